From an optimization exercise on the open Yosys and OpenROAD flow, aimed at small area; shortcuts taken in it are not production practice.
At most, simulation tests tie the RTL to the original design; equivalence was not proved.
Order is by start time. A run may have started before the one above it ended, and the first run may already hold edits.
The series may have gaps, and a smaller design here may also do less where the tests do not look.
No functional check of the RTL was part of run 9.

--- design/flow/design.v ---
module lcd_ctrl(clk, reset, datain, cmd, cmd_valid, dataout, output_valid, busy);
input           clk;
input           reset;
input   [7:0]   datain;
input   [2:0]   cmd;
input           cmd_valid;
output  reg     [7:0]dataout;
output  reg     output_valid;
output  reg     busy;
reg   [7:0]buffer[107:0]; 
reg   [6:0]count;
reg   [3:0]out_count;
reg   [6:0]origin;
reg   [1:0]state;
reg   valid, sign;
parameter load = 3'd0,
          in = 3'd1,
          fit = 3'd2,
          right = 3'd3,
          left = 3'd4,
          up = 3'd5,
          down = 3'd6;  
integer i;         
always@(posedge clk)
begin
  if(reset)
    begin
      output_valid <= 1'b0;
      busy <= 1'b0;
      count <= 7'd0;
      out_count <= 4'd0;
      origin <= 7'd0;
      state <= 2'd0;
      valid <= 1'b0;
      sign <= 1'b0;
      for(i = 0; i < 108; i = i + 1)
        buffer[i] <= 0;
    end
  else
    begin
      if(cmd_valid)
        begin
          if(!busy)
            begin
              busy <= 1'b1;
              case(state)
                2'd0:begin
                  if(cmd == load)
                    begin
                      state <= 2'd1;
                      origin <= 7'd13;
                      valid <= 1'b1;
                      output_valid <= 1'b0;
                      sign <= 1'b1;
                    end
                  else
                    begin
                      state <= 2'd0;
                      origin <= 7'd0;
                      valid <= 1'b0;
                      output_valid <= 1'b1;
                      sign <= 1'b0;
                    end
                end
                2'd1:begin
                  case(cmd)
                    load:begin
                      state <= 2'd1;
                      origin <= 7'd13;
                      valid <= 1'b1;
                      output_valid <= 1'b0;
                      sign <= 1'b1;
                    end
                    in:begin
                      state <= 2'd2;
                      origin <= 7'd40;
                      output_valid <= 1'b1;
                      sign <= 1'b0;
                    end
                    fit:begin
                      state <= 2'd1;
                      origin <= 7'd13;
                      output_valid <= 1'b1;
                      sign <= 1'b1;
                    end
                    right:begin
                      state <= 2'd1;
                      origin <= 7'd13;
                      output_valid <= 1'b1;
                      sign <= 1'b1;
                    end
                    left:begin
                      state <= 2'd1;
                      origin <= 7'd13;
                      output_valid <= 1'b1;
                      sign <= 1'b1;
                    end
                    up:begin
                      state <= 2'd1;
                      origin <= 7'd13;
                      output_valid <= 1'b1;
                      sign <= 1'b1;
                    end
                    down:begin
                      state <= 2'd1;
                      origin <= 7'd13;
                      output_valid <= 1'b1;
                      sign <= 1'b1;
                    end
                    default:begin
                      state <= 2'd0;
                      origin <= origin;
                      output_valid <= 1'b0;
                      sign <= 1'b0;
                    end
                  endcase
                end
                2'd2:begin
                  case(cmd)
                    load:begin
                      state <= 2'd1;
                      origin <= 7'd13;
                      valid <= 1'b1;
                      output_valid <= 1'b0;
                      sign <= 1'b1;
                    end
                    in:begin
                      state <= 2'd2;
                      origin <= origin;
                      output_valid <= 1'b1;
                      sign <= 1'b0;
                    end
                    fit:begin
                      state <= 2'd1;
                      origin <= 7'd13;
                      output_valid <= 1'b1;
                      sign <= 1'b1;
                    end
                    right:begin
                      state <= 2'd2;
                      output_valid <= 1'b1;
                      sign <= 1'b0;
                      if(origin == 7'd8 || origin == 7'd20 || origin == 7'd32 || origin == 7'd44 || origin == 7'd56 || origin == 7'd68)
                        origin <= origin;
                      else
                        origin <= origin + 1;
                    end
                    left:begin
                      state <= 2'd2;
                      output_valid <= 1'b1;
                      sign <= 1'b0;
                      if(origin == 7'd0 || origin == 7'd12 || origin == 7'd24 || origin == 7'd36 || origin == 7'd48 || origin == 7'd60)
                        origin <= origin;
                      else
                        origin <= origin - 1;
                    end
                    up:begin
                      state <= 2'd2;
                      output_valid <= 1'b1;
                      sign <= 1'b0;
                      if(origin == 0 || origin == 1 || origin == 2 || origin == 3 || origin == 4 || origin == 5 || origin == 6 || origin == 7 || origin == 8)
                        origin <= origin;
                      else
                        origin <= origin - 12;
                    end
                    down:begin
                      state <= 2'd2;
                      output_valid <= 1'b1;
                      sign <= 1'b0;
                      if(origin == 60 || origin == 61 || origin == 62 || origin == 63 || origin == 64 || origin == 65 || origin == 66 || origin == 67 || origin == 68)
                        origin <= origin;
                      else
                        origin <= origin + 12;
                    end
                    default:begin
                      state <= 2'd0;
                      sign <= 1'b0;
                      origin <= origin;
                      output_valid <= 1'b0;
                    end
                  endcase
                end
                default:begin
                  state <= 2'd0;
                  origin <= origin;
                  output_valid <= 1'b0;
                  sign <= 1'b0;
                end
              endcase
            end
          else
            begin
              origin <= origin;
              valid <= valid;
              output_valid <= output_valid;
              sign <= sign;
            end
        end
      else
        begin
          if(valid)
            begin
              if(count == 7'd108)
                begin
                  count <= 7'd0;
                  output_valid <= 1;
                  valid <= 0;
                end
              else
                begin
                  buffer[count] <= datain;
                  count <= count + 1;
                end
            end
          else
            begin
              if(output_valid)
                begin
                  if(out_count == 4'd15)
                    begin
                      out_count <= 4'd0;
                      output_valid <= 0;
                      busy <= 0;
                      if(sign)
                        origin <= origin - 81;
                      else
                        origin <= origin - 39;
                    end
                  else
                    begin
                      out_count <= out_count + 1;
                      if(sign)
                        begin
                          if(out_count == 4'd3 || out_count == 4'd7 || out_count == 4'd11)
                            begin
                              origin <= origin + 15;
                            end
                          else
                            begin
                              origin <= origin + 3;
                            end
                        end
                      else
                        begin
                          if(out_count == 4'd3 || out_count == 4'd7 || out_count == 4'd11)
                            begin
                              origin <= origin + 9;
                            end
                          else
                            begin
                              origin <= origin + 1;
                            end
                        end                     
                    end
                end
              else
                begin
                  origin <= origin;
                  valid <= valid;
                 	output_valid <= output_valid;
                end
            end
        end   
    end       
end        
always@(negedge clk)
begin
  if(reset)
      dataout <= 8'd0;     
  else
    begin
    if(valid)
        dataout <= 8'd0;
    else
        dataout <= buffer[origin];
  end 
end                                                             
endmodule
--- design/flow/run.sh ---
#!/bin/bash
# synth_recipe.tcl (not shown) runs the flow's synth.tcl, then flattens the netlist and writes it again
# the make line also repeats each setting of config.mk as NAME=value (left out here)
make -C /OpenROAD-flow-scripts/flow DESIGN_CONFIG=/design/flow/config.mk WORK_HOME=/design/flow/orfs CLKGATE_MAP_FILE= SYNTH_SCRIPT=/design/flow/synth_recipe.tcl finish
--- design/flow/config.mk ---
export PLATFORM = sky130hd
export DESIGN_NAME = lcd_ctrl
export DESIGN_NICKNAME = lcd_ctrl
export VERILOG_FILES = /design/flow/design.v
export SDC_FILE = /design/flow/constraint.sdc
export NUM_CORES = 4
export LEC_CHECK = 0
export CAP_MARGIN = 20
export CORE_MARGIN = 2
export CORE_UTILIZATION = 40
export SLEW_MARGIN = 20
--- design/flow/constraint.sdc ---
create_clock -name core_clock -period 8.0 [get_ports {clk}]
set_input_delay 1.6000 -clock core_clock [delete_from_list [all_inputs] [get_ports {clk}]]
set_output_delay 1.6000 -clock core_clock [all_outputs]
set_load 0.01 [all_outputs]
==> results.txt, run 1 <==
worst-path cell chain clkdlybuf4s50_1; slowest cell delay on critical path 0.62 ns; Slew @ Worst Pin between 1 and 1.5 ns; Fillers 10.6k; via count 27.8k; synth warn 1; hold_ws 0.500 ns; total grt overflow 0; Main synth FF type edfxtp_1; syn_area_per_cell 14.9 µm²; largest area contributor in the netlist edfxtp_1; post-synthesis instance total roughly 3.3k; total of max-cap violations 0; Max stage delay cell, worst path clkdlybuf4s50_1; post-synthesis sequential area ratio 63.9%; Mapped Area 49100 µm²; Core Region 122000 µm²; clock buffer depth 3; clk slew on worst S/H paths approximately 0.060 ns; dpl hpwl 81.3 mm; CTS root buffer clkbuf_16; Final Wtd Congestion 0.836; remaining routing DRC violations 0; Post-CTS Hold Buffers 0; top cells by count, synth edfxtp_1, and2_1, mux4_2; element type at the critical path end output port; skew final between 0.02 and 0.03 ns; CTS tree built; Synth Area in Compound Gates 3.87%; first-pass GRT wire length between 150 and 200 mm; n_diodes 0; wire per inst approximately 26 µm; Final ANT Viol Nets 0; Max H-tree Level 3; library cells used by synthesis 73; outcome timing/DRC/antenna clean; FP Rows 128; Hold WC Path Type flip-flop to flip-flop; first-pass iteration count of the detailed router 5; Synthesized Nets 3339; largest family of logic cells by synthesized area simple AND/OR/NAND/NOR gates; Tot GR Track Use 20.6%; headroom to the max-slew limit 19.8%; top-count cell post-synth edfxtp_1; DRT Wirelength 129 mm; I/O pin count 24; CTS resizes 0; Final Hold Fails 0; # setup viols final 0; CP arrival 5.81 ns; max-slew violations 0; Post-Synth Simple-Gate Area 16.0%; Nets around 3.3k; mux contribution to synthesized area between 10% and 20%; die area 126000 µm²; pin count of the biggest net entering global routing 90; #FFs+latches synth about 1.1k; CP bufs+invs 1; Async S/R FF share, synth 0%; initial antenna violation count 3; initial drt markers roughly 2.8k; Adder-Cell Fraction of Synth Area less than 1%; worst path required time 6.40 ns; die width 354 µm; Area contributors post-synth edfxtp_1, mux4_2, and2_1; startpoint types flip-flop; clk latency of the worst-skew pair 0.70 ns; EDFF count, synth 1024; CP delay by family, top buffers and inverters; Post CTS Setup Buffer Count 0; via count of the first global-routing pass roughly 28k; Initial Utilization 40.3%; vias per std cell 5.57; TritonCTS buffer count 109; clk sink count 1056; RSZ-0062 raised after global routing false; post-synth top area share 62.6%; die height 354 µm; Area Growth Syn to Fin 11.1%; setup_tns 0 ns; XOR/XNOR Fraction of Synth Area 0.303%; fraction of layout cells with a size suffix above 1 18.7%; buffers added on ports 23; Crit Path Class flip-flop to output port; crit path max fanout 1
-- worst reg2reg max path, cell delays in order (launching register included) --
cell,delay (ns)
dfxtp_4,0.88
buf_4,0.51
mux4_2,0.60
a22oi_1,0.34
o22ai_1,0.23
o21ai_0,0.44
o32ai_1,0.14
-- path summary, 6_finish.rpt --
kind | from | endpoint | slack, ns | depth (start not counted)
hold reg to reg | out_count[1] | out_count[1] | 0.50 | 2
setup / recovery | dataout[6] | dataout[6] | 0.59 | 1
hold / removal | out_count[1] | out_count[1] | 0.50 | 2
setup reg to reg | origin[0] | dataout[4] | 0.71 | 6
-- flip-flops by register name, indices dropped and copies added, names as in the netlist --
signal / count
buffer: 1024
sign: 1
origin: 7
state: 2
busy: 1
dataout: 8
count: 7
out_count: 4
valid: 1
output_valid: 1
-- cell type report --
cell class / instances / area (µm²) / share of cell area (%)
clock buffers: 144 / 2940 / 5.40
clock inverters: 64 / 507 / 0.929
inverters: 17 / 66.3 / 0.122
multi-input cells: 1981 / 16500 / 30.3
flip-flops and latches: 1056 / 31400 / 57.6
well taps: 1625 / 2030 / 3.73
repair buffers: 104 / 1040 / 1.91
-- cell usage in the layout (no fill, tap or decap), types with 19 or more instances in the layout --
cell and n:
nand2_1 90, nor2_1 175, mux4_2 256, edfxtp_1 1024, dfxtp_1 28, clkbuf_16 112
a22oi_1 22, buf_4 72, a221oi_1 41, mux2i_1 50, ha_1 25, a21oi_1 58
inv_1 25, o21ai_0 42, clkinv_1 19, and2_1 870, clkbuf_1 30, or2_2 109
-- cell families after synthesis --
kind of cell,Yosys count
multiplexers,308
adder cells (fa/ha/maj),27
AO/OA/AOI/OAI,272
flip-flops,1056
XOR/XNOR,17
AND/OR/NAND/NOR,1357
buffers and inverters,262
-- metrics by stage --
| step | instances | setup slack [ns] | util (%) | area, µm² |
|---|---|---|---|---|
| 6_report | 4991 | 0.591 | 44.8 | 54500 |
| 5_1_grt | 4991 | 0.530 | 44.8 | 54500 |
| 4_1_cts | 4991 | 0.548 | 44.8 | 54500 |
| 3_5_place_dp | 4784 | 0.677 | 42.0 | 51100 |
| 3_3_place_gp | 4783 | 0.0991 | 42.0 | 51100 |
| 2_1_floorplan | 3299 | 1.39 | - | 49100 |
-- metal layers --
layer / GRT usage, % / vias to the layer above / part of all wire (%)
met2: 33.2 / 991 / 48
met5: 0 / - / 0
met4: 5.44 / 0 / 2.4
li1: - / 12269 / -
met1: 29.2 / 14370 / 43
met3: 3.13 / 192 / 7.0
Power of run 1 is not shown: the default activity estimate is doubtful for this run.
==> run 2: changes to the inputs <==
==> design/flow/design.v (replaced) <==
module lcd_ctrl(clk, reset, datain, cmd, cmd_valid, dataout, output_valid, busy);
input           clk;
input           reset;
input   [7:0]   datain;
input   [2:0]   cmd;
input           cmd_valid;
output  [7:0]   dataout;
output  reg     output_valid;
output  reg     busy;
reg   [7:0] ring [0:107];
reg         loading;       
reg         img;           
reg         zoom;          
reg   [3:0] fr, fc;        
reg   [3:0] pr, pc;        
reg   [3:0] out_count;
wire accept = cmd_valid & ~busy;
wire [1:0] j = out_count[1:0];
integer i;
always @(posedge clk) begin
  ring[0] <= loading ? datain : ring[107];
  for (i = 1; i < 108; i = i + 1)
    ring[i] <= ring[i-1];
end
always @(posedge clk) begin
  if (accept && cmd == 3'd0) begin
    fr <= 4'd0;
    fc <= 4'd0;
  end else if (fc == 4'd11) begin
    fc <= 4'd0;
    fr <= (fr == 4'd8) ? 4'd0 : fr + 4'd1;
  end else
    fc <= fc + 4'd1;
end
always @(posedge clk) begin
  if (reset) begin
    busy <= 1'b0;
    output_valid <= 1'b0;
    loading <= 1'b0;
    img <= 1'b0;
  end else if (accept) begin
    busy <= 1'b1;
    out_count <= 4'd0;
    if (cmd == 3'd0) begin
      loading <= 1'b1;
      img <= 1'b1;
      zoom <= 1'b0;
      pr <= 4'd1;
      pc <= 4'd1;
    end else begin
      output_valid <= 1'b1;
      if (img) begin
        case (cmd)
          3'd1: if (!zoom) begin
                  zoom <= 1'b1;
                  pr <= 4'd3;
                  pc <= 4'd4;
                end
          3'd2: begin
                  zoom <= 1'b0;
                  pr <= 4'd1;
                  pc <= 4'd1;
                end
          3'd3: if (zoom && pc != 4'd8) pc <= pc + 4'd1;
          3'd4: if (zoom && pc != 4'd0) pc <= pc - 4'd1;
          3'd5: if (zoom && pr != 4'd0) pr <= pr - 4'd1;
          3'd6: if (zoom && pr != 4'd5) pr <= pr + 4'd1;
          default: ;
        endcase
      end
    end
  end else if (loading) begin
    if (fr == 4'd8 && fc == 4'd11)
      loading <= 1'b0;
  end else if (output_valid) begin
    out_count <= out_count + 4'd1;
    if (out_count == 4'd15) begin
      output_valid <= 1'b0;
      busy <= 1'b0;
    end
    if (j != 2'd3)
      pc <= pc + (zoom ? 4'd1 : 4'd3);
    else begin
      pc <= pc - (zoom ? 4'd3 : 4'd9);
      if (out_count[3:2] == 2'd3)
        pr <= pr - (zoom ? 4'd3 : 4'd6);
      else
        pr <= pr + (zoom ? 4'd1 : 4'd2);
    end
  end else if (busy)
    output_valid <= 1'b1;
end
wire [4:0] dc = {1'b0, pc} - {1'b0, fc};
wire       bw = dc[4];
wire [3:0] mc = bw ? dc[3:0] + 4'd12 : dc[3:0];
wire [4:0] dr = {1'b0, pr} - {1'b0, fr} - {4'd0, bw};
wire [3:0] mr = dr[4] ? dr[3:0] + 4'd9 : dr[3:0];
reg [7:0] rowval [0:8];
reg [7:0] dout;
integer r, c;
always @(*) begin
  for (r = 0; r < 9; r = r + 1) begin
    rowval[r] = 8'd0;
    for (c = 0; c < 12; c = c + 1)
      rowval[r] = rowval[r] | ({8{mc == c}} & ring[107 - (12*r + c)]);
  end
  dout = 8'd0;
  for (r = 0; r < 9; r = r + 1)
    dout = dout | ({8{img && mr == r}} & rowval[r]);
end
assign dataout = dout;
endmodule
--- a/design/flow/config.mk
+++ b/design/flow/config.mk
@@ -5,6 +5,7 @@
 export SDC_FILE = /design/flow/constraint.sdc
 export NUM_CORES = 4
 export LEC_CHECK = 0
+export ABC_AREA = 1
 export CAP_MARGIN = 20
 export CORE_MARGIN = 2
 export CORE_UTILIZATION = 40
==> results.txt, run 2 <==
clock buffer depth 3 (unchanged); post-synthesis sequential area ratio 64.3% (was 63.9%); pin count of the biggest net entering global routing 163 (was 90); max-slew violations 0 (unchanged); buffers added on ports 23 (unchanged); # setup viols final 0 (unchanged); first-pass GRT wire length 107 mm (was 192 mm); Post CTS Setup Buffer Count 0 (unchanged); Final Wtd Congestion 0.834 (was 0.836); die area 71800 µm² (was 126000 µm²); Area Growth Syn to Fin 15.4% (was 11.1%); crit path max fanout 8 (was 1); wire per inst 16.6 µm (was 25.8 µm); syn_area_per_cell 9.16 µm² (was 14.9 µm²); top-count cell post-synth dfxtp_1 (was edfxtp_1); RSZ-0062 raised after global routing false (unchanged); total of max-cap violations 0 (unchanged); Async S/R FF share, synth 0% (unchanged); Final ANT Viol Nets 0 (unchanged); initial antenna violation count 0 (was 3); clk latency of the worst-skew pair 0.63 ns (was 0.70 ns); EDFF count, synth 13 (was 1024); clk sink count 889 (was 1056); first-pass iteration count of the detailed router 5 (unchanged); CTS root buffer clkbuf_16 (unchanged); outcome timing/DRC/antenna clean (unchanged); largest area contributor in the netlist dfxtp_1 (was edfxtp_1); most frequent cells in the layout dfxtp_1, nand3_1, nand2_1, nor2_1, clkbuf_16 (was edfxtp_1, and2_1, mux4_2, nor2_1, clkbuf_16); Core Region 68800 µm² (was 122000 µm²); TritonCTS buffer count 88 (was 109); Slew @ Worst Pin 1.11 ns (was 1.20 ns); Area contributors post-synth dfxtp_1, nand3_1, nand2_1 (was edfxtp_1, mux4_2, and2_1); Mapped Area 27900 µm² (was 49100 µm²); die height 268 µm (was 354 µm); Nets 3052 (was 3317); FP Rows 96 (was 128); initial drt markers 1330 (was 2795); remaining routing DRC violations 0 (unchanged); DP Worst Slack 1.14 ns (was 0.677 ns); Main synth FF type dfxtp_1 (was edfxtp_1); die width 268 µm (was 354 µm); Initial Utilization 40.5% (was 40.3%); CP delay by family, top adder cells (was buffers and inverters); Synthesized Nets 3088 (was 3339); library cells used by synthesis 40 (was 73); CTS tree built (unchanged); Tot GR Track Use 18.6% (was 20.6%); vias per std cell 5.08 (was 5.57); Max stage delay cell, worst path clkdlybuf4s50_1 (unchanged); top cells by count, synth dfxtp_1, nand3_1, nand2_1 (was edfxtp_1, and2_1, mux4_2); Final Hold Fails 0 (unchanged); Max H-tree Level 3 (unchanged); element type at the critical path end output port (unchanged); Hold WC Path Type flip-flop to flip-flop (unchanged); Biggest register ring (was buffer); CP bufs+invs 5 (was 1); worst path required time 6.40 ns (about the same); post-synthesis instance total 3044 (was 3299); via count of the first global-routing pass 20.2k (was 28.3k); most common cell after layout, fill and taps aside dfxtp_1 (was edfxtp_1); CP arrival 5.96 ns (was 5.81 ns); slowest cell delay on critical path 0.59 ns (was 0.62 ns); headroom to the max-slew limit 25.4% (was 19.8%); via count 20.4k (was 27.8k); total grt overflow 0 (unchanged); hold_ws 0.337 ns (was 0.500 ns); Crit Path Class flip-flop to output port (unchanged); startpoint types flip-flop (unchanged); #FFs+latches synth 889 (was 1056); n_diodes 0 (unchanged); DRT Wirelength 66.7 mm (was 129 mm); synth warn 3 (was 1); skew final 0.0166 ns (was 0.0270 ns); Peak Freq roughly 130 MHz; final setup margin 0.444 ns (was 0.591 ns); max reg flops 864 (was 1024); period utilization a little over nine tenths; dpl hpwl 39.3 mm (was 81.3 mm); fraction of layout cells with a size suffix above 1 6.42% (was 18.7%); clk slew on worst S/H paths 0.06 ns (about the same); worst-path cell chain inv_1 -> ha_1 -> inv_1 -> fa_1 -> inv_1 -> nor2_1 -> nor2_2 -> fa_1 -> inv_1 -> ha_1 -> nor2_1 -> fa_1 -> nand2_1 -> a21oi_4 -> xor2_4 -> o21ai_0 -> nand3_1 -> nor2_1 -> nand2_1 -> nand2_1 -> nor2_1 -> nand2_1 -> clkdlybuf4s50_1 (was clkdlybuf4s50_1); post-synth top area share 62.9% (was 62.6%); setup_tns 0 ns (unchanged); I/O pin count 24 (unchanged); Final min period 7.56 ns
[run 2: logic make-up after synthesis]
| logic type | share of synthesized area (%) |
|---|---|
| and+or+nand+nor | 28.6 |
| buffers and inverters | 3.53 |
| adders and majority gates | 1.51 |
| AOI/OAI and AO/OA | 1.18 |
| xor gates and xnor gates | 0.880 |
| DFF | 64.3 |
[run 2: routing by layer]
metal | global-route usage, % | part of all wire [%] | vias to the layer above
met4 | 6.15 | 2.1 | 0
met2 | 30.3 | 45 | 459
met5 | 0 | 0 | -
met3 | 2.89 | 4.8 | 107
li1 | - | - | 9994
met1 | 25.4 | 48 | 9828
[run 2: layout make-up]
class | count | area, µm²
fillers | 6282 | 36700
flip-flops and latches | 889 | 17900
multi-input cells | 1924 | 9010
clock buffers | 127 | 2610
well taps | 931 | 1160
repair buffers | 53 | 631
clock inverters | 37 | 611
inverters | 52 | 198
[run 2: stage by stage]
step / std cells / util (%) / area (µm²)
after floorplan: 3044 / - / 27900
after global placement: 3848 / 42.0 / 28900
after detailed placement: 3849 / 42.0 / 28900
after CTS: 4013 / 46.7 / 32200
after global routing: 4013 / 46.7 / 32200
final: 4013 / 46.7 / 32200
[run 2: final timing paths]
path | start | to | slack [ns] | cells after the start
max | pc[0] | dataout[7] | 0.44 | 23
max reg2reg | loading | pc[3] | 5.19 | 5
min reg2reg | ring[17][0] | ring[18][0] | 0.34 | 0
min | ring[17][0] | ring[18][0] | 0.34 | 0
[run 2: what timing repair did]
action / 4_1_cts / 5_1_grt
endpoints found under the setup margin: 0 / 5
gates resized for setup: 0 / 2
hold buffers: 0 / 0
[run 2: worst reg2reg max path: stages (launching register included)]
cell and delay, ns:
dfxtp_1 0.38, inv_1 0.45, nand2_1 0.15, a21oi_1 0.46
o311ai_0 0.33, a211oi_1 0.68
Power of run 2 is not shown: the default activity estimate is doubtful for this run.
==> run 3: changes to the inputs <==
==> design/flow/flow/run.sh (new file) <==
#!/bin/bash
# Standard layout (standard.sh), with synthesis mapped by flow/synth_abc.tcl.
set -euo pipefail
work=$(pwd)
export FLOW_ABC_SCRIPT=$work/flow/area.abc
bash standard.sh SYNTH_SCRIPT=$work/flow/synth_abc.tcl finish > $work/flow_make.log 2>&1
==> design/flow/flow/area.abc (new file) <==
strash
&get -n
&st
&dch -f
&nf -R 1000
&st
&syn2
&dch -f
&nf -R 1000
&put
==> design/flow/flow/synth_abc.tcl (new file) <==
# synth_recipe.tcl (the standard synthesis), except that the final mapping to
# library cells runs flow/area.abc, an area-recovering &nf script, instead of
# ORFS's abc_area.script. Registers are mapped before ABC runs, so they are
# the standard synthesis's registers with the same names and cells.
proc synth {args} { yosys synth -nofsm -noshare {*}$args }
proc abc {args} {
  set keep {}
  set skip 0
  foreach a $args {
    if {$skip} { set skip 0; continue }
    if {$a in {-script -D}} { set skip 1; continue }
    lappend keep $a
  }
  yosys abc -script $::env(FLOW_ABC_SCRIPT) {*}$keep
}
source $::env(SCRIPTS_DIR)/synth.tcl
# left out here: clear keep_hierarchy, flatten, clean up, hide names made inside functions, write 1_2_yosys.v
==> design/flow/standard.sh (new file) <==
#!/bin/bash
# synth_recipe.tcl (not shown) runs the flow's synth.tcl, then flattens the netlist and writes it again
# the make line also repeats each setting of config.mk as NAME=value (left out here)
make -C /OpenROAD-flow-scripts/flow DESIGN_CONFIG=/design/flow/config.mk WORK_HOME=/design/flow/orfs CLKGATE_MAP_FILE= SYNTH_SCRIPT=/design/flow/synth_recipe.tcl "${@:-finish}"
removed: design/flow/run.sh
==> results.txt, run 3 <==
outcome timing/DRC/antenna clean (unchanged); Max H-tree Level 3 (unchanged); pin count of the biggest net entering global routing 68 (was 163); Nets 1860 (was 3052); r2r setup slk 5.68 ns (was 5.19 ns); Crit Path Class flip-flop to output port (unchanged); Reg area 17900 µm² (unchanged); Final Wtd Congestion 0.790 (was 0.834); Area Growth Syn to Fin 18.9% (was 15.4%); Final min period 7.64 ns (was 7.56 ns); Synth Area in Compound Gates 16.7% (was 1.18%); max-slew violations 0 (unchanged); Async S/R FF share, synth 0% (unchanged); FP Rows 89 (was 96); Final Hold Fails 0 (unchanged); Peak Freq 131 MHz (was 132 MHz); CP delay by family, top adder cells (unchanged); CP bufs+invs 5 (unchanged); Hold WC Path Type flip-flop to flip-flop (unchanged); CTS root buffer clkbuf_16 (unchanged); via count of the first global-routing pass 15.3k (was 20.2k); total of max-cap violations 0 (unchanged); library cells used by synthesis 37 (was 40); CP arrival 6.04 ns (was 5.96 ns); die area 61200 µm² (was 71800 µm²); final core utilization 47.9% (was 46.7%); XOR/XNOR Fraction of Synth Area 0.998% (was 0.880%); clock buffer depth 3 (unchanged); Multi-input gate area 5830 µm² (was 9010 µm²); n_diodes 0 (unchanged); largest family of logic cells by synthesized area compound AO/OA/AOI/OAI gates (was simple AND/OR/NAND/NOR gates); initial antenna violation count 1 (was 0); CTS tree built (unchanged); element type at the critical path end output port (unchanged); dpl hpwl 32.2 mm (was 39.3 mm); Core Region 58800 µm² (was 68800 µm²); sink of the worst hold path ring[102][0] (was ring[18][0]); Final Instance Area 28200 µm² (was 32200 µm²); first-pass GRT wire length 90.2 mm (was 107 mm); worst path required time 6.40 ns (about the same); worst-case reg-to-reg path depth 4 (was 5); period utilization 95.5% (was 94.5%); clk latency of the worst-skew pair 0.62 ns (was 0.63 ns); hold depth 0 (unchanged); total grt overflow 0 (unchanged); initial drt markers 1536 (was 1330); vias per std cell 5.61 (was 5.08); Area contributors post-synth dfxtp_1, a222oi_1, a221oi_1 (was dfxtp_1, nand3_1, nand2_1); DP Area 25300 µm² (was 28900 µm²); Post-Synth Simple-Gate Area 4.07% (was 28.6%); wire per inst 22.2 µm (was 16.6 µm); largest area contributor in the netlist dfxtp_1 (unchanged); die width 247 µm (was 268 µm); Initial Utilization 40.3% (was 40.5%); skew final 0.0136 ns (was 0.0166 ns); mux contribution to synthesized area 0.422% (was 0%); startpoint types flip-flop (unchanged); top-count cell post-synth dfxtp_1 (unchanged); most common cell after layout, fill and taps aside dfxtp_1 (unchanged); clk slew on worst S/H paths 0.06 ns (about the same); post-synth top area share 74.0% (was 62.9%); top cells by count, synth dfxtp_1, a222oi_1, a221oi_1 (was dfxtp_1, nand3_1, nand2_1); Biggest register ring (unchanged); via count 14.9k (was 20.4k); I/O pin count 24 (unchanged); Main synth FF type dfxtp_1 (unchanged); slowest cell delay on critical path 0.53 ns (was 0.59 ns); Post-CTS Hold Buffers 0 (unchanged); Final ANT Viol Nets 0 (unchanged); max reg flops 864 (unchanged); setup_tns 0 ns (unchanged); synth warn 3 (unchanged); syn_area_per_cell 14.2 µm² (was 9.16 µm²); Tot GR Track Use 19.1% (was 18.6%); Max stage delay cell, worst path clkdlybuf4s50_1 (unchanged); headroom to the max-slew limit 27.0% (was 25.4%); TritonCTS buffer count 83 (was 88); R2R Path End pr[3] (was pc[3]); buffers added on ports 23 (unchanged); post-synthesis sequential area ratio 75.6% (was 64.3%); first-pass iteration count of the detailed router 6 (was 5); EDFF count, synth 13 (unchanged); Synthesized Nets 1719 (was 3088); Adder-Cell Fraction of Synth Area 1.77% (was 1.51%); Fillers 5148 (was 6282); crit path max fanout 6 (was 8); most frequent cells in the layout dfxtp_1, a222oi_1, a221oi_1, clkbuf_16, a22o_1 (was dfxtp_1, nand3_1, nand2_1, nor2_1, clkbuf_16); DRT Wirelength 58.8 mm (was 66.7 mm); post-synthesis instance total 1675 (was 3044); Slew @ Worst Pin 1.09 ns (was 1.11 ns); #FFs+latches synth 889 (unchanged); clk sink count 889 (unchanged); # setup viols final 0 (unchanged); HP Start ring[101][0] (was ring[17][0]); R2R Path Start busy (was loading); remaining routing DRC violations 0 (unchanged); worst-path cell chain clkinv_1 -> ha_1 -> clkinv_1 -> fa_1 -> a31oi_1 -> fa_1 -> clkinv_1 -> ha_1 -> nor2_1 -> fa_1 -> nand2_1 -> a21oi_1 -> xnor2_2 -> nor2b_1 -> xnor2_2 -> nand2_1 -> or2_0 -> buf_4 -> a31oi_1 -> nor4_1 -> nand3_1 -> clkdlybuf4s50_1 (was inv_1 -> ha_1 -> inv_1 -> fa_1 -> inv_1 -> nor2_1 -> nor2_2 -> fa_1 -> inv_1 -> ha_1 -> nor2_1 -> fa_1 -> nand2_1 -> a21oi_4 -> xor2_4 -> o21ai_0 -> nand3_1 -> nor2_1 -> nand2_1 -> nand2_1 -> nor2_1 -> nand2_1 -> clkdlybuf4s50_1); die height 247 µm (was 268 µm); fraction of layout cells with a size suffix above 1 9.67% (was 6.42%); RSZ-0062 raised after global routing false (unchanged); Mapped Area 23700 µm² (was 27900 µm²)
## run 3: worst max-delay path by stage
| stage | from | end | slack [ns] | depth (start not counted) |
|---|---|---|---|---|
| global placement | pc[0] | dataout[7] | 0.90 | 22 |
| finish | pc[0] | dataout[3] | 0.36 | 22 |
| floorplan | pc[0] | dataout[4] | 1.14 | 14 |
| detailed placement | pc[0] | dataout[5] | 0.71 | 22 |
| CTS | pc[0] | dataout[7] | 0.06 | 22 |
| global route | pc[0] | dataout[3] | 0.02 | 22 |
## run 3: cells by family after synthesis
| family | after synthesis |
|---|---|
| fa+ha+maj | 30 |
| flops | 889 |
| simple gates | 208 |
| buf+inv | 24 |
| xor+xnor | 27 |
| mux | 9 |
| compound gates | 488 |
## run 3: layer usage
layer	part of all wire, %	GRT usage (%)	vias up
li1	-	-	6812
met1	46	26.2	7533
met2	45	30.3	441
met3	6.0	3.58	110
met4	2.7	6.55	0
met5	0	0	-
## run 3: area by class of cell
cell class | count | share of cell area [%]
sequential | 889 | 63.6
multi-input combinational | 762 | 20.7
clock buffer | 126 | 8.77
tap | 773 | 3.43
timing repair buffer | 56 | 2.05
clock inverter | 25 | 1.10
inverter | 24 | 0.320
## run 3: per-stage QoR
step / worst slack, ns / hold WS [ns] / instances
global placement: 0.901 / 0.329 / 2503
detailed placement: 0.708 / 0.335 / 2503
CTS: 0.0630 / 0.343 / 2654
global route: 0.0198 / 0.349 / 2655
floorplan: 1.14 / 0.326 / 1675
finish: 0.362 / 0.338 / 2655
## run 3: what timing repair did
item                       CTS  global route
setup buffers                0             1
resized for setup            1            11
setup endpoints to repair    1             8
Power of run 3 is not shown: the default activity estimate is doubtful for this run.
==> run 4: changes to the inputs <==
--- a/design/flow/config.mk
+++ b/design/flow/config.mk
@@ -8,5 +8,6 @@
 export ABC_AREA = 1
 export CAP_MARGIN = 20
 export CORE_MARGIN = 2
-export CORE_UTILIZATION = 40
+export CORE_UTILIZATION = 65
+export CTS_BUF_LIST = sky130_fd_sc_hd__clkbuf_4
 export SLEW_MARGIN = 20
==> results.txt, run 4 <==
outcome timing/DRC/antenna clean (unchanged); Final min period 7.67 ns (was 7.64 ns); CTS root buffer clkbuf_4 (was clkbuf_16); top-count cell post-synth dfxtp_1 (unchanged); CP bufs+invs 5 (unchanged); Synthesized Nets 1719 (unchanged); wire per inst 22.2 µm (about the same); Async S/R FF share, synth 0% (unchanged); pin count of the biggest net entering global routing 73 (was 68); Biggest register ring (unchanged); total grt overflow 0 (unchanged); max-slew violations 0 (unchanged); DRT Wirelength 56.7 mm (was 58.8 mm); Final Wtd Congestion 0.834 (was 0.790); first-pass iteration count of the detailed router 6 (unchanged); via count of the first global-routing pass 16.1k (was 15.3k); TritonCTS buffer count 199 (was 83); headroom to the max-slew limit 29.4% (was 27.0%); post-synthesis instance total 1675 (unchanged); startpoint types flip-flop (unchanged); syn_area_per_cell 14.2 µm² (unchanged); most common cell after layout, fill and taps aside dfxtp_1 (unchanged); #FFs+latches synth 889 (unchanged); largest area contributor in the netlist dfxtp_1 (unchanged); first-pass GRT wire length 88.3 mm (was 90.2 mm); Mapped Area 23700 µm² (unchanged); Area contributors post-synth dfxtp_1, a222oi_1, a221oi_1 (unchanged); r2r setup slk 5.63 ns (was 5.68 ns); CP arrival 6.07 ns (was 6.04 ns); Core Region 35700 µm² (was 58800 µm²); post-synthesis sequential area ratio 75.6% (unchanged); Area Growth Syn to Fin 16.8% (was 18.9%); most frequent cells in the layout dfxtp_1, clkbuf_4, a222oi_1, a221oi_1, a22o_1 (was dfxtp_1, a222oi_1, a221oi_1, clkbuf_16, a22o_1); Slew @ Worst Pin 1.06 ns (was 1.09 ns); # setup viols final 0 (unchanged); worst path required time 6.40 ns (about the same); die area 38000 µm² (was 61200 µm²); slowest cell delay on critical path 0.52 ns (was 0.53 ns); final core utilization 77.5% (was 47.9%); clk sink count 889 (unchanged); period utilization 95.9% (was 95.5%); vias per std cell 6.12 (was 5.61); Tot GR Track Use 30.0% (was 19.1%); sink of the worst hold path ring[87][7] (was ring[102][0]); dpl hpwl 32.1 mm (was 32.2 mm); Max H-tree Level 4 (was 3); I/O pin count 24 (unchanged); Max stage delay cell, worst path clkdlybuf4s50_1 (unchanged); Final ANT Viol Nets 0 (unchanged); initial drt markers 1599 (was 1536); initial antenna violation count 3 (was 1); FP Rows 69 (was 89); total of max-cap violations 0 (unchanged); via count 15.6k (was 14.9k); R2R Path Start busy (unchanged); Initial Utilization 66.3% (was 40.3%); Main synth FF type dfxtp_1 (unchanged); hold depth 0 (unchanged); buffers added on ports 23 (unchanged); post-synth top area share 74.0% (unchanged); clk slew on worst S/H paths 0.07 ns (was 0.06 ns); EDFF count, synth 13 (unchanged); Crit Path Class flip-flop to output port (unchanged); Hold WC Path Type flip-flop to flip-flop (unchanged); Final Non-Filler Cells 2555 (was 2655); synth warn 3 (unchanged); worst-path cell chain clkinv_1 -> ha_1 -> clkinv_1 -> fa_1 -> a31oi_2 -> fa_1 -> clkinv_1 -> ha_1 -> nor2_1 -> fa_1 -> nand2_1 -> a21oi_1 -> xnor2_2 -> nor2b_1 -> xnor2_2 -> nand2b_1 -> or2_4 -> buf_4 -> a31oi_1 -> nor4_1 -> nand3_1 -> clkdlybuf4s50_1 (was clkinv_1 -> ha_1 -> clkinv_1 -> fa_1 -> a31oi_1 -> fa_1 -> clkinv_1 -> ha_1 -> nor2_1 -> fa_1 -> nand2_1 -> a21oi_1 -> xnor2_2 -> nor2b_1 -> xnor2_2 -> nand2_1 -> or2_0 -> buf_4 -> a31oi_1 -> nor4_1 -> nand3_1 -> clkdlybuf4s50_1); Peak Freq 130 MHz (was 131 MHz); Final Hold Fails 0 (unchanged); max reg flops 864 (unchanged); Nets 1984 (was 1860); die height 195 µm (was 247 µm); fraction of layout cells with a size suffix above 1 18.7% (was 9.67%); top cells by count, synth dfxtp_1, a222oi_1, a221oi_1 (unchanged); DP Cell Count 2195 (was 2503); worst-case reg-to-reg path depth 4 (unchanged); crit path max fanout 5 (was 6); skew final 0.0600 ns (was 0.0136 ns); CP delay by family, top adder cells (unchanged); die width 195 µm (was 247 µm); HP Start ring[86][7] (was ring[101][0]); R2R Path End pr[1] (was pr[3]); clock buffer depth 3 (unchanged); CTS tree built (unchanged); element type at the critical path end output port (unchanged); library cells used by synthesis 37 (unchanged); remaining routing DRC violations 0 (unchanged); clk latency of the worst-skew pair 0.91 ns (was 0.62 ns)
## run 4: cell count changes in the layout (fill, tap and decap cells not counted), moves of 9 or more
| cell | previous run | this run |
|---|---|---|
| clkinv_1 | 24 | 54 |
| clkbuf_4 | 0 | 307 |
| clkbuf_1 | 23 | 0 |
| clkbuf_16 | 86 | 0 |
| clkbuf_8 | 17 | 0 |
| buf_4 | 25 | 34 |
## run 4: repair_timing
item | 4_1_cts | 5_1_grt
endpoints found under the setup margin | 8 | 8
resized for setup | 14 | 10
buffers inserted | 3 | 2
hold endpoints to repair | 0 | 0
pin swaps | 1 | 1
hold buffers | 0 | 0
## run 4: worst max-delay path by stage
stage / start / end / slack, ns / cells past startpoint
after global placement: pc[0] / dataout[6] / 0.84 / 22
final: pc[0] / dataout[3] / 0.33 / 22
after detailed placement: pc[0] / dataout[1] / 0.60 / 20
after floorplan: pc[0] / dataout[4] / 1.14 / 14
after CTS: pc[0] / dataout[1] / 0.01 / 22
after global routing: pc[0] / dataout[3] / -0.02 / 22
## run 4: cells by family after synthesis
family / synth area share [%]
buffers and inverters: 0.380
AO/OA/AOI/OAI: 16.7
flip-flops: 75.6
multiplexers: 0.422
XOR/XNOR: 0.998
AND/OR/NAND/NOR: 4.07
adder cells (fa/ha/maj): 1.77
## run 4: area by class of cell
| cell class | count | area (µm²) |
|---|---|---|
| antenna | 3 | 7.51 |
| timing repair buffer | 64 | 626 |
| multi-input combinational | 762 | 5890 |
| clock buffer | 307 | 2300 |
| inverter | 24 | 90.1 |
| fill | 2334 | 8060 |
| tap | 461 | 577 |
| clock inverter | 45 | 267 |
| sequential | 889 | 17900 |
## run 4: metal layers
metal | part of all wire (%) | global-route usage, %
met5 | 0 | 0
met4 | 2.2 | 11.6
met3 | 7.1 | 7.55
met2 | 47 | 46.9
met1 | 44 | 40.5
## run 4: worst reg2reg max path, delay by kind of cell, from the launching register on
kind	cells	cell delay (ns)
AOI/OAI and AO/OA	2	0.71
DFF	1	0.34
and+or+nand+nor	2	0.96
## run 4: metrics by stage
step	hold slack [ns]	TNS, ns	area, µm²	setup slack (ns)
2_1_floorplan	0.326	0	23700	1.14
3_3_place_gp	0.331	0	25000	0.844
3_5_place_dp	0.335	0	25000	0.596
4_1_cts	0.301	0	27600	0.00996
5_1_grt	0.305	-0.0237	27700	-0.0237
6_report	0.304	0	27700	0.330
Power of run 4 is not shown: the default activity estimate is doubtful for this run.
==> run 5: changes to the inputs <==
==> design/flow/design.v (replaced) <==
module lcd_ctrl(clk, reset, datain, cmd, cmd_valid, dataout, output_valid, busy);
input           clk;
input           reset;
input   [7:0]   datain;
input   [2:0]   cmd;
input           cmd_valid;
output  [7:0]   dataout;
output  reg     output_valid;
output  reg     busy;
reg   [7:0] ring [0:107];
reg         loading;       
reg         img;           
reg         zoom;          
reg   [3:0] fr, fc;        
reg   [2:0] orow;          
reg   [3:0] ocol;          
reg   [3:0] out_count;
wire accept = cmd_valid & ~busy;
integer i;
always @(posedge clk) begin
  ring[0] <= loading ? datain : ring[107];
  for (i = 1; i < 108; i = i + 1)
    ring[i] <= ring[i-1];
end
always @(posedge clk) begin
  if (accept && cmd == 3'd0) begin
    fr <= 4'd0;
    fc <= 4'd0;
  end else if (fc == 4'd11) begin
    fc <= 4'd0;
    fr <= (fr == 4'd8) ? 4'd0 : fr + 4'd1;
  end else
    fc <= fc + 4'd1;
end
always @(posedge clk) begin
  if (reset) begin
    busy <= 1'b0;
    output_valid <= 1'b0;
    loading <= 1'b0;
    img <= 1'b0;
  end else if (accept) begin
    busy <= 1'b1;
    out_count <= 4'd0;
    if (cmd == 3'd0) begin
      loading <= 1'b1;
      img <= 1'b1;
      zoom <= 1'b0;
    end else begin
      output_valid <= 1'b1;
      if (img) begin
        case (cmd)
          3'd1: if (!zoom) begin
                  zoom <= 1'b1;
                  orow <= 3'd3;
                  ocol <= 4'd4;
                end
          3'd2: zoom <= 1'b0;
          3'd3: if (zoom && ocol != 4'd8) ocol <= ocol + 4'd1;
          3'd4: if (zoom && ocol != 4'd0) ocol <= ocol - 4'd1;
          3'd5: if (zoom && orow != 3'd0) orow <= orow - 3'd1;
          3'd6: if (zoom && orow != 3'd5) orow <= orow + 3'd1;
          default: ;
        endcase
      end
    end
  end else if (loading) begin
    if (fr == 4'd8 && fc == 4'd11)
      loading <= 1'b0;
  end else if (output_valid) begin
    out_count <= out_count + 4'd1;
    if (out_count == 4'd15) begin
      output_valid <= 1'b0;
      busy <= 1'b0;
    end
  end else if (busy)
    output_valid <= 1'b1;
end
wire [1:0] vi = out_count[3:2];
wire [1:0] vj = out_count[1:0];
wire [3:0] pr = zoom ? {1'b0, orow} + {2'b0, vi} : {1'b0, vi, 1'b1};
wire [3:0] pc = zoom ? ocol + {2'b0, vj} : {vj, 2'b01} - {2'b0, vj};
wire [4:0] dc = {1'b0, pc} - {1'b0, fc};
wire       bw = dc[4];
wire [4:0] dr = {1'b0, pr} - {1'b0, fr} - {4'd0, bw};
wire [11:0] colsel;
wire [8:0]  rowsel;
genvar gr, gc, gb;
generate
  for (gc = 0; gc < 12; gc = gc + 1) begin : CS
    assign colsel[gc] = (dc == gc) | (dc == gc + 20);
  end
  for (gr = 0; gr < 9; gr = gr + 1) begin : RS
    assign rowsel[gr] = img & ((dr == gr) | (dr == gr + 23));
  end
endgenerate
wire [7:0] rowval [0:8];
generate
  for (gr = 0; gr < 9; gr = gr + 1) begin : RV
    for (gb = 0; gb < 8; gb = gb + 1) begin : B
      wire [3:0] part_n;
      for (gc = 0; gc < 4; gc = gc + 1) begin : P
        lcd_ctrl_sel3 u (
          .d0(ring[107 - (12*gr + 3*gc)][gb]),     .s0(colsel[3*gc]),
          .d1(ring[107 - (12*gr + 3*gc + 1)][gb]), .s1(colsel[3*gc + 1]),
          .d2(ring[107 - (12*gr + 3*gc + 2)][gb]), .s2(colsel[3*gc + 2]),
          .y_n(part_n[gc]));
      end
      assign rowval[gr][gb] = ~&part_n;
    end
  end
  for (gb = 0; gb < 8; gb = gb + 1) begin : O
    wire [2:0] part_n;
    for (gr = 0; gr < 3; gr = gr + 1) begin : P
      lcd_ctrl_sel3 u (
        .d0(rowval[3*gr][gb]),     .s0(rowsel[3*gr]),
        .d1(rowval[3*gr + 1][gb]), .s1(rowsel[3*gr + 1]),
        .d2(rowval[3*gr + 2][gb]), .s2(rowsel[3*gr + 2]),
        .y_n(part_n[gr]));
    end
    assign dataout[gb] = ~&part_n;
  end
endgenerate
endmodule
module lcd_ctrl_sel3(d0, d1, d2, s0, s1, s2, y_n);
input  d0, d1, d2, s0, s1, s2;
output y_n;
assign y_n = ~((d0 & s0) | (d1 & s1) | (d2 & s2));
endmodule
==> design/flow/flow/run.sh (replaced) <==
#!/bin/bash
# Standard layout (standard.sh), with synthesis mapped by flow/synth_abc.tcl and
# the small select module lcd_ctrl_sel3 kept as its own module during synthesis
# (the netlist is flattened before layout, as in the standard synthesis).
set -euo pipefail
work=$(pwd)
export FLOW_ABC_SCRIPT=$work/flow/area.abc
bash standard.sh SYNTH_SCRIPT=$work/flow/synth_abc.tcl SYNTH_KEEP_MODULES=lcd_ctrl_sel3 finish > $work/flow_make.log 2>&1
--- a/design/flow/config.mk
+++ b/design/flow/config.mk
@@ -9,5 +9,7 @@
 export CAP_MARGIN = 20
 export CORE_MARGIN = 2
 export CORE_UTILIZATION = 65
-export CTS_BUF_LIST = sky130_fd_sc_hd__clkbuf_4
+export CTS_BUF_LIST = sky130_fd_sc_hd__clkbuf_16
+export CTS_CLUSTER_DIAMETER = 100
+export CTS_CLUSTER_SIZE = 30
 export SLEW_MARGIN = 20
==> results.txt, run 5 <==
total of max-cap violations 0 (unchanged); post-synthesis instance total 1504 (was 1675); via count 13.7k (was 15.6k); first-pass GRT wire length 78.7 mm (was 88.3 mm); die area 36900 µm² (was 38000 µm²); Peak Freq 129 MHz (was 130 MHz); final setup margin 0.276 ns (was 0.330 ns); Area contributors post-synth dfxtp_1, a222oi_1, nand4_1 (was dfxtp_1, a222oi_1, a221oi_1); CP bufs+invs 4 (was 5); Fillers 2339 (was 2334); outcome timing/DRC/antenna clean (unchanged); DRT Wirelength 50.6 mm (was 56.7 mm); pin count of the biggest net entering global routing 64 (was 73); Critical Path Start out_count[0] (was pc[0]); DP Worst Slack 0.553 ns (was 0.596 ns); crit path max fanout 6 (was 5); max reg flops 864 (unchanged); #FFs+latches synth 888 (was 889); Worst Setup EP dataout[3] (unchanged); r2r setup slk 5.95 ns (was 5.63 ns); dpl hpwl 28.4 mm (was 32.1 mm); Hold WC Path Type flip-flop to flip-flop (unchanged); element type at the critical path end output port (unchanged); slowest cell delay on critical path 0.58 ns (was 0.52 ns); Initial Utilization 66.2% (was 66.3%); CTS tree built (unchanged); vias per std cell 6.65 (was 6.12); initial drt markers 2208 (was 1599); total grt overflow 0 (unchanged); skew final 0.0219 ns (was 0.0600 ns); Synthesized Nets 1544 (was 1719); Async S/R FF share, synth 0% (unchanged); synth warn 3 (unchanged); Main synth FF type dfxtp_1 (unchanged); top cells by count, synth dfxtp_1, a222oi_1, nand4_1 (was dfxtp_1, a222oi_1, a221oi_1); most common cell after layout, fill and taps aside dfxtp_1 (unchanged); busiest grt layer met2 (unchanged); worst path required time 6.40 ns (about the same); setup_tns 0 ns (unchanged); Slew @ Worst Pin 1.07 ns (was 1.06 ns); Nets 1637 (was 1984); GR Util met1 39.2% (was 40.5%); Area Growth Syn to Fin 9.45% (was 16.8%); headroom to the max-slew limit 28.7% (was 29.4%); R2R Path End ocol[1] (was pr[1]); Post-CTS Hold Buffers 0 (unchanged); post-synth top area share 76.3% (was 74.0%); CP delay by family, top adder cells (unchanged); FP Rows 68 (was 69); Final Wtd Congestion 0.804 (was 0.834); worst-case reg-to-reg path depth 5 (was 4); via count of the first global-routing pass 13.9k (was 16.1k); TritonCTS buffer count 35 (was 199); clk slew on worst S/H paths 0.11 ns (was 0.07 ns); period utilization 96.5% (was 95.9%); cell mode on critical path fa_1; CP arrival 6.12 ns (was 6.07 ns); Mapped Area 23000 µm² (was 23700 µm²); Core Region 34700 µm² (was 35700 µm²); Final Hold Fails 0 (unchanged); first-pass iteration count of the detailed router 13 (was 6); die height 192 µm (was 195 µm); Tot GR Track Use 27.6% (was 30.0%); Crit Path Class flip-flop to output port (unchanged); clk latency of the worst-skew pair 0.54 ns (was 0.91 ns); Biggest register ring (unchanged); syn_area_per_cell 15.3 µm² (was 14.2 µm²); worst-path cell chain ha_1 -> fa_1 -> mux2_1 -> clkinv_1 -> fa_1 -> clkinv_1 -> a21o_1 -> a21oi_2 -> fa_1 -> fa_1 -> nand2_1 -> a21oi_1 -> xor2_1 -> nor2_1 -> nand2_1 -> nor2_1 -> a31oi_1 -> nor2_1 -> buf_4 -> a222oi_1 -> nand3_1 -> clkdlybuf4s50_1 (was clkinv_1 -> ha_1 -> clkinv_1 -> fa_1 -> a31oi_2 -> fa_1 -> clkinv_1 -> ha_1 -> nor2_1 -> fa_1 -> nand2_1 -> a21oi_1 -> xnor2_2 -> nor2b_1 -> xnor2_2 -> nand2b_1 -> or2_4 -> buf_4 -> a31oi_1 -> nor4_1 -> nand3_1 -> clkdlybuf4s50_1); top-count cell post-synth dfxtp_1 (unchanged); # setup viols final 0 (unchanged); n_diodes 0 (was 3); buffers added on ports 23 (unchanged); remaining routing DRC violations 0 (unchanged); startpoint types flip-flop (unchanged); cell count along the critical path 22 (unchanged); clock buffer depth 3 (unchanged); die width 192 µm (was 195 µm); initial antenna violation count 0 (was 3); wire per inst 24.6 µm (was 22.2 µm); most frequent cells in the layout dfxtp_1, a222oi_1, nand4_1, nor2_1, clkbuf_16 (was dfxtp_1, clkbuf_4, a222oi_1, a221oi_1, a22o_1); I/O pin count 24 (unchanged); Max H-tree Level 2 (was 4); EDFF count, synth 12 (was 13); met2 usage 44.5% (was 46.9%); Final min period 7.72 ns (was 7.67 ns); fraction of layout cells with a size suffix above 1 5.44% (was 18.7%); post-synthesis sequential area ratio 77.8% (was 75.6%); met3 GRT Util 3.78% (was 7.55%); clk sink count 888 (was 889); Max stage delay cell, worst path clkdlybuf4s50_1 (unchanged); library cells used by synthesis 35 (was 37); R2R Path Start busy (unchanged); largest area contributor in the netlist dfxtp_1 (unchanged); max-slew violations 0 (unchanged); CTS root buffer clkbuf_16 (was clkbuf_4); Final ANT Viol Nets 0 (unchanged)
-- run 5: layout make-up --
class                   count  area, µm²  area share (%)
inverters                  17       63.8           0.254
clock inverters             4       32.5           0.129
repair buffers             56        578            2.30
flip-flops and latches    888      17900            71.1
clock buffers              35        876            3.48
multi-input cells         599       5150            20.5
well taps                 455        569            2.26
-- run 5: worst register-to-register path: cells and delay by family, from the launching register on --
kind | cells | cell delay, ns
flops | 1 | 0.37
simple gates | 3 | 0.79
compound gates | 2 | 0.56
-- run 5: cell families after synthesis --
group           Yosys count  share of synthesized area (%)
buf+inv                  17                          0.277
flops                   888                           77.8
simple gates            190                           4.39
mux                      10                          0.484
xor+xnor                 21                          0.800
fa+ha+maj                26                           1.64
compound gates          352                           14.6
-- run 5: metal layers --
metal / share of wire [%] / routed length [µm]
met1: 44 / 22200
met2: 46 / 23400
met3: 7.7 / 3880
met4: 2.2 / 1110
met5: 0 / 0
-- run 5: worst min-delay path by stage --
stage | from | end | slack [ns] | depth (start not counted)
final | ring[98][4] | ring[99][4] | 0.34 | 0
after detailed placement | ring[38][0] | ring[39][0] | 0.34 | 0
after global routing | ring[91][6] | ring[92][6] | 0.34 | 0
after floorplan | ring[101][0] | ring[102][0] | 0.33 | 0
after CTS | ring[91][6] | ring[92][6] | 0.34 | 0
after global placement | ring[75][7] | ring[76][7] | 0.33 | 0
-- run 5: modules after synthesis, one instance, submodules excluded --
module         cells inside  cell area, µm²
lcd_ctrl               1192           19900
lcd_ctrl_sel3             1            10.0
-- run 5: per-stage QoR --
| step | area [µm²] | cells | hold slack [ns] | utilization [%] |
|---|---|---|---|---|
| after CTS | 25200 | 2054 | 0.344 | 72.5 |
| after global routing | 25200 | 2054 | 0.337 | 72.5 |
| after floorplan | 23000 | 1504 | 0.330 | - |
| after global placement | 24200 | 2015 | 0.332 | 69.8 |
| after detailed placement | 24200 | 2015 | 0.336 | 69.8 |
| final | 25200 | 2054 | 0.340 | 72.5 |
-- run 5: what timing repair did --
| item | CTS | global route |
|---|---|---|
| endpoints found under the hold margin | 0 | 0 |
| setup endpoints to repair | 4 | 8 |
| buffers inserted | 0 | 0 |
| gates resized for setup | 3 | 3 |
Power of run 5 is not shown: the default activity estimate is doubtful for this run.
==> run 6: changes to the inputs <==
--- a/design/flow/config.mk
+++ b/design/flow/config.mk
@@ -9,7 +9,7 @@
 export CAP_MARGIN = 20
 export CORE_MARGIN = 2
 export CORE_UTILIZATION = 65
-export CTS_BUF_LIST = sky130_fd_sc_hd__clkbuf_16
-export CTS_CLUSTER_DIAMETER = 100
-export CTS_CLUSTER_SIZE = 30
+export CTS_BUF_LIST = sky130_fd_sc_hd__clkbuf_8
+export CTS_CLUSTER_DIAMETER = 60
+export CTS_CLUSTER_SIZE = 18
 export SLEW_MARGIN = 20
==> results.txt, run 6 <==
outcome timing/DRC/antenna clean (unchanged); #FFs+latches synth 888 (unchanged); synth warn 3 (unchanged); Critical Path Start out_count[0] (unchanged); pin count of the biggest net entering global routing 64 (unchanged); Area contributors post-synth dfxtp_1, a222oi_1, nand4_1 (unchanged); top cells by count, synth dfxtp_1, a222oi_1, nand4_1 (unchanged); CTS tree built (unchanged); R2R Path Start busy (unchanged); Fillers 2369 (was 2339); first-pass GRT wire length 79.1 mm (was 78.7 mm); startpoint types flip-flop (unchanged); Crit Path Class flip-flop to output port (unchanged); crit path max fanout 8 (was 6); worst path required time 6.40 ns (about the same); CTS root buffer clkbuf_8 (was clkbuf_16); Mapped Area 23000 µm² (unchanged); Tot GR Track Use 28.0% (was 27.6%); initial drt markers 1922 (was 2208); n_diodes 0 (unchanged); Initial Utilization 66.2% (unchanged); Multi-input gate area 5180 µm² (was 5150 µm²); Final Wtd Congestion 0.804 (unchanged); Post CTS Setup Buffer Count 0 (unchanged); post-synthesis instance total 1504 (unchanged); Final Hold Fails 0 (unchanged); skew final 0.0104 ns (was 0.0219 ns); I/O pin count 24 (unchanged); via count of the first global-routing pass 14.0k (was 13.9k); period utilization 96.5% (about the same); Peak Freq 129 MHz (about the same); DP Cell Count 2015 (unchanged); top-count cell post-synth dfxtp_1 (unchanged); HP Start ring[15][2] (was ring[98][4]); Max stage delay cell, worst path clkdlybuf4s50_1 (unchanged); Final min period 7.72 ns (about the same); clk sink count 888 (unchanged); Max H-tree Level 2 (unchanged); EDFF count, synth 12 (unchanged); vias per std cell 6.61 (was 6.65); element type at the critical path end output port (unchanged); max reg flops 864 (unchanged); die height 192 µm (unchanged); Reg area 17900 µm² (unchanged); Nets 1657 (was 1637); most frequent cells in the layout dfxtp_1, a222oi_1, nand4_1, clkbuf_8, nor2_1 (was dfxtp_1, a222oi_1, nand4_1, nor2_1, clkbuf_16); library cells used by synthesis 35 (unchanged); Area Growth Syn to Fin 9.22% (was 9.45%); syn_area_per_cell 15.3 µm² (unchanged); max-slew violations 0 (unchanged); DRT Wirelength 50.9 mm (was 50.6 mm); post-synthesis sequential area ratio 77.8% (unchanged); die area 36900 µm² (unchanged); buffers added on ports 23 (unchanged); CP bufs+invs 4 (unchanged); largest area contributor in the netlist dfxtp_1 (unchanged); Biggest register ring (unchanged); total grt overflow 0 (unchanged); Post-CTS Hold Buffers 0 (unchanged); FP Rows 68 (unchanged); total of max-cap violations 0 (unchanged); clock buffer depth 3 (unchanged); initial antenna violation count 0 (unchanged); Hold WC Path Type flip-flop to flip-flop (unchanged); final setup margin 0.276 ns (about the same); Final Non-Filler Cells 2076 (was 2054); via count 13.7k (about the same); dpl hpwl 28.4 mm (unchanged); remaining routing DRC violations 0 (unchanged); wire per inst 24.5 µm (was 24.6 µm); CP delay by family, top adder cells (unchanged); Synthesized Nets 1544 (unchanged); # setup viols final 0 (unchanged); post-synth top area share 76.3% (unchanged); slowest cell delay on critical path 0.53 ns (was 0.58 ns); Main synth FF type dfxtp_1 (unchanged); cell mode on critical path fa_1 (unchanged); RSZ-0062 raised after global routing true; DP Worst Slack 0.553 ns (unchanged); Final Instance Area 25100 µm² (was 25200 µm²); TritonCTS buffer count 55 (was 35); CP arrival 6.12 ns (about the same); die width 192 µm (unchanged); worst-path cell chain ha_1 -> fa_1 -> mux2_1 -> clkinv_1 -> fa_1 -> clkinv_1 -> a21o_1 -> a21oi_2 -> fa_1 -> fa_1 -> nand2_1 -> a21oi_1 -> xnor2_1 -> nor4_1 -> o21ai_0 -> nor2_1 -> buf_4 -> a222oi_1 -> nand3_1 -> clkdlybuf4s50_1 (was ha_1 -> fa_1 -> mux2_1 -> clkinv_1 -> fa_1 -> clkinv_1 -> a21o_1 -> a21oi_2 -> fa_1 -> fa_1 -> nand2_1 -> a21oi_1 -> xor2_1 -> nor2_1 -> nand2_1 -> nor2_1 -> a31oi_1 -> nor2_1 -> buf_4 -> a222oi_1 -> nand3_1 -> clkdlybuf4s50_1); DP Area 24200 µm² (unchanged); headroom to the max-slew limit 31.2% (was 28.7%); most common cell after layout, fill and taps aside dfxtp_1 (unchanged); Final ANT Viol Nets 0 (unchanged); Core Region 34700 µm² (unchanged); clk slew on worst S/H paths 0.10 ns (was 0.11 ns); first-pass iteration count of the detailed router 8 (was 13); Slew @ Worst Pin 1.03 ns (was 1.07 ns); clk latency of the worst-skew pair 0.68 ns (was 0.54 ns); fraction of layout cells with a size suffix above 1 7.09% (was 5.44%); Async S/R FF share, synth 0% (unchanged)
-- run 6: cell counts after synthesis --
No cell type changed its count.
-- run 6: final timing paths --
check / end / slack [ns] / cells past startpoint
worst max register to register: ocol[0] / 5.96 / 5
worst min register to register: ring[16][2] / 0.35 / 0
worst max-delay path: dataout[4] / 0.28 / 20
worst min-delay path: ring[16][2] / 0.35 / 0
-- run 6: Yosys stat by module, one instance, submodules excluded --
module,times used,flip-flops and latches
lcd_ctrl_sel3,312,0
lcd_ctrl,1,888
-- run 6: cells by family after synthesis --
group,synth area share (%)
xor gates and xnor gates,0.800
buffers and inverters,0.277
DFF,77.8
adders and majority gates,1.64
muxes,0.484
and+or+nand+nor,4.39
AOI/OAI and AO/OA,14.6
-- run 6: timing repair --
| item | CTS | global route |
|---|---|---|
| gates resized for setup | 4 | 10 |
| endpoints found under the setup margin | 8 | 8 |
| gates cloned | 0 | 0 |
-- run 6: per-stage QoR --
step	TNS, ns	util [%]	hold WS [ns]
global route	-0.0930	72.4	0.353
detailed placement	0	69.8	0.336
floorplan	0	-	0.330
global placement	0	69.8	0.332
CTS	0	72.3	0.341
finish	0	72.4	0.349
-- run 6: layer usage --
layer,share of wire [%],wire [µm],GRT usage [%]
met3,7.4,3750,4.20
met1,44,22300,39.5
met4,2.5,1290,9.84
met5,0,0,0
met2,46,23600,44.3
-- run 6: layout make-up --
type	count	share of cell area, %
repair buffers	56	2.30
clock buffers	56	3.07
inverters	17	0.254
multi-input cells	599	20.6
clock inverters	5	0.234
well taps	455	2.27
flip-flops and latches	888	71.3
Power of run 6 is not shown: the default activity estimate is doubtful for this run.
==> run 7: changes to the inputs <==
--- a/design/flow/config.mk
+++ b/design/flow/config.mk
@@ -6,10 +6,10 @@
 export NUM_CORES = 4
 export LEC_CHECK = 0
 export ABC_AREA = 1
-export CAP_MARGIN = 20
+export CAP_MARGIN = 0
 export CORE_MARGIN = 2
-export CORE_UTILIZATION = 65
+export CORE_UTILIZATION = 75
 export CTS_BUF_LIST = sky130_fd_sc_hd__clkbuf_8
 export CTS_CLUSTER_DIAMETER = 60
 export CTS_CLUSTER_SIZE = 18
-export SLEW_MARGIN = 20
+export SLEW_MARGIN = 0
==> results.txt, run 7 <==
Area Growth Syn to Fin 8.61% (was 9.22%); R2R Path Start busy (unchanged); Area contributors post-synth dfxtp_1, a222oi_1, nand4_1 (unchanged); Post-Synth Simple-Gate Area 4.39% (unchanged); dpl hpwl 29.2 mm (was 28.4 mm); setup_tns 0 ns (unchanged); library cells used by synthesis 35 (unchanged); Core Region 30400 µm² (was 34700 µm²); vias per std cell 6.94 (was 6.61); skew final 0.0304 ns (was 0.0104 ns); Mapped Area 23000 µm² (unchanged); total grt overflow 0 (unchanged); largest family of logic cells by synthesized area compound AO/OA/AOI/OAI gates (unchanged); Fillers 1713 (was 2369); mux contribution to synthesized area 0.484% (unchanged); Peak Freq 131 MHz (was 129 MHz); EDFF count, synth 12 (unchanged); DRT Wirelength 51.4 mm (was 50.9 mm); slowest cell delay on critical path 0.53 ns (about the same); period utilization 95.2% (was 96.5%); RSZ-0062 raised after global routing false (was true); remaining routing DRC violations 0 (unchanged); initial antenna violation count 0 (unchanged); most frequent cells in the layout dfxtp_1, a222oi_1, nand4_1, clkbuf_8, nor2_1 (unchanged); post-synthesis instance total 1504 (unchanged); outcome timing/DRC/antenna clean (unchanged); Post-CTS Hold Buffers 0 (unchanged); max-slew violations 0 (unchanged); XOR/XNOR Fraction of Synth Area 0.800% (unchanged); Main synth FF type dfxtp_1 (unchanged); post-synthesis sequential area ratio 77.8% (unchanged); cell mode on critical path fa_1 (unchanged); total of max-cap violations 0 (unchanged); # setup viols final 0 (unchanged); Tot GR Track Use 32.0% (was 28.0%); CTS root buffer clkbuf_8 (unchanged); largest area contributor in the netlist dfxtp_1 (unchanged); Final min period 7.61 ns (was 7.72 ns); clk sink count 888 (unchanged); buffers added on ports 23 (unchanged); fraction of layout cells with a size suffix above 1 6.78% (was 7.09%); die width 179 µm (was 192 µm); via count 14.0k (was 13.7k); Synthesized Nets 1544 (unchanged); Max stage delay cell, worst path clkdlybuf4s50_1 (unchanged); first-pass GRT wire length 78.7 mm (was 79.1 mm); top-count cell post-synth dfxtp_1 (unchanged); startpoint types flip-flop (unchanged); via count of the first global-routing pass 14.3k (was 14.0k); Adder-Cell Fraction of Synth Area 1.64% (unchanged); die area 32100 µm² (was 36900 µm²); Synth Area in Compound Gates 14.6% (unchanged); Max H-tree Level 2 (unchanged); most common cell after layout, fill and taps aside dfxtp_1 (unchanged); n_diodes 0 (unchanged); Worst Setup EP dataout[2] (was dataout[4]); Hold WC Path Type flip-flop to flip-flop (unchanged); r2r setup slk 5.96 ns (about the same); TritonCTS buffer count 55 (unchanged); Final Hold Fails 0 (unchanged); FP Rows 64 (was 68); max reg flops 864 (unchanged); top cells by count, synth dfxtp_1, a222oi_1, nand4_1 (unchanged); R2R Path End zoom (was ocol[0]); Biggest register ring (unchanged); pin count of the biggest net entering global routing 73 (was 64); clock buffer depth 3 (unchanged); headroom to the max-slew limit 37.8% (was 31.2%); die height 179 µm (was 192 µm); post-synth top area share 76.3% (unchanged); Nets 1659 (was 1657); #FFs+latches synth 888 (unchanged); Async S/R FF share, synth 0% (unchanged); I/O pin count 24 (unchanged); Initial Utilization 75.6% (was 66.2%); clk slew on worst S/H paths 0.11 ns (was 0.10 ns); CTS tree built (unchanged); first-pass iteration count of the detailed router 15 (was 8); Slew @ Worst Pin 0.933 ns (was 1.03 ns); syn_area_per_cell 15.3 µm² (unchanged); Critical Path Start out_count[0] (unchanged); element type at the critical path end output port (unchanged); synth warn 3 (unchanged); crit path max fanout 8 (unchanged); worst-case reg-to-reg path depth 4 (was 5); Crit Path Class flip-flop to output port (unchanged); initial drt markers 2057 (was 1922); Final Wtd Congestion 0.805 (was 0.804); worst path required time 6.40 ns (about the same); worst-path cell chain ha_1 -> fa_1 -> mux2_1 -> clkinv_1 -> fa_1 -> clkinv_1 -> a21o_1 -> a21oi_2 -> fa_1 -> fa_1 -> nand2_1 -> a21oi_1 -> xor2_1 -> nor2_1 -> nand2_1 -> nor2_1 -> a31oi_1 -> nor2_1 -> buf_4 -> a222oi_1 -> nand3_1 -> clkdlybuf4s50_1 (was ha_1 -> fa_1 -> mux2_1 -> clkinv_1 -> fa_1 -> clkinv_1 -> a21o_1 -> a21oi_2 -> fa_1 -> fa_1 -> nand2_1 -> a21oi_1 -> xnor2_1 -> nor4_1 -> o21ai_0 -> nor2_1 -> buf_4 -> a222oi_1 -> nand3_1 -> clkdlybuf4s50_1); clk latency of the worst-skew pair 0.64 ns (was 0.68 ns); Final ANT Viol Nets 0 (unchanged); CP arrival 6.01 ns (was 6.12 ns); wire per inst 25.5 µm (was 24.5 µm)
## run 7: cell counts after synthesis
Identical to the previous run, type by type.
## run 7: what timing repair did
item	in CTS	in global routing
setup endpoints to repair	0	8
buffers inserted	0	0
gates resized for setup	0	4
## run 7: worst min path at each step
stage | startpoint | to | slack (ns) | depth (start not counted)
floorplan | ring[101][0] | ring[102][0] | 0.33 | 0
global placement | ring[2][4] | ring[3][4] | 0.33 | 0
detailed placement | ring[8][5] | ring[9][5] | 0.34 | 0
CTS | ring[11][2] | ring[12][2] | 0.33 | 0
global route | ring[11][2] | ring[12][2] | 0.34 | 0
finish | ring[29][4] | ring[30][4] | 0.34 | 0
## run 7: routing by layer
layer / wire length [µm] / global-route usage (%) / vias to the layer above
met1: 21400 / 44.1 / 6987
met4: 1270 / 10.9 / 0
met2: 24200 / 51.8 / 642
met3: 4440 / 5.51 / 80
li1: - / - / 6304
met5: 0 / 0 / -
## run 7: worst max-delay path, delay by kind of cell, from the launching register on
family	cells	cell delay, ns
adder cells (fa/ha/maj)	5	2.07
AO/OA/AOI/OAI	5	0.92
buffers and inverters	4	0.90
AND/OR/NAND/NOR	6	0.63
flip-flops	1	0.51
XOR/XNOR	1	0.19
multiplexers	1	0.16
## run 7: Yosys stat by module, one instance, submodules excluded
module,flip-flops and latches,times used
lcd_ctrl,888,1
lcd_ctrl_sel3,0,312
## run 7: per-stage QoR
stage,hold slack (ns),setup WS [ns],utilization (%),std cells,area (µm²)
finish,0.338,0.386,82.1,2018,25000
global route,0.344,0.0377,82.1,2018,25000
CTS,0.333,0.187,82.1,2018,25000
detailed placement,0.335,0.901,79.4,1958,24200
global placement,0.333,0.985,79.4,1958,24200
floorplan,0.330,0.963,-,1504,23000
## run 7: cell families (layout without fill, tap and decap cells)
group | Yosys count | in the layout
xor gates and xnor gates | 21 | 21
muxes | 10 | 10
adders and majority gates | 26 | 26
DFF | 888 | 888
buffers and inverters | 17 | 135
and+or+nand+nor | 190 | 190
AOI/OAI and AO/OA | 352 | 352
## run 7: area by class of cell
class	count	area, µm²	share of cell area (%)
timing repair buffer	58	568	2.27
multi-input combinational	599	5150	20.6
clock buffer	56	771	3.09
sequential	888	17900	71.7
tap	396	495	1.98
inverter	17	63.8	0.255
clock inverter	4	35.0	0.140
Power of run 7 is not shown: the default activity estimate is doubtful for this run.
==> run 8: changes to the inputs <==
==> design/flow/flow/run.sh (replaced) <==
#!/bin/bash
# Standard layout (standard.sh), with synthesis mapped by flow/synth_abc.tcl and
# the small select module lcd_ctrl_sel3 kept as its own module during synthesis
# (the netlist is flattened before layout, as in the standard synthesis).
# Every port still gets a buffer; it is a buf_1.
set -euo pipefail
work=$(pwd)
export FLOW_ABC_SCRIPT=$work/flow/area.abc
bash standard.sh SYNTH_SCRIPT=$work/flow/synth_abc.tcl SYNTH_KEEP_MODULES=lcd_ctrl_sel3 \
  "BUFFER_PORTS_ARGS=-buffer_cell sky130_fd_sc_hd__buf_1" finish > $work/flow_make.log 2>&1
==> results.txt, run 8 <==
Tot GR Track Use 32.4% (was 32.0%); headroom to the max-slew limit 22.2% (was 37.8%); r2r setup slk 5.97 ns (was 5.96 ns); Post-CTS Hold Buffers 0 (unchanged); TritonCTS buffer count 55 (unchanged); Final min period 7.68 ns (was 7.61 ns); slowest cell delay on critical path 0.92 ns (was 0.53 ns); CTS root buffer clkbuf_8 (unchanged); #FFs+latches synth 888 (unchanged); total grt overflow 0 (unchanged); worst-path cell chain ha_1 -> fa_1 -> mux2_1 -> clkinv_1 -> fa_1 -> clkinv_1 -> a21o_1 -> a21oi_1 -> fa_1 -> fa_1 -> nand2_1 -> a21oi_1 -> xnor2_1 -> nor4_1 -> o21ai_0 -> nor2_1 -> a222oi_1 -> nand3_1 -> buf_1 (was ha_1 -> fa_1 -> mux2_1 -> clkinv_1 -> fa_1 -> clkinv_1 -> a21o_1 -> a21oi_2 -> fa_1 -> fa_1 -> nand2_1 -> a21oi_1 -> xor2_1 -> nor2_1 -> nand2_1 -> nor2_1 -> a31oi_1 -> nor2_1 -> buf_4 -> a222oi_1 -> nand3_1 -> clkdlybuf4s50_1); Synthesized Nets 1544 (unchanged); clk latency of the worst-skew pair 0.65 ns (was 0.64 ns); clk sink count 888 (unchanged); max-slew violations 0 (unchanged); vias per std cell 6.95 (was 6.94); syn_area_per_cell 15.3 µm² (unchanged); die height 179 µm (unchanged); R2R Path Start zoom (was busy); # setup viols final 0 (unchanged); library cells used by synthesis 35 (unchanged); Slew @ Worst Pin 1.16 ns (was 0.933 ns); Peak Freq 130 MHz (was 131 MHz); period utilization 96.0% (was 95.2%); largest area contributor in the netlist dfxtp_1 (unchanged); Max stage delay cell, worst path nor2_1 (was clkdlybuf4s50_1); Crit Path Class flip-flop to output port (unchanged); die width 179 µm (unchanged); Fillers 1713 (unchanged); FP Rows 64 (unchanged); post-synthesis sequential area ratio 77.8% (unchanged); n_diodes 0 (unchanged); wire per inst 25.6 µm (was 25.5 µm); DP Area 24000 µm² (was 24200 µm²); Final Wtd Congestion 0.820 (was 0.805); post-synth top area share 76.3% (unchanged); setup_tns 0 ns (unchanged); hold depth 0 (unchanged); Biggest register ring (unchanged); Area Growth Syn to Fin 8.18% (was 8.61%); crit path max fanout 8 (unchanged); skew final 0.0265 ns (was 0.0304 ns); Main synth FF type dfxtp_1 (unchanged); dpl hpwl 29.4 mm (was 29.2 mm); clock buffer depth 3 (unchanged); top cells by count, synth dfxtp_1, a222oi_1, nand4_1 (unchanged); first-pass iteration count of the detailed router 12 (was 15); first-pass GRT wire length 79.4 mm (was 78.7 mm); most common cell after layout, fill and taps aside dfxtp_1 (unchanged); CTS tree built (unchanged); Nets 1655 (was 1659); Mapped Area 23000 µm² (unchanged); via count 14.0k (about the same); top-count cell post-synth dfxtp_1 (unchanged); initial drt markers 2451 (was 2057); Initial Utilization 75.6% (unchanged); via count of the first global-routing pass 14.3k (about the same); Core Region 30400 µm² (unchanged); Multi-input gate area 5140 µm² (was 5150 µm²); total of max-cap violations 0 (unchanged); Final ANT Viol Nets 0 (unchanged); I/O pin count 24 (unchanged); synth warn 3 (unchanged); Async S/R FF share, synth 0% (unchanged); cell mode on critical path fa_1 (unchanged); outcome timing/DRC/antenna clean (unchanged); startpoint types flip-flop (unchanged); CP delay by family, top adder cells (unchanged); Final Instance Area 24900 µm² (was 25000 µm²); worst path required time 6.40 ns (about the same); worst-case reg-to-reg path depth 4 (unchanged); CP arrival 6.08 ns (was 6.01 ns); sink of the worst hold path ring[86][4] (was ring[30][4]); initial antenna violation count 0 (unchanged); Area contributors post-synth dfxtp_1, a222oi_1, nand4_1 (unchanged); RSZ-0062 raised after global routing false (unchanged); element type at the critical path end output port (unchanged); remaining routing DRC violations 0 (unchanged); max reg flops 864 (unchanged); fraction of layout cells with a size suffix above 1 6.42% (was 6.78%); Reg area 17900 µm² (unchanged); Max H-tree Level 2 (unchanged); post-synthesis instance total 1504 (unchanged); Final Hold Fails 0 (unchanged); buffers added on ports 23 (unchanged); HP Start ring[85][4] (was ring[29][4]); DRT Wirelength 51.6 mm (was 51.4 mm); R2R Path End ocol[1] (was zoom); clk slew on worst S/H paths 0.10 ns (was 0.11 ns); die area 32100 µm² (unchanged); most frequent cells in the layout dfxtp_1, a222oi_1, nand4_1, clkbuf_8, nor2_1 (unchanged); Hold WC Path Type flip-flop to flip-flop (unchanged); pin count of the biggest net entering global routing 73 (unchanged); CP bufs+invs 3 (was 4); EDFF count, synth 12 (unchanged)
-- run 8: cell counts after synthesis --
Identical to the previous run, type by type.
-- run 8: per-stage QoR --
stage          hold slack, ns  setup slack, ns  utilization (%)  std cells
4_1_cts                 0.333            0.372             81.8       2016
6_report                0.334            0.319             81.8       2016
2_1_floorplan           0.330            0.963                -       1504
3_5_place_dp            0.336             1.09             78.8       1954
3_3_place_gp            0.332             1.28             78.8       1954
5_1_grt                 0.352           0.0654             81.8       2016
-- run 8: final cells by class --
cell class              instances  area share [%]
clock inverters                 5           0.422
inverters                      17           0.257
multi-input cells             599            20.7
clock buffers                  57            3.15
repair buffers                 54            1.58
flip-flops and latches        888            71.9
well taps                     396            1.99
-- run 8: logic make-up (layout without fill, tap and decap cells) --
family          count (synthesis)  in the layout  share of synthesized area (%)
compound gates                352            352                           14.6
xor+xnor                       21             21                          0.800
fa+ha+maj                      26             26                           1.64
buf+inv                        17            133                          0.277
flops                         888            888                           77.8
mux                            10             10                          0.484
simple gates                  190            190                           4.39
-- run 8: worst max-delay path by stage --
stage | to | slack (ns) | startpoint | depth (start not counted)
global placement | dataout[7] | 1.28 | out_count[0] | 19
global route | dataout[6] | 0.07 | out_count[0] | 24
finish | dataout[2] | 0.32 | out_count[0] | 19
detailed placement | dataout[4] | 1.09 | out_count[0] | 22
floorplan | dataout[0] | 0.96 | out_count[0] | 15
CTS | dataout[2] | 0.37 | out_count[0] | 22
-- run 8: per-module statistics from Yosys, one instance, submodules excluded --
module	cell area, µm²	flops+latches	cells inside	copies in the design
lcd_ctrl	19900	888	1192	1
lcd_ctrl_sel3	10.0	0	1	312
-- run 8: timing repair --
item / CTS / global route
setup endpoints to repair: 0 / 7
setup buffers: 0 / 0
resized for setup: 0 / 2
-- run 8: metal layers --
layer	up-vias	global-route usage, %	wire [µm]
met5	-	0	0
met4	0	9.64	1060
met3	85	6.28	4570
met2	650	53.0	24700
met1	6975	44.1	21400
li1	6308	-	-
Power of run 8 is not shown: the default activity estimate is doubtful for this run.
==> run 9: changes to the inputs <==
--- a/design/flow/design.v
+++ b/design/flow/design.v
@@ -82,12 +82,12 @@
 wire [4:0] dc = {1'b0, pc} - {1'b0, fc};
 wire       bw = dc[4];
 wire [4:0] dr = {1'b0, pr} - {1'b0, fr} - {4'd0, bw};
-wire [11:0] colsel;
+wire [11:0] colsel [0:3];
 wire [8:0]  rowsel;
 genvar gr, gc, gb;
 generate
-  for (gc = 0; gc < 12; gc = gc + 1) begin : CS
-    assign colsel[gc] = (dc == gc) | (dc == gc + 20);
+  for (gb = 0; gb < 4; gb = gb + 1) begin : CS
+    lcd_ctrl_coldec u (.d(dc), .sel(colsel[gb]));
   end
   for (gr = 0; gr < 9; gr = gr + 1) begin : RS
     assign rowsel[gr] = img & ((dr == gr) | (dr == gr + 23));
@@ -100,9 +100,9 @@
       wire [3:0] part_n;
       for (gc = 0; gc < 4; gc = gc + 1) begin : P
         lcd_ctrl_sel3 u (
-          .d0(ring[107 - (12*gr + 3*gc)][gb]),     .s0(colsel[3*gc]),
-          .d1(ring[107 - (12*gr + 3*gc + 1)][gb]), .s1(colsel[3*gc + 1]),
-          .d2(ring[107 - (12*gr + 3*gc + 2)][gb]), .s2(colsel[3*gc + 2]),
+          .d0(ring[107 - (12*gr + 3*gc)][gb]),     .s0(colsel[gb/2][3*gc]),
+          .d1(ring[107 - (12*gr + 3*gc + 1)][gb]), .s1(colsel[gb/2][3*gc + 1]),
+          .d2(ring[107 - (12*gr + 3*gc + 2)][gb]), .s2(colsel[gb/2][3*gc + 2]),
           .y_n(part_n[gc]));
       end
       assign rowval[gr][gb] = ~&part_n;
@@ -126,3 +126,13 @@
 output y_n;
 assign y_n = ~((d0 & s0) | (d1 & s1) | (d2 & s2));
 endmodule
+module lcd_ctrl_coldec(d, sel);
+input  [4:0]  d;
+output [11:0] sel;
+genvar c;
+generate
+  for (c = 0; c < 12; c = c + 1) begin : S
+    assign sel[c] = (d == c) | (d == c + 20);
+  end
+endgenerate
+endmodule
==> design/flow/flow/run.sh (replaced) <==
#!/bin/bash
# Standard layout (standard.sh), with synthesis mapped by flow/synth_abc.tcl and
# the small modules lcd_ctrl_sel3 and lcd_ctrl_coldec kept as its own module during synthesis
# as their own modules during synthesis (the netlist is flattened before layout, as in the standard synthesis).
# Every port still gets a buffer; it is a buf_1.
set -euo pipefail
work=$(pwd)
export FLOW_ABC_SCRIPT=$work/flow/area.abc
bash standard.sh SYNTH_SCRIPT=$work/flow/synth_abc.tcl "SYNTH_KEEP_MODULES=lcd_ctrl_sel3 lcd_ctrl_coldec" \
  "BUFFER_PORTS_ARGS=-buffer_cell sky130_fd_sc_hd__buf_1" finish > $work/flow_make.log 2>&1
==> results.txt, run 9 <==
outcome timing/DRC/antenna clean (unchanged); total grt overflow 0 (unchanged); period utilization 95.3% (was 96.0%); most common cell after layout, fill and taps aside dfxtp_1 (unchanged); Max H-tree Level 2 (unchanged); first-pass GRT wire length 82.7 mm (was 79.4 mm); FP Rows 64 (unchanged); most frequent cells in the layout dfxtp_1, a222oi_1, nand4_1, nor2_1, clkbuf_8 (was dfxtp_1, a222oi_1, nand4_1, clkbuf_8, nor2_1); pin count of the biggest net entering global routing 25 (was 73); Post CTS Setup Buffer Count 0 (unchanged); worst-case reg-to-reg path depth 4 (unchanged); Synthesized Nets 1607 (was 1544); die area 32500 µm² (was 32100 µm²); largest area contributor in the netlist dfxtp_1 (unchanged); initial antenna violation count 1 (was 0); final core utilization 82.3% (was 81.8%); Final Non-Filler Cells 2100 (was 2016); Tot GR Track Use 32.0% (was 32.4%); headroom to the max-slew limit 30.0% (was 22.2%); fraction of layout cells with a size suffix above 1 7.34% (was 6.42%); Adder-Cell Fraction of Synth Area 1.62% (was 1.64%); Final Wtd Congestion 0.825 (was 0.820); top-count cell post-synth dfxtp_1 (unchanged); total of max-cap violations 0 (unchanged); Synth Area in Compound Gates 14.6% (about the same); setup_tns 0 ns (unchanged); vias per std cell 6.94 (was 6.95); Final Hold Fails 0 (unchanged); R2R Path Start zoom (unchanged); HP Start ring[90][0] (was ring[85][4]); remaining routing DRC violations 0 (unchanged); slowest cell delay on critical path 0.78 ns (was 0.92 ns); I/O pin count 24 (unchanged); worst-path cell chain ha_1 -> fa_1 -> mux2_1 -> fa_1 -> a21o_1 -> a21oi_1 -> buf_4 -> fa_1 -> clkinv_1 -> ha_1 -> clkinv_1 -> o21ai_0 -> xnor2_1 -> nor2_1 -> nand2_1 -> nand2_1 -> o21ai_0 -> nor2_1 -> a222oi_1 -> nand3_1 -> buf_1 (was ha_1 -> fa_1 -> mux2_1 -> clkinv_1 -> fa_1 -> clkinv_1 -> a21o_1 -> a21oi_1 -> fa_1 -> fa_1 -> nand2_1 -> a21oi_1 -> xnor2_1 -> nor4_1 -> o21ai_0 -> nor2_1 -> a222oi_1 -> nand3_1 -> buf_1); Critical Path Start out_count[0] (unchanged); Final ANT Viol Nets 0 (unchanged); cell mode on critical path fa_1 (unchanged); Fillers 1683 (was 1713); Biggest register ring (unchanged); CP arrival 6.03 ns (was 6.08 ns); startpoint types flip-flop (unchanged); sink of the worst hold path ring[91][0] (was ring[86][4]); TritonCTS buffer count 55 (unchanged); mux contribution to synthesized area 0.478% (was 0.484%); Hold WC Path Type flip-flop to flip-flop (unchanged); syn_area_per_cell 14.9 µm² (was 15.3 µm²); EDFF count, synth 12 (unchanged); n_diodes 0 (unchanged); die height 180 µm (was 179 µm); Area contributors post-synth dfxtp_1, a222oi_1, nand4_1 (unchanged); dpl hpwl 31.9 mm (was 29.4 mm); Area Growth Syn to Fin 8.05% (was 8.18%); Peak Freq 131 MHz (was 130 MHz); Initial Utilization 76.2% (was 75.6%); via count 14.6k (was 14.0k); clk latency of the worst-skew pair 0.63 ns (was 0.65 ns); Core Region 30600 µm² (was 30400 µm²); CP bufs+invs 4 (was 3); first-pass iteration count of the detailed router 14 (was 12); Post-CTS Hold Buffers 0 (unchanged); initial drt markers 2306 (was 2451); DRT Wirelength 52.4 mm (was 51.6 mm); Mapped Area 23300 µm² (was 23000 µm²); synth warn 3 (unchanged); cell count along the critical path 21 (was 19); Slew @ Worst Pin 1.05 ns (was 1.16 ns); Main synth FF type dfxtp_1 (unchanged); Async S/R FF share, synth 0% (unchanged); buffers added on ports 23 (unchanged); CP delay by family, top adder cells (unchanged); DP Cell Count 2037 (was 1954); die width 180 µm (was 179 µm); skew final 0.0161 ns (was 0.0265 ns); post-synthesis instance total 1567 (was 1504); max reg flops 864 (unchanged); via count of the first global-routing pass 15.1k (was 14.3k); post-synth top area share 75.3% (was 76.3%); r2r setup slk 6.07 ns (was 5.97 ns); Nets 1738 (was 1655); worst path required time 6.40 ns (about the same); CTS resizes 0 (unchanged); clk slew on worst S/H paths 0.11 ns (was 0.10 ns); post-synthesis sequential area ratio 76.8% (was 77.8%); Multi-input gate area 5430 µm² (was 5140 µm²); crit path max fanout 9 (was 8); Final min period 7.63 ns (was 7.68 ns); max-slew violations 0 (unchanged); XOR/XNOR Fraction of Synth Area 0.714% (was 0.800%); Reg area 17900 µm² (unchanged); # setup viols final 0 (unchanged); R2R Path End ocol[1] (unchanged); clock buffer depth 3 (unchanged); CTS tree built (unchanged); hold depth 0 (unchanged); clk sink count 888 (unchanged); largest family of logic cells by synthesized area compound AO/OA/AOI/OAI gates (unchanged); library cells used by synthesis 34 (was 35); CTS root buffer clkbuf_8 (unchanged); RSZ-0062 raised after global routing false (unchanged); top cells by count, synth dfxtp_1, a222oi_1, nand4_1 (unchanged); Post-Synth Simple-Gate Area 5.51% (was 4.39%); element type at the critical path end output port (unchanged); wire per inst 25.0 µm (was 25.6 µm); #FFs+latches synth 888 (unchanged); Max stage delay cell, worst path nor2_1 (unchanged); Crit Path Class flip-flop to output port (unchanged)
## run 9: cell types whose count changed after synthesis, sizes merged, moves of 3 or more
cell / previous run / this run
nor3: 9 / 19
nand2b: 11 / 17
nand2: 17 / 27
nor2: 47 / 69
a21oi: 18 / 21
nor2b: 6 / 13
o21ai: 9 / 13
## run 9: modules after synthesis (local to each module, per instance)
module           cells  cell area [µm²]  flops+latches
lcd_ctrl_sel3        1             10.0              0
lcd_ctrl          1167            19800            888
lcd_ctrl_coldec     22              100              0
## run 9: worst max path at each step
stage / to / slack (ns)
global placement: dataout[1] / 1.41
global route: dataout[5] / 0.003
floorplan: dataout[0] / 1.86
detailed placement: dataout[2] / 1.21
finish: dataout[6] / 0.37
CTS: dataout[2] / 0.47
## run 9: kinds of logic after synthesis
logic type                 Yosys count
AOI/OAI and AO/OA                  360
buffers and inverters               16
adders and majority gates           26
DFF                                888
xor gates and xnor gates            19
muxes                               10
and+or+nand+nor                    248
## run 9: layer usage
| metal | track usage, % | vias up | routed length (µm) |
|---|---|---|---|
| met5 | 0 | - | 11 |
| met4 | 12.4 | 2 | 1530 |
| met3 | 5.60 | 121 | 4920 |
| met2 | 52.1 | 755 | 24700 |
| met1 | 43.4 | 7133 | 21300 |
| li1 | - | 6555 | - |
## run 9: area by class of cell
cell class / count / share of cell area [%]
Clock buffer: 56 / 3.06
Clock inverter: 7 / 0.174
Sequential cell: 888 / 71.1
Multi-Input combinational cell: 663 / 21.6
Timing Repair Buffer: 74 / 1.86
Inverter: 16 / 0.239
Tap cell: 396 / 1.97
## run 9: through the flow
| stage | hold slack, ns | cell area [µm²] | setup slack [ns] |
|---|---|---|---|
| 2_1_floorplan | 0.330 | 23300 | 1.86 |
| 3_3_place_gp | 0.333 | 24400 | 1.41 |
| 6_report | 0.341 | 25200 | 0.374 |
| 3_5_place_dp | 0.336 | 24400 | 1.21 |
| 4_1_cts | 0.344 | 25200 | 0.469 |
| 5_1_grt | 0.354 | 25200 | 0.00255 |
## run 9: worst reg2reg max path: stages (launching register included)
cell and delay, ns:
edfxtp_1 0.63, nor3b_1 0.24, nor3_1 0.21, o221ai_1 0.16
a21oi_1 0.36
Power of run 9 is not shown: the default activity estimate is doubtful for this run.
==> run 10: changes to the inputs <==
--- a/design/flow/design.v
+++ b/design/flow/design.v
@@ -82,12 +82,12 @@
 wire [4:0] dc = {1'b0, pc} - {1'b0, fc};
 wire       bw = dc[4];
 wire [4:0] dr = {1'b0, pr} - {1'b0, fr} - {4'd0, bw};
-wire [11:0] colsel [0:3];
+wire [11:0] colsel;
 wire [8:0]  rowsel;
 genvar gr, gc, gb;
 generate
-  for (gb = 0; gb < 4; gb = gb + 1) begin : CS
-    lcd_ctrl_coldec u (.d(dc), .sel(colsel[gb]));
+  for (gc = 0; gc < 12; gc = gc + 1) begin : CS
+    assign colsel[gc] = (dc == gc) | (dc == gc + 20);
   end
   for (gr = 0; gr < 9; gr = gr + 1) begin : RS
     assign rowsel[gr] = img & ((dr == gr) | (dr == gr + 23));
@@ -100,9 +100,9 @@
       wire [3:0] part_n;
       for (gc = 0; gc < 4; gc = gc + 1) begin : P
         lcd_ctrl_sel3 u (
-          .d0(ring[107 - (12*gr + 3*gc)][gb]),     .s0(colsel[gb/2][3*gc]),
-          .d1(ring[107 - (12*gr + 3*gc + 1)][gb]), .s1(colsel[gb/2][3*gc + 1]),
-          .d2(ring[107 - (12*gr + 3*gc + 2)][gb]), .s2(colsel[gb/2][3*gc + 2]),
+          .d0(ring[107 - (12*gr + 3*gc)][gb]),     .s0(colsel[3*gc]),
+          .d1(ring[107 - (12*gr + 3*gc + 1)][gb]), .s1(colsel[3*gc + 1]),
+          .d2(ring[107 - (12*gr + 3*gc + 2)][gb]), .s2(colsel[3*gc + 2]),
           .y_n(part_n[gc]));
       end
       assign rowval[gr][gb] = ~&part_n;
@@ -126,13 +126,3 @@
 output y_n;
 assign y_n = ~((d0 & s0) | (d1 & s1) | (d2 & s2));
 endmodule
-module lcd_ctrl_coldec(d, sel);
-input  [4:0]  d;
-output [11:0] sel;
-genvar c;
-generate
-  for (c = 0; c < 12; c = c + 1) begin : S
-    assign sel[c] = (d == c) | (d == c + 20);
-  end
-endgenerate
-endmodule
==> design/flow/flow/run.sh (replaced) <==
#!/bin/bash
# Standard layout (standard.sh), with synthesis mapped by flow/synth_abc.tcl and
# the small select module lcd_ctrl_sel3 kept as its own module during synthesis
# (the netlist is flattened before layout, as in the standard synthesis).
# Every port still gets a buffer; it is a buf_1.
set -euo pipefail
work=$(pwd)
export FLOW_ABC_SCRIPT=$work/flow/area.abc
bash standard.sh SYNTH_SCRIPT=$work/flow/synth_abc.tcl SYNTH_KEEP_MODULES=lcd_ctrl_sel3 \
  "BUFFER_PORTS_ARGS=-buffer_cell sky130_fd_sc_hd__buf_1" finish > $work/flow_make.log 2>&1
--- a/design/flow/config.mk
+++ b/design/flow/config.mk
@@ -6,10 +6,10 @@
 export NUM_CORES = 4
 export LEC_CHECK = 0
 export ABC_AREA = 1
-export CAP_MARGIN = 0
+export CAP_MARGIN = 20
 export CORE_MARGIN = 2
-export CORE_UTILIZATION = 75
+export CORE_UTILIZATION = 65
 export CTS_BUF_LIST = sky130_fd_sc_hd__clkbuf_8
 export CTS_CLUSTER_DIAMETER = 60
 export CTS_CLUSTER_SIZE = 18
-export SLEW_MARGIN = 0
+export SLEW_MARGIN = 20
==> results.txt, run 10 <==
outcome timing/DRC/antenna clean (unchanged); busiest grt layer met2 (unchanged); # setup viols final 0 (unchanged); Area Growth Syn to Fin 8.24% (was 8.05%); DRT Wirelength 51.1 mm (was 52.4 mm); Max H-tree Level 2 (unchanged); total of max-cap violations 0 (unchanged); #FFs+latches synth 888 (unchanged); wire per inst 24.6 µm (was 25.0 µm); dpl hpwl 28.4 mm (was 31.9 mm); Nets 1652 (was 1738); Fillers 2376 (was 1683); TritonCTS buffer count 56 (was 55); Final min period 7.74 ns (was 7.63 ns); total grt overflow 0 (unchanged); skew final 0.0254 ns (was 0.0161 ns); Core Region 34700 µm² (was 30600 µm²); GR Util met1 39.5% (was 43.4%); max-slew violations 0 (unchanged); RSZ-0062 raised after global routing false (unchanged); post-synthesis sequential area ratio 77.8% (was 76.8%); r2r setup slk 5.92 ns (was 6.07 ns); CTS tree built (unchanged); Final Wtd Congestion 0.776 (was 0.825); fraction of layout cells with a size suffix above 1 6.25% (was 7.34%); via count 13.8k (was 14.6k); max reg flops 864 (unchanged); Hold WC Path Type flip-flop to flip-flop (unchanged); remaining routing DRC violations 0 (unchanged); first-pass iteration count of the detailed router 8 (was 14); startpoint types flip-flop (unchanged); Slew @ Worst Pin 1.16 ns (was 1.05 ns); CTS root buffer clkbuf_8 (unchanged); vias per std cell 6.67 (was 6.94); period utilization 96.7% (was 95.3%); Final ANT Viol Nets 0 (unchanged); setup_tns 0 ns (unchanged); worst path required time 6.40 ns (about the same); clk latency of the worst-skew pair 0.69 ns (was 0.63 ns); clk sink count 888 (unchanged); Final Non-Filler Cells 2072 (was 2100); most common cell after layout, fill and taps aside dfxtp_1 (unchanged); buffers added on ports 23 (unchanged); element type at the critical path end output port (unchanged); pin count of the biggest net entering global routing 65 (was 25); Post-CTS Hold Buffers 0 (unchanged); syn_area_per_cell 15.3 µm² (was 14.9 µm²); post-synth top area share 76.3% (was 75.3%); clk slew on worst S/H paths 0.11 ns (about the same); Post CTS Setup Buffer Count 0 (unchanged); crit path max fanout 8 (was 9); most frequent cells in the layout dfxtp_1, a222oi_1, nand4_1, clkbuf_8, nor2_1 (was dfxtp_1, a222oi_1, nand4_1, nor2_1, clkbuf_8); initial drt markers 1831 (was 2306); Main synth FF type dfxtp_1 (unchanged); final setup margin 0.263 ns (was 0.374 ns); I/O pin count 24 (unchanged); die area 36900 µm² (was 32500 µm²); DP Cell Count 2009 (was 2037); Final Hold Fails 0 (unchanged); Peak Freq 129 MHz (was 131 MHz); Initial Utilization 66.2% (was 76.2%); CP arrival 6.14 ns (was 6.03 ns); FP Rows 68 (was 64); Mapped Area 23000 µm² (was 23300 µm²); die width 192 µm (was 180 µm); Tot GR Track Use 28.0% (was 32.0%); Crit Path Class flip-flop to output port (unchanged); DP Worst Slack 0.974 ns (was 1.21 ns); first-pass GRT wire length 79.6 mm (was 82.7 mm); top cells by count, synth dfxtp_1, a222oi_1, nand4_1 (unchanged); met2 usage 45.6% (was 52.1%); synth warn 3 (unchanged); Async S/R FF share, synth 0% (unchanged); EDFF count, synth 12 (unchanged); met3 GRT Util 3.65% (was 5.60%); die height 192 µm (was 180 µm); n_diodes 0 (unchanged); CTS resizes 0 (unchanged); Biggest register ring (unchanged); largest area contributor in the netlist dfxtp_1 (unchanged); Synthesized Nets 1544 (was 1607); top-count cell post-synth dfxtp_1 (unchanged); library cells used by synthesis 35 (was 34); initial antenna violation count 0 (was 1); headroom to the max-slew limit 22.2% (was 30.0%); Area contributors post-synth dfxtp_1, a222oi_1, nand4_1 (unchanged); via count of the first global-routing pass 14.1k (was 15.1k); post-synthesis instance total 1504 (was 1567); clock buffer depth 3 (unchanged)
## run 10: changes by cell type after synthesis, moves of 3 or more
cell      before  now
nor3_1        19    9
nor2b_1       13    6
nand2_1       27   17
nand2b_1      17   11
o21ai_0       13    9
nor2_1        69   47
a21oi_1       21   18
## run 10: cell type report
type	instances	area, µm²	share of cell area (%)
sequential	888	17900	71.9
inverter	17	63.8	0.256
clock inverter	6	51.3	0.206
clock buffer	57	785	3.15
timing repair buffer	50	389	1.56
multi-input combinational	599	5140	20.6
tap	455	569	2.29
## run 10: cell families (layout without fill, tap and decap cells)
logic type | after synthesis | in the layout | share of synthesized area (%)
simple gates | 190 | 190 | 4.39
compound gates | 352 | 352 | 14.6
buf+inv | 17 | 130 | 0.277
fa+ha+maj | 26 | 26 | 1.64
mux | 10 | 10 | 0.484
xor+xnor | 21 | 21 | 0.800
flops | 888 | 888 | 77.8
## run 10: path summary, 6_finish.rpt
path / depth (start not counted) / to / startpoint
max: 19 / dataout[3] / out_count[0]
min: 0 / ring[57][1] / ring[56][1]
max reg2reg: 4 / zoom / busy
min reg2reg: 0 / ring[57][1] / ring[56][1]
## run 10: Yosys stat by module (local to each module, per instance)
module         flip-flops and latches  cell area [µm²]  cells
lcd_ctrl                          888            19900   1192
lcd_ctrl_sel3                       0             10.0      1
## run 10: per-layer routing
metal,share of wire (%),up-vias,routed length (µm)
li1,-,6299,-
met4,2.1,0,1100
met5,0,-,0
met1,44,6931,22600
met2,47,513,23800
met3,7.0,87,3600
## run 10: metrics by stage
step                instance area [µm²]  hold slack [ns]  util [%]
floorplan                         23000            0.330         -
global placement                  24100            0.332      69.3
CTS                               24900            0.342      71.7
global route                      24900            0.344      71.7
detailed placement                24100            0.335      69.3
finish                            24900            0.336      71.7
## run 10: worst max-delay path, cell delays in order, from the launching register on
cell      delay (ns)
edfxtp_1        0.49
ha_1            0.25
fa_1            0.48
mux2_1          0.16
clkinv_1        0.09
fa_1            0.43
clkinv_1        0.06
a21o_1          0.11
a21oi_1         0.11
fa_1            0.46
fa_1            0.45
nand2_1         0.10
a21oi_1         0.11
xnor2_1         0.17
nor4_1          0.23
o21ai_0         0.14
nor2_1          0.92
a222oi_1        0.27
nand3_1         0.25
buf_1           0.19
Power of run 10 is not shown: the default activity estimate is doubtful for this run.
==> run 11: changes to the inputs <==
--- a/design/flow/design.v
+++ b/design/flow/design.v
@@ -26,11 +26,11 @@
   if (accept && cmd == 3'd0) begin
     fr <= 4'd0;
     fc <= 4'd0;
-  end else if (fc == 4'd11) begin
-    fc <= 4'd0;
-    fr <= (fr == 4'd8) ? 4'd0 : fr + 4'd1;
+  end else if (fc == 4'd0) begin
+    fc <= 4'd11;
+    fr <= (fr == 4'd0) ? 4'd8 : fr - 4'd1;
   end else
-    fc <= fc + 4'd1;
+    fc <= fc - 4'd1;
 end
 always @(posedge clk) begin
   if (reset) begin
@@ -40,7 +40,6 @@
     img <= 1'b0;
   end else if (accept) begin
     busy <= 1'b1;
-    out_count <= 4'd0;
     if (cmd == 3'd0) begin
       loading <= 1'b1;
       img <= 1'b1;
@@ -64,10 +63,9 @@
       end
     end
   end else if (loading) begin
-    if (fr == 4'd8 && fc == 4'd11)
+    if (fr == 4'd0 && fc == 4'd1)
       loading <= 1'b0;
   end else if (output_valid) begin
-    out_count <= out_count + 4'd1;
     if (out_count == 4'd15) begin
       output_valid <= 1'b0;
       busy <= 1'b0;
@@ -75,22 +73,24 @@
   end else if (busy)
     output_valid <= 1'b1;
 end
+always @(posedge clk)
+  out_count <= output_valid ? out_count + 4'd1 : 4'd0;
 wire [1:0] vi = out_count[3:2];
 wire [1:0] vj = out_count[1:0];
 wire [3:0] pr = zoom ? {1'b0, orow} + {2'b0, vi} : {1'b0, vi, 1'b1};
 wire [3:0] pc = zoom ? ocol + {2'b0, vj} : {vj, 2'b01} - {2'b0, vj};
-wire [4:0] dc = {1'b0, pc} - {1'b0, fc};
-wire       bw = dc[4];
-wire [4:0] dr = {1'b0, pr} - {1'b0, fr} - {4'd0, bw};
+wire [4:0] dc = {1'b0, pc} + {1'b0, fc};
+wire       cy = dc > 5'd11;
+wire [4:0] dr = {1'b0, pr} + {1'b0, fr} + {4'd0, cy};
 wire [11:0] colsel;
 wire [8:0]  rowsel;
 genvar gr, gc, gb;
 generate
   for (gc = 0; gc < 12; gc = gc + 1) begin : CS
-    assign colsel[gc] = (dc == gc) | (dc == gc + 20);
+    assign colsel[gc] = (dc == gc) | (dc == gc + 12);
   end
   for (gr = 0; gr < 9; gr = gr + 1) begin : RS
-    assign rowsel[gr] = img & ((dr == gr) | (dr == gr + 23));
+    assign rowsel[gr] = img & ((dr == gr) | (dr == gr + 9));
   end
 endgenerate
 wire [7:0] rowval [0:8];
==> results.txt, run 11 <==
max-slew violations 0 (unchanged); n_diodes 0 (unchanged); top cells by count, synth dfxtp_1, a222oi_1, nand4_1 (unchanged); first-pass iteration count of the detailed router 11 (was 8); max reg flops 864 (unchanged); most frequent cells in the layout dfxtp_1, a222oi_1, nand4_1, clkbuf_8, buf_4 (was dfxtp_1, a222oi_1, nand4_1, clkbuf_8, nor2_1); total grt overflow 0 (unchanged); top-count cell post-synth dfxtp_1 (unchanged); setup_tns 0 ns (unchanged); clk sink count 888 (unchanged); vias per std cell 6.68 (was 6.67); worst path required time 6.40 ns (about the same); TritonCTS buffer count 55 (was 56); fraction of layout cells with a size suffix above 1 7.90% (was 6.25%); most common cell after layout, fill and taps aside dfxtp_1 (unchanged); via count 13.9k (was 13.8k); DRT Wirelength 52.3 mm (was 51.1 mm); Crit Path Class flip-flop to output port (unchanged); buffers added on ports 23 (unchanged); initial drt markers 2031 (was 1831); Final Wtd Congestion 0.787 (was 0.776); RSZ-0062 raised after global routing false (unchanged); dpl hpwl 30.4 mm (was 28.4 mm); Max stage delay cell, worst path edfxtp_1 (was nor2_1); library cells used by synthesis 33 (was 35); total of max-cap violations 0 (unchanged); syn_area_per_cell 15.3 µm² (about the same); I/O pin count 24 (unchanged); #FFs+latches synth 888 (unchanged); initial antenna violation count 0 (unchanged); Fillers 2394 (was 2376); crit path max fanout 8 (unchanged); Area Growth Syn to Fin 8.91% (was 8.24%); synth warn 3 (unchanged); outcome timing/DRC/antenna clean (unchanged); die area 36700 µm² (was 36900 µm²); Max H-tree Level 2 (unchanged); first-pass GRT wire length 80.5 mm (was 79.6 mm); CTS root buffer clkbuf_8 (unchanged); CP delay by family, top compound AO/OA/AOI/OAI gates (was adder cells); worst-path cell chain ha_1 -> fa_1 -> mux2_1 -> ha_1 -> a21o_1 -> a21oi_1 -> xor2_2 -> clkinv_1 -> a21oi_1 -> fa_1 -> clkinv_1 -> a21o_1 -> a21oi_1 -> xor2_2 -> xor2_2 -> nand2b_1 -> nor2_4 -> a222oi_1 -> nand3_1 -> buf_1 (was ha_1 -> fa_1 -> mux2_1 -> clkinv_1 -> fa_1 -> clkinv_1 -> a21o_1 -> a21oi_1 -> fa_1 -> fa_1 -> nand2_1 -> a21oi_1 -> xnor2_1 -> nor4_1 -> o21ai_0 -> nor2_1 -> a222oi_1 -> nand3_1 -> buf_1); Core Region 34600 µm² (was 34700 µm²); headroom to the max-slew limit 31.8% (was 22.2%); post-synthesis sequential area ratio 78.0% (was 77.8%); Area contributors post-synth dfxtp_1, a222oi_1, nand4_1 (unchanged); Hold WC Path Type flip-flop to flip-flop (unchanged); period utilization 94.5% (was 96.7%); hold_ws 0.342 ns (was 0.336 ns); EDFF count, synth 8 (was 12); slowest cell delay on critical path 0.46 ns (was 0.92 ns); post-synthesis instance total 1496 (was 1504); clk latency of the worst-skew pair 0.69 ns (about the same); Async S/R FF share, synth 0% (unchanged); Nets 1657 (was 1652); Main synth FF type dfxtp_1 (unchanged); Final min period 7.56 ns (was 7.74 ns); remaining routing DRC violations 0 (unchanged); via count of the first global-routing pass 13.9k (was 14.1k); CP arrival 5.96 ns (was 6.14 ns); CTS tree built (unchanged); Initial Utilization 66.1% (was 66.2%); Post-CTS Hold Buffers 0 (unchanged); Tot GR Track Use 28.7% (was 28.0%); Peak Freq 132 MHz (was 129 MHz); element type at the critical path end output port (unchanged); Synthesized Nets 1534 (was 1544); Biggest register ring (unchanged); largest area contributor in the netlist dfxtp_1 (unchanged); post-synth top area share 76.9% (was 76.3%); skew final 0.0203 ns (was 0.0254 ns); Final ANT Viol Nets 0 (unchanged); final core utilization 72.0% (was 71.7%); die width 192 µm (about the same); startpoint types flip-flop (unchanged); clk slew on worst S/H paths 0.11 ns (about the same); pin count of the biggest net entering global routing 64 (was 65); die height 192 µm (about the same); wire per inst 25.2 µm (was 24.6 µm); FP Rows 68 (unchanged); Mapped Area 22900 µm² (was 23000 µm²); r2r setup slk 5.95 ns (was 5.92 ns); Final Hold Fails 0 (unchanged); # setup viols final 0 (unchanged); CP bufs+invs 3 (unchanged); clock buffer depth 3 (unchanged); Slew @ Worst Pin 1.02 ns (was 1.16 ns)
## run 11: kinds of logic (layout without fill, tap and decap cells)
logic type                 Yosys count  in the layout  share of synthesized area, %
AOI/OAI and AO/OA                  355            355                          14.7
xor gates and xnor gates            17             17                         0.650
DFF                                888            888                          78.0
and+or+nand+nor                    190            190                          4.40
buffers and inverters               12            136                         0.197
muxes                               10             10                         0.492
adders and majority gates           24             24                          1.54
## run 11: worst paths after layout
check,endpoint,cells after the start,start
min reg2reg,ring[60][5],0,ring[59][5]
max,dataout[7],20,ocol[0]
min,ring[60][5],0,ring[59][5]
max reg2reg,ocol[2],3,zoom
## run 11: area by class of cell
class	count	area, µm²	share of cell area (%)
Sequential cell	888	17900	71.6
Multi-Input combinational cell	596	5200	20.9
Clock buffer	56	771	3.09
Tap cell	455	569	2.28
Timing Repair Buffer	66	472	1.89
Inverter	12	45.0	0.181
Clock inverter	2	18.8	0.0753
## run 11: per-layer routing
metal	track usage, %	wire (µm)
met4	8.67	1160
met2	45.2	23600
met1	40.8	23500
met5	0	0
met3	4.84	4030
## run 11: stage by stage
step	cell area [µm²]	std cells	worst slack [ns]
after floorplan	22900	1496	0.906
after global placement	24000	2014	0.758
after detailed placement	24000	2014	0.642
after CTS	24800	2072	0.0422
after global routing	24900	2075	0.0788
final	24900	2075	0.439
## run 11: repair_timing
item | 4_1_cts | 5_1_grt
pin swaps | 0 | 2
endpoints found under the setup margin | 8 | 8
gates cloned | 0 | 0
endpoints found under the hold margin | 0 | 0
setup buffers | 0 | 3
resized for setup | 5 | 12
## run 11: Yosys stat by module, one instance, submodules excluded
module | copies in the design | flip-flops and latches
lcd_ctrl | 1 | 888
lcd_ctrl_sel3 | 312 | 0
Power of run 11 is not shown: the default activity estimate is doubtful for this run.
==> run 12: changes to the inputs <==
--- a/design/flow/config.mk
+++ b/design/flow/config.mk
@@ -8,7 +8,7 @@
 export ABC_AREA = 1
 export CAP_MARGIN = 20
 export CORE_MARGIN = 2
-export CORE_UTILIZATION = 65
+export CORE_UTILIZATION = 85
 export CTS_BUF_LIST = sky130_fd_sc_hd__clkbuf_8
 export CTS_CLUSTER_DIAMETER = 60
 export CTS_CLUSTER_SIZE = 18
==> results.txt, run 12 <==
Tot GR Track Use 43.4% (was 28.7%); EDFF count, synth 8 (unchanged); die width 168 µm (was 192 µm); Mapped Area 22900 µm² (unchanged); FP Rows 60 (was 68); #FFs+latches synth 888 (unchanged); Fillers 875 (was 2394); pin count of the biggest net entering global routing 73 (was 64); CTS tree built (unchanged); # setup viols final 0 (unchanged); library cells used by synthesis 33 (unchanged); dpl hpwl 32.3 mm (was 30.4 mm); most frequent cells in the layout dfxtp_1, a222oi_1, nand4_1, clkbuf_8, nor2_1 (was dfxtp_1, a222oi_1, nand4_1, clkbuf_8, buf_4); DP Area 23700 µm² (was 24000 µm²); largest area contributor in the netlist dfxtp_1 (unchanged); syn_area_per_cell 15.3 µm² (unchanged); DP Cell Count 1885 (was 2014); Multi-input gate area 5170 µm² (was 5200 µm²); total grt overflow 0 (unchanged); die area 28300 µm² (was 36700 µm²); vias per std cell 7.81 (was 6.68); Final ANT Viol Nets 0 (unchanged); max-slew violations 0 (unchanged); Post-CTS Hold Buffers 0 (unchanged); CTS root buffer clkbuf_8 (unchanged); wire per inst 32.1 µm (was 25.2 µm); Slew @ Worst Pin 1.12 ns (was 1.02 ns); initial drt markers 3428 (was 2031); first-pass GRT wire length 93.7 mm (was 80.5 mm); Final Wtd Congestion 0.797 (was 0.787); Area contributors post-synth dfxtp_1, a222oi_1, nand4_1 (unchanged); Biggest register ring (unchanged); total of max-cap violations 0 (unchanged); most common cell after layout, fill and taps aside dfxtp_1 (unchanged); Crit Path Class flip-flop to output port (unchanged); remaining routing DRC violations 0 (unchanged); hold depth 0 (unchanged); element type at the critical path end output port (unchanged); worst path required time 6.40 ns (about the same); n_diodes 0 (unchanged); Final min period 7.82 ns (was 7.56 ns); Initial Utilization 85.7% (was 66.1%); Hold WC Path Type flip-flop to flip-flop (unchanged); period utilization 97.8% (was 94.5%); I/O pin count 24 (unchanged); Area Growth Syn to Fin 7.70% (was 8.91%); Main synth FF type dfxtp_1 (unchanged); clk slew on worst S/H paths 0.12 ns (was 0.11 ns); post-synth top area share 76.9% (unchanged); Reg area 17900 µm² (unchanged); Nets 1641 (was 1657); worst-case reg-to-reg path depth 3 (unchanged); Max H-tree Level 2 (unchanged); outcome timing/DRC/antenna clean (unchanged); Final Hold Fails 0 (unchanged); post-synthesis sequential area ratio 78.0% (unchanged); fraction of layout cells with a size suffix above 1 6.85% (was 7.90%); Final Non-Filler Cells 1947 (was 2075); top cells by count, synth dfxtp_1, a222oi_1, nand4_1 (unchanged); clk latency of the worst-skew pair 0.63 ns (was 0.69 ns); die height 168 µm (was 192 µm); Synthesized Nets 1534 (unchanged); skew final 0.0234 ns (was 0.0203 ns); via count 15.2k (was 13.9k); buffers added on ports 23 (unchanged); post-synthesis instance total 1496 (unchanged); Core Region 26700 µm² (was 34600 µm²); Peak Freq 128 MHz (was 132 MHz); crit path max fanout 8 (unchanged); initial antenna violation count 0 (unchanged); headroom to the max-slew limit 25.4% (was 31.8%); top-count cell post-synth dfxtp_1 (unchanged); TritonCTS buffer count 55 (unchanged); Async S/R FF share, synth 0% (unchanged); via count of the first global-routing pass 16.1k (was 13.9k); startpoint types flip-flop (unchanged); clk sink count 888 (unchanged); first-pass iteration count of the detailed router 14 (was 11); CP arrival 6.22 ns (was 5.96 ns); max reg flops 864 (unchanged); clock buffer depth 3 (unchanged); DRT Wirelength 62.5 mm (was 52.3 mm); Final Instance Area 24700 µm² (was 24900 µm²); synth warn 3 (unchanged)
==> run 12: cell counts after synthesis <==
No cell type changed its count.
==> run 12: per-module statistics from Yosys (local to each module, per instance) <==
module	cell area, µm²	cells inside	times used	flip-flops and latches
lcd_ctrl	19800	1184	1	888
lcd_ctrl_sel3	10.0	1	312	0
==> run 12: cells by family after synthesis <==
logic type               Yosys count  synth area share [%]
AO/OA/AOI/OAI                    355                  14.7
XOR/XNOR                          17                 0.650
adder cells (fa/ha/maj)           24                  1.54
buffers and inverters             12                 0.197
flip-flops                       888                  78.0
multiplexers                      10                 0.492
AND/OR/NAND/NOR                  190                  4.40
==> run 12: worst max-delay path, stage by stage, from the launching register on <==
cell      delay, ns
edfxtp_1       0.47
ha_1           0.27
fa_1           0.42
mux2_1         0.32
ha_1           0.29
a21o_1         0.18
a21oi_1        0.22
xor2_2         0.29
clkinv_1       0.10
a21oi_1        0.21
fa_1           0.25
clkinv_1       0.13
a21o_1         0.18
a21oi_1        0.24
xor2_2         0.38
buf_4          0.22
nor2_1         0.07
a21oi_1        0.20
a211oi_1       0.09
buf_4          0.25
a222oi_1       0.42
nand3_1        0.23
buf_1          0.19
==> run 12: metrics by stage <==
| step | hold WS (ns) | worst slack, ns | setup TNS [ns] | utilization [%] |
|---|---|---|---|---|
| 2_1_floorplan | 0.330 | 0.906 | 0 | - |
| 3_3_place_gp | 0.331 | 0.811 | 0 | 88.9 |
| 3_5_place_dp | 0.336 | 0.501 | 0 | 88.9 |
| 4_1_cts | 0.341 | 0.0396 | 0 | 92.0 |
| 5_1_grt | 0.342 | -0.0683 | -0.160 | 92.3 |
| 6_report | 0.335 | 0.178 | 0 | 92.3 |
==> run 12: final cells by class <==
| cell class | instances | share of cell area (%) |
|---|---|---|
| sequential | 888 | 72.4 |
| multi-input combinational | 596 | 21.0 |
| clock buffer | 57 | 3.18 |
| tap | 341 | 1.73 |
| timing repair buffer | 50 | 1.38 |
| inverter | 12 | 0.183 |
| clock inverter | 3 | 0.127 |
==> run 12: repair_timing <==
item / in CTS / in global routing
endpoints found under the setup margin: 8 / 8
cloned: 0 / 0
resized for setup: 7 / 9
pin swaps: 0 / 1
setup buffers: 0 / 2
==> run 12: worst paths after layout <==
kind                            startpoint         end  slack, ns
worst min register to register  ring[8][2]  ring[9][2]       0.33
worst min-delay path            ring[8][2]  ring[9][2]       0.33
worst max-delay path               ocol[0]  dataout[0]       0.18
worst max register to register        zoom     ocol[3]       5.93
==> run 12: routing by layer <==
metal / global-route usage (%) / up-vias / wire length (µm)
met5: 0 / - / 0
met4: 23.8 / 0 / 3450
met3: 7.78 / 298 / 7240
met2: 73.1 / 1323 / 30900
met1: 53.6 / 7320 / 20900
li1: - / 6270 / -
Power of run 12 is not shown: the default activity estimate is doubtful for this run.
==> run 13: changes to the inputs <==
--- a/design/flow/config.mk
+++ b/design/flow/config.mk
@@ -8,8 +8,8 @@
 export ABC_AREA = 1
 export CAP_MARGIN = 20
 export CORE_MARGIN = 2
-export CORE_UTILIZATION = 85
-export CTS_BUF_LIST = sky130_fd_sc_hd__clkbuf_8
-export CTS_CLUSTER_DIAMETER = 60
-export CTS_CLUSTER_SIZE = 18
+export CORE_UTILIZATION = 65
+export CTS_BUF_LIST = sky130_fd_sc_hd__clkbuf_4
+export CTS_CLUSTER_DIAMETER = 40
+export CTS_CLUSTER_SIZE = 10
 export SLEW_MARGIN = 20
==> results.txt, run 13 <==
outcome timing/DRC/antenna clean (unchanged); I/O pin count 24 (unchanged); Main synth FF type dfxtp_1 (unchanged); DRT Wirelength 53.0 mm (was 62.5 mm); Nets 1705 (was 1641); via count 14.2k (was 15.2k); syn_area_per_cell 15.3 µm² (unchanged); vias per std cell 6.64 (was 7.81); post-synthesis sequential area ratio 78.0% (unchanged); top cells by count, synth dfxtp_1, a222oi_1, nand4_1 (unchanged); CTS root buffer clkbuf_4 (was clkbuf_8); Max stage delay cell, worst path edfxtp_1 (unchanged); buffers added on ports 23 (unchanged); Async S/R FF share, synth 0% (unchanged); Final Non-Filler Cells 2140 (was 1947); fraction of layout cells with a size suffix above 1 11.3% (was 6.85%); Max H-tree Level 3 (was 2); Final min period 7.66 ns (was 7.82 ns); Core Region 34600 µm² (was 26700 µm²); slowest cell delay on critical path 0.46 ns (was 0.47 ns); largest area contributor in the netlist dfxtp_1 (unchanged); # setup viols final 0 (unchanged); worst-path cell chain ha_1 -> fa_1 -> mux2_1 -> ha_1 -> a21o_1 -> a21oi_1 -> xor2_2 -> clkinv_1 -> a21oi_1 -> fa_1 -> clkinv_1 -> a21o_1 -> a21oi_1 -> xor2_2 -> xor2_2 -> nand2b_2 -> nor2_4 -> a222oi_1 -> nand3_1 -> buf_1 (was ha_1 -> fa_1 -> mux2_1 -> ha_1 -> a21o_1 -> a21oi_1 -> xor2_2 -> clkinv_1 -> a21oi_1 -> fa_1 -> clkinv_1 -> a21o_1 -> a21oi_1 -> xor2_2 -> buf_4 -> nor2_1 -> a21oi_1 -> a211oi_1 -> buf_4 -> a222oi_1 -> nand3_1 -> buf_1); #FFs+latches synth 888 (unchanged); wire per inst 24.8 µm (was 32.1 µm); EDFF count, synth 8 (unchanged); period utilization 95.8% (was 97.8%); clock buffer depth 3 (unchanged); most common cell after layout, fill and taps aside dfxtp_1 (unchanged); setup_tns 0 ns (unchanged); Tot GR Track Use 29.3% (was 43.4%); total grt overflow 0 (unchanged); Crit Path Class flip-flop to output port (unchanged); DP Worst Slack 0.642 ns (was 0.501 ns); total of max-cap violations 0 (unchanged); Hold WC Path Type flip-flop to flip-flop (unchanged); Final Hold Fails 0 (unchanged); worst path required time 6.40 ns (about the same); post-synthesis instance total 1496 (unchanged); most frequent cells in the layout dfxtp_1, a222oi_1, clkbuf_4, nand4_1, buf_4 (was dfxtp_1, a222oi_1, nand4_1, clkbuf_8, nor2_1); library cells used by synthesis 33 (unchanged); pin count of the biggest net entering global routing 64 (was 73); DP Cell Count 2014 (was 1885); die area 36700 µm² (was 28300 µm²); Peak Freq 130 MHz (was 128 MHz); Final ANT Viol Nets 0 (unchanged); CP arrival 6.06 ns (was 6.22 ns); Post-CTS Hold Buffers 0 (unchanged); Initial Utilization 66.1% (was 85.7%); Area Growth Syn to Fin 9.81% (was 7.70%); post-synth top area share 76.9% (unchanged); remaining routing DRC violations 0 (unchanged); dpl hpwl 30.4 mm (was 32.3 mm); CTS tree built (unchanged); via count of the first global-routing pass 14.4k (was 16.1k); skew final 0.0401 ns (was 0.0234 ns); die height 192 µm (was 168 µm); startpoint types flip-flop (unchanged); headroom to the max-slew limit 32.0% (was 25.4%); FP Rows 68 (was 60); Final Instance Area 25100 µm² (was 24700 µm²); max reg flops 864 (unchanged); synth warn 3 (unchanged); first-pass iteration count of the detailed router 10 (was 14); crit path max fanout 8 (unchanged); TritonCTS buffer count 101 (was 55); Biggest register ring (unchanged); element type at the critical path end output port (unchanged); Slew @ Worst Pin 1.02 ns (was 1.12 ns); clk latency of the worst-skew pair 0.82 ns (was 0.63 ns); die width 192 µm (was 168 µm); clk sink count 888 (unchanged); Final Wtd Congestion 0.787 (was 0.797); Synthesized Nets 1534 (unchanged); max-slew violations 0 (unchanged); DP Area 24000 µm² (was 23700 µm²); Mapped Area 22900 µm² (unchanged); top-count cell post-synth dfxtp_1 (unchanged); initial drt markers 2089 (was 3428); Area contributors post-synth dfxtp_1, a222oi_1, nand4_1 (unchanged); CP bufs+invs 3 (was 5); final setup margin 0.337 ns (was 0.178 ns); first-pass GRT wire length 82.2 mm (was 93.7 mm); initial antenna violation count 2 (was 0); CP delay by family, top compound AO/OA/AOI/OAI gates (unchanged); clk slew on worst S/H paths 0.10 ns (was 0.12 ns)
==> run 13: final timing paths <==
path                    start     endpoint  slack (ns)  cells past startpoint
setup / recovery      ocol[0]   dataout[7]        0.34                     20
hold / removal    ring[97][0]  ring[98][0]        0.32                      0
setup reg to reg         zoom      ocol[0]        5.93                      3
hold reg to reg   ring[97][0]  ring[98][0]        0.32                      0
==> run 13: what timing repair did <==
action,CTS,global route
setup endpoints to repair,8,8
buffers inserted,2,3
gates resized for setup,10,10
gates cloned,0,0
pin swaps,1,3
==> run 13: per-stage QoR <==
stage / utilization, % / hold slack [ns]
2_1_floorplan: - / 0.330
3_3_place_gp: 69.4 / 0.332
3_5_place_dp: 69.4 / 0.335
4_1_cts: 72.3 / 0.329
5_1_grt: 72.6 / 0.334
6_report: 72.6 / 0.324
==> run 13: modules after synthesis (local to each module, per instance) <==
module         area, µm²  cells  flops+latches
lcd_ctrl           19800   1184            888
lcd_ctrl_sel3       10.0      1              0
==> run 13: layer usage <==
| metal | track usage (%) | vias to the layer above | part of all wire, % |
|---|---|---|---|
| li1 | - | 6455 | - |
| met1 | 41.4 | 7076 | 44 |
| met2 | 45.7 | 594 | 45 |
| met3 | 5.06 | 86 | 8.1 |
| met4 | 10.4 | 0 | 2.1 |
| met5 | 0 | - | 0 |
==> run 13: logic make-up (layout without fill, tap and decap cells) <==
kind of cell               Yosys count  after routing  share of synthesized area, %
muxes                               10             10                         0.492
xor gates and xnor gates            17             17                         0.650
AOI/OAI and AO/OA                  355            355                          14.7
buffers and inverters               12            199                         0.197
and+or+nand+nor                    190            190                          4.40
adders and majority gates           24             24                          1.54
other                                0              2                             0
DFF                                888            888                          78.0
==> run 13: area by class of cell <==
class / count / area [µm²]
sequential: 888 / 17900
timing repair buffer: 68 / 487
inverter: 12 / 45.0
clock inverter: 13 / 163
multi-input combinational: 596 / 5220
tap: 455 / 569
antenna: 2 / 5.00
fill: 2405 / 9490
clock buffer: 106 / 796
Power of run 13 is not shown: the default activity estimate is doubtful for this run.
==> run 14: changes to the inputs <==
--- a/design/flow/config.mk
+++ b/design/flow/config.mk
@@ -9,7 +9,7 @@
 export CAP_MARGIN = 20
 export CORE_MARGIN = 2
 export CORE_UTILIZATION = 65
-export CTS_BUF_LIST = sky130_fd_sc_hd__clkbuf_4
-export CTS_CLUSTER_DIAMETER = 40
-export CTS_CLUSTER_SIZE = 10
+export CTS_BUF_LIST = sky130_fd_sc_hd__clkbuf_8
+export CTS_CLUSTER_DIAMETER = 60
+export CTS_CLUSTER_SIZE = 21
 export SLEW_MARGIN = 20
==> results.txt, run 14 <==
worst-path cell chain ha_1 -> fa_1 -> mux2_1 -> ha_1 -> a21o_1 -> a21oi_1 -> xor2_2 -> clkinv_1 -> a21oi_1 -> fa_1 -> clkinv_1 -> a21o_1 -> a21oi_1 -> xor2_2 -> xor2_2 -> nand2b_1 -> nor2_4 -> a222oi_1 -> nand3_1 -> buf_1 (was ha_1 -> fa_1 -> mux2_1 -> ha_1 -> a21o_1 -> a21oi_1 -> xor2_2 -> clkinv_1 -> a21oi_1 -> fa_1 -> clkinv_1 -> a21o_1 -> a21oi_1 -> xor2_2 -> xor2_2 -> nand2b_2 -> nor2_4 -> a222oi_1 -> nand3_1 -> buf_1); Main synth FF type dfxtp_1 (unchanged); r2r setup slk 5.97 ns (was 5.93 ns); RSZ-0062 raised after global routing false; cell count along the critical path 20 (unchanged); headroom to the max-slew limit 33.0% (was 32.0%); CP bufs+invs 3 (unchanged); Final Non-Filler Cells 2073 (was 2140); Mapped Area 22900 µm² (unchanged); library cells used by synthesis 33 (unchanged); post-synthesis sequential area ratio 78.0% (unchanged); Initial Utilization 66.1% (unchanged); worst-case reg-to-reg path depth 3 (unchanged); Peak Freq 132 MHz (was 130 MHz); Slew @ Worst Pin 1.00 ns (was 1.02 ns); dpl hpwl 30.4 mm (unchanged); crit path max fanout 8 (unchanged); vias per std cell 6.73 (was 6.64); Nets 1651 (was 1705); period utilization 94.5% (was 95.8%); pin count of the biggest net entering global routing 64 (unchanged); Async S/R FF share, synth 0% (unchanged); buffers added on ports 23 (unchanged); final setup margin 0.436 ns (was 0.337 ns); via count 13.9k (was 14.2k); Final Wtd Congestion 0.787 (unchanged); CTS tree built (unchanged); Max H-tree Level 2 (was 3); Final ANT Viol Nets 0 (unchanged); CTS root buffer clkbuf_8 (was clkbuf_4); clock buffer depth 3 (unchanged); Biggest register ring (unchanged); wire per inst 25.2 µm (was 24.8 µm); #FFs+latches synth 888 (unchanged); clk slew on worst S/H paths 0.12 ns (was 0.10 ns); Final min period 7.56 ns (was 7.66 ns); first-pass GRT wire length 80.6 mm (was 82.2 mm); post-synthesis instance total 1496 (unchanged); max reg flops 864 (unchanged); Area Growth Syn to Fin 8.78% (was 9.81%); most common cell after layout, fill and taps aside dfxtp_1 (unchanged); max-slew violations 0 (unchanged); largest area contributor in the netlist dfxtp_1 (unchanged); Final Hold Fails 0 (unchanged); top-count cell post-synth dfxtp_1 (unchanged); final core utilization 71.9% (was 72.6%); EDFF count, synth 8 (unchanged); Core Region 34600 µm² (unchanged); element type at the critical path end output port (unchanged); DP Cell Count 2014 (unchanged); startpoint types flip-flop (unchanged); most frequent cells in the layout dfxtp_1, a222oi_1, nand4_1, clkbuf_8, buf_4 (was dfxtp_1, a222oi_1, clkbuf_4, nand4_1, buf_4); initial drt markers 1956 (was 2089); R2R Path End ocol[0] (unchanged); # setup viols final 0 (unchanged); outcome timing/DRC/antenna clean (unchanged); slowest cell delay on critical path 0.47 ns (was 0.46 ns); worst path required time 6.40 ns (about the same); FP Rows 68 (unchanged); die area 36700 µm² (unchanged); Area contributors post-synth dfxtp_1, a222oi_1, nand4_1 (unchanged); post-synth top area share 76.9% (unchanged); setup_tns 0 ns (unchanged); via count of the first global-routing pass 13.9k (was 14.4k); Crit Path Class flip-flop to output port (unchanged); I/O pin count 24 (unchanged); skew final 0.0368 ns (was 0.0401 ns); Critical Path Start ocol[0] (unchanged); total grt overflow 0 (unchanged); TritonCTS buffer count 49 (was 101); CP arrival 5.96 ns (was 6.06 ns); initial antenna violation count 0 (was 2); die width 192 µm (unchanged); synth warn 3 (unchanged); DP Worst Slack 0.642 ns (unchanged); syn_area_per_cell 15.3 µm² (unchanged); top cells by count, synth dfxtp_1, a222oi_1, nand4_1 (unchanged); DRT Wirelength 52.2 mm (was 53.0 mm); Tot GR Track Use 28.6% (was 29.3%); CP delay by family, top compound AO/OA/AOI/OAI gates (unchanged); first-pass iteration count of the detailed router 12 (was 10); fraction of layout cells with a size suffix above 1 7.79% (was 11.3%); HP Start ring[65][3] (was ring[97][0]); die height 192 µm (unchanged); Max stage delay cell, worst path edfxtp_1 (unchanged); Worst Setup EP dataout[7] (unchanged); n_diodes 0 (was 2); Synthesized Nets 1534 (unchanged); remaining routing DRC violations 0 (unchanged); clk latency of the worst-skew pair 0.68 ns (was 0.82 ns); Hold WC Path Type flip-flop to flip-flop (unchanged); total of max-cap violations 0 (unchanged); R2R Path Start zoom (unchanged); clk sink count 888 (unchanged)
[run 14: changes by cell type in the layout (fill, tap and decap cells not counted), sizes merged]
| cell | delta |
|---|---|
| buf | -2 |
| clkbuf | -55 |
| clkinvlp | -1 |
| bufinv | -4 |
| inv | +1 |
| diode | -2 |
| clkinv | -4 |
[run 14: area by class of cell]
class | instances | area (µm²)
Inverter | 12 | 45.0
Fill cell | 2392 | 9720
Tap cell | 455 | 569
Timing Repair Buffer | 66 | 472
Clock buffer | 51 | 702
Multi-Input combinational cell | 596 | 5200
Clock inverter | 5 | 57.6
Sequential cell | 888 | 17900
[run 14: how the worst min path moves through the flow]
stage	endpoint	slack [ns]	cells after the start
after global placement	ring[15][1]	0.33	0
final	ring[66][3]	0.33	0
after global routing	ring[66][3]	0.34	0
after floorplan	ring[102][0]	0.33	0
after CTS	ring[101][7]	0.34	0
after detailed placement	ring[30][3]	0.33	0
[run 14: through the flow]
step | hold slack [ns] | instance area [µm²]
after global placement | 0.332 | 24000
final | 0.332 | 24900
after global routing | 0.341 | 24900
after CTS | 0.342 | 24800
after detailed placement | 0.335 | 24000
after floorplan | 0.330 | 22900
[run 14: worst register-to-register path, cell delays in order (launching register included)]
cell and delay, ns:
edfxtp_1 0.62, nand3b_1 0.18, nand3_1 0.13, nor4_1 0.74
[run 14: routing by layer]
metal	track usage, %	wire length [µm]	vias up
met5	0	0	-
met4	8.25	1030	0
met3	4.06	4180	77
met2	45.8	23800	549
met1	40.9	23200	7030
li1	-	-	6289
[run 14: cell families after synthesis]
logic type / share of synthesized area (%)
flops: 78.0
fa+ha+maj: 1.54
compound gates: 14.7
buf+inv: 0.197
xor+xnor: 0.650
simple gates: 4.40
mux: 0.492
[run 14: Yosys stat by module (local to each module, per instance)]
| module | flops+latches | copies in the design | cells inside | cell area (µm²) |
|---|---|---|---|---|
| lcd_ctrl | 888 | 1 | 1184 | 19800 |
| lcd_ctrl_sel3 | 0 | 312 | 1 | 10.0 |
[run 14: timing repair]
action                                  in CTS  in global routing
gates resized for setup                      5                 12
pin swaps                                    0                  2
endpoints found under the setup margin       8                  8
hold buffers                                 0                  0
setup buffers                                0                  3
Power of run 14 is not shown: the default activity estimate is doubtful for this run.
==> run 15: changes to the inputs <==
==> design/flow/flow/run.sh (replaced) <==
#!/bin/bash
# Standard layout (standard.sh), except for synthesis:
# - flow/synth_abc.tcl maps the logic with flow/area.abc, an area-recovering
#   &nf script, instead of ORFS's abc_area.script;
# - the small select module lcd_ctrl_sel3 is kept as its own module during
#   synthesis (the netlist is flattened before layout, as in the standard
#   synthesis);
# - adders are left to ABC (no full-adder cell extraction).
# Every port still gets a buffer; it is a buf_1.
set -euo pipefail
work=$(pwd)
export FLOW_ABC_SCRIPT=$work/flow/area.abc
bash standard.sh SYNTH_SCRIPT=$work/flow/synth_abc.tcl SYNTH_KEEP_MODULES=lcd_ctrl_sel3 \
  ADDER_MAP_FILE= "BUFFER_PORTS_ARGS=-buffer_cell sky130_fd_sc_hd__buf_1" finish > $work/flow_make.log 2>&1
--- a/design/flow/config.mk
+++ b/design/flow/config.mk
@@ -11,5 +11,5 @@
 export CORE_UTILIZATION = 65
 export CTS_BUF_LIST = sky130_fd_sc_hd__clkbuf_8
 export CTS_CLUSTER_DIAMETER = 60
-export CTS_CLUSTER_SIZE = 21
+export CTS_CLUSTER_SIZE = 18
 export SLEW_MARGIN = 20
==> results.txt, run 15 <==
I/O pin count 24 (unchanged); total grt overflow 0 (unchanged); sink of the worst hold path ring[70][4] (was ring[66][3]); FP Rows 68 (unchanged); first-pass iteration count of the detailed router 10 (was 12); post-synthesis instance total 1506 (was 1496); Initial Utilization 65.9% (was 66.1%); crit path max fanout 8 (unchanged); Core Region 34500 µm² (was 34600 µm²); CTS root buffer clkbuf_8 (unchanged); Hold WC Path Type flip-flop to flip-flop (unchanged); clk latency of the worst-skew pair 0.68 ns (about the same); most frequent cells in the layout dfxtp_1, a222oi_1, nand4_1, clkbuf_8, nor2_1 (was dfxtp_1, a222oi_1, nand4_1, clkbuf_8, buf_4); Fillers 2373 (was 2392); pin count of the biggest net entering global routing 42 (was 64); R2R Path End ocol[2] (was ocol[0]); CTS tree built (unchanged); hold depth 0 (unchanged); Mapped Area 22800 µm² (was 22900 µm²); EDFF count, synth 8 (unchanged); #FFs+latches synth 888 (unchanged); largest area contributor in the netlist dfxtp_1 (unchanged); element type at the critical path end output port (unchanged); Final Wtd Congestion 0.798 (was 0.787); wire per inst 24.6 µm (was 25.2 µm); R2R Path Start zoom (unchanged); syn_area_per_cell 15.1 µm² (was 15.3 µm²); die area 36500 µm² (was 36700 µm²); Biggest register ring (unchanged); HP Start ring[69][4] (was ring[65][3]); Area Growth Syn to Fin 8.98% (was 8.78%); n_diodes 0 (unchanged); total of max-cap violations 0 (unchanged); vias per std cell 6.67 (was 6.73); skew final 0.0239 ns (was 0.0368 ns); buffers added on ports 23 (unchanged); clk slew on worst S/H paths 0.10 ns (was 0.12 ns); hold_ws 0.336 ns (was 0.332 ns); top cells by count, synth dfxtp_1, a222oi_1, nand4_1 (unchanged); max reg flops 864 (unchanged); final core utilization 71.8% (was 71.9%); Final min period 7.55 ns (was 7.56 ns); post-synthesis sequential area ratio 78.5% (was 78.0%); Async S/R FF share, synth 0% (unchanged); Tot GR Track Use 28.4% (was 28.6%); TritonCTS buffer count 55 (was 49); max-slew violations 0 (unchanged); Area contributors post-synth dfxtp_1, a222oi_1, nand4_1 (unchanged); Final Hold Fails 0 (unchanged); clock buffer depth 3 (unchanged); worst-case reg-to-reg path depth 3 (unchanged); via count of the first global-routing pass 13.9k (about the same); post-synth top area share 77.4% (was 76.9%); headroom to the max-slew limit 34.7% (was 33.0%); initial drt markers 1963 (was 1956); via count 13.9k (about the same); synth warn 3 (unchanged); library cells used by synthesis 32 (was 33); startpoint types flip-flop (unchanged); top-count cell post-synth dfxtp_1 (unchanged); initial antenna violation count 1 (was 0); Crit Path Class flip-flop to output port (unchanged); Final Instance Area 24800 µm² (was 24900 µm²); DP Area 23900 µm² (was 24000 µm²); die height 191 µm (was 192 µm); remaining routing DRC violations 0 (unchanged); Nets 1635 (was 1651); Final ANT Viol Nets 0 (unchanged); Max H-tree Level 2 (unchanged); Main synth FF type dfxtp_1 (unchanged); clk sink count 888 (unchanged); Synthesized Nets 1520 (was 1534); first-pass GRT wire length 79.4 mm (was 80.6 mm); CP arrival 5.95 ns (was 5.96 ns); DRT Wirelength 51.1 mm (was 52.2 mm); # setup viols final 0 (unchanged); outcome timing/DRC/antenna clean (unchanged); fraction of layout cells with a size suffix above 1 7.21% (was 7.79%); die width 191 µm (was 192 µm); most common cell after layout, fill and taps aside dfxtp_1 (unchanged); worst path required time 6.40 ns (about the same); r2r setup slk 5.94 ns (was 5.97 ns); Slew @ Worst Pin 0.976 ns (was 1.00 ns); period utilization 94.4% (was 94.5%); Peak Freq 132 MHz (about the same); dpl hpwl 28.4 mm (was 30.4 mm)
[run 15: repair_timing]
item,4_1_cts,5_1_grt
setup buffers,0,4
hold buffers,0,0
resized for setup,0,12
setup endpoints to repair,0,8
[run 15: worst max-delay path by stage]
| stage | from | endpoint | slack (ns) | depth (start not counted) |
|---|---|---|---|---|
| floorplan | ocol[0] | dataout[0] | 0.87 | 16 |
| global placement | ocol[0] | dataout[5] | 0.89 | 23 |
| detailed placement | ocol[0] | dataout[7] | 0.74 | 23 |
| CTS | ocol[0] | dataout[7] | 0.01 | 23 |
| global route | ocol[0] | dataout[4] | -0.02 | 21 |
| finish | ocol[0] | dataout[0] | 0.45 | 21 |
[run 15: cell type report]
cell class                 count  area (µm²)  share of cell area (%)
inverter                       5        18.8                  0.0757
clock inverter                 3        22.5                  0.0908
timing repair buffer          58         503                    2.03
clock buffer                  56         771                    3.11
multi-input combinational    613        5060                    20.4
sequential                   888       17900                    72.0
tap                          455         569                    2.30
[run 15: modules after synthesis, one instance, submodules excluded]
module         cells inside  times used  flip-flops and latches
lcd_ctrl               1194           1                     888
lcd_ctrl_sel3             1         312                       0
[run 15: routing by layer]
| metal | vias up | global-route usage (%) | wire, µm |
|---|---|---|---|
| li1 | 6339 | - | - |
| met4 | 0 | 7.81 | 1090 |
| met2 | 576 | 44.6 | 23300 |
| met1 | 6872 | 40.6 | 22400 |
| met3 | 77 | 5.38 | 4270 |
| met5 | - | 0 | 0 |
[run 15: stage by stage]
stage          setup TNS (ns)  std cells  setup WS (ns)
2_1_floorplan               0       1506          0.875
3_3_place_gp                0       2014          0.888
3_5_place_dp                0       2015          0.741
4_1_cts                     0       2074         0.0130
5_1_grt               -0.0511       2078        -0.0234
6_report                    0       2078          0.446
[run 15: critical path, cell delays in order, from the launching register on]
cell	delay, ns
edfxtp_1	0.46
and2_0	0.24
o21ai_0	0.16
a21oi_1	0.07
xor2_1	0.18
xnor2_1	0.36
nor2_1	0.13
a21o_1	0.20
maj3_1	0.42
a211oi_1	0.23
nor2_1	0.11
o21a_1	0.17
a21oi_1	0.19
nand2_1	0.08
o21ai_0	0.18
xnor2_2	0.27
nand2b_1	0.25
or3_1	0.37
a21oi_2	0.67
a222oi_1	0.20
nand3_1	0.19
buf_1	0.17
[run 15: logic make-up (layout without fill, tap and decap cells)]
logic type	after synthesis	in the layout	share of synthesized area [%]
AOI/OAI and AO/OA	369	369	15.2
xor gates and xnor gates	25	25	0.962
adders and majority gates	3	3	0.132
buffers and inverters	5	122	0.0825
DFF	888	888	78.5
muxes	9	9	0.445
and+or+nand+nor	207	207	4.68
Power of run 15 is not shown: the default activity estimate is doubtful for this run.
==> run 16: changes to the inputs <==
--- a/design/flow/config.mk
+++ b/design/flow/config.mk
@@ -8,7 +8,7 @@
 export ABC_AREA = 1
 export CAP_MARGIN = 20
 export CORE_MARGIN = 2
-export CORE_UTILIZATION = 65
+export CORE_UTILIZATION = 75
 export CTS_BUF_LIST = sky130_fd_sc_hd__clkbuf_8
 export CTS_CLUSTER_DIAMETER = 60
 export CTS_CLUSTER_SIZE = 18
==> results.txt, run 16 <==
dpl hpwl 29.8 mm (was 28.4 mm); die area 31800 µm² (was 36500 µm²); via count 14.1k (was 13.9k); CP delay by family, top compound AO/OA/AOI/OAI gates (unchanged); CP arrival 6.02 ns (was 5.95 ns); Final Hold Fails 0 (unchanged); RSZ-0062 raised after global routing false; HP Start ring[14][5] (was ring[69][4]); n_diodes 0 (unchanged); Post CTS Setup Buffer Count 0 (unchanged); slowest cell delay on critical path 0.64 ns (was 0.67 ns); startpoint types flip-flop (unchanged); max reg flops 864 (unchanged); first-pass GRT wire length 79.9 mm (was 79.4 mm); clock buffer depth 3 (unchanged); initial drt markers 2399 (was 1963); DRT Wirelength 51.9 mm (was 51.1 mm); largest area contributor in the netlist dfxtp_1 (unchanged); Final ANT Viol Nets 0 (unchanged); sink of the worst hold path ring[15][5] (was ring[70][4]); most common cell after layout, fill and taps aside dfxtp_1 (unchanged); clk latency of the worst-skew pair 0.65 ns (was 0.68 ns); Peak Freq 131 MHz (was 132 MHz); die width 178 µm (was 191 µm); hold depth 0 (unchanged); max-slew violations 0 (unchanged); #FFs+latches synth 888 (unchanged); initial antenna violation count 0 (was 1); element type at the critical path end output port (unchanged); syn_area_per_cell 15.1 µm² (unchanged); post-synth top area share 77.4% (unchanged); FP Rows 63 (was 68); Tot GR Track Use 32.8% (was 28.4%); first-pass iteration count of the detailed router 13 (was 10); pin count of the biggest net entering global routing 73 (was 42); Async S/R FF share, synth 0% (unchanged); Initial Utilization 76.4% (was 65.9%); cell mode on critical path a21oi_1; metal3 WL 4.48 mm (was 4.27 mm); setup_tns 0 ns (unchanged); vias per std cell 7.01 (was 6.67); EDFF count, synth 8 (unchanged); Nets 1634 (was 1635); Crit Path Class flip-flop to output port (unchanged); Final Wtd Congestion 0.797 (was 0.798); top cells by count, synth dfxtp_1, a222oi_1, nand4_1 (unchanged); post-synthesis instance total 1506 (unchanged); Mapped Area 22800 µm² (unchanged); CP bufs+invs 2 (was 1); Slew @ Worst Pin 1.06 ns (was 0.976 ns); I/O pin count 24 (unchanged); most frequent cells in the layout dfxtp_1, a222oi_1, nand4_1, clkbuf_8, nor2_1 (unchanged); Max stage delay cell, worst path a21oi_1 (was a21oi_2); Final min period 7.62 ns (was 7.55 ns); Core Region 29800 µm² (was 34500 µm²); fraction of layout cells with a size suffix above 1 6.83% (was 7.21%); top-count cell post-synth dfxtp_1 (unchanged); total grt overflow 0 (unchanged); Area Growth Syn to Fin 8.15% (was 8.98%); worst-path cell chain and2_0 -> o21ai_0 -> a21oi_1 -> xor2_1 -> xnor2_1 -> nor2_1 -> a21o_1 -> maj3_1 -> a211oi_1 -> nor2_1 -> o21a_1 -> a21oi_1 -> nand2_1 -> o21ai_0 -> xnor2_1 -> nand2b_1 -> or3_1 -> a21oi_1 -> buf_4 -> a222oi_1 -> nand3_1 -> buf_1 (was and2_0 -> o21ai_0 -> a21oi_1 -> xor2_1 -> xnor2_1 -> nor2_1 -> a21o_1 -> maj3_1 -> a211oi_1 -> nor2_1 -> o21a_1 -> a21oi_1 -> nand2_1 -> o21ai_0 -> xnor2_2 -> nand2b_1 -> or3_1 -> a21oi_2 -> a222oi_1 -> nand3_1 -> buf_1); period utilization 95.2% (was 94.4%); remaining routing DRC violations 0 (unchanged); clk slew on worst S/H paths 0.11 ns (was 0.10 ns); Hold WC Path Type flip-flop to flip-flop (unchanged); Area contributors post-synth dfxtp_1, a222oi_1, nand4_1 (unchanged); crit path max fanout 7 (was 8); R2R Path End ocol[2] (unchanged); post-synthesis sequential area ratio 78.5% (unchanged); wire per inst 25.8 µm (was 24.6 µm); CTS resizes 0 (unchanged); Biggest register ring (unchanged); Main synth FF type dfxtp_1 (unchanged); synth warn 3 (unchanged); Post-CTS Hold Buffers 0 (unchanged); clk sink count 888 (unchanged); worst-case reg-to-reg path depth 3 (unchanged); max layer used met4 (unchanged); skew final 0.0310 ns (was 0.0239 ns); worst path required time 6.40 ns (about the same); TritonCTS buffer count 55 (unchanged); buffers added on ports 23 (unchanged); M1 wire length 21.1 mm (was 22.4 mm); CTS tree built (unchanged); met2 WL 24.4 mm (was 23.3 mm); Max H-tree Level 2 (unchanged); # setup viols final 0 (unchanged); R2R Path Start zoom (unchanged); via count of the first global-routing pass 14.5k (was 13.9k); total of max-cap violations 0 (unchanged); CTS root buffer clkbuf_8 (unchanged); die height 178 µm (was 191 µm); r2r setup slk 5.89 ns (was 5.94 ns); outcome timing/DRC/antenna clean (unchanged); library cells used by synthesis 32 (unchanged); Synthesized Nets 1520 (unchanged); headroom to the max-slew limit 29.2% (was 34.7%)
-- run 16: layout make-up --
type,instances,area [µm²]
fillers,1598,5180
multi-input cells,613,4990
inverters,5,18.8
well taps,390,488
repair buffers,57,433
clock inverters,5,38.8
flip-flops and latches,888,17900
clock buffers,57,785
-- run 16: how the worst max path moves through the flow --
| stage | startpoint | endpoint | slack, ns | depth (start not counted) |
|---|---|---|---|---|
| global route | ocol[0] | dataout[4] | 0.04 | 22 |
| floorplan | ocol[0] | dataout[0] | 0.87 | 16 |
| finish | ocol[0] | dataout[4] | 0.38 | 22 |
| detailed placement | ocol[0] | dataout[2] | 1.08 | 24 |
| CTS | ocol[0] | dataout[2] | 0.33 | 24 |
| global placement | ocol[0] | dataout[0] | 0.84 | 23 |
-- run 16: logic make-up after synthesis --
family | synth area share, %
flip-flops | 78.5
AND/OR/NAND/NOR | 4.68
AO/OA/AOI/OAI | 15.2
buffers and inverters | 0.0825
adder cells (fa/ha/maj) | 0.132
XOR/XNOR | 0.962
multiplexers | 0.445
-- run 16: per-layer routing --
metal  GRT usage [%]  vias to the layer above
met5               0                        -
met4            14.6                        0
met3            6.07                      124
met2            52.8                      706
met1            43.7                     6969
li1                -                     6336
-- run 16: per-module statistics from Yosys, one instance, submodules excluded --
module	times used	cells	flip-flops and latches
lcd_ctrl_sel3	312	1	0
lcd_ctrl	1	1194	888
-- run 16: per-stage QoR --
stage	std cells	hold WS (ns)	util (%)	instance area (µm²)	setup slack, ns
after global placement	1952	0.332	79.7	23800	0.844
after detailed placement	1953	0.336	79.8	23800	1.08
after CTS	2015	0.331	82.6	24600	0.332
after floorplan	1506	0.330	-	22800	0.875
final	2015	0.327	82.6	24600	0.384
after global routing	2015	0.332	82.6	24600	0.0395
Power of run 16 is not shown: the default activity estimate is doubtful for this run.
==> run 17: changes to the inputs <==
--- a/design/flow/config.mk
+++ b/design/flow/config.mk
@@ -8,7 +8,7 @@
 export ABC_AREA = 1
 export CAP_MARGIN = 20
 export CORE_MARGIN = 2
-export CORE_UTILIZATION = 75
+export CORE_UTILIZATION = 70
 export CTS_BUF_LIST = sky130_fd_sc_hd__clkbuf_8
 export CTS_CLUSTER_DIAMETER = 60
 export CTS_CLUSTER_SIZE = 18
==> results.txt, run 17 <==
clock buffer depth 3 (unchanged); worst-case reg-to-reg path depth 3 (unchanged); skew final 0.0148 ns (was 0.0310 ns); Nets 1629 (was 1634); Synth Area in Compound Gates 15.2% (unchanged); CTS tree built (unchanged); Max H-tree Level 2 (unchanged); Hold WC Path Type flip-flop to flip-flop (unchanged); largest family of logic cells by synthesized area compound AO/OA/AOI/OAI gates (unchanged); Tot GR Track Use 30.1% (was 32.8%); Multi-input gate area 5030 µm² (was 4990 µm²); headroom to the max-slew limit 27.8% (was 29.2%); startpoint types flip-flop (unchanged); DP Area 23800 µm² (about the same); Adder-Cell Fraction of Synth Area 0.132% (unchanged); die area 34000 µm² (was 31800 µm²); period utilization 95.3% (was 95.2%); initial drt markers 2250 (was 2399); Final Instance Area 24700 µm² (was 24600 µm²); Reg area 17900 µm² (unchanged); post-synthesis instance total 1506 (unchanged); total grt overflow 0 (unchanged); CTS root buffer clkbuf_8 (unchanged); CP arrival 6.03 ns (was 6.02 ns); final core utilization 76.4% (was 82.6%); r2r setup slk 5.93 ns (was 5.89 ns); wire per inst 24.6 µm (was 25.8 µm); max-slew violations 0 (unchanged); setup_tns 0 ns (unchanged); remaining routing DRC violations 0 (unchanged); Peak Freq 131 MHz (about the same); element type at the critical path end output port (unchanged); top cells by count, synth dfxtp_1, a222oi_1, nand4_1 (unchanged); fraction of layout cells with a size suffix above 1 6.61% (was 6.83%); Worst Setup EP dataout[3] (was dataout[4]); buffers added on ports 23 (unchanged); RSZ-0062 raised after global routing false (unchanged); R2R Path End ocol[0] (was ocol[2]); total of max-cap violations 0 (unchanged); Fillers 2029 (was 1598); first-pass iteration count of the detailed router 8 (was 13); Slew @ Worst Pin 1.08 ns (was 1.06 ns); crit path max fanout 8 (was 7); hold depth 0 (unchanged); Area contributors post-synth dfxtp_1, a222oi_1, nand4_1 (unchanged); Main synth FF type dfxtp_1 (unchanged); DRT Wirelength 50.6 mm (was 51.9 mm); HP Start ring[34][3] (was ring[14][5]); most common cell after layout, fill and taps aside dfxtp_1 (unchanged); Biggest register ring (unchanged); clk slew on worst S/H paths 0.11 ns (about the same); EDFF count, synth 8 (unchanged); Post-Synth Simple-Gate Area 4.68% (unchanged); most frequent cells in the layout dfxtp_1, a222oi_1, nand4_1, clkbuf_8, nor2_1 (unchanged); outcome timing/DRC/antenna clean (unchanged); Async S/R FF share, synth 0% (unchanged); # setup viols final 0 (unchanged); dpl hpwl 28.1 mm (was 29.8 mm); Mapped Area 22800 µm² (unchanged); clk sink count 888 (unchanged); Critical Path Start ocol[0] (unchanged); Initial Utilization 70.5% (was 76.4%); die height 184 µm (was 178 µm); first-pass GRT wire length 78.7 mm (was 79.9 mm); n_diodes 0 (unchanged); synth warn 3 (unchanged); post-synthesis sequential area ratio 78.5% (unchanged); via count of the first global-routing pass 14.0k (was 14.5k); Crit Path Class flip-flop to output port (unchanged); post-synth top area share 77.4% (unchanged); worst path required time 6.40 ns (about the same); library cells used by synthesis 32 (unchanged); R2R Path Start zoom (unchanged); TritonCTS buffer count 55 (unchanged); largest area contributor in the netlist dfxtp_1 (unchanged); #FFs+latches synth 888 (unchanged); FP Rows 66 (was 63); vias per std cell 6.77 (was 7.01); Final ANT Viol Nets 0 (unchanged); via count 13.9k (was 14.1k); Synthesized Nets 1520 (unchanged); clk latency of the worst-skew pair 0.67 ns (was 0.65 ns); Final Wtd Congestion 0.780 (was 0.797); pin count of the biggest net entering global routing 65 (was 73); die width 184 µm (was 178 µm); top-count cell post-synth dfxtp_1 (unchanged); Area Growth Syn to Fin 8.37% (was 8.15%); Final Hold Fails 0 (unchanged); Final min period 7.63 ns (was 7.62 ns); mux contribution to synthesized area 0.445% (unchanged); I/O pin count 24 (unchanged); Post-CTS Hold Buffers 0 (unchanged); XOR/XNOR Fraction of Synth Area 0.962% (unchanged); Core Region 32300 µm² (was 29800 µm²); initial antenna violation count 0 (unchanged); max reg flops 864 (unchanged); syn_area_per_cell 15.1 µm² (unchanged)
[run 17: cell counts after synthesis]
No cell type changed its count.
[run 17: stage by stage]
stage	hold slack (ns)	setup WS, ns	cells
3_5_place_dp	0.336	0.724	1998
5_1_grt	0.350	0.0155	2060
3_3_place_gp	0.332	1.07	1998
4_1_cts	0.350	0.0102	2058
2_1_floorplan	0.330	0.875	1506
6_report	0.347	0.373	2060
[run 17: area by class of cell]
type                       count  share of cell area (%)
tap                          442                    2.24
multi-input combinational    613                    20.4
sequential                   888                    72.4
inverter                       5                  0.0761
timing repair buffer          52                    1.69
clock buffer                  55                    3.07
clock inverter                 5                   0.122
[run 17: cell families (layout without fill, tap and decap cells)]
| family | after synthesis | in the layout |
|---|---|---|
| xor gates and xnor gates | 25 | 25 |
| DFF | 888 | 888 |
| muxes | 9 | 9 |
| adders and majority gates | 3 | 3 |
| and+or+nand+nor | 207 | 207 |
| AOI/OAI and AO/OA | 369 | 369 |
| buffers and inverters | 5 | 117 |
[run 17: routing by layer]
layer,part of all wire [%],track usage (%)
met5,0,0
met4,3.3,12.5
met3,8.4,5.06
met2,46,47.2
met1,43,41.9
[run 17: timing repair]
action	in CTS	in global routing
resized for setup	1	6
setup buffers	0	2
pin swaps	0	3
endpoints found under the setup margin	2	8
[run 17: worst min-delay path by stage]
stage / to / slack (ns)
after floorplan: ring[102][0] / 0.33
after global placement: ring[32][2] / 0.33
after detailed placement: ring[69][5] / 0.34
after CTS: ring[83][1] / 0.35
after global routing: ring[27][3] / 0.35
final: ring[35][3] / 0.35
[run 17: modules after synthesis (local to each module, per instance)]
module	cells	flip-flops and latches	copies in the design	cell area (µm²)
lcd_ctrl	1194	888	1	19600
lcd_ctrl_sel3	1	0	312	10.0
[run 17: worst max-delay path, stage by stage (launching register included)]
cell      delay (ns)
edfxtp_1        0.48
and2_0          0.24
o21ai_0         0.16
a21oi_1         0.07
xor2_1          0.17
xnor2_1         0.34
nor2_1          0.12
a21o_1          0.20
maj3_1          0.42
a211oi_1        0.23
nor2_1          0.11
o21a_1          0.18
a21oi_1         0.19
nand2_1         0.08
o21ai_0         0.12
a21oi_1         0.16
a21o_1          0.16
o21ai_0         0.18
and2_0          0.25
nand3_1         0.33
nor2_4          0.53
a222oi_1        0.22
nand3_1         0.24
buf_1           0.18
Power of run 17 is not shown: the default activity estimate is doubtful for this run.
==> run 18: changes to the inputs <==
--- a/design/flow/config.mk
+++ b/design/flow/config.mk
@@ -6,10 +6,10 @@
 export NUM_CORES = 4
 export LEC_CHECK = 0
 export ABC_AREA = 1
-export CAP_MARGIN = 20
+export CAP_MARGIN = 0
 export CORE_MARGIN = 2
 export CORE_UTILIZATION = 70
 export CTS_BUF_LIST = sky130_fd_sc_hd__clkbuf_8
 export CTS_CLUSTER_DIAMETER = 60
 export CTS_CLUSTER_SIZE = 18
-export SLEW_MARGIN = 20
+export SLEW_MARGIN = 0
==> results.txt, run 18 <==
outcome timing/DRC/antenna clean (unchanged); Final Instance Area 24800 µm² (was 24700 µm²); CTS tree built (unchanged); crit path max fanout 7 (was 8); GR Util met1 42.0% (was 41.9%); skew final 0.0190 ns (was 0.0148 ns); Slew @ Worst Pin 1.07 ns (was 1.08 ns); max reg flops 864 (unchanged); max-slew violations 0 (unchanged); Async S/R FF share, synth 0% (unchanged); slowest cell delay on critical path 0.48 ns (was 0.53 ns); Final Non-Filler Cells 2068 (was 2060); final core utilization 76.7% (was 76.4%); clk sink count 888 (unchanged); Core Region 32300 µm² (unchanged); die height 184 µm (unchanged); Final min period 7.59 ns (was 7.63 ns); fraction of layout cells with a size suffix above 1 7.07% (was 6.61%); setup_tns 0 ns (unchanged); met3 GRT Util 5.63% (was 5.06%); worst path required time 6.40 ns (about the same); die area 34000 µm² (unchanged); syn_area_per_cell 15.1 µm² (unchanged); first-pass iteration count of the detailed router 10 (was 8); CP arrival 5.99 ns (was 6.03 ns); vias per std cell 6.77 (about the same); FP Rows 66 (unchanged); pin count of the biggest net entering global routing 65 (unchanged); DRT Wirelength 50.9 mm (was 50.6 mm); I/O pin count 24 (unchanged); Peak Freq 132 MHz (was 131 MHz); # setup viols final 0 (unchanged); TritonCTS buffer count 55 (unchanged); Hold WC Path Type flip-flop to flip-flop (unchanged); largest area contributor in the netlist dfxtp_1 (unchanged); total grt overflow 0 (unchanged); Final Hold Fails 0 (unchanged); element type at the critical path end output port (unchanged); busiest grt layer met2 (unchanged); first-pass GRT wire length 78.5 mm (was 78.7 mm); die width 184 µm (unchanged); Synthesized Nets 1520 (unchanged); CP bufs+invs 2 (was 1); post-synthesis sequential area ratio 78.5% (unchanged); DP Area 23800 µm² (about the same); top-count cell post-synth dfxtp_1 (unchanged); synth warn 3 (unchanged); Post-CTS Hold Buffers 0 (unchanged); library cells used by synthesis 32 (unchanged); Tot GR Track Use 30.0% (was 30.1%); remaining routing DRC violations 0 (unchanged); most common cell after layout, fill and taps aside dfxtp_1 (unchanged); n_diodes 0 (unchanged); Max H-tree Level 2 (unchanged); clk slew on worst S/H paths 0.11 ns (about the same); buffers added on ports 23 (unchanged); initial antenna violation count 0 (unchanged); worst-path cell chain and2_0 -> o21ai_0 -> a21oi_1 -> xor2_1 -> xnor2_1 -> nor2_1 -> a21o_1 -> maj3_1 -> a211oi_1 -> nor2_1 -> o21a_1 -> a21oi_1 -> nand2_1 -> o21ai_0 -> a21oi_1 -> a21o_1 -> o21ai_0 -> and2_0 -> nand3_1 -> nor3b_4 -> buf_4 -> a222oi_1 -> nand3_1 -> buf_1 (was and2_0 -> o21ai_0 -> a21oi_1 -> xor2_1 -> xnor2_1 -> nor2_1 -> a21o_1 -> maj3_1 -> a211oi_1 -> nor2_1 -> o21a_1 -> a21oi_1 -> nand2_1 -> o21ai_0 -> a21oi_1 -> a21o_1 -> o21ai_0 -> and2_0 -> nand3_1 -> nor2_4 -> a222oi_1 -> nand3_1 -> buf_1); DP Cell Count 1998 (unchanged); dpl hpwl 28.2 mm (was 28.1 mm); via count 14.0k (was 13.9k); post-synth top area share 77.4% (unchanged); Synth Area in Compound Gates 15.2% (unchanged); met2 usage 47.0% (was 47.2%); most frequent cells in the layout dfxtp_1, a222oi_1, nand4_1, clkbuf_8, nor2_1 (unchanged); #FFs+latches synth 888 (unchanged); Final Wtd Congestion 0.780 (unchanged); clk latency of the worst-skew pair 0.67 ns (about the same); mux contribution to synthesized area 0.445% (unchanged); Final ANT Viol Nets 0 (unchanged); Nets 1636 (was 1629); EDFF count, synth 8 (unchanged); Area Growth Syn to Fin 8.87% (was 8.37%); initial drt markers 1978 (was 2250); total of max-cap violations 0 (unchanged); post-synthesis instance total 1506 (unchanged); Post-Synth Simple-Gate Area 4.68% (unchanged); largest family of logic cells by synthesized area compound AO/OA/AOI/OAI gates (unchanged); Main synth FF type dfxtp_1 (unchanged); CP delay by family, top compound AO/OA/AOI/OAI gates (was simple AND/OR/NAND/NOR gates); XOR/XNOR Fraction of Synth Area 0.962% (unchanged); CTS root buffer clkbuf_8 (unchanged); Adder-Cell Fraction of Synth Area 0.132% (unchanged); Crit Path Class flip-flop to output port (unchanged); via count of the first global-routing pass 14.0k (about the same); Initial Utilization 70.5% (unchanged); Mapped Area 22800 µm² (unchanged); wire per inst 24.6 µm (about the same); clock buffer depth 3 (unchanged); Max stage delay cell, worst path edfxtp_1 (was nor2_4); top cells by count, synth dfxtp_1, a222oi_1, nand4_1 (unchanged); startpoint types flip-flop (unchanged); Biggest register ring (unchanged); headroom to the max-slew limit 27.8% (about the same); period utilization 94.9% (was 95.3%); Area contributors post-synth dfxtp_1, a222oi_1, nand4_1 (unchanged)
==> run 18: modules after synthesis (local to each module, per instance) <==
module         times used  cells inside  cell area [µm²]
lcd_ctrl                1          1194            19600
lcd_ctrl_sel3         312             1             10.0
==> run 18: logic make-up after synthesis <==
family	Yosys count
XOR/XNOR	25
AO/OA/AOI/OAI	369
AND/OR/NAND/NOR	207
adder cells (fa/ha/maj)	3
buffers and inverters	5
multiplexers	9
flip-flops	888
==> run 18: path summary, 6_finish.rpt <==
path	startpoint	end	slack, ns	depth (start not counted)
setup / recovery	ocol[0]	dataout[2]	0.41	24
hold reg to reg	ring[34][3]	ring[35][3]	0.34	0
setup reg to reg	zoom	ocol[2]	5.91	3
hold / removal	ring[34][3]	ring[35][3]	0.34	0
==> run 18: layout make-up <==
type | instances | area [µm²]
Clock inverter | 5 | 27.5
Tap cell | 442 | 553
Fill cell | 2039 | 7510
Inverter | 5 | 18.8
Clock buffer | 56 | 771
Timing Repair Buffer | 59 | 507
Sequential cell | 888 | 17900
Multi-Input combinational cell | 613 | 5040
==> run 18: stage by stage <==
step / setup slack [ns] / hold slack (ns)
floorplan: 0.875 / 0.330
global placement: 1.07 / 0.332
detailed placement: 0.715 / 0.336
CTS: 0.0109 / 0.330
global route: -0.131 / 0.341
finish: 0.411 / 0.337
==> run 18: timing repair <==
action | 4_1_cts | 5_1_grt
endpoints found under the setup margin | 2 | 8
buffers inserted | 0 | 9
cloned | 0 | 0
resized for setup | 1 | 13
pin swaps | 0 | 5
==> run 18: metal layers <==
metal	up-vias	part of all wire, %
met2	639	46
met3	107	8.7
met5	-	0
met4	0	3.0
li1	6328	-
met1	6921	43
Power of run 18 is not shown: the default activity estimate is doubtful for this run.

## re-timing with driven ports
How much do the figures lean on ideal ports? The routed layouts below were timed once more, with nothing changed but the port constraints. Step 1, drivers: a clkbuf_16 drives clk and a buf_2 each remaining input, both assumed. Step 2 moves the port delays by t, midway between the first and last clock arrival at a register: inputs arrive t later, outputs are due t later. That takes back most of the time a late clock gives input paths. a / b / c = ideal / step 1 / step 2; a / b = the first two.
run | t (ns) | setup slack, ns | worst setup path after step 2 | latest minus earliest clock arrival (ns) | worst register clock-pin slew, ns
run 2 | 0.686 | 0.444 / 0.381 / 1.067 | register to output | 0.028 / 0.028 | 0.07 / 0.07
run 3 | 0.671 | 0.362 / 0.305 / 0.976 | register to output | 0.018 / 0.018 | 0.06 / 0.06
run 4 | 0.933 | 0.330 / 0.275 / 1.208 | register to output | 0.063 / 0.062 | 0.08 / 0.08
run 5 | 0.592 | 0.276 / 0.220 / 0.812 | register to output | 0.028 / 0.028 | 0.11 / 0.11
run 6 | 0.722 | 0.276 / 0.224 / 0.947 | register to output | 0.017 / 0.017 | 0.11 / 0.11
run 7 | 0.672 | 0.386 / 0.336 / 1.008 | register to output | 0.030 / 0.030 | 0.11 / 0.11
run 8 | 0.691 | 0.319 / 0.266 / 0.957 | register to output | 0.031 / 0.031 | 0.11 / 0.11
run 9 | 0.678 | 0.374 / 0.322 / 1.000 | register to output | 0.022 / 0.022 | 0.11 / 0.11
run 10 | 0.719 | 0.263 / 0.212 / 0.931 | register to output | 0.038 / 0.038 | 0.11 / 0.11
run 11 | 0.727 | 0.439 / 0.387 / 1.114 | register to output | 0.027 / 0.028 | 0.11 / 0.11
run 12 | 0.666 | 0.178 / 0.128 / 0.794 | register to output | 0.032 / 0.032 | 0.12 / 0.12
run 13 | 0.853 | 0.337 / 0.290 / 1.143 | register to output | 0.052 / 0.052 | 0.11 / 0.11
run 14 | 0.707 | 0.436 / 0.385 / 1.092 | register to output | 0.041 / 0.042 | 0.12 / 0.12
run 15 | 0.714 | 0.446 / 0.398 / 1.112 | register to output | 0.032 / 0.032 | 0.11 / 0.11
run 16 | 0.678 | 0.384 / 0.334 / 1.013 | register to output | 0.040 / 0.041 | 0.11 / 0.11
run 17 | 0.714 | 0.373 / 0.323 / 1.037 | register to output | 0.017 / 0.017 | 0.11 / 0.11
run 18 | 0.711 | 0.411 / 0.360 / 1.071 | register to output | 0.022 / 0.022 | 0.11 / 0.11
After both steps every run listed still meets setup and hold.
